What follows belongs to an exercise in optimizing a design on an open flow for small area, a short achievable clock period and few clock cycles per item; a production flow would make more cautious choices. RTL that was checked went through simulation tests only; none was proved equivalent to the original. Order is by start time. A run may have started before the one above it ended, and the first run may already hold edits. The series may have gaps, and a smaller design here may also do less where the tests do not look. Function not checked in runs 2 to 6, 8, 9, 12, 13, 15 and 16: the RTL went through the layout flow alone.

<file path="flow/config.mk">
export PLATFORM = sky130hd
export DESIGN_NAME = sha_256
export DESIGN_NICKNAME = sha_256
export VERILOG_FILES = /design/flow/design.v
export SDC_FILE = /design/flow/constraint.sdc
export NUM_CORES = 4
export LEC_CHECK = 0
export CAP_MARGIN = 20
export CORE_MARGIN = 2
export CORE_UTILIZATION = 40
export SLEW_MARGIN = 20
</file>
<file path="flow/constraint.sdc">
create_clock -name core_clock -period 10.0 [get_ports {i_clk}]
set_input_delay 2.0000 -clock core_clock [delete_from_list [all_inputs] [get_ports {i_clk}]]
set_output_delay 2.0000 -clock core_clock [all_outputs]
set_load 0.01 [all_outputs]
</file>
<file path="flow/design.v">
module sha256_counter_i (
    input wire        i_clk,
    input wire        i_rst,
    input wire        clr_i,
    input wire        cnt_i_en,
    output reg [7:0]  i
);
    always @(posedge i_clk or negedge i_rst) begin
        if (!i_rst) begin
            i <= 0;
        end else begin
            if (clr_i) i <= 0;
            else if (cnt_i_en) i <= i + 8'd1;
            else i <= i;
        end
    end
endmodule
module sha256_counter_j (
    input wire        i_clk,
    input wire        i_rst,
    input wire        clr_j,
    input wire        cnt_j_en,
    output reg [6:0]  j
);
    always @(posedge i_clk or negedge i_rst) begin
        if (!i_rst) begin
            j <= 0;
        end else begin
            if (clr_j) j <= 0;
            else if (cnt_j_en) j <= j + 7'd1;
            else j <= j;
        end
    end
endmodule
module sha256_functions (
    input  wire [6:0]  j,
    output reg  [31:0] k_j
);
    always @(*) begin
        case (j)
            7'd0: k_j = 32'h428a2f98;
            7'd1: k_j = 32'h71374491;
            7'd2: k_j = 32'hb5c0fbcf;
            7'd3: k_j = 32'he9b5dba5;
            7'd4: k_j = 32'h3956c25b;
            7'd5: k_j = 32'h59f111f1;
            7'd6: k_j = 32'h923f82a4;
            7'd7: k_j = 32'hab1c5ed5;
            7'd8: k_j = 32'hd807aa98;
            7'd9: k_j = 32'h12835b01;
            7'd10: k_j = 32'h243185be;
            7'd11: k_j = 32'h550c7dc3;
            7'd12: k_j = 32'h72be5d74;
            7'd13: k_j = 32'h80deb1fe;
            7'd14: k_j = 32'h9bdc06a7;
            7'd15: k_j = 32'hc19bf174;
            7'd16: k_j = 32'he49b69c1;
            7'd17: k_j = 32'hefbe4786;
            7'd18: k_j = 32'h0fc19dc6;
            7'd19: k_j = 32'h240ca1cc;
            7'd20: k_j = 32'h2de92c6f;
            7'd21: k_j = 32'h4a7484aa;
            7'd22: k_j = 32'h5cb0a9dc;
            7'd23: k_j = 32'h76f988da;
            7'd24: k_j = 32'h983e5152;
            7'd25: k_j = 32'ha831c66d;
            7'd26: k_j = 32'hb00327c8;
            7'd27: k_j = 32'hbf597fc7;
            7'd28: k_j = 32'hc6e00bf3;
            7'd29: k_j = 32'hd5a79147;
            7'd30: k_j = 32'h06ca6351;
            7'd31: k_j = 32'h14292967;
            7'd32: k_j = 32'h27b70a85;
            7'd33: k_j = 32'h2e1b2138;
            7'd34: k_j = 32'h4d2c6dfc;
            7'd35: k_j = 32'h53380d13;
            7'd36: k_j = 32'h650a7354;
            7'd37: k_j = 32'h766a0abb;
            7'd38: k_j = 32'h81c2c92e;
            7'd39: k_j = 32'h92722c85;
            7'd40: k_j = 32'ha2bfe8a1;
            7'd41: k_j = 32'ha81a664b;
            7'd42: k_j = 32'hc24b8b70;
            7'd43: k_j = 32'hc76c51a3;
            7'd44: k_j = 32'hd192e819;
            7'd45: k_j = 32'hd6990624;
            7'd46: k_j = 32'hf40e3585;
            7'd47: k_j = 32'h106aa070;
            7'd48: k_j = 32'h19a4c116;
            7'd49: k_j = 32'h1e376c08;
            7'd50: k_j = 32'h2748774c;
            7'd51: k_j = 32'h34b0bcb5;
            7'd52: k_j = 32'h391c0cb3;
            7'd53: k_j = 32'h4ed8aa4a;
            7'd54: k_j = 32'h5b9cca4f;
            7'd55: k_j = 32'h682e6ff3;
            7'd56: k_j = 32'h748f82ee;
            7'd57: k_j = 32'h78a5636f;
            7'd58: k_j = 32'h84c87814;
            7'd59: k_j = 32'h8cc70208;
            7'd60: k_j = 32'h90befffa;
            7'd61: k_j = 32'ha4506ceb;
            7'd62: k_j = 32'hbef9a3f7;
            7'd63: k_j = 32'hc67178f2;
            default: k_j = 32'h00000000;
        endcase
    end
endmodule
module sha256_scheduler (
    input wire clk,
    input wire rst,
    input wire [511:0] i_block,
    input wire i_enable,
    output reg [31:0] W_out
);
    parameter  IDLE = 2'd0,
               LOAD = 2'd1,
               GEN  = 2'd2; 
    wire [31:0] w_new;
    reg [1:0] state, next_state;
    reg [511:0] i_block_reg;
    reg [31:0] w_mem [0:15];
    reg [5:0] j;
    assign w_new = sigma1(w_mem[14]) + w_mem[9] + sigma0(w_mem[1]) + w_mem[0];
    function [31:0] sigma0(input [31:0] x);
        sigma0 = {x[6:0], x[31:7]} ^ {x[17:0], x[31:18]} ^ (x >> 3);
    endfunction
    function [31:0] sigma1(input [31:0] x);
        sigma1 = {x[16:0], x[31:17]} ^ {x[18:0], x[31:19]} ^ (x >> 10);
    endfunction
    always @(*) begin
        next_state = state;
        case (state)
            IDLE: begin
                if (i_enable) next_state = LOAD;
            end
            LOAD: begin
                if (j == 6'd15) begin
                    next_state = GEN;
                end;
            end
            GEN: begin
                if (j == 6'd63) begin
                    next_state = IDLE;
                end
            end
            default: next_state = state;
        endcase
    end
    always @(posedge clk or negedge rst) begin
        if (!rst) begin
            state <= IDLE;
            j <= 0;
            W_out <= 0;
            i_block_reg <= 0;
            w_mem[0]  <= 0;
            w_mem[1]  <= 0;
            w_mem[2]  <= 0;
            w_mem[3]  <= 0;
            w_mem[4]  <= 0;
            w_mem[5]  <= 0;
            w_mem[6]  <= 0;
            w_mem[7]  <= 0;
            w_mem[8]  <= 0;
            w_mem[9]  <= 0;
            w_mem[10] <= 0;
            w_mem[11] <= 0;
            w_mem[12] <= 0;
            w_mem[13] <= 0;
            w_mem[14] <= 0;
            w_mem[15] <= 0;
        end else begin
            state <= next_state;
            i_block_reg <= i_block;
            case (state)
                IDLE: begin
                    j <= 0;
                    W_out <= 0;
                end
                LOAD: begin
                    w_mem[j] <= i_block_reg[511 - j*32 -: 32];
                    W_out <= i_block_reg[511 - j*32 -: 32];
                    j <= j + 1;
                end
                GEN: begin
                    W_out <= w_new;
                    w_mem[0] <= w_mem[1];
                    w_mem[1] <= w_mem[2];
                    w_mem[2] <= w_mem[3];
                    w_mem[3] <= w_mem[4];
                    w_mem[4] <= w_mem[5];
                    w_mem[5] <= w_mem[6];
                    w_mem[6] <= w_mem[7];
                    w_mem[7] <= w_mem[8];
                    w_mem[8] <= w_mem[9];
                    w_mem[9] <= w_mem[10];
                    w_mem[10] <= w_mem[11];
                    w_mem[11] <= w_mem[12];
                    w_mem[12] <= w_mem[13];
                    w_mem[13] <= w_mem[14];
                    w_mem[14] <= w_mem[15];
                    w_mem[15] <= w_new;
                    if (j < 63) begin
                        j <= j + 1;
                    end
                end
                default: state <= next_state;
            endcase
        end
    end
    reg [60:0] display;
    always @(*) begin
        case(state)
            IDLE: display = "IDLE";
            LOAD: display = "LOAD";
            GEN:  display = "GEN ";
            default: display = "UNKNOW";
        endcase
    end
endmodule
module sha_256(
    input wire i_clk,
    input wire i_rst,
    input wire i_enable,
    input [511:0] i_data,
    input [7:0] i_N,
    output reg [255:0] o_data,
    output reg o_done
);
    parameter IDLE = 2'd0,
              INITIAL = 2'd1,
              COMPRESS = 2'd2,
              FINISH = 2'd3;  
    reg [1:0] state, next_state;
    reg [31:0] a,b,c,d,e,f,g,h;
    reg [31:0] H [0:7];
    reg cnt_j_en, cnt_i_en;
    reg clr_j, clr_i;
    wire [31:0] w_out;
    wire [31:0] k_j;
    wire [6:0] counter_j;
    wire [7:0] counter_i;
    reg  [7:0] n_reg;
    wire [31:0] t1;
    wire [31:0] t2;
    wire last_blk = (counter_i == n_reg);
    sha256_counter_j u_counter_j(
        .i_clk(i_clk),
        .i_rst(i_rst),
        .clr_j(clr_j),
        .cnt_j_en(cnt_j_en),
        .j(counter_j)
    );
    sha256_counter_i u_counter_i(
        .i_clk(i_clk),
        .i_rst(i_rst),
        .clr_i(clr_i),
        .cnt_i_en(cnt_i_en),
        .i(counter_i)
    );
    sha256_scheduler u_scheduler(
        .clk(i_clk),
        .rst(i_rst),
        .i_block(i_data),
        .i_enable(i_enable),
        .W_out(w_out)
    );
    sha256_functions u_functions (
        .j(counter_j),
        .k_j(k_j)
    );
    always @(*) begin
        clr_j   = 0;
        clr_i   = 0;
        cnt_i_en = 0;
        cnt_j_en = 0;
        next_state = state;
        case(state)
            IDLE: begin
                clr_j = 1;
                clr_i = 1;
                if (i_enable) next_state = INITIAL;
            end
            INITIAL: begin
                next_state = COMPRESS;
                cnt_i_en = 1;
            end
            COMPRESS: begin
                cnt_j_en = 1;
                if (counter_j == 7'd64) begin
                    next_state = FINISH;
                    clr_j = 1;
                    cnt_j_en = 0;
                end
            end
            FINISH: begin
                if (last_blk) clr_i = 1;
                if (i_enable) next_state = INITIAL;
                else if(last_blk) next_state = IDLE;
            end
            default: next_state = state;
        endcase
    end
    always@(posedge i_clk or negedge i_rst) begin
        if(!i_rst) begin
            state <= IDLE;
            a <= 0; b <= 0; c <= 0; d <= 0; e <= 0; f <= 0; g <= 0; h <= 0;
            o_done <= 0;
            o_data <= 0;
            n_reg <= 0;
            H[0] <= 32'h6a09e667;
            H[1] <= 32'hbb67ae85;
            H[2] <= 32'h3c6ef372;
            H[3] <= 32'ha54ff53a;
            H[4] <= 32'h510e527f;
            H[5] <= 32'h9b05688c;
            H[6] <= 32'h1f83d9ab;
            H[7] <= 32'h5be0cd19;
        end else begin
            state <= next_state;
            case(state)
                IDLE: begin
                    o_done <= 1;
                    a <= H[0]; b <= H[1];
                    c <= H[2]; d <= H[3];
                    e <= H[4]; f <= H[5];
                    g <= H[6]; h <= H[7];
                    if (i_enable) begin
                        o_done <= 0;
                        n_reg <= i_N;
                    end
                    state <= next_state;
                end
                INITIAL: begin
                    o_done <= 0;
                    a <= H[0]; b <= H[1];
                    c <= H[2]; d <= H[3];
                    e <= H[4]; f <= H[5];
                    g <= H[6]; h <= H[7];
                    state <= next_state;
                end
                COMPRESS: begin
                    a <= t1 + t2;
                    b <= a;
                    c <= b;
                    d <= c;
                    e <= d + t1;
                    f <= e;
                    g <= f;
                    h <= g;
                    if (counter_j == 7'd64) begin
                        o_done <= 1;
                        H[0] <= a + H[0];
                        H[1] <= b + H[1];
                        H[2] <= c + H[2];
                        H[3] <= d + H[3];
                        H[4] <= e + H[4];
                        H[5] <= f + H[5];
                        H[6] <= g + H[6];
                        H[7] <= h + H[7];
                        if (last_blk) begin
                            o_data <= {
                                a + H[0],
                                b + H[1],
                                c + H[2],
                                d + H[3],
                                e + H[4],
                                f + H[5],
                                g + H[6],
                                h + H[7]
                            };
                        end
                    end 
                    state <= next_state;
                end
                FINISH: begin
                    if (i_enable) begin
                        o_done <= 0;
                        if (last_blk) n_reg <= i_N;
                    end
                    if (last_blk) begin
                        H[0] <= 32'h6a09e667;
                        H[1] <= 32'hbb67ae85;
                        H[2] <= 32'h3c6ef372;
                        H[3] <= 32'ha54ff53a;
                        H[4] <= 32'h510e527f;
                        H[5] <= 32'h9b05688c;
                        H[6] <= 32'h1f83d9ab;
                        H[7] <= 32'h5be0cd19;
                    end
                    state <= next_state;
                end
            endcase
        end
    end
    function [31:0] CH(input [31:0] e, f, g);
        CH = (e & f) ^ (~e & g);
    endfunction
    function [31:0] MAJ(input [31:0] a, b, c);
        MAJ = (a & b) ^ (a & c) ^ (b & c);
    endfunction
    function [31:0] SIG0(input [31:0] x);
        SIG0 = {x[1:0], x[31:2]} ^ {x[12:0], x[31:13]} ^ {x[21:0], x[31:22]};
    endfunction
    function [31:0] SIG1(input [31:0] x);
        SIG1 = {x[5:0], x[31:6]} ^ {x[10:0], x[31:11]} ^ {x[24:0], x[31:25]};
    endfunction
    assign t1 = h + SIG1(e) + CH(e, f, g) + k_j + w_out;
    assign t2 = SIG0(a) + MAJ(a, b, c);
    reg[8*8:0] DISPLAY;
    always@(*) begin
        case(state) 
            IDLE: DISPLAY = "IDLE";
            INITIAL: DISPLAY = "INITIAL";
            COMPRESS: DISPLAY = "COMPRESS";
            FINISH: DISPLAY = "FINISH";
            default: DISPLAY = "UNKNOW";
        endcase
    end
endmodule
</file>
<file path="flow/run.sh">
#!/bin/bash
# synth_recipe.tcl (not shown) runs the flow's synth.tcl, then flattens the netlist and writes it again
# the make line also repeats each setting of config.mk as NAME=value (left out here)
make -C /OpenROAD-flow-scripts/flow DESIGN_CONFIG=/design/flow/config.mk WORK_HOME=/design/flow/orfs CLKGATE_MAP_FILE= SYNTH_SCRIPT=/design/flow/synth_recipe.tcl finish
</file>
==> impl_metrics.tcl, run 1 <==
set metrics [dict create \
    initial_core_util_pct 40.33 \
    layout.nets 11390 \
    hold_class "reg -> reg" \
    grt_overflow 0 \
    synthCells 9593 \
    crit_fanout 11 \
    start_kind "flop" \
    clk_pin_slew_ns 0.07 \
    period_needed_ns 9.432 \
    synth_xor_area_share_pct 5.421 \
    worst_setup_path_end_kind "flop" \
    cts-htree-levels 4 \
    yosys_warnings 7 \
    synthDistinctLibCells 86 \
    synth_compound_area_share_pct 17.25 \
    final_common_cell "dfrtp_1" \
    grt_pass1_wl_um 544000 \
    track_usage_pct 29.32 \
    yosys.area_share.simple_pct 8.102 \
    cap_viol_max_count 0 \
    drt_pass1_iterations 7 \
    die_area_um2 252500 \
    drt_first_iter_violations 7069 \
    ys_seq_area_share_pct 46.96 \
    setup_viol 0 \
    timing.critical_path.max_delay_family "compound AO/OA/AOI/OAI gates" \
    tightest_slew_ns 1.166 \
    ys.flop_type "dfrtp_1" \
    avgViaCountPerCell 5.623 \
    synth.area.mux_share_pct 9.026 \
    place_congestion 0.9719 \
    ioPinCount 780 \
    port_buffers 779 \
    period_share_pct 94.32 \
    syn_nets 10720 \
    area_growth_pct 19.75 \
    syn_area_um2 99380 \
    crit_top_cell "inv_1" \
    tns_ns 0 \
    critPathRequiredTime_ns 10.69 \
    crit_arrival_ns 10.12 \
    ys_ff_latch 1858 \
    routedWlPerCell_um 27.11 \
    synth-edff-count 0 \
    wl_um 373700 \
    skew_ns 0.1298 \
    criticalPathCategory "reg -> reg" \
    synth_top_family_by_area "compound AO/OA/AOI/OAI gates" \
    rows 182 \
    path_buf_inv 9 \
    synthAdderAreaFrac_pct 9.060 \
    grt_start_max_net_pins 243 \
    final_hold_viol_count 0 \
    design.core.area_um2 246400 \
    numClockSinks 1858 \
    fmaxAchievable_ghz 0.1060 \
    cts_made_buffers 202 \
    rsz0062_at_grt "no" \
    antenna_found_initial 37 \
    clkLatencyLatePin_ns 0.94 \
    fillers 22780 \
    drive_above_1_share_pct 12.20 \
    die_y_um 502.5 \
    avgSynthCellArea_um2 10.36 \
    layout_common_cells "dfrtp_1, a21oi_1, nor2_1, clkdlybuf4s50_1, nand2_1" \
    vias 77510 \
    dp_hpwl_um 284000 \
    drc 0 \
    slew_viol_final 0 \
    grt_pass1_vias 77150 \
    cts_tree "yes" \
    async_flop_share_pct 100.0 \
    relSlewSlack_pct 21.48 \
    run_status "timing/DRC/antenna clean" \
    die_x_um 502.5 \
    cts_root_buffer "clkbuf_16" \
    cts.path.max_buffers 3 \
    worst_path_max_delay_cell "fa_1" \
    slowest_delay_ns 0.52 \
    drtAntennaViolNets 0 \
]
-- final timing paths --
kind	startpoint	endpoint	slack, ns	cells after the start
worst max-delay path	u_counter_j.j[1]$_DFFE_PN0P_	a[31]$_DFFE_PN0P_	0.57	41
worst min-delay path	u_scheduler.W_out[11]$_DFFE_PN0N_	u_scheduler.W_out[11]$_DFFE_PN0N_	0.48	1
worst max register to register	u_counter_j.j[1]$_DFFE_PN0P_	a[31]$_DFFE_PN0P_	0.57	41
worst min register to register	u_scheduler.W_out[11]$_DFFE_PN0N_	u_scheduler.W_out[11]$_DFFE_PN0N_	0.48	1
max in group asynchronous	i_rst	u_scheduler.i_block_reg[20]$_DFF_PN0_	6.78	3
min in group asynchronous	i_rst	u_scheduler.w_mem[4][17]$_DFFE_PN0P_	1.03	1
-- metrics by stage --
stage	util [%]	area (um2)	hold WS (ns)	cells	worst slack (ns)
6_report	48.30	119000	0.4763	13790	0.5679
5_1_grt	48.29	119000	0.4993	13780	0.04270
4_1_cts	48.24	118800	0.4792	13750	0.2750
3_5_place_dp	45.33	111700	0.4666	13370	0.3659
3_3_place_gp	45.32	111700	0.4541	13370	0.3533
2_1_floorplan	-	99380	0.4390	9593	1.831
-- metal layers --
layer,vias up,routed length (um),part of all wire (%),GRT usage (%)
li1,34990,-,-,-
met1,39320,157000,42,39.04
met2,2662,176900,47,47.90
met3,527,21800,5.8,4.161
met4,12,17850,4.8,12.39
met5,-,80,0.021,0
-- final cells by class --
cell class / count / area, um2 / share of cell area, %
sequential: 1858 / 46680 / 39.23
antenna: 36 / 90.09 / 0.07570
inverter: 481 / 1809 / 1.520
clock inverter: 94 / 1398 / 1.174
multi-input combinational: 6644 / 48860 / 41.06
clock buffer: 285 / 5767 / 4.846
tap: 3312 / 4144 / 3.482
timing repair buffer: 1076 / 10250 / 8.615
-- cells in the mapped netlist (159+ instances only) --
library cell,instances,area (um2)
a21o_1,178,1336
a21oi_1,1324,6626
clkbuf_1,509,1911
dfrtp_1,1722,43090
fa_1,195,3904
ha_1,406,5080
inv_1,478,1794
mux2_2,259,2917
mux2i_1,247,2472
mux4_2,159,3581
nand2_1,640,2402
nor2_1,809,3037
o21ai_0,617,3088
xnor2_1,402,3521
xor2_1,208,1822
-- what timing repair did --
| item | in CTS | in global routing |
|---|---|---|
| setup endpoints to repair | 0 | 6 |
| hold buffers | 0 | 0 |
| setup buffers | 0 | 2 |
| resized for setup | 0 | 8 |
-- cell families after synthesis --
| logic type | count (synthesis) |
|---|---|
| AOI/OAI and AO/OA | 2878 |
| and+or+nand+nor | 1886 |
| DFF | 1858 |
| buffers and inverters | 1091 |
| muxes | 665 |
| xor gates and xnor gates | 612 |
| adders and majority gates | 603 |
Testbench counts, summed over its fixed seeds: cycles 32,763, blocks 489.
Power of run 1 is not shown: default switching activity piles up to over one toggle a cycle in this logic, so the estimate is an artifact.
==> inputs of run 2 (changes only) <==
==> flow/design.v (replaced) <==
module sha256_counter_i (
    input wire        i_clk,
    input wire        i_rst,
    input wire        clr_i,
    input wire        cnt_i_en,
    output reg [7:0]  i
);
    always @(posedge i_clk or negedge i_rst) begin
        if (!i_rst) begin
            i <= 0;
        end else begin
            if (clr_i) i <= 0;
            else if (cnt_i_en) i <= i + 8'd1;
            else i <= i;
        end
    end
endmodule
module sha256_counter_j (
    input wire        i_clk,
    input wire        i_rst,
    input wire        clr_j,
    input wire        cnt_j_en,
    output reg [6:0]  j
);
    always @(posedge i_clk or negedge i_rst) begin
        if (!i_rst) begin
            j <= 0;
        end else begin
            if (clr_j) j <= 0;
            else if (cnt_j_en) j <= j + 7'd1;
            else j <= j;
        end
    end
endmodule
module sha256_functions (
    input  wire [5:0]  j,
    output reg  [31:0] k_j
);
    always @(*) begin
        case (j)
            6'd0: k_j = 32'h428a2f98;
            6'd1: k_j = 32'h71374491;
            6'd2: k_j = 32'hb5c0fbcf;
            6'd3: k_j = 32'he9b5dba5;
            6'd4: k_j = 32'h3956c25b;
            6'd5: k_j = 32'h59f111f1;
            6'd6: k_j = 32'h923f82a4;
            6'd7: k_j = 32'hab1c5ed5;
            6'd8: k_j = 32'hd807aa98;
            6'd9: k_j = 32'h12835b01;
            6'd10: k_j = 32'h243185be;
            6'd11: k_j = 32'h550c7dc3;
            6'd12: k_j = 32'h72be5d74;
            6'd13: k_j = 32'h80deb1fe;
            6'd14: k_j = 32'h9bdc06a7;
            6'd15: k_j = 32'hc19bf174;
            6'd16: k_j = 32'he49b69c1;
            6'd17: k_j = 32'hefbe4786;
            6'd18: k_j = 32'h0fc19dc6;
            6'd19: k_j = 32'h240ca1cc;
            6'd20: k_j = 32'h2de92c6f;
            6'd21: k_j = 32'h4a7484aa;
            6'd22: k_j = 32'h5cb0a9dc;
            6'd23: k_j = 32'h76f988da;
            6'd24: k_j = 32'h983e5152;
            6'd25: k_j = 32'ha831c66d;
            6'd26: k_j = 32'hb00327c8;
            6'd27: k_j = 32'hbf597fc7;
            6'd28: k_j = 32'hc6e00bf3;
            6'd29: k_j = 32'hd5a79147;
            6'd30: k_j = 32'h06ca6351;
            6'd31: k_j = 32'h14292967;
            6'd32: k_j = 32'h27b70a85;
            6'd33: k_j = 32'h2e1b2138;
            6'd34: k_j = 32'h4d2c6dfc;
            6'd35: k_j = 32'h53380d13;
            6'd36: k_j = 32'h650a7354;
            6'd37: k_j = 32'h766a0abb;
            6'd38: k_j = 32'h81c2c92e;
            6'd39: k_j = 32'h92722c85;
            6'd40: k_j = 32'ha2bfe8a1;
            6'd41: k_j = 32'ha81a664b;
            6'd42: k_j = 32'hc24b8b70;
            6'd43: k_j = 32'hc76c51a3;
            6'd44: k_j = 32'hd192e819;
            6'd45: k_j = 32'hd6990624;
            6'd46: k_j = 32'hf40e3585;
            6'd47: k_j = 32'h106aa070;
            6'd48: k_j = 32'h19a4c116;
            6'd49: k_j = 32'h1e376c08;
            6'd50: k_j = 32'h2748774c;
            6'd51: k_j = 32'h34b0bcb5;
            6'd52: k_j = 32'h391c0cb3;
            6'd53: k_j = 32'h4ed8aa4a;
            6'd54: k_j = 32'h5b9cca4f;
            6'd55: k_j = 32'h682e6ff3;
            6'd56: k_j = 32'h748f82ee;
            6'd57: k_j = 32'h78a5636f;
            6'd58: k_j = 32'h84c87814;
            6'd59: k_j = 32'h8cc70208;
            6'd60: k_j = 32'h90befffa;
            6'd61: k_j = 32'ha4506ceb;
            6'd62: k_j = 32'hbef9a3f7;
            default: k_j = 32'hc67178f2;
        endcase
    end
endmodule
module sha256_scheduler (
    input  wire         clk,
    input  wire [511:0] i_block,
    input  wire [5:0]   k,
    output wire [31:0]  W_out
);
    reg [511:0] win;    
    function [31:0] sigma0(input [31:0] x);
        sigma0 = {x[6:0], x[31:7]} ^ {x[17:0], x[31:18]} ^ (x >> 3);
    endfunction
    function [31:0] sigma1(input [31:0] x);
        sigma1 = {x[16:0], x[31:17]} ^ {x[18:0], x[31:19]} ^ (x >> 10);
    endfunction
    wire [31:0] w_new = sigma1(win[14*32 +: 32]) + win[9*32 +: 32] +
                        sigma0(win[1*32 +: 32]) + win[0 +: 32];
    wire [31:0] w_blk = i_block[511 - 32*k[3:0] -: 32];
    wire [31:0] w_in  = (k[5:4] != 2'd0) ? w_new : w_blk;
    always @(posedge clk) win <= {w_in, win[511:32]};
    assign W_out = win[511:480];
endmodule
module sha_256(
    input wire i_clk,
    input wire i_rst,
    input wire i_enable,
    input [511:0] i_data,
    input [7:0] i_N,
    output reg [255:0] o_data,
    output reg o_done
);
    localparam [255:0] IV = {32'h6a09e667, 32'hbb67ae85, 32'h3c6ef372, 32'ha54ff53a,
                             32'h510e527f, 32'h9b05688c, 32'h1f83d9ab, 32'h5be0cd19};
    reg  [5:0]  k;        
    reg         fin;      
    reg         first;    
    reg  [7:0]  nrem;     
    reg  [31:0] a, b, c, d, e, f, g, h;
    reg  [31:0] hk;       
    wire busy   = ~o_done;
    wire is_new = (nrem == 8'd1);
    wire hsh    = busy & ((k[5:1] == 5'b11111) | (k == 6'd0));
    wire [31:0] w;
    wire [31:0] k_j;
    sha256_scheduler u_scheduler (
        .clk(i_clk),
        .i_block(i_data),
        .k(k),
        .W_out(w)
    );
    sha256_functions u_functions (
        .j(k),
        .k_j(k_j)
    );
    function [31:0] CH(input [31:0] x, y, z);
        CH = (x & y) ^ (~x & z);
    endfunction
    function [31:0] MAJ(input [31:0] x, y, z);
        MAJ = (x & y) ^ (x & z) ^ (y & z);
    endfunction
    function [31:0] SIG0(input [31:0] x);
        SIG0 = {x[1:0], x[31:2]} ^ {x[12:0], x[31:13]} ^ {x[21:0], x[31:22]};
    endfunction
    function [31:0] SIG1(input [31:0] x);
        SIG1 = {x[5:0], x[31:6]} ^ {x[10:0], x[31:11]} ^ {x[24:0], x[31:25]};
    endfunction
    wire [31:0] s1 = SIG1(e);
    wire [31:0] ch = CH(e, f, g);
    wire [31:0] s0 = SIG0(a);
    wire [31:0] mj = MAJ(a, b, c);
    wire [31:0] a_n = hk + w + s1 + ch + s0 + mj;
    wire [31:0] e_n = d + hk + w + s1 + ch;
    wire [31:0] H0 = o_data[255:224], H1 = o_data[223:192], H2 = o_data[191:160], H3 = o_data[159:128];
    wire [31:0] H4 = o_data[127:96],  H5 = o_data[95:64],   H6 = o_data[63:32],   H7 = o_data[31:0];
    wire [255:0] start = is_new ? IV : o_data;
    always @(posedge i_clk or negedge i_rst) begin
        if (!i_rst) begin
            o_done <= 1'b0;
            k      <= 6'd0;
            fin    <= 1'b0;
            first  <= 1'b0;
            nrem   <= 8'd1;
        end else if (o_done) begin
            if (i_enable) begin
                o_done <= 1'b0;
                k      <= 6'd1;
                first  <= is_new;
                nrem   <= is_new ? i_N : nrem - 8'd1;
            end
        end else if (fin) begin
            fin    <= 1'b0;
            o_done <= 1'b1;
        end else if (k == 6'd0) begin
            fin <= 1'b1;
        end else begin
            k <= k + 6'd1;
        end
    end
    always @(posedge i_clk) begin
        if (o_done) begin
            {a, b, c, d, e, f, g, h} <= start;
            hk <= (is_new ? IV[31:0] : H7) + k_j;
        end else begin
            a <= a_n; b <= a; c <= b; d <= c;
            e <= e_n; f <= e; g <= f; h <= g;
            hk <= g + k_j;
        end
    end
    always @(posedge i_clk) begin
        if (busy & first & (k == 6'd1)) begin
            o_data <= IV;
        end else if (hsh) begin
            o_data <= {H3 + a, H0, H1, H2, H7 + e, H4, H5, H6};
        end
    end
endmodule
==> impl_metrics.tcl, run 2 <==
set metrics [dict create \
    syn_nets 6685 \
    yosysTopAreaCellShare_pct 37.89 \
    grt_start_max_net_pins 145 \
    die_y_um 371.8 \
    wl_um 236100 \
    slew_viol_final 0 \
    rows 134 \
    port_buffers 779 \
    grt_pass1_vias 42450 \
    die_area_um2 138200 \
    ioPinCount 780 \
    fillers 12320 \
    track_usage_pct 33.43 \
    final_hold_viol_count 0 \
    layout.nets 7270 \
    reg2regPathDepth 18 \
    skew_ns 0.04234 \
    avgSynthCellArea_um2 9.555 \
    cts_tree "yes" \
    period_needed_ns 6.208 \
    avgViaCountPerCell 5.531 \
    seq_area_um2 20950 \
    yosys.cell_count.top_type "dfxtp_1" \
    drc 0 \
    ys_ff_latch 1041 \
    start_kind "flop" \
    dp_hpwl_um 190500 \
    die_x_um 371.8 \
    drt_pass1_iterations 6 \
    rsz0062_at_grt "no" \
    vias 44870 \
    synth-edff-count 0 \
    cts.path.max_buffers 3 \
    drtAntennaViolNets 0 \
    crit_arrival_ns 6.83 \
    numClockSinks 1041 \
    synth_top_area_cell "dfxtp_1" \
    final_common_cell "dfxtp_1" \
    cap_viol_max_count 0 \
    largest_reg_flops 512 \
    synth_top_family_by_area "adder cells" \
    drive_above_1_share_pct 7.248 \
    initial_core_util_pct 40.44 \
    yosys.area_share.simple_pct 11.52 \
    relSlewSlack_pct 22.80 \
    tns_ns 0 \
    tightest_slew_ns 1.146 \
    synthAdderAreaFrac_pct 15.19 \
    setup_viol 0 \
    cts-resized-gates 0 \
    ys_seq_area_share_pct 38.67 \
    cts-htree-levels 3 \
    synth_compound_area_share_pct 14.08 \
    top_register "u_scheduler.win" \
    worst_setup_path_end_kind "flop" \
    grt_pass1_wl_um 327400 \
    cts_root_buffer "clkbuf_16" \
    crit_fanout 36 \
    routedWlPerCell_um 29.11 \
    synth_xor_area_share_pct 7.203 \
    run_status "timing/DRC/antenna clean" \
    criticalPathCategory "reg -> reg" \
    drt_first_iter_violations 4928 \
    ys.flop_type "dfxtp_1" \
    syn_area_um2 54110 \
    cts_hold_buf 0 \
    post_cts_buffers 0 \
    yosys_warnings 3 \
    layout_common_cells "dfxtp_1, clkdlybuf4s50_1, nand2_1, a21oi_1, inv_1" \
    antenna_found_initial 43 \
    synthCells 5663 \
    synthDistinctLibCells 91 \
    async_flop_share_pct 1.633 \
    clkLatencyLatePin_ns 0.73 \
    place_congestion 0.9911 \
    hp-start "u_scheduler.win[70]$_DFF_P_" \
    synth.area.mux_share_pct 7.982 \
    grt_overflow 0 \
    design.core.area_um2 133800 \
    hold-path-cell-count 0 \
    fmaxAchievable_ghz 0.1611 \
    area_growth_pct 23.80 \
    r2r_end "hk[30]$_DFF_P_" \
    r2r_start "k[0]$_DFFE_PN0P_" \
    holdPathEnd "u_scheduler.win[38]$_DFF_P_" \
    yosys-top-cells-area "dfxtp_1, fa_1, mux4_2, ha_1, xnor2_1" \
    period_share_pct 62.08 \
    clk_pin_slew_ns 0.07 \
    cts_made_buffers 101 \
    hold_class "reg -> reg" \
    reg2reg_setup_slack_ns 3.79 \
    synth_common_cells "dfxtp_1, nand2_1, a21oi_1" \
    critPathRequiredTime_ns 10.62 \
    multi_input_area_um2 30340 \
]
run 2: area by class of cell:
class	count	share of cell area [%]
inverter	432	2.424
timing repair buffer	819	12.14
tap	1768	3.302
clock inverter	53	1.182
clock buffer	135	4.343
multi-input combinational	3853	45.30
antenna	11	0.04109
sequential	1041	31.27
run 2: cell families (layout without fill, tap and decap cells):
logic type,count (synthesis),after routing
AND/OR/NAND/NOR,1474,1474
AO/OA/AOI/OAI,1213,1213
flip-flops,1041,1041
buffers and inverters,769,1439
adder cells (fa/ha/maj),506,506
XOR/XNOR,445,445
multiplexers,215,215
other,0,11
run 2: worst max-delay path by stage:
stage	start	endpoint	slack, ns
global placement	k[0]$_DFFE_PN0P_	hk[30]$_DFF_P_	3.85
detailed placement	k[0]$_DFFE_PN0P_	hk[30]$_DFF_P_	3.90
finish	k[0]$_DFFE_PN0P_	hk[30]$_DFF_P_	3.79
CTS	k[0]$_DFFE_PN0P_	hk[30]$_DFF_P_	3.88
floorplan	k[2]$_DFFE_PN0P_	hk[30]$_DFF_P_	4.79
global route	k[0]$_DFFE_PN0P_	hk[30]$_DFF_P_	3.46
run 2: metal layers:
layer | vias to the layer above | track usage, % | routed length (um) | share of wire [%]
li1 | 20400 | - | - | -
met3 | 236 | 5.668 | 17180 | 7.3
met4 | 0 | 6.126 | 4706 | 2.0
met1 | 22430 | 50.43 | 111600 | 47
met5 | - | 0 | 0 | 0
met2 | 1799 | 50.28 | 102600 | 43
run 2: critical path, cell delays in order (launching register included):
cell and delay (ns):
dfrtp_4 0.89, clkinv_1 0.55, ha_1 0.82, nand2_1 0.41, and3_1 0.32, o311ai_0 0.36
o21a_1 0.20, inv_1 0.05, fa_1 0.40, nor2b_1 0.17, o2111ai_1 0.17, a31oi_1 0.24
o221a_2 0.30, a221o_1 0.26, o211ai_2 0.13, a211oi_1 0.40, a311o_1 0.25, a21oi_2 0.07
xnor2_1 0.12
run 2: stage by stage:
stage	setup slack (ns)	hold slack, ns	utilization [%]	std cells	instance area, um2
2_1_floorplan	4.785	0.3096	-	5663	54110
3_3_place_gp	3.851	0.3096	47.28	7913	63260
3_5_place_dp	3.905	0.3121	47.28	7913	63260
4_1_cts	3.885	0.2992	50.05	8101	66960
5_1_grt	3.459	0.3065	50.05	8103	66970
6_report	3.792	0.3029	50.07	8112	66990
Power of run 2 is left out for the same reason.
==> inputs of run 3 (changes only) <==
--- a/flow/design.v
+++ b/flow/design.v
@@ -40,68 +40,91 @@
         case (j)
-            6'd0: k_j = 32'h428a2f98;
-            6'd1: k_j = 32'h71374491;
-            6'd2: k_j = 32'hb5c0fbcf;
-            6'd3: k_j = 32'he9b5dba5;
-            6'd4: k_j = 32'h3956c25b;
-            6'd5: k_j = 32'h59f111f1;
-            6'd6: k_j = 32'h923f82a4;
-            6'd7: k_j = 32'hab1c5ed5;
-            6'd8: k_j = 32'hd807aa98;
-            6'd9: k_j = 32'h12835b01;
-            6'd10: k_j = 32'h243185be;
-            6'd11: k_j = 32'h550c7dc3;
-            6'd12: k_j = 32'h72be5d74;
-            6'd13: k_j = 32'h80deb1fe;
-            6'd14: k_j = 32'h9bdc06a7;
-            6'd15: k_j = 32'hc19bf174;
-            6'd16: k_j = 32'he49b69c1;
-            6'd17: k_j = 32'hefbe4786;
-            6'd18: k_j = 32'h0fc19dc6;
-            6'd19: k_j = 32'h240ca1cc;
-            6'd20: k_j = 32'h2de92c6f;
-            6'd21: k_j = 32'h4a7484aa;
-            6'd22: k_j = 32'h5cb0a9dc;
-            6'd23: k_j = 32'h76f988da;
-            6'd24: k_j = 32'h983e5152;
-            6'd25: k_j = 32'ha831c66d;
-            6'd26: k_j = 32'hb00327c8;
-            6'd27: k_j = 32'hbf597fc7;
-            6'd28: k_j = 32'hc6e00bf3;
-            6'd29: k_j = 32'hd5a79147;
-            6'd30: k_j = 32'h06ca6351;
-            6'd31: k_j = 32'h14292967;
-            6'd32: k_j = 32'h27b70a85;
-            6'd33: k_j = 32'h2e1b2138;
-            6'd34: k_j = 32'h4d2c6dfc;
-            6'd35: k_j = 32'h53380d13;
-            6'd36: k_j = 32'h650a7354;
-            6'd37: k_j = 32'h766a0abb;
-            6'd38: k_j = 32'h81c2c92e;
-            6'd39: k_j = 32'h92722c85;
-            6'd40: k_j = 32'ha2bfe8a1;
-            6'd41: k_j = 32'ha81a664b;
-            6'd42: k_j = 32'hc24b8b70;
-            6'd43: k_j = 32'hc76c51a3;
-            6'd44: k_j = 32'hd192e819;
-            6'd45: k_j = 32'hd6990624;
-            6'd46: k_j = 32'hf40e3585;
-            6'd47: k_j = 32'h106aa070;
-            6'd48: k_j = 32'h19a4c116;
-            6'd49: k_j = 32'h1e376c08;
-            6'd50: k_j = 32'h2748774c;
-            6'd51: k_j = 32'h34b0bcb5;
-            6'd52: k_j = 32'h391c0cb3;
-            6'd53: k_j = 32'h4ed8aa4a;
-            6'd54: k_j = 32'h5b9cca4f;
-            6'd55: k_j = 32'h682e6ff3;
-            6'd56: k_j = 32'h748f82ee;
-            6'd57: k_j = 32'h78a5636f;
-            6'd58: k_j = 32'h84c87814;
-            6'd59: k_j = 32'h8cc70208;
-            6'd60: k_j = 32'h90befffa;
-            6'd61: k_j = 32'ha4506ceb;
-            6'd62: k_j = 32'hbef9a3f7;
-            default: k_j = 32'hc67178f2;
+            6'd0: k_j = 32'h71374491;
+            6'd1: k_j = 32'hb5c0fbcf;
+            6'd2: k_j = 32'he9b5dba5;
+            6'd3: k_j = 32'h3956c25b;
+            6'd4: k_j = 32'h59f111f1;
+            6'd5: k_j = 32'h923f82a4;
+            6'd6: k_j = 32'hab1c5ed5;
+            6'd7: k_j = 32'hd807aa98;
+            6'd8: k_j = 32'h12835b01;
+            6'd9: k_j = 32'h243185be;
+            6'd10: k_j = 32'h550c7dc3;
+            6'd11: k_j = 32'h72be5d74;
+            6'd12: k_j = 32'h80deb1fe;
+            6'd13: k_j = 32'h9bdc06a7;
+            6'd14: k_j = 32'hc19bf174;
+            6'd15: k_j = 32'he49b69c1;
+            6'd16: k_j = 32'hefbe4786;
+            6'd17: k_j = 32'h0fc19dc6;
+            6'd18: k_j = 32'h240ca1cc;
+            6'd19: k_j = 32'h2de92c6f;
+            6'd20: k_j = 32'h4a7484aa;
+            6'd21: k_j = 32'h5cb0a9dc;
+            6'd22: k_j = 32'h76f988da;
+            6'd23: k_j = 32'h983e5152;
+            6'd24: k_j = 32'ha831c66d;
+            6'd25: k_j = 32'hb00327c8;
+            6'd26: k_j = 32'hbf597fc7;
+            6'd27: k_j = 32'hc6e00bf3;
+            6'd28: k_j = 32'hd5a79147;
+            6'd29: k_j = 32'h06ca6351;
+            6'd30: k_j = 32'h14292967;
+            6'd31: k_j = 32'h27b70a85;
+            6'd32: k_j = 32'h2e1b2138;
+            6'd33: k_j = 32'h4d2c6dfc;
+            6'd34: k_j = 32'h53380d13;
+            6'd35: k_j = 32'h650a7354;
+            6'd36: k_j = 32'h766a0abb;
+            6'd37: k_j = 32'h81c2c92e;
+            6'd38: k_j = 32'h92722c85;
+            6'd39: k_j = 32'ha2bfe8a1;
+            6'd40: k_j = 32'ha81a664b;
+            6'd41: k_j = 32'hc24b8b70;
+            6'd42: k_j = 32'hc76c51a3;
+            6'd43: k_j = 32'hd192e819;
+            6'd44: k_j = 32'hd6990624;
+            6'd45: k_j = 32'hf40e3585;
+            6'd46: k_j = 32'h106aa070;
+            6'd47: k_j = 32'h19a4c116;
+            6'd48: k_j = 32'h1e376c08;
+            6'd49: k_j = 32'h2748774c;
+            6'd50: k_j = 32'h34b0bcb5;
+            6'd51: k_j = 32'h391c0cb3;
+            6'd52: k_j = 32'h4ed8aa4a;
+            6'd53: k_j = 32'h5b9cca4f;
+            6'd54: k_j = 32'h682e6ff3;
+            6'd55: k_j = 32'h748f82ee;
+            6'd56: k_j = 32'h78a5636f;
+            6'd57: k_j = 32'h84c87814;
+            6'd58: k_j = 32'h8cc70208;
+            6'd59: k_j = 32'h90befffa;
+            6'd60: k_j = 32'ha4506ceb;
+            6'd61: k_j = 32'hbef9a3f7;
+            6'd62: k_j = 32'hc67178f2;
+            default: k_j = 32'h428a2f98;
         endcase
     end
+endmodule
+module sha256_add (
+    input  wire [31:0] x,
+    input  wire [31:0] y,
+    output wire [31:0] s
+);
+    reg [31:0] g, p;
+    integer i, d;
+    always @(*) begin
+        g = x & y;
+        p = x ^ y;
+        for (d = 1; d < 32; d = d * 2)
+            for (i = 2 * d - 1; i < 32; i = i + 2 * d) begin
+                g[i] = g[i] | (p[i] & g[i - d]);
+                p[i] = p[i] & p[i - d];
+            end
+        for (d = 8; d >= 1; d = d / 2)
+            for (i = 3 * d - 1; i < 32; i = i + 2 * d) begin
+                g[i] = g[i] | (p[i] & g[i - d]);
+                p[i] = p[i] & p[i - d];
+            end
+    end
+    assign s = x ^ y ^ {g[30:0], 1'b0};
 endmodule
@@ -120,4 +143,10 @@
     endfunction
-    wire [31:0] w_new = sigma1(win[14*32 +: 32]) + win[9*32 +: 32] +
-                        sigma0(win[1*32 +: 32]) + win[0 +: 32];
+    wire [31:0] o1 = win[9*32 +: 32], o2 = win[0 +: 32];
+    wire [31:0] o3 = sigma0(win[1*32 +: 32]), o4 = sigma1(win[14*32 +: 32]);
+    wire [31:0] s1 = o1 ^ o2 ^ o3;
+    wire [31:0] c1 = {(o1[30:0] & o2[30:0]) | (o1[30:0] & o3[30:0]) | (o2[30:0] & o3[30:0]), 1'b0};
+    wire [31:0] s2 = s1 ^ c1 ^ o4;
+    wire [31:0] c2 = {(s1[30:0] & c1[30:0]) | (s1[30:0] & o4[30:0]) | (c1[30:0] & o4[30:0]), 1'b0};
+    wire [31:0] w_new;
+    sha256_add u_add (.x(s2), .y(c2), .s(w_new));
     wire [31:0] w_blk = i_block[511 - 32*k[3:0] -: 32];
@@ -142,6 +171,8 @@
     reg  [7:0]  nrem;     
+    reg         is_new;   
     reg  [31:0] a, b, c, d, e, f, g, h;
     reg  [31:0] hk;       
+    reg  [31:0] kq;       
     wire busy   = ~o_done;
-    wire is_new = (nrem == 8'd1);
+    wire [7:0] nrem_n = is_new ? i_N : nrem - 8'd1;
     wire hsh    = busy & ((k[5:1] == 5'b11111) | (k == 6'd0));
@@ -175,2 +206,8 @@
     wire [31:0] mj = MAJ(a, b, c);
+    function [31:0] FS(input [31:0] x, y, z);
+        FS = x ^ y ^ z;
+    endfunction
+    function [31:0] FC(input [31:0] x, y, z);
+        FC = {(x[30:0] & y[30:0]) | (x[30:0] & z[30:0]) | (y[30:0] & z[30:0]), 1'b0};
+    endfunction
     wire [31:0] a_n = hk + w + s1 + ch + s0 + mj;
@@ -180,2 +217,7 @@
     wire [255:0] start = is_new ? IV : o_data;
+    wire [31:0] hk_in = o_done ? (is_new ? IV[31:0] : H7) : g;
+    wire [31:0] hk_n, h3a, h7e;
+    sha256_add u_addk (.x(hk_in), .y(o_done ? 32'h428a2f98 : kq), .s(hk_n));
+    sha256_add u_addh (.x(H3), .y(a), .s(h3a));
+    sha256_add u_addl (.x(H7), .y(e), .s(h7e));
     always @(posedge i_clk or negedge i_rst) begin
@@ -187,2 +229,3 @@
             nrem   <= 8'd1;
+            is_new <= 1'b1;
         end else if (o_done) begin
@@ -192,3 +235,4 @@
                 first  <= is_new;
-                nrem   <= is_new ? i_N : nrem - 8'd1;
+                nrem   <= nrem_n;
+                is_new <= (nrem_n == 8'd1);
             end
@@ -206,3 +250,3 @@
             {a, b, c, d, e, f, g, h} <= start;
-            hk <= (is_new ? IV[31:0] : H7) + k_j;
+            kq <= 32'h71374491;
         end else begin
@@ -210,4 +254,5 @@
             e <= e_n; f <= e; g <= f; h <= g;
-            hk <= g + k_j;
-        end
+            kq <= k_j;
+        end
+        hk <= hk_n;
     end
@@ -217,5 +262,5 @@
         end else if (hsh) begin
-            o_data <= {H3 + a, H0, H1, H2, H7 + e, H4, H5, H6};
-        end
-    end
-endmodule
+            o_data <= {h3a, H0, H1, H2, h7e, H4, H5, H6};
+        end
+    end
+endmodule
--- a/flow/config.mk
+++ b/flow/config.mk
@@ -10,2 +10,3 @@
 export CORE_UTILIZATION = 40
+export SETUP_SLACK_MARGIN = 5
 export SLEW_MARGIN = 20
==> impl_metrics.tcl, run 3 <==
set metrics [dict create \
    avgViaCountPerCell 5.544 \
    drive_above_1_share_pct 9.595 \
    tightest_slew_ns 1.073 \
    avgSynthCellArea_um2 9.864 \
    cap_viol_max_count 0 \
    grt_pass1_vias 41810 \
    crit_arrival_ns 5.53 \
    yosysTopAreaCellShare_pct 39.17 \
    whs_ns 0.3110 \
    initial_core_util_pct 40.39 \
    layout_common_cells "dfxtp_1, clkdlybuf4s50_1, nand2_1, inv_1, a21oi_1" \
    cts_hold_buf 0 \
    clk_pin_slew_ns 0.06 \
    cts.path.max_buffers 3 \
    final_hold_viol_count 0 \
    setup_viol 0 \
    largest_reg_flops 512 \
    ys_seq_area_share_pct 40.01 \
    routedWlPerCell_um 29.42 \
    synthDistinctLibCells 72 \
    skew_ns 0.07590 \
    criticalPathCategory "reg -> reg" \
    drt_pass1_iterations 6 \
    crit_fanout 6 \
    period_share_pct 49.50 \
    async_flop_share_pct 1.676 \
    final_common_cell "dfxtp_1" \
    yosys_warnings 4 \
    dp_hpwl_um 187400 \
    antenna_found_initial 34 \
    grt_start_max_net_pins 161 \
    numClockSinks 1074 \
    relSlewSlack_pct 28.49 \
    hold_class "reg -> reg" \
    rows 134 \
    start_kind "flop" \
    drc 0 \
    cts_made_buffers 104 \
    cts-htree-levels 3 \
    drtAntennaViolNets 0 \
    cts_root_buffer "clkbuf_16" \
    yosys-top-cells-area "dfxtp_1, fa_1, mux4_2, nand2_1, ha_1" \
    period_needed_ns 4.950 \
    place_congestion 0.9854 \
    drt_first_iter_violations 5029 \
    run_status "timing/DRC/antenna clean" \
    die_area_um2 137900 \
    clkLatencyLatePin_ns 0.76 \
    design.core.area_um2 133600 \
    wl_um 233900 \
    fmaxAchievable_ghz 0.2020 \
    die_x_um 371.3 \
    syn_area_um2 53980 \
    grt_pass1_wl_um 325200 \
    rsz0062_at_grt "yes" \
    fillers 12200 \
    track_usage_pct 33.34 \
    port_buffers 779 \
    syn_nets 6535 \
    cts_tree "yes" \
    slew_viol_final 0 \
    grt_overflow 0 \
    worst_setup_path_end_kind "flop" \
    top_register "u_scheduler.win" \
    yosys.cell_count.top_type "dfxtp_1" \
    layout.nets 7147 \
    ioPinCount 780 \
    vias 44070 \
    ys_ff_latch 1074 \
    synthCells 5472 \
    synth_top_area_cell "dfxtp_1" \
    synth-edff-count 0 \
    area_growth_pct 25.10 \
    tns_ns 0 \
    synth_common_cells "dfxtp_1, nand2_1, inv_1" \
    critPathRequiredTime_ns 10.58 \
    ys.flop_type "dfxtp_1" \
    die_y_um 371.3 \
]
[run 3: changes by cell type in the layout (fill, tap and decap cells not counted), sizes merged, moves of 23 or more]
cell,before,now
o21ai,271,197
buf,40,70
ha,245,201
nor2,391,368
fa,254,339
xnor2,316,236
a21o,133,81
o22ai,11,34
a21oi,447,378
dfxtp,1024,1056
[run 3: worst paths after layout]
path / start / endpoint / slack (ns) / depth (start not counted)
setup / recovery: e[16]$_DFF_P_ / e[31]$_DFF_P_ / 5.05 / 17
hold / removal: u_scheduler.win[402]$_DFF_P_ / u_scheduler.win[370]$_DFF_P_ / 0.31 / 0
setup reg to reg: e[16]$_DFF_P_ / e[31]$_DFF_P_ / 5.05 / 17
hold reg to reg: u_scheduler.win[402]$_DFF_P_ / u_scheduler.win[370]$_DFF_P_ / 0.31 / 0
max in group asynchronous: i_rst / k[0]$_DFFE_PN0P_ / 8.23 / 1
min in group asynchronous: i_rst / nrem[7]$_DFFE_PN0P_ / 1.29 / 1
[run 3: logic make-up after synthesis]
| kind of cell | count (synthesis) | synth area share, % |
|---|---|---|
| XOR/XNOR | 370 | 6.004 |
| adder cells (fa/ha/maj) | 555 | 17.51 |
| AO/OA/AOI/OAI | 1002 | 11.55 |
| flip-flops | 1074 | 40.01 |
| buffers and inverters | 788 | 5.591 |
| multiplexers | 210 | 7.773 |
| AND/OR/NAND/NOR | 1473 | 11.57 |
[run 3: repair_timing]
action | 4_1_cts | 5_1_grt
endpoints found under the setup margin | 35 | 30
setup buffers | 5 | 23
pin swaps | 7 | 31
cloned | 1 | 0
resized for setup | 72 | 92
[run 3: worst max-delay path, stage by stage (launching register included)]
cell and delay (ns):
dfxtp_4 0.40, xnor2_2 0.28, xnor2_2 0.17, fa_1 0.47, fa_1 0.51, inv_1 0.05, fa_1 0.48, inv_1 0.04
ha_1 0.39, a21o_1 0.25, nand2_1 0.10, nand4b_1 0.16, a31oi_2 0.28, o211ai_1 0.20, o221ai_2 0.33, nor2b_1 0.11
or4_1 0.40, and4_1 0.16
[run 3: cell type report]
| type | instances | area (um2) | share of cell area, % |
|---|---|---|---|
| Tap cell | 1768 | 2212 | 3.276 |
| Timing Repair Buffer | 849 | 8443 | 12.50 |
| Clock inverter | 39 | 456.7 | 0.6763 |
| Sequential cell | 1074 | 21710 | 32.16 |
| Clock buffer | 153 | 3038 | 4.499 |
| Antenna cell | 10 | 25.02 | 0.03706 |
| Inverter | 445 | 1677 | 2.483 |
| Multi-Input combinational cell | 3610 | 29960 | 44.37 |
[run 3: metrics by stage]
step	std cells	setup slack (ns)	area [um2]	util [%]
floorplan	5472	5.261	53980	-
global placement	7717	4.582	63040	47.18
detailed placement	7717	4.546	63040	47.18
CTS	7915	5.002	66860	50.04
global route	7941	4.855	67510	50.52
finish	7948	5.050	67530	50.53
[run 3: per-layer routing]
metal | track usage (%) | vias to the layer above | part of all wire, % | wire length, um
met2 | 47.58 | 2001 | 42 | 97510
met5 | 0 | - | 0.012 | 27
li1 | - | 19590 | - | -
met4 | 6.423 | 4 | 2.0 | 4772
met1 | 51.93 | 22230 | 48 | 112200
met3 | 6.333 | 239 | 8.3 | 19340
Power of run 3 is left out for the same reason.
==> inputs of run 4 (changes only) <==
--- a/flow/config.mk
+++ b/flow/config.mk
@@ -10,3 +10,3 @@
 export CORE_UTILIZATION = 40
-export SETUP_SLACK_MARGIN = 5
+export SETUP_SLACK_MARGIN = 3
 export SLEW_MARGIN = 20
==> impl_metrics.tcl, run 4 <==
set metrics [dict create \
    run_status "timing/DRC/antenna clean" \
    avgViaCountPerCell 5.517 \
    cap_viol_max_count 0 \
    hold_class "reg -> reg" \
    track_usage_pct 33.20 \
    tns_ns 0 \
    rsz0062_at_grt "no" \
    cts.path.max_buffers 3 \
    r2r_end "e[31]$_DFF_P_" \
    cp-startpoint "e[14]$_DFF_P_" \
    cts-resized-gates 0 \
    syn_nets 6535 \
    die_y_um 371.3 \
    layout.nets 7118 \
    final_common_cell "dfxtp_1" \
    crit_fanout 7 \
    start_kind "flop" \
    relSlewSlack_pct 24.66 \
    cts-htree-levels 3 \
    dp_hpwl_um 187400 \
    fillers 12280 \
    skew_ns 0.07209 \
    layout_common_cells "dfxtp_1, clkdlybuf4s50_1, nand2_1, inv_1, a21oi_1" \
    initial_core_util_pct 40.39 \
    yosys.cell_count.top_type "dfxtp_1" \
    ioPinCount 780 \
    drt_pass1_iterations 8 \
    final_hold_viol_count 0 \
    syn_area_um2 53980 \
    slew_viol_final 0 \
    critPathCapture "e[31]$_DFF_P_" \
    vias 43690 \
    clkLatencyLatePin_ns 0.76 \
    drc 0 \
    period_needed_ns 5.647 \
    drtAntennaViolNets 0 \
    whs_ns 0.3111 \
    tightest_slew_ns 1.130 \
    cts_tree "yes" \
    stdcell_area_um2 66560 \
    top_register "u_scheduler.win" \
    die_x_um 371.3 \
    yosys-top-cells-area "dfxtp_1, fa_1, mux4_2, nand2_1, ha_1" \
    cts_root_buffer "clkbuf_16" \
    reg2reg_setup_slack_ns 4.35 \
    synth_common_cells "dfxtp_1, nand2_1, inv_1" \
    grt_pass1_wl_um 323700 \
    area_growth_pct 23.31 \
    grt_overflow 0 \
    numClockSinks 1074 \
    place_area_um2 63040 \
    clk_pin_slew_ns 0.07 \
    yosysTopAreaCellShare_pct 39.17 \
    cts_hold_buf 0 \
    antenna_found_initial 38 \
    ys.flop_type "dfxtp_1" \
    drt_first_iter_violations 5118 \
    synth-edff-count 0 \
    synthDistinctLibCells 72 \
    design.core.area_um2 133600 \
    criticalPathCategory "reg -> reg" \
    crit_arrival_ns 6.24 \
    worst_setup_path_end_kind "flop" \
    period_share_pct 56.47 \
    grt_start_max_net_pins 166 \
    wl_um 231900 \
    async_flop_share_pct 1.676 \
    place_congestion 0.9854 \
    yosys_warnings 4 \
    cts_made_buffers 104 \
    ys_seq_area_share_pct 40.01 \
    avgSynthCellArea_um2 9.864 \
    rows 134 \
    largest_reg_flops 512 \
    synth_top_area_cell "dfxtp_1" \
    routedWlPerCell_um 29.29 \
    fmaxAchievable_ghz 0.1771 \
    grt_pass1_vias 41680 \
    synthCells 5472 \
    port_buffers 779 \
    setup_viol 0 \
    drive_above_1_share_pct 7.246 \
    reg2regPathDepth 17 \
    critPathRequiredTime_ns 10.59 \
    die_area_um2 137900 \
    r2r_start "e[14]$_DFF_P_" \
    post_cts_buffers 0 \
    ys_ff_latch 1074 \
]
-- run 4: final cells by class --
class                      instances  area (um2)  share of cell area [%]
multi-input combinational       3610       29400                   44.17
inverter                         445        1674                   2.515
clock inverter                    39       456.7                  0.6862
timing repair buffer             820        8138                   12.23
sequential                      1074       21610                   32.48
clock buffer                     153        3038                   4.565
tap                             1768        2212                   3.324
antenna                            9       22.52                 0.03384
-- run 4: critical path, stage by stage (launching register included) --
cell and delay, ns:
dfxtp_1 0.61, xnor2_1 0.17, xnor2_1 0.48, fa_1 0.54, fa_1 0.51, inv_1 0.05, fa_1 0.47, inv_1 0.04
ha_1 0.32, nor2b_1 0.16, o2111ai_1 0.33, nand4b_1 0.20, a31oi_1 0.34, o211ai_1 0.19, o221ai_2 0.34, nor2b_1 0.11
or4_1 0.46, and4_1 0.16
-- run 4: worst min-delay path by stage --
stage,from,end,slack [ns],cells past startpoint
floorplan,u_scheduler.win[132]$_DFF_P_,u_scheduler.win[100]$_DFF_P_,0.31,0
global placement,u_scheduler.win[198]$_DFF_P_,u_scheduler.win[166]$_DFF_P_,0.31,0
detailed placement,u_scheduler.win[149]$_DFF_P_,u_scheduler.win[117]$_DFF_P_,0.31,0
CTS,u_scheduler.win[402]$_DFF_P_,u_scheduler.win[370]$_DFF_P_,0.31,0
global route,u_scheduler.win[262]$_DFF_P_,u_scheduler.win[230]$_DFF_P_,0.32,0
finish,u_scheduler.win[402]$_DFF_P_,u_scheduler.win[370]$_DFF_P_,0.31,0
-- run 4: logic make-up (layout without fill, tap and decap cells) --
family                   after synthesis  in the layout  synth area share (%)
AO/OA/AOI/OAI                       1002           1002                 11.55
buffers and inverters                788           1457                 5.591
flip-flops                          1074           1074                 40.01
multiplexers                         210            210                 7.773
adder cells (fa/ha/maj)              555            555                 17.51
AND/OR/NAND/NOR                     1473           1473                 11.57
XOR/XNOR                             370            370                 6.004
other                                  0              9                     0
-- run 4: metrics by stage --
step	util [%]	cells	worst slack [ns]
final	49.81	7918	4.353
after global routing	49.80	7913	4.085
after CTS	49.79	7909	4.372
after detailed placement	47.18	7717	4.546
after global placement	47.18	7717	4.582
after floorplan	-	5472	5.261
-- run 4: routing by layer --
metal	part of all wire [%]	global-route usage, %	wire length [um]	vias to the layer above
met3	8.3	6.220	19180	211
met5	0.012	0	27	-
met4	1.9	6.540	4421	4
li1	-	-	-	19520
met1	48	51.88	111500	21940
met2	42	47.18	96760	2007
Power of run 4 is left out for the same reason.
==> inputs of run 5 (changes only) <==
==> flow/flow/run.sh (new file) <==
#!/bin/bash
# Own layout flow: the standard ORFS flow with a few settings changed.
#  - ports are buffered with a plain buffer instead of the delay buffer the
#    resizer picks by default
set -euo pipefail
export BUFFER_PORTS_ARGS="-buffer_cell sky130_fd_sc_hd__buf_1"
export SETUP_SLACK_MARGIN=6

bash standard.sh > standard_flow.log 2>&1
==> flow/standard.sh (new file) <==
#!/bin/bash
# synth_recipe.tcl (not shown) runs the flow's synth.tcl, then flattens the netlist and writes it again
# the make line also repeats each setting of config.mk as NAME=value (left out here)
make -C /OpenROAD-flow-scripts/flow DESIGN_CONFIG=/design/flow/config.mk WORK_HOME=/design/flow/orfs CLKGATE_MAP_FILE= SYNTH_SCRIPT=/design/flow/synth_recipe.tcl "${@:-finish}"
--- a/flow/config.mk
+++ b/flow/config.mk
@@ -10,3 +10,2 @@
 export CORE_UTILIZATION = 40
-export SETUP_SLACK_MARGIN = 3
 export SLEW_MARGIN = 20
removed: flow/run.sh
==> impl_metrics.tcl, run 5 <==
set metrics [dict create \
    run_status "timing/DRC/antenna clean" \
    yosys_warnings 4 \
    layout_common_cells "dfxtp_1, buf_1, nand2_1, inv_1, nor2_1" \
    synth_top_area_cell "dfxtp_1" \
    track_usage_pct 32.95 \
    top_register "u_scheduler.win" \
    vias 45100 \
    fmaxAchievable_ghz 0.2020 \
    yosysTopAreaCellShare_pct 39.17 \
    slowest_delay_ns 0.55 \
    skew_ns 0.05857 \
    synth-edff-count 0 \
    clk_pin_slew_ns 0.06 \
    avgSynthCellArea_um2 9.864 \
    path_cells "xnor2_4, xnor2_4, fa_1, inv_2, fa_1, fa_1, inv_1, ha_2, inv_2, fa_2, nor2b_4, o2111ai_4, nand4b_1, a31oi_4, buf_6, buf_6, buf_6, buf_6, buf_6, o21ai_4, nand3_2, nand2_2, xnor2_2, o21ai_1" \
    period_share_pct 49.51 \
    yosys.cell_count.top_type "dfxtp_1" \
    cts_tree "yes" \
    dp_cells 7714 \
    cts_made_buffers 104 \
    hold_class "reg -> reg" \
    critPathRequiredTime_ns 10.62 \
    tightest_slew_ns 1.120 \
    routedWlPerCell_um 28.98 \
    drt_first_iter_violations 4719 \
    yosys.area_share.simple_pct 11.57 \
    drt_pass1_iterations 6 \
    design.core.area_um2 133600 \
    wl_um 234300 \
    final_hold_viol_count 0 \
    crit_arrival_ns 5.57 \
    cts_root_buffer "clkbuf_16" \
    cts-htree-levels 3 \
    synth_common_cells "dfxtp_1, nand2_1, inv_1" \
    dp_hpwl_um 182700 \
    die_area_um2 137900 \
    crit_fanout 4 \
    setup_viol 0 \
    antenna_found_initial 55 \
    async_flop_share_pct 1.676 \
    synth_compound_area_share_pct 11.55 \
    layout.nets 7272 \
    yosys-top-cells-area "dfxtp_1, fa_1, mux4_2, nand2_1, ha_1" \
    grt_pass1_vias 42630 \
    ys.flop_type "dfxtp_1" \
    synthCells 5472 \
    criticalPathCategory "reg -> reg" \
    synthDistinctLibCells 72 \
    worst_setup_path_end_kind "flop" \
    syn_nets 6535 \
    cts.path.max_buffers 3 \
    layout.cells.non_filler 8083 \
    ioPinCount 780 \
    drive_above_1_share_pct 16.00 \
    syn_area_um2 53980 \
    ys_ff_latch 1074 \
    drc 0 \
    grt_pass1_wl_um 321800 \
    synth.area.mux_share_pct 7.773 \
    tns_ns 0 \
    numClockSinks 1074 \
    die_x_um 371.3 \
    fillers 12240 \
    relSlewSlack_pct 25.35 \
    start_kind "flop" \
    rows 134 \
    area_growth_pct 22.82 \
    period_needed_ns 4.951 \
    slew_viol_final 0 \
    cap_viol_max_count 0 \
    grt_overflow 0 \
    rsz0062_at_grt "yes" \
    synthAdderAreaFrac_pct 17.51 \
    die_y_um 371.3 \
    grt_start_max_net_pins 184 \
    largest_reg_flops 512 \
    port_buffers 779 \
    final_common_cell "dfxtp_1" \
    ys_seq_area_share_pct 40.01 \
    crit_top_cell "buf_6" \
    clkLatencyLatePin_ns 0.75 \
    synth_top_family_by_area "adder cells" \
    synth_xor_area_share_pct 6.004 \
    place_congestion 1.054 \
    worst_path_max_delay_cell "fa_1" \
    initial_core_util_pct 40.39 \
    drtAntennaViolNets 0 \
    avgViaCountPerCell 5.580 \
]
==> run 5: cell counts after synthesis <==
No cell type changed its count.
==> run 5: final cells by class <==
cell class / instances / area [um2] / share of cell area (%)
Multi-Input combinational cell: 3611 / 31900 / 48.12
Clock inverter: 39 / 513.0 / 0.7738
Tap cell: 1768 / 2212 / 3.337
Clock buffer: 150 / 3005 / 4.533
Sequential cell: 1074 / 21860 / 32.98
Inverter: 445 / 1688 / 2.546
Timing Repair Buffer: 973 / 5057 / 7.629
Antenna cell: 23 / 57.56 / 0.08682
==> run 5: cell families after synthesis <==
family	count (synthesis)
and+or+nand+nor	1473
DFF	1074
AOI/OAI and AO/OA	1002
buffers and inverters	788
adders and majority gates	555
xor gates and xnor gates	370
muxes	210
==> run 5: path summary, 6_finish.rpt <==
check / startpoint / endpoint / slack (ns) / cells past startpoint
min: u_scheduler.win[348]$_DFF_P_ / u_scheduler.win[316]$_DFF_P_ / 0.31 / 0
min reg2reg: u_scheduler.win[348]$_DFF_P_ / u_scheduler.win[316]$_DFF_P_ / 0.31 / 0
max: e[12]$_DFF_P_ / e[19]$_DFF_P_ / 5.05 / 24
max reg2reg: e[12]$_DFF_P_ / e[19]$_DFF_P_ / 5.05 / 24
min in group asynchronous: i_rst / nrem[6]$_DFFE_PN0P_ / 1.24 / 1
max in group asynchronous: i_rst / o_done$_DFF_PN0_ / 8.32 / 1
==> run 5: worst max-delay path, delay by kind of cell, from the launching register on <==
kind,cells,cell delay [ns]
buffers and inverters,8,0.72
adder cells (fa/ha/maj),5,2.06
AND/OR/NAND/NOR,4,0.64
AO/OA/AOI/OAI,4,0.55
flip-flops,1,0.38
XOR/XNOR,3,0.45
==> run 5: repair_timing <==
item / in CTS / in global routing
buffers inserted: 78 / 67
pin swaps: 71 / 175
hold buffers: 0 / 0
endpoints found under the setup margin: 290 / 250
cloned: 6 / 6
gates resized for setup: 324 / 257
==> run 5: routing by layer <==
| layer | track usage (%) | wire length [um] |
|---|---|---|
| met1 | 48.56 | 105300 |
| met2 | 47.54 | 98530 |
| met3 | 8.561 | 23070 |
| met4 | 8.712 | 7221 |
| met5 | 0 | 155 |
==> run 5: through the flow <==
stage	setup WS (ns)	hold slack [ns]	util, %	area (um2)
after global placement	4.732	0.3096	43.92	58680
final	5.049	0.3106	49.61	66290
after floorplan	5.522	0.3095	-	54790
after detailed placement	4.642	0.3121	43.92	58680
after global routing	4.904	0.3142	49.58	66250
after CTS	5.174	0.3053	48.14	64320
Power of run 5 is left out for the same reason.
==> inputs of run 6 (changes only) <==
--- a/flow/flow/run.sh
+++ b/flow/flow/run.sh
@@ -7,3 +7,3 @@
 export SETUP_SLACK_MARGIN=6
-
+export ADDER_MAP_FILE=
 bash standard.sh > standard_flow.log 2>&1
==> impl_metrics.tcl, run 6 <==
set metrics [dict create \
    top_register "u_scheduler.win" \
    period_needed_ns 6.508 \
    initial_core_util_pct 40.21 \
    wl_um 248800 \
    setup_viol 0 \
    numClockSinks 1074 \
    reg2reg_setup_slack_ns 3.49 \
    syn_nets 7094 \
    final_hold_viol_count 0 \
    reg2regPathDepth 22 \
    track_usage_pct 32.34 \
    cap_viol_max_count 0 \
    die_area_um2 147100 \
    criticalPathCategory "reg -> reg" \
    ioPinCount 780 \
    start_kind "flop" \
    layout.cells.non_filler 9363 \
    clkLatencyLatePin_ns 0.76 \
    r2r_start "a[1]$_DFF_P_" \
    cts_tree "yes" \
    drive_above_1_share_pct 15.15 \
    routedWlPerCell_um 26.58 \
    critPathCapture "o_data[255]$_SDFFE_PP0P_" \
    drtAntennaViolNets 0 \
    tightest_slew_ns 1.175 \
    worst_setup_path_end_kind "flop" \
    async_flop_share_pct 1.676 \
    layout.nets 7870 \
    antenna_found_initial 59 \
    critPathRequiredTime_ns 10.65 \
    drt_pass1_iterations 6 \
    cp-startpoint "a[1]$_DFF_P_" \
    grt_start_max_net_pins 172 \
    rows 139 \
    design.core.area_um2 143300 \
    period_share_pct 65.08 \
    relSlewSlack_pct 21.69 \
    grt_pass1_vias 48370 \
    clk_pin_slew_ns 0.06 \
    vias 53150 \
    hold_class "reg -> reg" \
    slew_viol_final 0 \
    drc 0 \
    fillers 13610 \
    syn_area_um2 57620 \
    tns_ns 0 \
    synth-edff-count 0 \
    area_growth_pct 21.84 \
    place_ws_ns 3.148 \
    crit_fanout 4 \
    synthDistinctLibCells 84 \
    cts_root_buffer "clkbuf_16" \
    yosys.cell_count.top_type "dfxtp_1" \
    place_congestion 1.005 \
    synth_top_area_cell "dfxtp_1" \
    die_y_um 383.5 \
    fmaxAchievable_ghz 0.1537 \
    drt_first_iter_violations 5607 \
    grt_overflow 0 \
    rsz0062_at_grt "yes" \
    ys.flop_type "dfxtp_1" \
    multi_input_area_um2 36190 \
    port_buffers 779 \
    cts-htree-levels 3 \
    ys_ff_latch 1074 \
    cts.path.max_buffers 3 \
    avgViaCountPerCell 5.676 \
    yosys-top-cells-area "dfxtp_1, xnor2_1, nand2_1, mux4_2, a21oi_1" \
    layout_common_cells "dfxtp_1, nand2_1, buf_1, xnor2_1, nor2_1" \
    cts_hold_buf 0 \
    skew_ns 0.07358 \
    die_x_um 383.5 \
    synth_common_cells "dfxtp_1, nand2_1, xnor2_1" \
    yosys_warnings 4 \
    cts_made_buffers 108 \
    dp_hpwl_um 188300 \
    largest_reg_flops 512 \
    yosysTopAreaCellShare_pct 36.69 \
    dp_cells 8908 \
    ys_seq_area_share_pct 37.48 \
    r2r_end "o_data[255]$_SDFFE_PP0P_" \
    final_common_cell "dfxtp_1" \
    run_status "timing/DRC/antenna clean" \
    seq_area_um2 21760 \
    synthCells 6571 \
    fin_ws_ns 3.492 \
    avgSynthCellArea_um2 8.768 \
    grt_pass1_wl_um 347500 \
    crit_arrival_ns 7.16 \
]
-- run 6: cell types whose count changed after synthesis, moves of 220 or more --
| cell | before | now |
|---|---|---|
| nor2_1 | 368 | 614 |
| nand2_1 | 712 | 995 |
| inv_1 | 443 | 116 |
| xnor2_1 | 236 | 680 |
| fa_1 | 339 | 0 |
| maj3_1 | 15 | 235 |
-- run 6: how the worst min path moves through the flow --
stage                                  from                            to  slack [ns]  depth (start not counted)
3_3_place_gp   u_scheduler.win[342]$_DFF_P_  u_scheduler.win[310]$_DFF_P_        0.31                          0
3_5_place_dp    u_scheduler.win[87]$_DFF_P_   u_scheduler.win[55]$_DFF_P_        0.31                          0
5_1_grt        u_scheduler.win[145]$_DFF_P_  u_scheduler.win[113]$_DFF_P_        0.32                          0
6_report       u_scheduler.win[145]$_DFF_P_  u_scheduler.win[113]$_DFF_P_        0.31                          0
4_1_cts        u_scheduler.win[145]$_DFF_P_  u_scheduler.win[113]$_DFF_P_        0.32                          0
2_1_floorplan  u_scheduler.win[132]$_DFF_P_  u_scheduler.win[100]$_DFF_P_        0.31                          0
-- run 6: layout make-up --
cell class                      count  area share, %
Antenna cell                       22        0.07842
Sequential cell                  1074          31.00
Tap cell                         1903          3.392
Timing Repair Buffer             1060          7.969
Clock inverter                     53         0.9874
Multi-Input combinational cell   4984          51.56
Inverter                          119         0.6523
Clock buffer                      148          4.367
-- run 6: worst max-delay path: stages, from the launching register on --
cell      delay [ns]
dfxtp_4         0.36
o211ai_4        0.22
a31oi_4         0.12
maj3_2          0.34
maj3_2          0.33
maj3_2          0.37
a31oi_4         0.22
maj3_4          0.24
o211ai_4        0.08
maj3_2          0.32
a221o_1         0.32
maj3_2          0.36
a221oi_4        0.29
inv_2           0.05
maj3_2          0.33
maj3_2          0.34
maj3_2          0.36
maj3_2          0.34
maj3_2          0.36
maj3_2          0.34
maj3_2          0.35
a2111o_1        0.29
a31oi_1         0.12
-- run 6: what timing repair did --
action / in CTS / in global routing
setup endpoints to repair: 139 / 216
pin swaps: 184 / 151
endpoints found under the hold margin: 0 / 0
gates cloned: 4 / 2
buffers inserted: 161 / 65
gates resized for setup: 317 / 150
-- run 6: metrics by stage --
| step | util, % | hold slack (ns) | instance area [um2] |
|---|---|---|---|
| 6_report | 48.98 | 0.3108 | 70200 |
| 5_1_grt | 48.95 | 0.3210 | 70150 |
| 4_1_cts | 48.09 | 0.3153 | 68920 |
| 3_5_place_dp | 43.62 | 0.3121 | 62510 |
| 3_3_place_gp | 43.62 | 0.3096 | 62510 |
| 2_1_floorplan | - | 0.3096 | 58300 |
-- run 6: per-layer routing --
| layer | GRT usage, % | share of wire [%] |
|---|---|---|
| met1 | 48.23 | 46 |
| met3 | 6.488 | 9.4 |
| met4 | 8.402 | 2.9 |
| met2 | 47.14 | 42 |
| met5 | 0 | 0.069 |
-- run 6: cells by family (layout without fill, tap and decap cells) --
family / count (synthesis) / after routing / synth area share [%]
AOI/OAI and AO/OA: 1448 / 1448 / 15.41
xor gates and xnor gates: 1033 / 1033 / 17.29
adders and majority gates: 249 / 249 / 4.360
buffers and inverters: 514 / 1380 / 3.370
DFF: 1074 / 1074 / 37.48
muxes: 223 / 223 / 7.407
other: 0 / 22 / 0
and+or+nand+nor: 2030 / 2031 / 14.69
Power of run 6 is left out for the same reason.
==> inputs of run 7 (changes only) <==
--- a/flow/design.v
+++ b/flow/design.v
@@ -212,4 +212,11 @@
     endfunction
-    wire [31:0] a_n = hk + w + s1 + ch + s0 + mj;
-    wire [31:0] e_n = d + hk + w + s1 + ch;
+    wire [31:0] pa1 = FS(hk, w, ch),     qa1 = FC(hk, w, ch);
+    wire [31:0] pa2 = FS(s1, s0, mj),    qa2 = FC(s1, s0, mj);
+    wire [31:0] pa3 = FS(pa1, qa1, pa2), qa3 = FC(pa1, qa1, pa2);
+    wire [31:0] pa4 = FS(pa3, qa3, qa2), qa4 = FC(pa3, qa3, qa2);
+    wire [31:0] pe1 = FS(d, hk, w),      qe1 = FC(d, hk, w);
+    wire [31:0] pe2 = FS(pe1, qe1, ch),  qe2 = FC(pe1, qe1, ch);
+    wire [31:0] pe3 = FS(pe2, qe2, s1),  qe3 = FC(pe2, qe2, s1);
+    wire [31:0] a_n = pa4 + qa4;
+    wire [31:0] e_n = pe3 + qe3;
     wire [31:0] H0 = o_data[255:224], H1 = o_data[223:192], H2 = o_data[191:160], H3 = o_data[159:128];
--- a/flow/flow/run.sh
+++ b/flow/flow/run.sh
@@ -7,3 +7,3 @@
 export SETUP_SLACK_MARGIN=6
-export ADDER_MAP_FILE=
+
 bash standard.sh > standard_flow.log 2>&1
==> impl_metrics.tcl, run 7 <==
set metrics [dict create \
    run_status "timing/DRC/antenna clean" \
    start_kind "flop" \
    rows 135 \
    worst_setup_path_end_kind "flop" \
    rsz0062_at_grt "yes" \
    ys.flop_type "dfxtp_1" \
    cts-htree-levels 3 \
    multi_input_area_um2 32420 \
    cts_tree "yes" \
    avgViaCountPerCell 5.612 \
    relSlewSlack_pct 34.24 \
    wl_um 259100 \
    tns_ns 0 \
    drive_above_1_share_pct 17.43 \
    drt_pass1_iterations 6 \
    ys_seq_area_share_pct 39.67 \
    numClockSinks 1074 \
    cp-startpoint "e[20]$_DFF_P_" \
    crit_fanout 5 \
    syn_nets 6676 \
    seq_area_um2 21880 \
    cap_viol_max_count 0 \
    r2r_start "e[20]$_DFF_P_" \
    holdPathEnd "u_scheduler.win[322]$_DFF_P_" \
    largest_reg_flops 512 \
    fmaxAchievable_ghz 0.2047 \
    hold-path-cell-count 0 \
    yosysTopAreaCellShare_pct 38.84 \
    setup_viol 0 \
    synth-edff-count 0 \
    initial_core_util_pct 40.23 \
    place_congestion 1.019 \
    port_buffers 779 \
    grt_pass1_vias 44300 \
    clkLatencyLatePin_ns 0.74 \
    top_usage_layer "met2" \
    yosys.cell_count.top_type "dfxtp_1" \
    final_hold_viol_count 0 \
    vias 46450 \
    avgSynthCellArea_um2 9.697 \
    grt_use_met1_pct 53.61 \
    yosys_warnings 4 \
    routedWlPerCell_um 31.30 \
    crit_arrival_ns 5.55 \
    syn_area_um2 54430 \
    cts_made_buffers 102 \
    antenna_found_initial 59 \
    cts.path.max_buffers 3 \
    die_y_um 372.9 \
    hold_class "reg -> reg" \
    grt_util_met2_pct 53.73 \
    grt_overflow 0 \
    synthDistinctLibCells 85 \
    drt_first_iter_violations 5180 \
    critPathRequiredTime_ns 10.66 \
    die_x_um 372.9 \
    drtAntennaViolNets 0 \
    drc 0 \
    period_needed_ns 4.884 \
    final_common_cell "dfxtp_1" \
    ioPinCount 780 \
    clk_pin_slew_ns 0.07 \
    design.core.area_um2 135300 \
    tightest_slew_ns 0.9853 \
    synthCells 5613 \
    layout_common_cells "dfxtp_1, buf_1, nand2_1, inv_1, nor2_1" \
    dp_hpwl_um 200700 \
    top_register "u_scheduler.win" \
    layout.nets 7456 \
    grt_pass1_wl_um 354900 \
    synth_top_area_cell "dfxtp_1" \
    ys_ff_latch 1074 \
    slew_viol_final 0 \
    reg2regPathDepth 16 \
    area_growth_pct 24.02 \
    grt_start_max_net_pins 183 \
    hp-start "u_scheduler.win[354]$_DFF_P_" \
    cts_root_buffer "clkbuf_16" \
    gr-usage-met3_pct 7.290 \
    r2r_end "a[29]$_DFF_P_" \
    period_share_pct 48.84 \
    skew_ns 0.06902 \
    yosys-top-cells-area "dfxtp_1, fa_1, mux4_2, nand2_1, ha_1" \
    async_flop_share_pct 1.676 \
    synth_common_cells "dfxtp_1, nand2_1, inv_1" \
    track_usage_pct 36.33 \
    reg2reg_setup_slack_ns 5.12 \
    criticalPathCategory "reg -> reg" \
    die_area_um2 139000 \
    fillers 12570 \
]
-- run 7: worst max-delay path by stage --
stage	slack [ns]	end
detailed placement	4.65	a[27]$_DFF_P_
global route	5.05	a[27]$_DFF_P_
finish	5.12	a[29]$_DFF_P_
CTS	5.18	a[29]$_DFF_P_
floorplan	5.47	a[27]$_DFF_P_
global placement	4.69	a[27]$_DFF_P_
-- run 7: routing by layer --
| layer | share of wire (%) | vias to the layer above | wire [um] |
|---|---|---|---|
| met3 | 8.9 | 405 | 22970 |
| li1 | - | 20270 | - |
| met4 | 3.3 | 16 | 8469 |
| met2 | 43 | 2240 | 110600 |
| met1 | 45 | 23520 | 116900 |
| met5 | 0.034 | - | 88 |
-- run 7: layout make-up --
class / instances / area share (%)
repair inverters: 2 / 0.02595
inverters: 494 / 2.777
multi-input cells: 3697 / 48.02
clock inverters: 51 / 1.005
flip-flops and latches: 1074 / 32.42
repair buffers: 1022 / 8.111
clock buffers: 136 / 4.267
diodes: 20 / 0.07414
well taps: 1781 / 3.301
-- run 7: critical path, stage by stage (launching register included) --
cell       delay [ns]
dfxtp_4          0.39
xor2_2           0.20
xnor2_2          0.30
fa_1             0.51
fa_1             0.55
inv_2            0.05
fa_1             0.52
ha_4             0.23
inv_4            0.05
o21bai_1         0.06
a2111o_1         0.40
a211o_1          0.38
o211ai_4         0.26
a31oi_4          0.14
a2111oi_4        0.47
nor4_2           0.10
nor3_2           0.19
-- run 7: repair_timing --
item | CTS | global route
buffers inserted | 124 | 63
resized for setup | 459 | 225
endpoints found under the hold margin | 0 | 0
hold buffers | 0 | 0
gates cloned | 12 | 1
pin swaps | 173 | 167
endpoints found under the setup margin | 170 | 173
-- run 7: stage by stage --
step	setup slack, ns	instance area [um2]	hold slack, ns	instances	util, %
2_1_floorplan	5.470	54790	0.3095	5613	-
3_3_place_gp	4.691	58950	0.3096	7870	43.57
3_5_place_dp	4.646	58950	0.3120	7870	43.57
4_1_cts	5.177	65870	0.3138	8193	48.69
5_1_grt	5.049	67470	0.3244	8262	49.87
6_report	5.116	67500	0.3200	8277	49.89
-- run 7: logic make-up after synthesis --
kind of cell | synth area share, %
compound gates | 11.85
simple gates | 12.14
mux | 7.528
flops | 39.67
fa+ha+maj | 17.11
buf+inv | 5.823
xor+xnor | 5.889
Testbench counts for the RTL of run 7, summed over its fixed seeds: cycles 32,274, blocks 489.
Power of run 7 is left out for the same reason.
==> inputs of run 8 (changes only) <==
--- a/flow/design.v
+++ b/flow/design.v
@@ -143,13 +143,13 @@
     endfunction
-    wire [31:0] o1 = win[9*32 +: 32], o2 = win[0 +: 32];
-    wire [31:0] o3 = sigma0(win[1*32 +: 32]), o4 = sigma1(win[14*32 +: 32]);
-    wire [31:0] s1 = o1 ^ o2 ^ o3;
-    wire [31:0] c1 = {(o1[30:0] & o2[30:0]) | (o1[30:0] & o3[30:0]) | (o2[30:0] & o3[30:0]), 1'b0};
-    wire [31:0] s2 = s1 ^ c1 ^ o4;
-    wire [31:0] c2 = {(s1[30:0] & c1[30:0]) | (s1[30:0] & o4[30:0]) | (c1[30:0] & o4[30:0]), 1'b0};
-    wire [31:0] w_new;
-    sha256_add u_add (.x(s2), .y(c2), .s(w_new));
+    reg  [31:0] pre;
+    wire [31:0] o1 = win[10*32 +: 32], o2 = win[1*32 +: 32], o3 = sigma0(win[2*32 +: 32]);
+    wire [31:0] ps = o1 ^ o2 ^ o3;
+    wire [31:0] pc = {(o1[30:0] & o2[30:0]) | (o1[30:0] & o3[30:0]) | (o2[30:0] & o3[30:0]), 1'b0};
+    wire [31:0] w_new = sigma1(win[14*32 +: 32]) + pre;
     wire [31:0] w_blk = i_block[511 - 32*k[3:0] -: 32];
     wire [31:0] w_in  = (k[5:4] != 2'd0) ? w_new : w_blk;
-    always @(posedge clk) win <= {w_in, win[511:32]};
+    always @(posedge clk) begin
+        win <= {w_in, win[511:32]};
+        pre <= ps + pc;
+    end
     assign W_out = win[511:480];
@@ -227,4 +227,13 @@
     sha256_add u_addk (.x(hk_in), .y(o_done ? 32'h428a2f98 : kq), .s(hk_n));
-    sha256_add u_addh (.x(H3), .y(a), .s(h3a));
-    sha256_add u_addl (.x(H7), .y(e), .s(h7e));
+    reg [31:0] iva, ive;
+    always @(*) begin
+        case ({k[5], k[0], fin})
+            3'b100:  begin iva = IV[159:128]; ive = IV[31:0];  end
+            3'b110:  begin iva = IV[191:160]; ive = IV[63:32]; end
+            3'b000:  begin iva = IV[223:192]; ive = IV[95:64]; end
+            default: begin iva = IV[255:224]; ive = IV[127:96]; end
+        endcase
+    end
+    sha256_add u_addh (.x(first ? iva : H3), .y(a), .s(h3a));
+    sha256_add u_addl (.x(first ? ive : H7), .y(e), .s(h7e));
     always @(posedge i_clk or negedge i_rst) begin
@@ -266,5 +275,3 @@
     always @(posedge i_clk) begin
-        if (busy & first & (k == 6'd1)) begin
-            o_data <= IV;
-        end else if (hsh) begin
+        if (hsh) begin
             o_data <= {h3a, H0, H1, H2, h7e, H4, H5, H6};
--- a/flow/flow/run.sh
+++ b/flow/flow/run.sh
@@ -7,3 +7,3 @@
 export SETUP_SLACK_MARGIN=6
-
+export ADDER_MAP_FILE=
 bash standard.sh > standard_flow.log 2>&1
==> impl_metrics.tcl, run 8 <==
set metrics [dict create \
    vias 48850 \
    period_share_pct 48.52 \
    final_common_cell "buf_1" \
    grt_use_met1_pct 45.23 \
    criticalPathCategory "reg -> reg" \
    drive_above_1_share_pct 19.18 \
    grt_pass1_wl_um 338200 \
    initial_core_util_pct 40.30 \
    yosysTopAreaCellShare_pct 28.10 \
    worst_setup_path_end_kind "flop" \
    clk_pin_slew_ns 0.06 \
    worst_path_max_delay_cell "or4_4" \
    setup_viol 0 \
    cts_tree "yes" \
    syn_nets 6048 \
    start_kind "flop" \
    cap_viol_max_count 0 \
    relSlewSlack_pct 30.47 \
    gr-usage-met3_pct 7.071 \
    grt_util_met2_pct 49.95 \
    syn_area_um2 56990 \
    period_needed_ns 4.852 \
    synthDistinctLibCells 111 \
    place_congestion 0.9936 \
    ys_ff_latch 1074 \
    avgSynthCellArea_um2 10.32 \
    area_growth_pct 24.69 \
    reg2reg_setup_slack_ns 5.15 \
    ioPinCount 780 \
    rows 138 \
    design.core.area_um2 141400 \
    yosys-top-cells-area "dfxtp_1, edfxtp_1, xnor2_1, mux4_2, maj3_1" \
    die_y_um 381.5 \
    cts_made_buffers 108 \
    layout_common_cells "buf_1, dfxtp_1, xnor2_1, nor2_1, nand2_1" \
    die_x_um 381.5 \
    path_cells "mux2_4, maj3_2, xnor3_1, xnor2_2, or4_4, and3_4, maj3_2, buf_6, buf_6, buf_6, maj3_2, a21oi_4, o311ai_4, o311ai_4, nand2b_4, nand2_4, maj3_2, xor2_1, a21oi_1" \
    hold_class "reg -> reg" \
    numClockSinks 1074 \
    tns_ns 0 \
    yosys.cell_count.top_type "dfxtp_1" \
    top_register "u_scheduler.win" \
    cts_root_buffer "clkbuf_16" \
    run_status "timing/DRC/antenna clean" \
    antenna_found_initial 54 \
    stdcell_area_um2 71060 \
    largest_reg_flops 480 \
    grt_start_max_net_pins 123 \
    ys_seq_area_share_pct 42.39 \
    avgViaCountPerCell 5.761 \
    ys.flop_type "dfxtp_1" \
    rsz0062_at_grt "yes" \
    die_area_um2 145500 \
    cts-htree-levels 3 \
    slew_viol_final 0 \
    place_area_um2 62110 \
    grt_overflow 0 \
    tightest_slew_ns 1.036 \
    synth_common_cells "dfxtp_1, xnor2_1, nor2_1" \
    clkLatencyLatePin_ns 0.77 \
    top_usage_layer "met2" \
    skew_ns 0.07121 \
    final_hold_viol_count 0 \
    async_flop_share_pct 1.676 \
    critPathRequiredTime_ns 10.62 \
    synth-edff-count 256 \
    drt_pass1_iterations 6 \
    layout.nets 7005 \
    routedWlPerCell_um 28.98 \
    drtAntennaViolNets 0 \
    crit_top_cell "maj3_2" \
    synth_top_area_cell "dfxtp_1" \
    drc 0 \
    yosys_warnings 4 \
    fmaxAchievable_ghz 0.2061 \
    slowest_delay_ns 0.49 \
    wl_um 245800 \
    path_buf_inv 3 \
    track_usage_pct 32.51 \
    dp_hpwl_um 189500 \
    crit_arrival_ns 5.48 \
    drt_first_iter_violations 5014 \
    synthCells 5525 \
    cts.path.max_buffers 3 \
    timing.critical_path.max_delay_family "adder cells" \
    grt_pass1_vias 46030 \
    port_buffers 779 \
    crit_fanout 4 \
]
-- run 8: area by class of cell --
cell class                 count  area [um2]
sequential                  1074       24430
timing repair buffer        1110        5922
fill                       12900       70350
clock inverter                62       883.3
multi-input combinational   4064       33880
tap                         1890        2365
clock buffer                 142        3075
antenna                       14       35.03
inverter                     124       474.2
-- run 8: layer usage --
layer	up-vias	wire length, um
met3	401	23200
met2	2364	108100
met1	24350	105100
met5	-	103
li1	21720	-
met4	16	9342
-- run 8: timing repair --
action / CTS / global route
gates resized for setup: 442 / 234
hold buffers: 0 / 0
gates cloned: 5 / 0
endpoints found under the setup margin: 388 / 283
buffers inserted: 167 / 107
pin swaps: 161 / 143
-- run 8: cell families after synthesis --
group	Yosys count	synth area share (%)
muxes	210	7.245
adders and majority gates	264	4.643
AOI/OAI and AO/OA	1293	14.76
and+or+nand+nor	1260	9.787
buffers and inverters	389	2.639
xor gates and xnor gates	1035	18.54
DFF	1074	42.39
-- run 8: per-stage QoR --
step	worst slack [ns]	util [%]	instances	hold WS (ns)
floorplan	3.923	-	5525	0.3095
global placement	3.935	43.92	7982	0.3097
detailed placement	3.867	43.92	7983	0.3121
CTS	5.165	48.88	8359	0.3187
global route	5.052	50.23	8469	0.3259
finish	5.148	50.25	8480	0.3162
-- run 8: final timing paths --
kind	from	endpoint	depth (start not counted)
max	e[1]$_DFF_P_	a[25]$_DFF_P_	19
min	u_scheduler.win[413]$_DFF_P_	u_scheduler.win[381]$_DFF_P_	0
max reg2reg	e[1]$_DFF_P_	a[25]$_DFF_P_	19
min reg2reg	u_scheduler.win[413]$_DFF_P_	u_scheduler.win[381]$_DFF_P_	0
max in group asynchronous	i_rst	k[0]$_DFFE_PN0P_	1
min in group asynchronous	i_rst	nrem[7]$_DFFE_PN0P_	1
Power of run 8 is left out for the same reason.
==> inputs of run 9 (changes only) <==
--- a/flow/flow/run.sh
+++ b/flow/flow/run.sh
@@ -7,3 +7,3 @@
 export SETUP_SLACK_MARGIN=6
-export ADDER_MAP_FILE=
+
 bash standard.sh > standard_flow.log 2>&1
==> impl_metrics.tcl, run 9 <==
set metrics [dict create \
    grt_pass1_wl_um 321800 \
    yosys.cell_count.top_type "dfxtp_1" \
    run_status "timing/DRC/antenna clean" \
    yosysTopAreaCellShare_pct 29.38 \
    ys.flop_type "dfxtp_1" \
    grt_overflow 0 \
    design.core.area_um2 135300 \
    layout_common_cells "buf_1, dfxtp_1, inv_1, fa_1, edfxtp_1" \
    dp_hpwl_um 184600 \
    die_y_um 373.2 \
    async_flop_share_pct 1.676 \
    cts.path.max_buffers 3 \
    die_area_um2 139300 \
    grt_start_max_net_pins 98 \
    ys_ff_latch 1074 \
    synth_top_area_cell "dfxtp_1" \
    grt_pass1_vias 41330 \
    synth_common_cells "dfxtp_1, inv_1, fa_1" \
    clkLatencyLatePin_ns 0.74 \
    tns_ns 0 \
    reg2regPathDepth 16 \
    fmaxAchievable_ghz 0.1969 \
    cp-startpoint "e[18]$_DFF_P_" \
    final_hold_viol_count 0 \
    setup_viol 0 \
    syn_nets 5897 \
    criticalPathCategory "reg -> reg" \
    die_x_um 373.2 \
    r2r_end "a[31]$_DFF_P_" \
    skew_ns 0.04461 \
    cts_root_buffer "clkbuf_16" \
    period_share_pct 50.79 \
    port_buffers 779 \
    syn_area_um2 54520 \
    routedWlPerCell_um 30.78 \
    cts_tree "yes" \
    start_kind "flop" \
    largest_reg_flops 480 \
    synth-edff-count 256 \
    final_common_cell "buf_1" \
    place_congestion 1.018 \
    cts_made_buffers 107 \
    hold_class "reg -> reg" \
    synthDistinctLibCells 92 \
    period_needed_ns 5.079 \
    drive_above_1_share_pct 17.13 \
    drtAntennaViolNets 0 \
    wl_um 233700 \
    rsz0062_at_grt "yes" \
    cts-htree-levels 3 \
    critPathCapture "a[31]$_DFF_P_" \
    top_register "u_scheduler.win" \
    avgSynthCellArea_um2 11.25 \
    yosys-top-cells-area "dfxtp_1, edfxtp_1, fa_1, mux4_2, ha_1" \
    clk_pin_slew_ns 0.07 \
    area_growth_pct 22.31 \
    cap_viol_max_count 0 \
    yosys_warnings 4 \
    numClockSinks 1074 \
    avgViaCountPerCell 5.605 \
    grt_use_met1_pct 46.70 \
    critPathRequiredTime_ns 10.61 \
    synthCells 4847 \
    relSlewSlack_pct 31.80 \
    ys_seq_area_share_pct 44.31 \
    r2r_start "e[18]$_DFF_P_" \
    worst_setup_path_end_kind "flop" \
    crit_arrival_ns 5.69 \
    rows 135 \
    slew_viol_final 0 \
    cts_hold_buf 0 \
    layout.nets 6753 \
    ioPinCount 780 \
    vias 42540 \
    fillers 12350 \
    tightest_slew_ns 1.022 \
    antenna_found_initial 58 \
    reg2reg_setup_slack_ns 4.92 \
    gr-usage-met3_pct 6.020 \
    top_usage_layer "met2" \
    initial_core_util_pct 40.29 \
    crit_fanout 6 \
    drc 0 \
    drt_pass1_iterations 6 \
    grt_util_met2_pct 49.60 \
    track_usage_pct 32.80 \
    drt_first_iter_violations 4891 \
]
-- run 9: cell count changes in the layout (fill, tap and decap cells not counted), moves of 77 or more --
cell,previous run,this run
inv_1,119,545
xnor2_1,591,213
nor2_1,475,182
fa_1,0,276
maj3_1,213,1
nand2_1,416,211
ha_1,0,200
xor2_1,239,123
buf_4,253,150
o21ai_0,290,191
a21oi_1,285,206
a21o_1,46,123
-- run 9: timing repair --
action / CTS / global route
buffers inserted: 110 / 55
endpoints found under the setup margin: 361 / 155
resized for setup: 396 / 147
cloned: 6 / 3
pin swaps: 113 / 110
-- run 9: area by class of cell --
| class | count | area [um2] | area share (%) |
|---|---|---|---|
| multi-input cells | 2963 | 29330 | 43.99 |
| flip-flops and latches | 1074 | 24410 | 36.61 |
| repair buffers | 986 | 4980 | 7.468 |
| clock buffers | 137 | 2944 | 4.415 |
| well taps | 1781 | 2228 | 3.342 |
| inverters | 570 | 2201 | 3.301 |
| clock inverters | 59 | 528.0 | 0.7919 |
| diodes | 19 | 47.55 | 0.07131 |
| repair inverters | 1 | 8.758 | 0.01314 |
-- run 9: per-layer routing --
layer | vias up | part of all wire [%]
met2 | 2161 | 43
met5 | - | 0.065
met4 | 22 | 4.5
met1 | 21380 | 44
met3 | 444 | 8.5
li1 | 18530 | -
-- run 9: how the worst min path moves through the flow --
| stage | to | cells after the start | slack (ns) | start |
|---|---|---|---|---|
| 2_1_floorplan | u_scheduler.win[100]$_DFF_P_ | 0 | 0.31 | u_scheduler.win[132]$_DFF_P_ |
| 3_3_place_gp | u_scheduler.win[198]$_DFF_P_ | 0 | 0.31 | u_scheduler.win[230]$_DFF_P_ |
| 3_5_place_dp | u_scheduler.win[143]$_DFF_P_ | 0 | 0.31 | u_scheduler.win[175]$_DFF_P_ |
| 4_1_cts | u_scheduler.win[388]$_DFF_P_ | 0 | 0.31 | u_scheduler.win[420]$_DFF_P_ |
| 5_1_grt | u_scheduler.win[93]$_DFF_P_ | 0 | 0.33 | u_scheduler.win[125]$_DFF_P_ |
| 6_report | u_scheduler.win[388]$_DFF_P_ | 0 | 0.31 | u_scheduler.win[420]$_DFF_P_ |
-- run 9: kinds of logic after synthesis --
family                     share of synthesized area [%]
adders and majority gates                          16.19
xor gates and xnor gates                           6.426
and+or+nand+nor                                    6.442
buffers and inverters                              5.644
DFF                                                44.31
AOI/OAI and AO/OA                                  13.46
muxes                                              7.530
-- run 9: critical path, cell delays in order, from the launching register on --
cell and delay, ns:
dfxtp_4 0.41, xor2_2 0.21, xnor2_1 0.42, fa_1 0.54, fa_1 0.56, inv_1 0.05, fa_1 0.45, ha_1 0.38
o21a_2 0.15, o21ai_1 0.33, nor3_4 0.11, o2111ai_4 0.28, a211oi_2 0.13, or4_1 0.52, a31oi_1 0.18, xnor2_1 0.14
o21ai_1 0.08
-- run 9: stage by stage --
step	hold slack (ns)	instances	area (um2)	setup slack (ns)	utilization (%)
floorplan	0.3096	4847	54910	3.695	-
global placement	0.3096	7201	59310	4.106	43.84
detailed placement	0.3121	7201	59310	4.095	43.84
CTS	0.3053	7513	65470	4.935	48.39
global route	0.3254	7585	66670	4.780	49.27
finish	0.3145	7590	66680	4.921	49.28
Power of run 9 is left out for the same reason.
==> inputs of run 10 (changes only) <==
--- a/flow/design.v
+++ b/flow/design.v
@@ -143,13 +143,13 @@
     endfunction
-    reg  [31:0] pre;
-    wire [31:0] o1 = win[10*32 +: 32], o2 = win[1*32 +: 32], o3 = sigma0(win[2*32 +: 32]);
-    wire [31:0] ps = o1 ^ o2 ^ o3;
-    wire [31:0] pc = {(o1[30:0] & o2[30:0]) | (o1[30:0] & o3[30:0]) | (o2[30:0] & o3[30:0]), 1'b0};
-    wire [31:0] w_new = sigma1(win[14*32 +: 32]) + pre;
+    wire [31:0] o1 = win[9*32 +: 32], o2 = win[0 +: 32];
+    wire [31:0] o3 = sigma0(win[1*32 +: 32]), o4 = sigma1(win[14*32 +: 32]);
+    wire [31:0] s1 = o1 ^ o2 ^ o3;
+    wire [31:0] c1 = {(o1[30:0] & o2[30:0]) | (o1[30:0] & o3[30:0]) | (o2[30:0] & o3[30:0]), 1'b0};
+    wire [31:0] s2 = s1 ^ c1 ^ o4;
+    wire [31:0] c2 = {(s1[30:0] & c1[30:0]) | (s1[30:0] & o4[30:0]) | (c1[30:0] & o4[30:0]), 1'b0};
+    wire [31:0] w_new;
+    sha256_add u_add (.x(s2), .y(c2), .s(w_new));
     wire [31:0] w_blk = i_block[511 - 32*k[3:0] -: 32];
     wire [31:0] w_in  = (k[5:4] != 2'd0) ? w_new : w_blk;
-    always @(posedge clk) begin
-        win <= {w_in, win[511:32]};
-        pre <= ps + pc;
-    end
+    always @(posedge clk) win <= {w_in, win[511:32]};
     assign W_out = win[511:480];
@@ -227,13 +227,4 @@
     sha256_add u_addk (.x(hk_in), .y(o_done ? 32'h428a2f98 : kq), .s(hk_n));
-    reg [31:0] iva, ive;
-    always @(*) begin
-        case ({k[5], k[0], fin})
-            3'b100:  begin iva = IV[159:128]; ive = IV[31:0];  end
-            3'b110:  begin iva = IV[191:160]; ive = IV[63:32]; end
-            3'b000:  begin iva = IV[223:192]; ive = IV[95:64]; end
-            default: begin iva = IV[255:224]; ive = IV[127:96]; end
-        endcase
-    end
-    sha256_add u_addh (.x(first ? iva : H3), .y(a), .s(h3a));
-    sha256_add u_addl (.x(first ? ive : H7), .y(e), .s(h7e));
+    sha256_add u_addh (.x(H3), .y(a), .s(h3a));
+    sha256_add u_addl (.x(H7), .y(e), .s(h7e));
     always @(posedge i_clk or negedge i_rst) begin
@@ -275,3 +266,5 @@
     always @(posedge i_clk) begin
-        if (hsh) begin
+        if (busy & first & (k == 6'd1)) begin
+            o_data <= IV;
+        end else if (hsh) begin
             o_data <= {h3a, H0, H1, H2, h7e, H4, H5, H6};
--- a/flow/flow/run.sh
+++ b/flow/flow/run.sh
@@ -7,3 +7,3 @@
 export SETUP_SLACK_MARGIN=6
-
+export ADDER_MAP_FILE=
 bash standard.sh > standard_flow.log 2>&1
==> impl_metrics.tcl, run 10 <==
set metrics [dict create \
    run_status "timing/DRC/antenna clean" \
    top_usage_layer "met2" \
    grt_pass1_wl_um 374100 \
    slew_viol_final 0 \
    antenna_found_initial 48 \
    slowest_delay_ns 0.52 \
    rows 141 \
    routedWlPerCell_um 28.42 \
    fmaxAchievable_ghz 0.2286 \
    grt_util_met2_pct 51.31 \
    avgSynthCellArea_um2 9.090 \
    stdcell_area_um2 73050 \
    cts_hold_buf 0 \
    wl_um 268000 \
    port_buffers 779 \
    die_area_um2 150900 \
    largest_reg_flops 512 \
    track_usage_pct 34.11 \
    setup_viol 0 \
    layout.nets 7917 \
    skew_ns 0.05296 \
    ys.flop_type "dfxtp_1" \
    cts.path.max_buffers 3 \
    final_hold_viol_count 0 \
    top_register "u_scheduler.win" \
    period_needed_ns 4.374 \
    yosysTopAreaCellShare_pct 35.76 \
    cts_root_buffer "clkbuf_16" \
    period_share_pct 43.74 \
    yosys-top-cells-area "dfxtp_1, xnor2_1, mux4_2, nand2_1, maj3_1" \
    numClockSinks 1074 \
    synth_common_cells "dfxtp_1, nand2_1, xnor2_1" \
    worst_path_max_delay_cell "xnor3_2" \
    path_cells "xnor3_2, xnor2_2, xor3_2, xnor2_2, a211oi_2, o221a_2, o31ai_4, buf_4, buf_6, buf_6, o31a_1, or2_4, a21o_1, o221a_2, o21ai_2, xor2_2, o21ai_2" \
    dp_hpwl_um 204000 \
    synthCells 6504 \
    drtAntennaViolNets 0 \
    yosys.cell_count.top_type "dfxtp_1" \
    tightest_slew_ns 1.083 \
    cts-htree-levels 3 \
    grt_pass1_vias 50780 \
    layout_common_cells "dfxtp_1, nand2_1, buf_1, nor2_1, xnor2_1" \
    drive_above_1_share_pct 18.53 \
    grt_use_met1_pct 49.01 \
    die_x_um 388.5 \
    async_flop_share_pct 1.676 \
    tns_ns 0 \
    drc 0 \
    syn_area_um2 59120 \
    design.core.area_um2 147300 \
    gr-usage-met3_pct 5.973 \
    ioPinCount 780 \
    drt_pass1_iterations 8 \
    relSlewSlack_pct 27.56 \
    avgViaCountPerCell 5.842 \
    initial_core_util_pct 40.14 \
    worst_setup_path_end_kind "flop" \
    cts_tree "yes" \
    hold_class "reg -> reg" \
    place_area_um2 63620 \
    cap_viol_max_count 0 \
    yosys_warnings 4 \
    rsz0062_at_grt "yes" \
    syn_nets 7027 \
    synth-edff-count 0 \
    grt_overflow 0 \
    place_congestion 1.026 \
    crit_arrival_ns 4.97 \
    die_y_um 388.5 \
    criticalPathCategory "reg -> reg" \
    ys_ff_latch 1074 \
    final_common_cell "dfxtp_1" \
    synth_top_area_cell "dfxtp_1" \
    ys_seq_area_share_pct 36.52 \
    critPathRequiredTime_ns 10.60 \
    vias 55090 \
    crit_fanout 4 \
    drt_first_iter_violations 6140 \
    grt_start_max_net_pins 169 \
    clk_pin_slew_ns 0.06 \
    cts_made_buffers 107 \
    clkLatencyLatePin_ns 0.76 \
    synthDistinctLibCells 110 \
    start_kind "flop" \
    area_growth_pct 23.56 \
]
-- run 10: cell types whose count changed after synthesis, moves of 231 or more --
| cell | delta |
|---|---|
| dfxtp_1 | +256 |
| nand2_1 | +693 |
| edfxtp_1 | -256 |
| ha_1 | -231 |
| inv_1 | -474 |
| xnor2_1 | +372 |
| nor2_1 | +424 |
| fa_1 | -296 |
| maj3_1 | +270 |
| a21oi_1 | +237 |
-- run 10: critical path: cells and delay by family, from the launching register on --
kind / cells / cell delay, ns
AND/OR/NAND/NOR: 1 / 0.25
XOR/XNOR: 5 / 1.51
flip-flops: 1 / 0.39
AO/OA/AOI/OAI: 8 / 1.68
buffers and inverters: 3 / 0.37
-- run 10: area by class of cell --
cell class                      count  area (um2)
Antenna cell                       15       37.54
Clock buffer                      147        3088
Clock inverter                     52       721.9
Fill cell                       13740       74260
Inverter                           96       379.1
Multi-Input combinational cell   4973       38300
Sequential cell                  1074       21980
Tap cell                         1930        2415
Timing Repair Buffer             1140        6116
Timing Repair inverter              2       17.52
-- run 10: routing by layer --
metal	share of wire, %	wire length (um)
met1	44	117600
met2	43	116100
met3	8.8	23660
met4	3.9	10570
met5	0.013	34
-- run 10: logic make-up (layout without fill, tap and decap cells) --
logic type	count (synthesis)	count (layout)	share of synthesized area, %
xor+xnor	1016	1016	18.29
flops	1074	1074	36.52
other cells	0	15	0
mux	227	227	7.316
simple gates	1988	1989	14.20
fa+ha+maj	280	280	4.759
buf+inv	458	1437	3.096
compound gates	1461	1461	15.81
-- run 10: final timing paths --
kind,startpoint,to,slack (ns),cells past startpoint
worst max-delay path,u_scheduler.win[43]$_DFF_P_,u_scheduler.win[495]$_DFF_P_,5.63,17
worst min-delay path,u_scheduler.win[421]$_DFF_P_,u_scheduler.win[389]$_DFF_P_,0.30,0
worst max register to register,u_scheduler.win[43]$_DFF_P_,u_scheduler.win[495]$_DFF_P_,5.63,17
worst min register to register,u_scheduler.win[421]$_DFF_P_,u_scheduler.win[389]$_DFF_P_,0.30,0
max in group asynchronous,i_rst,nrem[0]$_DFFE_PN1P_,8.52,2
min in group asynchronous,i_rst,nrem[4]$_DFFE_PN0P_,1.20,2
-- run 10: metrics by stage --
step	setup slack (ns)	hold WS, ns	instances	utilization (%)
2_1_floorplan	6.006	0.3096	6504	-
3_3_place_gp	4.823	0.3098	8911	43.17
3_5_place_dp	4.827	0.3121	8911	43.19
4_1_cts	5.655	0.2945	9309	48.29
5_1_grt	5.552	0.3036	9417	49.57
6_report	5.626	0.2982	9429	49.59
-- run 10: timing repair --
| item | CTS | global route |
|---|---|---|
| setup buffers | 194 | 105 |
| pin swaps | 181 | 203 |
| endpoints found under the setup margin | 276 | 177 |
| gates cloned | 5 | 0 |
| gates resized for setup | 549 | 244 |
Testbench counts for the RTL of run 10, summed over its fixed seeds: cycles 32,274, blocks 489.
Power of run 10 is left out for the same reason.
==> inputs of run 11 (changes only) <==
--- a/flow/flow/run.sh
+++ b/flow/flow/run.sh
@@ -7,3 +7,3 @@
 export SETUP_SLACK_MARGIN=6
-export ADDER_MAP_FILE=
+
 bash standard.sh > standard_flow.log 2>&1
--- a/flow/config.mk
+++ b/flow/config.mk
@@ -7,2 +7,3 @@
 export LEC_CHECK = 0
+export ABC_AREA = 1
 export CAP_MARGIN = 20
==> impl_metrics.tcl, run 11 <==
set metrics [dict create \
    drtAntennaViolNets 0 \
    synth_common_cells "nand2_1, dfxtp_1, inv_1" \
    worst_setup_path_end_kind "flop" \
    synth-edff-count 0 \
    initial_core_util_pct 40.24 \
    syn_nets 7693 \
    period_share_pct 42.69 \
    yosys.cell_count.top_type "nand2_1" \
    clkLatencyLatePin_ns 0.75 \
    ys_seq_area_share_pct 39.13 \
    synthCells 6630 \
    drc 0 \
    yosys-top-cells-area "dfxtp_1, fa_1, nand2_1, inv_1, o21ai_0" \
    top_register "u_scheduler.win" \
    hold_class "reg -> reg" \
    fillers 13110 \
    ys_ff_latch 1074 \
    reg2regPathDepth 22 \
    ioPinCount 780 \
    rsz0062_at_grt "yes" \
    fmaxAchievable_ghz 0.2342 \
    drt_first_iter_violations 5021 \
    tightest_slew_ns 1.145 \
    cts_tree "yes" \
    slew_viol_final 0 \
    start_kind "flop" \
    antenna_found_initial 32 \
    die_y_um 375.4 \
    place_congestion 1.013 \
    design.core.area_um2 137200 \
    yosys_warnings 4 \
    tns_ns 0 \
    synthDistinctLibCells 55 \
    layout.nets 8541 \
    async_flop_share_pct 1.676 \
    grt_overflow 0 \
    drive_above_1_share_pct 15.08 \
    dp_hpwl_um 205900 \
    vias 51080 \
    numClockSinks 1074 \
    grt_pass1_wl_um 364800 \
    critPathRequiredTime_ns 10.60 \
    setup_viol 0 \
    cts_root_buffer "clkbuf_16" \
    period_needed_ns 4.269 \
    syn_area_um2 55180 \
    critPathCapture "u_scheduler.win[511]$_DFF_P_" \
    largest_reg_flops 512 \
    r2r_start "u_scheduler.win[56]$_DFF_P_" \
    synth_top_area_cell "dfxtp_1" \
    crit_fanout 3 \
    crit_arrival_ns 4.87 \
    avgViaCountPerCell 5.448 \
    clk_pin_slew_ns 0.06 \
    seq_area_um2 21980 \
    die_area_um2 140900 \
    reg2reg_setup_slack_ns 5.73 \
    layout_common_cells "nand2_1, dfxtp_1, inv_1, buf_1, nor2_1" \
    routedWlPerCell_um 28.32 \
    cts.path.max_buffers 3 \
    multi_input_area_um2 32470 \
    criticalPathCategory "reg -> reg" \
    cp-startpoint "u_scheduler.win[56]$_DFF_P_" \
    yosysTopAreaCellShare_pct 38.31 \
    grt_pass1_vias 49260 \
    wl_um 265500 \
    track_usage_pct 36.04 \
    skew_ns 0.02690 \
    run_status "timing/DRC/antenna clean" \
    area_growth_pct 25.46 \
    cap_viol_max_count 0 \
    final_hold_viol_count 0 \
    drt_pass1_iterations 6 \
    grt_start_max_net_pins 161 \
    cts_made_buffers 110 \
    die_x_um 375.4 \
    final_common_cell "nand2_1" \
    ys.flop_type "dfxtp_1" \
    r2r_end "u_scheduler.win[511]$_DFF_P_" \
    avgSynthCellArea_um2 8.323 \
    relSlewSlack_pct 22.86 \
    port_buffers 779 \
    cts-htree-levels 3 \
    rows 136 \
]
==> run 11: worst max-delay path: stages (launching register included) <==
cell	delay [ns]
dfxtp_4	0.38
buf_12	0.14
xnor2_4	0.15
xor2_2	0.21
fa_1	0.46
fa_1	0.51
inv_2	0.04
ha_4	0.20
a21o_1	0.19
a21oi_2	0.11
nor2_1	0.05
nor3_2	0.26
nand2_4	0.13
nand2_4	0.09
nand2_4	0.06
nand2_2	0.07
nand2_2	0.05
fa_2	0.37
xnor2_2	0.16
xnor2_2	0.15
xor2_1	0.18
nand2_1	0.08
o21ai_2	0.06
==> run 11: layout make-up <==
type / count / area share [%]
multi-input cells: 4416 / 46.91
flip-flops and latches: 1074 / 31.75
repair buffers: 1053 / 8.026
inverters: 821 / 4.561
clock buffers: 142 / 4.310
well taps: 1794 / 3.242
clock inverters: 64 / 1.137
diodes: 10 / 0.03614
repair inverters: 2 / 0.02530
==> run 11: cell families (layout without fill, tap and decap cells) <==
group / after synthesis / in the layout / share of synthesized area [%]
xor gates and xnor gates: 330 / 330 / 5.238
adders and majority gates: 540 / 540 / 16.86
DFF: 1074 / 1074 / 39.13
other: 0 / 10 / 0
AOI/OAI and AO/OA: 1244 / 1244 / 13.36
buffers and inverters: 1140 / 2082 / 8.296
and+or+nand+nor: 2302 / 2302 / 17.12
==> run 11: worst min-delay path by stage <==
stage	start	endpoint	slack, ns	cells past startpoint
3_5_place_dp	u_scheduler.win[447]$_DFF_P_	u_scheduler.win[415]$_DFF_P_	0.31	0
4_1_cts	u_scheduler.win[267]$_DFF_P_	u_scheduler.win[235]$_DFF_P_	0.32	0
5_1_grt	u_scheduler.win[267]$_DFF_P_	u_scheduler.win[235]$_DFF_P_	0.32	0
3_3_place_gp	u_scheduler.win[360]$_DFF_P_	u_scheduler.win[328]$_DFF_P_	0.31	0
6_report	u_scheduler.win[146]$_DFF_P_	u_scheduler.win[114]$_DFF_P_	0.32	0
2_1_floorplan	u_scheduler.win[76]$_DFF_P_	u_scheduler.win[44]$_DFF_P_	0.31	0
==> run 11: repair_timing <==
item                       CTS  global route
setup endpoints to repair  259           233
cloned                       3             9
hold buffers                 0             0
pin swaps                  108           210
resized for setup          586           372
buffers inserted            90           119
==> run 11: per-layer routing <==
layer / global-route usage (%) / wire [um] / part of all wire, %
met4: 17.63 / 16290 / 6.1
met3: 5.288 / 18340 / 6.9
met2: 57.82 / 120500 / 45
met1: 47.59 / 110300 / 42
met5: 0 / 123 / 0.046
==> run 11: stage by stage <==
stage               setup WS, ns  std cells  cell area [um2]  hold slack (ns)  util, %
finish                     5.731       9376            69230           0.3166    50.48
global route               5.576       9370            69220           0.3229    50.47
floorplan                  6.001       6630            55260           0.3095        -
global placement           4.917       8939            59430           0.3097    43.33
CTS                        5.726       9238            66350           0.3180    48.38
detailed placement         4.905       8939            59430           0.3121    43.33
Power of run 11 is left out for the same reason.
==> inputs of run 12 (changes only) <==
--- a/flow/design.v
+++ b/flow/design.v
@@ -143,13 +143,13 @@
     endfunction
-    wire [31:0] o1 = win[9*32 +: 32], o2 = win[0 +: 32];
-    wire [31:0] o3 = sigma0(win[1*32 +: 32]), o4 = sigma1(win[14*32 +: 32]);
-    wire [31:0] s1 = o1 ^ o2 ^ o3;
-    wire [31:0] c1 = {(o1[30:0] & o2[30:0]) | (o1[30:0] & o3[30:0]) | (o2[30:0] & o3[30:0]), 1'b0};
-    wire [31:0] s2 = s1 ^ c1 ^ o4;
-    wire [31:0] c2 = {(s1[30:0] & c1[30:0]) | (s1[30:0] & o4[30:0]) | (c1[30:0] & o4[30:0]), 1'b0};
-    wire [31:0] w_new;
-    sha256_add u_add (.x(s2), .y(c2), .s(w_new));
+    reg  [31:0] pre;
+    wire [31:0] o1 = win[10*32 +: 32], o2 = win[1*32 +: 32], o3 = sigma0(win[2*32 +: 32]);
+    wire [31:0] ps = o1 ^ o2 ^ o3;
+    wire [31:0] pc = {(o1[30:0] & o2[30:0]) | (o1[30:0] & o3[30:0]) | (o2[30:0] & o3[30:0]), 1'b0};
+    wire [31:0] w_new = sigma1(win[14*32 +: 32]) + pre;
     wire [31:0] w_blk = i_block[511 - 32*k[3:0] -: 32];
     wire [31:0] w_in  = (k[5:4] != 2'd0) ? w_new : w_blk;
-    always @(posedge clk) win <= {w_in, win[511:32]};
+    always @(posedge clk) begin
+        win <= {w_in, win[511:32]};
+        pre <= ps + pc;
+    end
     assign W_out = win[511:480];
@@ -227,4 +227,13 @@
     sha256_add u_addk (.x(hk_in), .y(o_done ? 32'h428a2f98 : kq), .s(hk_n));
-    sha256_add u_addh (.x(H3), .y(a), .s(h3a));
-    sha256_add u_addl (.x(H7), .y(e), .s(h7e));
+    reg [31:0] iva, ive;
+    always @(*) begin
+        case ({k[5], k[0], fin})
+            3'b100:  begin iva = IV[159:128]; ive = IV[31:0];  end
+            3'b110:  begin iva = IV[191:160]; ive = IV[63:32]; end
+            3'b000:  begin iva = IV[223:192]; ive = IV[95:64]; end
+            default: begin iva = IV[255:224]; ive = IV[127:96]; end
+        endcase
+    end
+    sha256_add u_addh (.x(first ? iva : H3), .y(a), .s(h3a));
+    sha256_add u_addl (.x(first ? ive : H7), .y(e), .s(h7e));
     always @(posedge i_clk or negedge i_rst) begin
@@ -266,5 +275,3 @@
     always @(posedge i_clk) begin
-        if (busy & first & (k == 6'd1)) begin
-            o_data <= IV;
-        end else if (hsh) begin
+        if (hsh) begin
             o_data <= {h3a, H0, H1, H2, h7e, H4, H5, H6};
--- a/flow/flow/run.sh
+++ b/flow/flow/run.sh
@@ -6,4 +6,4 @@
 export BUFFER_PORTS_ARGS="-buffer_cell sky130_fd_sc_hd__buf_1"
-export SETUP_SLACK_MARGIN=6
-
+export SETUP_SLACK_MARGIN=7
+export ADDER_MAP_FILE=
 bash standard.sh > standard_flow.log 2>&1
==> impl_metrics.tcl, run 12 <==
set metrics [dict create \
    multi_input_area_um2 38110 \
    avgSynthCellArea_um2 6.975 \
    fillers 13050 \
    rsz0062_at_grt "yes" \
    grt_start_max_net_pins 82 \
    slowest_delay_ns 0.55 \
    cts_tree "yes" \
    clk_pin_slew_ns 0.07 \
    cts.path.max_buffers 3 \
    grt_util_met2_pct 62.29 \
    reg2regPathDepth 24 \
    cts_made_buffers 111 \
    largest_reg_flops 480 \
    drive_above_1_share_pct 33.20 \
    final_hold_viol_count 0 \
    period_share_pct 35.18 \
    hold_class "reg -> reg" \
    drt_first_iter_violations 7778 \
    drt_pass1_iterations 8 \
    ys_ff_latch 1074 \
    rows 140 \
    port_buffers 779 \
    die_area_um2 149500 \
    cts_hold_buf 0 \
    worst_setup_path_end_kind "output port" \
    clkLatencyLatePin_ns 0.77 \
    hp-start "u_scheduler.win[213]$_DFF_P_" \
    place_congestion 1.055 \
    grt_pass1_wl_um 437400 \
    ys.flop_type "dfxtp_1" \
    r2r_end "o_data[127]$_DFFE_PP_" \
    synth-edff-count 256 \
    area_growth_pct 44.86 \
    timing.critical_path.max_delay_family "flip-flops" \
    grt_overflow 0 \
    worst_path_max_delay_cell "edfxtp_1" \
    crit_fanout 3 \
    fmaxAchievable_ghz 0.2843 \
    critPathRequiredTime_ns 8.00 \
    die_y_um 386.7 \
    hold-path-cell-count 0 \
    layout.nets 10480 \
    initial_core_util_pct 40.24 \
    period_needed_ns 3.518 \
    wl_um 329100 \
    path_buf_inv 1 \
    syn_nets 8920 \
    ys_seq_area_share_pct 41.24 \
    die_x_um 386.7 \
    fin_util_pct 58.29 \
    drc 0 \
    crit_arrival_ns 1.52 \
    drtAntennaViolNets 0 \
    path_cells "buf_6" \
    design.core.area_um2 145600 \
    cts-htree-levels 3 \
    synthCells 8397 \
    track_usage_pct 40.63 \
    setup_viol 0 \
    final_common_cell "nand2_1" \
    reg2reg_setup_slack_ns 6.73 \
    start_kind "flop" \
    r2r_start "k[0]$_DFFE_PN0P_" \
    tightest_slew_ns 1.021 \
    cts_root_buffer "clkbuf_16" \
    grt_pass1_vias 60620 \
    synth_common_cells "nand2_1, inv_1, dfxtp_1" \
    cap_viol_max_count 0 \
    synth_top_area_cell "dfxtp_1" \
    syn_area_um2 58570 \
    dp_hpwl_um 241900 \
    grt_use_met1_pct 52.38 \
    relSlewSlack_pct 31.94 \
    layout_common_cells "nand2_1, inv_1, buf_4, dfxtp_1, buf_1" \
    top_register "u_scheduler.win" \
    yosysTopAreaCellShare_pct 27.34 \
    skew_ns 0.05110 \
    holdPathEnd "u_scheduler.win[181]$_DFF_P_" \
    vias 67900 \
    run_status "timing/DRC/antenna clean" \
    place_ws_ns 5.703 \
    routedWlPerCell_um 27.43 \
    seq_area_um2 24670 \
    synthDistinctLibCells 76 \
    criticalPathCategory "reg -> out" \
    slew_viol_final 0 \
    numClockSinks 1074 \
    tns_ns 0 \
    gr-usage-met3_pct 9.446 \
    yosys_warnings 4 \
    fin_ws_ns 6.482 \
    ioPinCount 780 \
    yosys-top-cells-area "dfxtp_1, nand2_1, edfxtp_1, inv_1, nand3_1" \
    async_flop_share_pct 1.676 \
    top_usage_layer "met2" \
    yosys.cell_count.top_type "nand2_1" \
    avgViaCountPerCell 5.660 \
    antenna_found_initial 51 \
    whs_ns 0.2954 \
]
run 12: cell families after synthesis:
kind of cell | share of synthesized area, %
adders and majority gates | 0.01709
DFF | 41.24
AOI/OAI and AO/OA | 14.91
xor gates and xnor gates | 5.541
buffers and inverters | 8.049
and+or+nand+nor | 30.24
run 12: worst max path at each step:
stage	cells past startpoint	end	startpoint
after floorplan	7	o_data[0]$_DFFE_PP_	o_done$_DFF_PN0_
after CTS	1	o_data[126]	o_data[126]$_DFFE_PP_
after detailed placement	21	o_data[251]$_DFFE_PP_	first$_DFFE_PN0P_
final	1	o_data[126]	o_data[126]$_DFFE_PP_
after global routing	1	o_data[126]	o_data[126]$_DFFE_PP_
after global placement	26	hk[31]$_DFF_P_	is_new$_DFFE_PN1P_
run 12: routing by layer:
| layer | vias to the layer above | wire (um) |
|---|---|---|
| met5 | - | 241 |
| met4 | 23 | 25460 |
| met3 | 1093 | 35860 |
| met2 | 4000 | 140300 |
| met1 | 32330 | 127200 |
| li1 | 30460 | - |
run 12: layout make-up:
| cell class | instances | area share (%) |
|---|---|---|
| antenna | 25 | 0.07373 |
| tap | 1917 | 2.827 |
| sequential | 1074 | 29.07 |
| inverter | 1044 | 5.003 |
| clock inverter | 70 | 1.090 |
| timing repair buffer | 1630 | 13.32 |
| clock buffer | 140 | 3.669 |
| timing repair inverter | 3 | 0.03392 |
| multi-input combinational | 6093 | 44.91 |
run 12: worst reg2reg max path, cell delays in order (launching register included):
cell      delay [ns]
dfrtp_1         0.41
buf_12          0.14
buf_12          0.13
buf_6           0.13
nand4_4         0.10
inv_4           0.07
nor2_8          0.23
buf_12          0.15
nand2_2         0.06
nand2_2         0.07
inv_1           0.04
nor2_2          0.16
nand2_2         0.11
nor4_4          0.37
nand2_4         0.11
nand2_8         0.12
nand2_4         0.06
nand2_4         0.10
nand2_4         0.06
nand2_4         0.08
nand2_2         0.05
nand2_2         0.08
nand2_2         0.07
nand3b_1        0.09
nand2_1         0.05
run 12: what timing repair did:
action	CTS	global route
pin swaps	159	640
endpoints found under the setup margin	800	576
gates resized for setup	1165	1854
setup buffers	443	347
cloned	17	8
run 12: per-stage QoR:
| stage | instances | area, um2 |
|---|---|---|
| floorplan | 8397 | 58630 |
| global placement | 10950 | 63520 |
| detailed placement | 10950 | 63520 |
| CTS | 11620 | 75520 |
| global route | 11980 | 84820 |
| finish | 12000 | 84850 |
Power of run 12 is left out for the same reason.
==> inputs of run 13 (changes only) <==
--- a/flow/flow/run.sh
+++ b/flow/flow/run.sh
@@ -6,3 +6,3 @@
 export BUFFER_PORTS_ARGS="-buffer_cell sky130_fd_sc_hd__buf_1"
-export SETUP_SLACK_MARGIN=7
+export SETUP_SLACK_MARGIN=6
 export ADDER_MAP_FILE=
==> impl_metrics.tcl, run 13 <==
set metrics [dict create \
    hp-start "u_scheduler.win[213]$_DFF_P_" \
    critPathRequiredTime_ns 10.52 \
    numClockSinks 1074 \
    grt_pass1_wl_um 412000 \
    ys_seq_area_share_pct 41.24 \
    setup_viol 0 \
    drt_first_iter_violations 6904 \
    layout.nets 9676 \
    yosysTopAreaCellShare_pct 27.34 \
    period_share_pct 40.00 \
    clk_pin_slew_ns 0.07 \
    avgSynthCellArea_um2 6.975 \
    cap_viol_max_count 0 \
    synth_top_area_cell "dfxtp_1" \
    hold_class "reg -> reg" \
    cts.path.max_buffers 3 \
    yosys.cell_count.top_type "nand2_1" \
    tightest_slew_ns 1.210 \
    area_growth_pct 15.97 \
    period_needed_ns 4.000 \
    place_congestion 1.055 \
    die_area_um2 149500 \
    drive_above_1_share_pct 6.368 \
    synthCells 8397 \
    initial_core_util_pct 40.24 \
    vias 61360 \
    yosys-top-cells-area "dfxtp_1, nand2_1, edfxtp_1, inv_1, nand3_1" \
    ioPinCount 780 \
    synth.area.mux_share_pct 0 \
    design.core.area_um2 145600 \
    worst_setup_path_end_kind "flop" \
    rows 140 \
    antenna_found_initial 46 \
    cts_tree "yes" \
    yosys.area_share.simple_pct 30.24 \
    synth_top_family_by_area "simple AND/OR/NAND/NOR gates" \
    place_ws_ns 5.703 \
    track_usage_pct 38.25 \
    cts-htree-levels 3 \
    tns_ns 0 \
    r2r_end "u_scheduler.win[485]$_DFF_P_" \
    ys.flop_type "dfxtp_1" \
    drc 0 \
    relSlewSlack_pct 18.60 \
    skew_ns 0.04244 \
    start_kind "flop" \
    dp_hpwl_um 241900 \
    yosys_warnings 4 \
    avgViaCountPerCell 5.482 \
    reg2reg_setup_slack_ns 6.00 \
    syn_nets 8920 \
    criticalPathCategory "reg -> reg" \
    clkLatencyLatePin_ns 0.76 \
    layout_common_cells "nand2_1, inv_1, dfxtp_1, buf_1, nor2_1" \
    r2r_start "k[0]$_DFFE_PN0P_" \
    cts_root_buffer "clkbuf_16" \
    synthAdderAreaFrac_pct 0.01709 \
    grt_overflow 0 \
    hold-path-cell-count 0 \
    die_x_um 386.7 \
    fmaxAchievable_ghz 0.2500 \
    reg2regPathDepth 8 \
    cts_made_buffers 111 \
    fin_ws_ns 6.000 \
    routedWlPerCell_um 26.56 \
    synth-edff-count 256 \
    wl_um 297400 \
    grt_start_max_net_pins 144 \
    cts_hold_buf 0 \
    syn_area_um2 58570 \
    synth_xor_area_share_pct 5.541 \
    slew_viol_final 0 \
    ys_ff_latch 1074 \
    port_buffers 779 \
    final_hold_viol_count 0 \
    die_y_um 386.7 \
    grt_pass1_vias 56620 \
    crit_fanout 81 \
    synth_compound_area_share_pct 14.91 \
    drtAntennaViolNets 0 \
    largest_reg_flops 480 \
    async_flop_share_pct 1.676 \
    holdPathEnd "u_scheduler.win[181]$_DFF_P_" \
    synth_common_cells "nand2_1, inv_1, dfxtp_1" \
    rsz0062_at_grt "yes" \
    run_status "timing/DRC/antenna clean" \
    final_common_cell "nand2_1" \
    top_register "u_scheduler.win" \
    crit_arrival_ns 4.52 \
    synthDistinctLibCells 76 \
    drt_pass1_iterations 8 \
]
[run 13: cell type report]
type / instances / area [um2]
Timing Repair Buffer: 829 / 3408
Multi-Input combinational cell: 6093 / 29890
Tap cell: 1917 / 2399
Fill cell: 14760 / 77640
Clock inverter: 70 / 924.6
Antenna cell: 27 / 67.56
Sequential cell: 1074 / 24190
Inverter: 1044 / 3935
Clock buffer: 140 / 3113
[run 13: timing repair]
| action | CTS | global route |
|---|---|---|
| gates cloned | 0 | 2 |
| setup endpoints to repair | 179 | 198 |
| setup buffers | 1 | 8 |
| pin swaps | 0 | 3 |
| gates resized for setup | 8 | 50 |
[run 13: worst max path at each step]
stage	start	to	depth (start not counted)
global route	e[19]$_DFF_P_	a[30]$_DFF_P_	25
floorplan	o_done$_DFF_PN0_	o_data[0]$_DFFE_PP_	7
global placement	is_new$_DFFE_PN1P_	hk[31]$_DFF_P_	26
CTS	o_done$_DFF_PN0_	o_data[178]$_DFFE_PP_	6
finish	k[0]$_DFFE_PN0P_	u_scheduler.win[485]$_DFF_P_	8
detailed placement	first$_DFFE_PN0P_	o_data[251]$_DFFE_PP_	21
[run 13: layer usage]
metal / share of wire [%] / global-route usage [%]
met1: 42 / 50.48
met2: 43 / 59.30
met3: 9.2 / 7.886
met4: 5.6 / 19.07
met5: 0.039 / 0
[run 13: critical path: stages, from the launching register on]
cell     delay, ns
dfrtp_1       0.40
buf_4         0.25
nand2_1       0.37
inv_4         0.34
buf_6         0.38
a22oi_1       0.52
a21oi_1       0.15
o41ai_1       0.93
o21ai_0       0.30
[run 13: metrics by stage]
stage,hold WS [ns],cells,area [um2],utilization [%]
after global routing,0.3054,11180,67900,46.64
after CTS,0.2934,11160,67610,46.45
final,0.2926,11190,67930,46.66
after floorplan,0.3096,8397,58630,-
after detailed placement,0.3121,10950,63520,43.64
after global placement,0.3095,10950,63520,43.64
[run 13: logic make-up after synthesis]
family | after synthesis
AO/OA/AOI/OAI | 1432
buffers and inverters | 1231
adder cells (fa/ha/maj) | 1
flip-flops | 1074
XOR/XNOR | 368
AND/OR/NAND/NOR | 4291
Power of run 13 is left out for the same reason.
==> inputs of run 14 (changes only) <==
--- a/flow/design.v
+++ b/flow/design.v
@@ -143,13 +143,13 @@
     endfunction
-    reg  [31:0] pre;
-    wire [31:0] o1 = win[10*32 +: 32], o2 = win[1*32 +: 32], o3 = sigma0(win[2*32 +: 32]);
-    wire [31:0] ps = o1 ^ o2 ^ o3;
-    wire [31:0] pc = {(o1[30:0] & o2[30:0]) | (o1[30:0] & o3[30:0]) | (o2[30:0] & o3[30:0]), 1'b0};
-    wire [31:0] w_new = sigma1(win[14*32 +: 32]) + pre;
+    wire [31:0] o1 = win[9*32 +: 32], o2 = win[0 +: 32];
+    wire [31:0] o3 = sigma0(win[1*32 +: 32]), o4 = sigma1(win[14*32 +: 32]);
+    wire [31:0] s1 = o1 ^ o2 ^ o3;
+    wire [31:0] c1 = {(o1[30:0] & o2[30:0]) | (o1[30:0] & o3[30:0]) | (o2[30:0] & o3[30:0]), 1'b0};
+    wire [31:0] s2 = s1 ^ c1 ^ o4;
+    wire [31:0] c2 = {(s1[30:0] & c1[30:0]) | (s1[30:0] & o4[30:0]) | (c1[30:0] & o4[30:0]), 1'b0};
+    wire [31:0] w_new;
+    sha256_add u_add (.x(s2), .y(c2), .s(w_new));
     wire [31:0] w_blk = i_block[511 - 32*k[3:0] -: 32];
     wire [31:0] w_in  = (k[5:4] != 2'd0) ? w_new : w_blk;
-    always @(posedge clk) begin
-        win <= {w_in, win[511:32]};
-        pre <= ps + pc;
-    end
+    always @(posedge clk) win <= {w_in, win[511:32]};
     assign W_out = win[511:480];
@@ -227,13 +227,4 @@
     sha256_add u_addk (.x(hk_in), .y(o_done ? 32'h428a2f98 : kq), .s(hk_n));
-    reg [31:0] iva, ive;
-    always @(*) begin
-        case ({k[5], k[0], fin})
-            3'b100:  begin iva = IV[159:128]; ive = IV[31:0];  end
-            3'b110:  begin iva = IV[191:160]; ive = IV[63:32]; end
-            3'b000:  begin iva = IV[223:192]; ive = IV[95:64]; end
-            default: begin iva = IV[255:224]; ive = IV[127:96]; end
-        endcase
-    end
-    sha256_add u_addh (.x(first ? iva : H3), .y(a), .s(h3a));
-    sha256_add u_addl (.x(first ? ive : H7), .y(e), .s(h7e));
+    sha256_add u_addh (.x(H3), .y(a), .s(h3a));
+    sha256_add u_addl (.x(H7), .y(e), .s(h7e));
     always @(posedge i_clk or negedge i_rst) begin
@@ -275,3 +266,5 @@
     always @(posedge i_clk) begin
-        if (hsh) begin
+        if (busy & first & (k == 6'd1)) begin
+            o_data <= IV;
+        end else if (hsh) begin
             o_data <= {h3a, H0, H1, H2, h7e, H4, H5, H6};
==> impl_metrics.tcl, run 14 <==
set metrics [dict create \
    die_y_um 387.6 \
    avgSynthCellArea_um2 6.747 \
    die_area_um2 150200 \
    drt_first_iter_violations 5999 \
    track_usage_pct 36.27 \
    synth-edff-count 0 \
    tns_ns 0 \
    antenna_found_initial 40 \
    cts_tree "yes" \
    top_register "u_scheduler.win" \
    clk_pin_slew_ns 0.06 \
    seq_area_um2 21640 \
    slew_viol_final 0 \
    final_hold_viol_count 0 \
    fin_ws_ns 6.069 \
    place_ws_ns 5.599 \
    period_needed_ns 3.931 \
    drive_above_1_share_pct 7.453 \
    place_congestion 1.061 \
    grt_overflow 0 \
    reg2regPathDepth 22 \
    area_growth_pct 14.67 \
    design.core.area_um2 145900 \
    ys_seq_area_share_pct 36.69 \
    layout_common_cells "nand2_1, dfxtp_1, inv_1, buf_1, nand3_1" \
    criticalPathCategory "reg -> out" \
    synth_common_cells "nand2_1, dfxtp_1, inv_1" \
    syn_area_um2 58850 \
    dp_hpwl_um 229600 \
    r2r_start "e[10]$_DFF_P_" \
    grt_pass1_wl_um 396100 \
    drtAntennaViolNets 0 \
    largest_reg_flops 512 \
    cap_viol_max_count 0 \
    hold-path-cell-count 0 \
    cts.path.max_buffers 3 \
    final_common_cell "nand2_1" \
    synthCells 8722 \
    worst_setup_path_end_kind "output port" \
    hold_class "reg -> reg" \
    gr-usage-met3_pct 7.047 \
    top_usage_layer "met2" \
    run_status "timing/DRC/antenna clean" \
    cts_root_buffer "clkbuf_16" \
    synth_top_area_cell "dfxtp_1" \
    synthDistinctLibCells 77 \
    ys.flop_type "dfxtp_1" \
    rows 140 \
    syn_nets 9245 \
    relSlewSlack_pct 20.45 \
    ioPinCount 780 \
    start_kind "flop" \
    grt_util_met2_pct 56.89 \
    avgViaCountPerCell 5.381 \
    yosys.cell_count.top_type "nand2_1" \
    routedWlPerCell_um 24.89 \
    holdPathEnd "u_scheduler.win[134]$_DFF_P_" \
    wl_um 283600 \
    grt_pass1_vias 55860 \
    rsz0062_at_grt "yes" \
    skew_ns 0.04837 \
    crit_fanout 71 \
    setup_viol 0 \
    cts_made_buffers 110 \
    reg2reg_setup_slack_ns 6.10 \
    fmaxAchievable_ghz 0.2544 \
    drt_pass1_iterations 7 \
    multi_input_area_um2 31980 \
    cts-htree-levels 3 \
    fillers 15230 \
    cp-startpoint "o_done$_DFF_PN0_" \
    ys_ff_latch 1074 \
    grt_use_met1_pct 48.95 \
    drc 0 \
    crit_arrival_ns 1.93 \
    async_flop_share_pct 1.676 \
    cts_hold_buf 0 \
    layout.nets 9890 \
    die_x_um 387.6 \
    numClockSinks 1074 \
    tightest_slew_ns 1.181 \
    vias 61300 \
    yosys_warnings 4 \
    clkLatencyLatePin_ns 0.78 \
    period_share_pct 39.31 \
    critPathRequiredTime_ns 8.00 \
    yosys-top-cells-area "dfxtp_1, nand2_1, inv_1, nand3_1, xor2_1" \
    hp-start "u_scheduler.win[166]$_DFF_P_" \
    grt_start_max_net_pins 183 \
    yosysTopAreaCellShare_pct 35.92 \
    r2r_end "a[23]$_DFF_P_" \
    port_buffers 779 \
    initial_core_util_pct 40.33 \
]
[run 14: cell types whose count changed after synthesis, moves of 51 or more]
| cell | change |
|---|---|
| clkbuf_1 | +72 |
| dfxtp_1 | +256 |
| edfxtp_1 | -256 |
| nand2_1 | -87 |
| nand2_2 | +51 |
| nand3_1 | +76 |
| o21ai_0 | +65 |
| xor2_1 | +53 |
[run 14: cells by family after synthesis]
family                 synth area share [%]
buffers and inverters                 9.368
AND/OR/NAND/NOR                       31.18
flip-flops                            36.69
AO/OA/AOI/OAI                         15.27
XOR/XNOR                              7.492
[run 14: worst max-delay path, stage by stage (launching register included)]
cell     delay (ns)
dfrtp_4        0.61
buf_16         0.31
buf_1          0.19
[run 14: timing repair]
item,4_1_cts,5_1_grt
pin swaps,1,0
buffers inserted,2,9
hold endpoints to repair,0,0
resized for setup,15,62
endpoints found under the setup margin,115,210
cloned,0,1
[run 14: area by class of cell]
class	count	share of cell area (%)
well taps	1917	3.554
clock inverters	47	0.9993
multi-input cells	6274	47.38
flip-flops and latches	1074	32.07
repair buffers	846	5.273
clock buffers	157	4.696
diodes	17	0.06304
inverters	1061	5.964
[run 14: per-stage QoR]
step	hold slack (ns)	cell area [um2]	util, %	instances
2_1_floorplan	0.3096	58850	-	8722
3_3_place_gp	0.3096	63190	43.30	11160
3_5_place_dp	0.3121	63210	43.32	11160
4_1_cts	0.2910	67130	46.01	11370
5_1_grt	0.3054	67450	46.23	11380
6_report	0.3088	67480	46.25	11390
[run 14: worst max-delay path by stage]
stage	endpoint	depth (start not counted)
6_report	o_done	2
5_1_grt	hk[31]$_DFF_P_	26
3_3_place_gp	u_scheduler.win[498]$_DFF_P_	5
3_5_place_dp	hk[31]$_DFF_P_	25
4_1_cts	o_done	2
2_1_floorplan	u_scheduler.win[495]$_DFF_P_	4
[run 14: routing by layer]
metal  up-vias  share of wire [%]  wire length [um]
met1     28820                 44            123400
met4        12                4.5             12650
met5         -              0.028                80
met3       467                8.4             23690
li1      29260                  -                 -
met2      2736                 44            123800
Testbench counts for the RTL of run 14, summed over its fixed seeds: cycles 32,274, blocks 489.
Power of run 14 is left out for the same reason.
==> inputs of run 15 (changes only) <==
--- a/flow/design.v
+++ b/flow/design.v
@@ -143,13 +143,13 @@
     endfunction
-    wire [31:0] o1 = win[9*32 +: 32], o2 = win[0 +: 32];
-    wire [31:0] o3 = sigma0(win[1*32 +: 32]), o4 = sigma1(win[14*32 +: 32]);
-    wire [31:0] s1 = o1 ^ o2 ^ o3;
-    wire [31:0] c1 = {(o1[30:0] & o2[30:0]) | (o1[30:0] & o3[30:0]) | (o2[30:0] & o3[30:0]), 1'b0};
-    wire [31:0] s2 = s1 ^ c1 ^ o4;
-    wire [31:0] c2 = {(s1[30:0] & c1[30:0]) | (s1[30:0] & o4[30:0]) | (c1[30:0] & o4[30:0]), 1'b0};
-    wire [31:0] w_new;
-    sha256_add u_add (.x(s2), .y(c2), .s(w_new));
+    reg  [31:0] pre;
+    wire [31:0] o1 = win[10*32 +: 32], o2 = win[1*32 +: 32], o3 = sigma0(win[2*32 +: 32]);
+    wire [31:0] ps = o1 ^ o2 ^ o3;
+    wire [31:0] pc = {(o1[30:0] & o2[30:0]) | (o1[30:0] & o3[30:0]) | (o2[30:0] & o3[30:0]), 1'b0};
+    wire [31:0] w_new = sigma1(win[14*32 +: 32]) + pre;
     wire [31:0] w_blk = i_block[511 - 32*k[3:0] -: 32];
     wire [31:0] w_in  = (k[5:4] != 2'd0) ? w_new : w_blk;
-    always @(posedge clk) win <= {w_in, win[511:32]};
+    always @(posedge clk) begin
+        win <= {w_in, win[511:32]};
+        pre <= ps + pc;
+    end
     assign W_out = win[511:480];
@@ -227,4 +227,13 @@
     sha256_add u_addk (.x(hk_in), .y(o_done ? 32'h428a2f98 : kq), .s(hk_n));
-    sha256_add u_addh (.x(H3), .y(a), .s(h3a));
-    sha256_add u_addl (.x(H7), .y(e), .s(h7e));
+    reg [31:0] iva, ive;
+    always @(*) begin
+        case ({k[5], k[0], fin})
+            3'b100:  begin iva = IV[159:128]; ive = IV[31:0];  end
+            3'b110:  begin iva = IV[191:160]; ive = IV[63:32]; end
+            3'b000:  begin iva = IV[223:192]; ive = IV[95:64]; end
+            default: begin iva = IV[255:224]; ive = IV[127:96]; end
+        endcase
+    end
+    sha256_add u_addh (.x(first ? iva : H3), .y(a), .s(h3a));
+    sha256_add u_addl (.x(first ? ive : H7), .y(e), .s(h7e));
     always @(posedge i_clk or negedge i_rst) begin
@@ -266,5 +275,3 @@
     always @(posedge i_clk) begin
-        if (busy & first & (k == 6'd1)) begin
-            o_data <= IV;
-        end else if (hsh) begin
+        if (hsh) begin
             o_data <= {h3a, H0, H1, H2, h7e, H4, H5, H6};
--- a/flow/flow/run.sh
+++ b/flow/flow/run.sh
@@ -6,3 +6,3 @@
 export BUFFER_PORTS_ARGS="-buffer_cell sky130_fd_sc_hd__buf_1"
-export SETUP_SLACK_MARGIN=6
+export SETUP_SLACK_MARGIN=6.5
 export ADDER_MAP_FILE=
==> impl_metrics.tcl, run 15 <==
set metrics [dict create \
    tightest_slew_ns 1.178 \
    cts_root_buffer "clkbuf_16" \
    die_y_um 386.7 \
    criticalPathCategory "reg -> reg" \
    slew_viol_final 0 \
    drc 0 \
    period_share_pct 36.95 \
    crit_top_cell "a21oi_1" \
    wl_um 302700 \
    ioPinCount 780 \
    cap_viol_max_count 0 \
    r2r_start "k[0]$_DFFE_PN0P_" \
    cts-htree-levels 3 \
    routedWlPerCell_um 26.79 \
    syn_area_um2 58570 \
    drt_pass1_iterations 8 \
    top_register "u_scheduler.win" \
    worst_path_max_delay_cell "a21oi_1" \
    period_needed_ns 3.695 \
    drtAntennaViolNets 0 \
    path_cells "buf_12, inv_1, nor2_4, buf_6, a22oi_1, a21oi_1, nor3_1, a21oi_1, o21bai_1" \
    hold_class "reg -> reg" \
    reg2reg_setup_slack_ns 6.31 \
    yosys.cell_count.top_type "nand2_1" \
    grt_pass1_wl_um 415400 \
    critPathRequiredTime_ns 10.65 \
    avgSynthCellArea_um2 6.975 \
    start_kind "flop" \
    yosysTopAreaCellShare_pct 27.34 \
    grt_overflow 0 \
    holdPathEnd "u_scheduler.win[181]$_DFF_P_" \
    syn_nets 8920 \
    run_status "timing/DRC/antenna clean" \
    path_buf_inv 3 \
    design.core.area_um2 145600 \
    cts_tree "yes" \
    ys_ff_latch 1074 \
    numClockSinks 1074 \
    dp_hpwl_um 241900 \
    synthDistinctLibCells 76 \
    hp-start "u_scheduler.win[213]$_DFF_P_" \
    rsz0062_at_grt "yes" \
    cts_hold_buf 0 \
    die_area_um2 149500 \
    grt_start_max_net_pins 129 \
    reg2regPathDepth 9 \
    ys.flop_type "dfxtp_1" \
    synth_top_area_cell "dfxtp_1" \
    yosys-top-cells-area "dfxtp_1, nand2_1, edfxtp_1, inv_1, nand3_1" \
    crit_fanout 66 \
    relSlewSlack_pct 21.48 \
    fmaxAchievable_ghz 0.2707 \
    synth_common_cells "nand2_1, inv_1, dfxtp_1" \
    track_usage_pct 38.60 \
    largest_reg_flops 480 \
    tns_ns 0 \
    slowest_delay_ns 0.65 \
    place_congestion 1.055 \
    setup_viol 0 \
    drive_above_1_share_pct 10.71 \
    antenna_found_initial 44 \
    initial_core_util_pct 40.24 \
    synth-edff-count 256 \
    ys_seq_area_share_pct 41.24 \
    clkLatencyLatePin_ns 0.77 \
    layout.nets 9780 \
    clk_pin_slew_ns 0.07 \
    rows 140 \
    avgViaCountPerCell 5.540 \
    final_hold_viol_count 0 \
    cts_made_buffers 111 \
    worst_setup_path_end_kind "flop" \
    r2r_end "u_scheduler.win[489]$_DFF_P_" \
    hold-path-cell-count 0 \
    final_common_cell "nand2_1" \
    yosys_warnings 4 \
    timing.critical_path.max_delay_family "compound AO/OA/AOI/OAI gates" \
    crit_arrival_ns 4.35 \
    cp.depth 9 \
    drt_first_iter_violations 7040 \
    grt_pass1_vias 57130 \
    async_flop_share_pct 1.676 \
    synthCells 8397 \
    vias 62600 \
    cts.path.max_buffers 3 \
    skew_ns 0.04606 \
    area_growth_pct 20.05 \
    layout_common_cells "nand2_1, inv_1, buf_1, dfxtp_1, nor2_1" \
    port_buffers 779 \
    die_x_um 386.7 \
]
==> run 15: changes by cell type in the layout (fill, tap and decap cells not counted), moves of 28 or more <==
| cell | change |
|---|---|
| dfxtp_4 | +31 |
| nand3_1 | -99 |
| nor3_1 | +28 |
| dfxtp_1 | -323 |
| edfxtp_1 | +256 |
| dfxtp_2 | +36 |
| buf_4 | +72 |
| inv_1 | -53 |
| xor2_1 | -50 |
| o21ai_0 | -80 |
==> run 15: layout make-up <==
class                   instances  area (um2)
fillers                     14580       75250
multi-input cells            6093       30920
flip-flops and latches       1074       24370
clock buffers                 140        3113
well taps                    1917        2399
inverters                    1044        4021
diodes                         28       70.07
clock inverters                70       924.6
repair buffers                933        4494
==> run 15: metrics by stage <==
step	instances	instance area (um2)	worst slack (ns)	utilization [%]	hold WS (ns)
finish	11300	70320	6.305	48.31	0.2911
global placement	10950	63520	5.794	43.64	0.3095
floorplan	8397	58630	0.1266	-	0.3096
global route	11290	70290	6.384	48.29	0.3055
detailed placement	10950	63520	5.703	43.64	0.3121
CTS	11210	68460	6.472	47.03	0.2934
==> run 15: worst register-to-register path: stages (launching register included) <==
cell and delay, ns:
dfrtp_1 0.44, buf_12 0.21, inv_1 0.29, nor2_4 0.21, buf_6 0.48, a22oi_1 0.35, a21oi_1 0.65, nor3_1 0.12
a21oi_1 0.65, o21bai_1 0.21
==> run 15: worst max-delay path by stage <==
stage                                from                      endpoint  slack (ns)
floorplan                o_done$_DFF_PN0_           o_data[0]$_DFFE_PP_        0.13
global placement       is_new$_DFFE_PN1P_                hk[31]$_DFF_P_        5.79
detailed placement      first$_DFFE_PN0P_         o_data[251]$_DFFE_PP_        5.70
CTS                 o_data[126]$_DFFE_PP_                   o_data[126]        6.47
global route                e[28]$_DFF_P_                 a[30]$_DFF_P_        6.38
finish                   k[0]$_DFFE_PN0P_  u_scheduler.win[489]$_DFF_P_        6.31
==> run 15: logic make-up (layout without fill, tap and decap cells) <==
family / Yosys count / count (layout) / synth area share (%)
and+or+nand+nor: 4291 / 4292 / 30.24
DFF: 1074 / 1074 / 41.24
buffers and inverters: 1231 / 2187 / 8.049
xor gates and xnor gates: 368 / 368 / 5.541
adders and majority gates: 1 / 1 / 0.01709
other: 0 / 28 / 0
AOI/OAI and AO/OA: 1432 / 1432 / 14.91
==> run 15: routing by layer <==
layer / wire length [um] / part of all wire, % / GRT usage (%)
met1: 125200 / 41 / 51.02
met5: 106 / 0.035 / 0
met2: 130300 / 43 / 59.65
met3: 28690 / 9.5 / 7.788
met4: 18510 / 6.1 / 19.72
==> run 15: repair_timing <==
item / in CTS / in global routing
endpoints found under the setup margin: 351 / 239
buffers inserted: 48 / 60
gates resized for setup: 142 / 377
pin swaps: 4 / 27
cloned: 3 / 4
Power of run 15 is left out for the same reason.
==> inputs of run 16 (changes only) <==
--- a/flow/config.mk
+++ b/flow/config.mk
@@ -10,3 +10,4 @@
 export CORE_MARGIN = 2
-export CORE_UTILIZATION = 40
+export CORE_UTILIZATION = 50
+export PLACE_DENSITY = 0.65
 export SLEW_MARGIN = 20
==> impl_metrics.tcl, run 16 <==
set metrics [dict create \
    final_hold_viol_count 0 \
    path_buf_inv 3 \
    antenna_found_initial 85 \
    syn_area_um2 58570 \
    clkLatencyLatePin_ns 0.75 \
    crit_top_cell "nand2_1" \
    yosys.area_share.simple_pct 30.24 \
    drt_first_iter_violations 9470 \
    fmaxAchievable_ghz 0.2716 \
    path_cells "buf_4, nor2_1, inv_1, nand2_1, inv_1, nand2_1, nand2_1, a31oi_1, o21ai_0, nand2_1, nand3_1" \
    final_common_cell "nand2_1" \
    routedWlPerCell_um 28.20 \
    design.core.area_um2 116200 \
    wl_um 307200 \
    fin_util_pct 59.49 \
    synthCells 8397 \
    drive_above_1_share_pct 9.970 \
    track_usage_pct 48.74 \
    die_area_um2 119900 \
    avgSynthCellArea_um2 6.975 \
    synth.area.mux_share_pct 0 \
    drt_pass1_iterations 10 \
    synth_compound_area_share_pct 14.91 \
    slew_viol_final 0 \
    drtAntennaViolNets 0 \
    skew_ns 0.04950 \
    whs_ns 0.3231 \
    slowest_delay_ns 0.51 \
    numClockSinks 1074 \
    rows 125 \
    reg2reg_setup_slack_ns 6.32 \
    place_congestion 1.108 \
    initial_core_util_pct 50.40 \
    avgViaCountPerCell 6.006 \
    ioPinCount 780 \
    die_y_um 346.3 \
    yosys_warnings 4 \
    seq_area_um2 24330 \
    period_share_pct 36.82 \
    hold_class "reg -> reg" \
    worst_setup_path_end_kind "flop" \
    dp_hpwl_um 240600 \
    setup_viol 0 \
    grt_overflow 0 \
    worst_path_max_delay_cell "nand3_1" \
    criticalPathCategory "reg -> reg" \
    synth_common_cells "nand2_1, inv_1, dfxtp_1" \
    largest_reg_flops 480 \
    fillers 10500 \
    syn_nets 8920 \
    start_kind "flop" \
    crit_fanout 21 \
    tns_ns 0 \
    drc 0 \
    rsz0062_at_grt "yes" \
    synthDistinctLibCells 76 \
    grt_start_max_net_pins 153 \
    run_status "timing/DRC/antenna clean" \
    crit_arrival_ns 4.08 \
    cts-htree-levels 3 \
    ys_ff_latch 1074 \
    area_growth_pct 18.02 \
    tightest_slew_ns 1.260 \
    critPathRequiredTime_ns 10.40 \
    yosys.cell_count.top_type "nand2_1" \
    synth-edff-count 256 \
    layout_common_cells "nand2_1, inv_1, buf_1, dfxtp_1, nor2_1" \
    async_flop_share_pct 1.676 \
    cap_viol_max_count 0 \
    cts_tree "yes" \
    synth_xor_area_share_pct 5.541 \
    yosys-top-cells-area "dfxtp_1, nand2_1, edfxtp_1, inv_1, nand3_1" \
    synth_top_family_by_area "simple AND/OR/NAND/NOR gates" \
    ys_seq_area_share_pct 41.24 \
    cts_root_buffer "clkbuf_16" \
    period_needed_ns 3.682 \
    cts.path.max_buffers 3 \
    layout.nets 9759 \
    grt_pass1_wl_um 417700 \
    ys.flop_type "dfxtp_1" \
    top_register "u_scheduler.win" \
    synthAdderAreaFrac_pct 0.01709 \
    grt_pass1_vias 58940 \
    relSlewSlack_pct 15.13 \
    port_buffers 779 \
    vias 65420 \
    synth_top_area_cell "dfxtp_1" \
    timing.critical_path.max_delay_family "simple AND/OR/NAND/NOR gates" \
    yosysTopAreaCellShare_pct 27.34 \
    clk_pin_slew_ns 0.07 \
    multi_input_area_um2 30710 \
    cts_made_buffers 107 \
    die_x_um 346.3 \
    cts_hold_buf 0 \
]
==> run 16: final timing paths <==
| kind | depth (start not counted) | to | from |
|---|---|---|---|
| max | 11 | kq[0]$_SDFF_PP1_ | k[2]$_DFFE_PN0P_ |
| min | 0 | u_scheduler.win[349]$_DFF_P_ | u_scheduler.win[381]$_DFF_P_ |
| max reg2reg | 11 | kq[0]$_SDFF_PP1_ | k[2]$_DFFE_PN0P_ |
| min reg2reg | 0 | u_scheduler.win[349]$_DFF_P_ | u_scheduler.win[381]$_DFF_P_ |
| max in group asynchronous | 2 | nrem[0]$_DFFE_PN1P_ | i_rst |
| min in group asynchronous | 2 | nrem[6]$_DFFE_PN0P_ | i_rst |
==> run 16: logic make-up (layout without fill, tap and decap cells) <==
logic type	count (synthesis)	count (layout)
compound gates	1432	1432
simple gates	4291	4292
other cells	0	41
xor+xnor	368	368
buf+inv	1231	2161
flops	1074	1074
fa+ha+maj	1	1
==> run 16: what timing repair did <==
| action | CTS | global route |
|---|---|---|
| setup endpoints to repair | 348 | 270 |
| pin swaps | 5 | 27 |
| buffers inserted | 30 | 54 |
| gates cloned | 1 | 5 |
| gates resized for setup | 100 | 335 |
| hold endpoints to repair | 0 | 0 |
==> run 16: metal layers <==
| metal | vias up | wire (um) | part of all wire [%] | track usage [%] |
|---|---|---|---|---|
| met4 | 44 | 27010 | 8.8 | 35.10 |
| met2 | 4843 | 124400 | 41 | 69.88 |
| met1 | 30370 | 111000 | 36 | 59.16 |
| li1 | 28970 | - | - | - |
| met5 | - | 711 | 0.23 | 0 |
| met3 | 1191 | 44010 | 14 | 19.42 |
==> run 16: layout make-up <==
cell class	instances	share of cell area, %
antenna	41	0.1484
clock buffer	138	4.351
clock inverter	63	1.046
inverter	1044	5.806
multi-input combinational	6093	44.42
sequential	1074	35.19
tap	1524	2.758
timing repair buffer	916	6.284
==> run 16: through the flow <==
stage	area, um2	cells	worst slack, ns
2_1_floorplan	58630	8397	0.1266
3_3_place_gp	63040	10560	5.757
3_5_place_dp	63060	10560	5.723
4_1_cts	67360	10790	6.454
5_1_grt	69040	10860	6.297
6_report	69130	10890	6.318
Power of run 16 is left out for the same reason.
==> inputs of run 17 (changes only) <==
--- a/flow/design.v
+++ b/flow/design.v
@@ -143,13 +143,13 @@
     endfunction
-    reg  [31:0] pre;
-    wire [31:0] o1 = win[10*32 +: 32], o2 = win[1*32 +: 32], o3 = sigma0(win[2*32 +: 32]);
-    wire [31:0] ps = o1 ^ o2 ^ o3;
-    wire [31:0] pc = {(o1[30:0] & o2[30:0]) | (o1[30:0] & o3[30:0]) | (o2[30:0] & o3[30:0]), 1'b0};
-    wire [31:0] w_new = sigma1(win[14*32 +: 32]) + pre;
+    wire [31:0] o1 = win[9*32 +: 32], o2 = win[0 +: 32];
+    wire [31:0] o3 = sigma0(win[1*32 +: 32]), o4 = sigma1(win[14*32 +: 32]);
+    wire [31:0] s1 = o1 ^ o2 ^ o3;
+    wire [31:0] c1 = {(o1[30:0] & o2[30:0]) | (o1[30:0] & o3[30:0]) | (o2[30:0] & o3[30:0]), 1'b0};
+    wire [31:0] s2 = s1 ^ c1 ^ o4;
+    wire [31:0] c2 = {(s1[30:0] & c1[30:0]) | (s1[30:0] & o4[30:0]) | (c1[30:0] & o4[30:0]), 1'b0};
+    wire [31:0] w_new;
+    sha256_add u_add (.x(s2), .y(c2), .s(w_new));
     wire [31:0] w_blk = i_block[511 - 32*k[3:0] -: 32];
     wire [31:0] w_in  = (k[5:4] != 2'd0) ? w_new : w_blk;
-    always @(posedge clk) begin
-        win <= {w_in, win[511:32]};
-        pre <= ps + pc;
-    end
+    always @(posedge clk) win <= {w_in, win[511:32]};
     assign W_out = win[511:480];
@@ -227,13 +227,4 @@
     sha256_add u_addk (.x(hk_in), .y(o_done ? 32'h428a2f98 : kq), .s(hk_n));
-    reg [31:0] iva, ive;
-    always @(*) begin
-        case ({k[5], k[0], fin})
-            3'b100:  begin iva = IV[159:128]; ive = IV[31:0];  end
-            3'b110:  begin iva = IV[191:160]; ive = IV[63:32]; end
-            3'b000:  begin iva = IV[223:192]; ive = IV[95:64]; end
-            default: begin iva = IV[255:224]; ive = IV[127:96]; end
-        endcase
-    end
-    sha256_add u_addh (.x(first ? iva : H3), .y(a), .s(h3a));
-    sha256_add u_addl (.x(first ? ive : H7), .y(e), .s(h7e));
+    sha256_add u_addh (.x(H3), .y(a), .s(h3a));
+    sha256_add u_addl (.x(H7), .y(e), .s(h7e));
     always @(posedge i_clk or negedge i_rst) begin
@@ -275,3 +266,5 @@
     always @(posedge i_clk) begin
-        if (hsh) begin
+        if (busy & first & (k == 6'd1)) begin
+            o_data <= IV;
+        end else if (hsh) begin
             o_data <= {h3a, H0, H1, H2, h7e, H4, H5, H6};
--- a/flow/flow/run.sh
+++ b/flow/flow/run.sh
@@ -6,3 +6,3 @@
 export BUFFER_PORTS_ARGS="-buffer_cell sky130_fd_sc_hd__buf_1"
-export SETUP_SLACK_MARGIN=6.5
+export SETUP_SLACK_MARGIN=6
 export ADDER_MAP_FILE=
--- a/flow/config.mk
+++ b/flow/config.mk
@@ -10,4 +10,5 @@
 export CORE_MARGIN = 2
-export CORE_UTILIZATION = 50
-export PLACE_DENSITY = 0.65
+export CORE_UTILIZATION = 40
+export CTS_CLUSTER_DIAMETER = 100
+export CTS_CLUSTER_SIZE = 30
 export SLEW_MARGIN = 20
==> impl_metrics.tcl, run 17 <==
set metrics [dict create \
    hold-path-cell-count 0 \
    criticalPathCategory "reg -> out" \
    setup_viol 0 \
    fmaxAchievable_ghz 0.2520 \
    die_y_um 387.6 \
    wl_um 280400 \
    routedWlPerCell_um 24.92 \
    grt_pass1_vias 55010 \
    yosys.cell_count.top_type "nand2_1" \
    synth.area.mux_share_pct 0 \
    hold_class "reg -> reg" \
    period_needed_ns 3.969 \
    cts_hold_buf 0 \
    reg2regPathDepth 21 \
    yosysTopAreaCellShare_pct 35.92 \
    syn_area_um2 58850 \
    grt_start_max_net_pins 183 \
    final_common_cell "nand2_1" \
    numClockSinks 1074 \
    critPathRequiredTime_ns 8.00 \
    cts.path.max_buffers 3 \
    tns_ns 0 \
    synthCells 8722 \
    dp_hpwl_um 229600 \
    yosys-top-cells-area "dfxtp_1, nand2_1, inv_1, nand3_1, xor2_1" \
    skew_ns 0.05582 \
    cts-htree-levels 2 \
    holdPathEnd "u_scheduler.win[147]$_DFF_P_" \
    grt_use_met1_pct 48.90 \
    synth_compound_area_share_pct 15.27 \
    synth_xor_area_share_pct 7.492 \
    yosys.area_share.simple_pct 31.18 \
    ys_seq_area_share_pct 36.69 \
    top_register "u_scheduler.win" \
    reg2reg_setup_slack_ns 6.15 \
    rows 140 \
    avgViaCountPerCell 5.389 \
    r2r_start "e[8]$_DFF_P_" \
    cts_root_buffer "clkbuf_16" \
    grt_pass1_wl_um 392000 \
    place_congestion 1.061 \
    cts_tree "yes" \
    track_usage_pct 35.85 \
    synth-edff-count 0 \
    grt_overflow 0 \
    r2r_end "a[23]$_DFF_P_" \
    crit_arrival_ns 1.97 \
    cts_made_buffers 49 \
    fin_util_pct 44.68 \
    rsz0062_at_grt "yes" \
    die_area_um2 150200 \
    layout.cells.non_filler 11250 \
    run_status "timing/DRC/antenna clean" \
    grt_util_met2_pct 56.65 \
    ys_ff_latch 1074 \
    final_hold_viol_count 0 \
    fillers 15410 \
    syn_nets 9245 \
    dp_cells 11160 \
    antenna_found_initial 39 \
    clkLatencyLatePin_ns 0.73 \
    fin_ws_ns 6.031 \
    synth_top_family_by_area "simple AND/OR/NAND/NOR gates" \
    port_buffers 779 \
    ys.flop_type "dfxtp_1" \
    gr-usage-met3_pct 5.898 \
    yosys_warnings 4 \
    async_flop_share_pct 1.676 \
    area_growth_pct 10.78 \
    vias 60640 \
    top_usage_layer "met2" \
    layout.nets 9821 \
    start_kind "flop" \
    crit_fanout 71 \
    synthDistinctLibCells 77 \
    period_share_pct 39.69 \
    drtAntennaViolNets 0 \
    drc 0 \
    design.core.area_um2 145900 \
    synth_top_area_cell "dfxtp_1" \
    tightest_slew_ns 1.150 \
    cap_viol_max_count 0 \
    die_x_um 387.6 \
    ioPinCount 780 \
    avgSynthCellArea_um2 6.747 \
    drt_first_iter_violations 6032 \
    layout_common_cells "nand2_1, dfxtp_1, inv_1, buf_1, nand3_1" \
    worst_setup_path_end_kind "output port" \
    initial_core_util_pct 40.33 \
    synth_common_cells "nand2_1, dfxtp_1, inv_1" \
    synthAdderAreaFrac_pct 0 \
    hp-start "u_scheduler.win[179]$_DFF_P_" \
    drive_above_1_share_pct 6.321 \
    drt_pass1_iterations 6 \
    place_ws_ns 5.599 \
    slew_viol_final 0 \
    relSlewSlack_pct 22.56 \
    multi_input_area_um2 31980 \
    seq_area_um2 21650 \
    clk_pin_slew_ns 0.11 \
    largest_reg_flops 512 \
]
## run 17: cell count changes after synthesis, sizes merged, moves of 17 or more
cell | previous run | this run
xnor2 | 142 | 164
clkbuf | 138 | 209
nand3 | 549 | 633
o22a | 31 | 13
buf | 48 | 103
edfxtp | 256 | 0
xor2 | 226 | 303
a21oi | 445 | 411
dfxtp | 800 | 1056
nand2 | 2828 | 2800
o21ai | 446 | 502
inv | 1035 | 1052
nor3 | 53 | 26
## run 17: worst max path at each step
stage,startpoint,endpoint,cells past startpoint
5_1_grt,o_done$_DFF_PN0_,hk[31]$_DFF_P_,26
6_report,o_done$_DFF_PN0_,o_done,3
3_5_place_dp,o_done$_DFF_PN0_,hk[31]$_DFF_P_,25
4_1_cts,o_done$_DFF_PN0_,o_done,2
3_3_place_gp,i_data[242],u_scheduler.win[498]$_DFF_P_,5
2_1_floorplan,i_data[239],u_scheduler.win[495]$_DFF_P_,4
## run 17: layout make-up
| class | instances | share of cell area [%] |
|---|---|---|
| antenna | 16 | 0.06142 |
| sequential | 1074 | 33.21 |
| clock inverter | 18 | 0.5758 |
| timing repair buffer | 838 | 5.336 |
| inverter | 1061 | 6.174 |
| multi-input combinational | 6274 | 49.05 |
| tap | 1917 | 3.679 |
| clock buffer | 53 | 1.919 |
## run 17: cell families (layout without fill, tap and decap cells)
| family | count (synthesis) | in the layout |
|---|---|---|
| AO/OA/AOI/OAI | 1469 | 1469 |
| XOR/XNOR | 467 | 467 |
| buffers and inverters | 1374 | 1970 |
| flip-flops | 1074 | 1074 |
| other | 0 | 16 |
| AND/OR/NAND/NOR | 4338 | 4338 |
## run 17: repair_timing
item | in CTS | in global routing
resized for setup | 14 | 65
pin swaps | 1 | 0
setup buffers | 2 | 2
setup endpoints to repair | 63 | 187
gates cloned | 0 | 0
## run 17: critical path: stages (launching register included)
cell	delay, ns
dfrtp_4	0.58
buf_12	0.17
buf_16	0.27
buf_1	0.19
## run 17: through the flow
stage	instance area [um2]	hold WS, ns
CTS	64910	0.3326
global route	65170	0.3389
global placement	63190	0.3096
detailed placement	63210	0.3121
floorplan	58850	0.3096
finish	65190	0.3310
## run 17: per-layer routing
metal  vias up  routed length (um)  part of all wire, %
met1     28540              123200                   44
met3       422               21990                  7.8
li1      29050                   -                    -
met2      2613              122900                   44
met5         -                 217                0.077
met4        18               12140                  4.3
Testbench counts for the RTL of run 17, summed over its fixed seeds: cycles 32,274, blocks 489.
Power of run 17 is left out for the same reason.
==> inputs of run 18 (changes only) <==
--- a/flow/design.v
+++ b/flow/design.v
@@ -40,66 +40,66 @@
         case (j)
-            6'd0: k_j = 32'h71374491;
-            6'd1: k_j = 32'hb5c0fbcf;
-            6'd2: k_j = 32'he9b5dba5;
-            6'd3: k_j = 32'h3956c25b;
-            6'd4: k_j = 32'h59f111f1;
-            6'd5: k_j = 32'h923f82a4;
-            6'd6: k_j = 32'hab1c5ed5;
-            6'd7: k_j = 32'hd807aa98;
-            6'd8: k_j = 32'h12835b01;
-            6'd9: k_j = 32'h243185be;
-            6'd10: k_j = 32'h550c7dc3;
-            6'd11: k_j = 32'h72be5d74;
-            6'd12: k_j = 32'h80deb1fe;
-            6'd13: k_j = 32'h9bdc06a7;
-            6'd14: k_j = 32'hc19bf174;
-            6'd15: k_j = 32'he49b69c1;
-            6'd16: k_j = 32'hefbe4786;
-            6'd17: k_j = 32'h0fc19dc6;
-            6'd18: k_j = 32'h240ca1cc;
-            6'd19: k_j = 32'h2de92c6f;
-            6'd20: k_j = 32'h4a7484aa;
-            6'd21: k_j = 32'h5cb0a9dc;
-            6'd22: k_j = 32'h76f988da;
-            6'd23: k_j = 32'h983e5152;
-            6'd24: k_j = 32'ha831c66d;
-            6'd25: k_j = 32'hb00327c8;
-            6'd26: k_j = 32'hbf597fc7;
-            6'd27: k_j = 32'hc6e00bf3;
-            6'd28: k_j = 32'hd5a79147;
-            6'd29: k_j = 32'h06ca6351;
-            6'd30: k_j = 32'h14292967;
-            6'd31: k_j = 32'h27b70a85;
-            6'd32: k_j = 32'h2e1b2138;
-            6'd33: k_j = 32'h4d2c6dfc;
-            6'd34: k_j = 32'h53380d13;
-            6'd35: k_j = 32'h650a7354;
-            6'd36: k_j = 32'h766a0abb;
-            6'd37: k_j = 32'h81c2c92e;
-            6'd38: k_j = 32'h92722c85;
-            6'd39: k_j = 32'ha2bfe8a1;
-            6'd40: k_j = 32'ha81a664b;
-            6'd41: k_j = 32'hc24b8b70;
-            6'd42: k_j = 32'hc76c51a3;
-            6'd43: k_j = 32'hd192e819;
-            6'd44: k_j = 32'hd6990624;
-            6'd45: k_j = 32'hf40e3585;
-            6'd46: k_j = 32'h106aa070;
-            6'd47: k_j = 32'h19a4c116;
-            6'd48: k_j = 32'h1e376c08;
-            6'd49: k_j = 32'h2748774c;
-            6'd50: k_j = 32'h34b0bcb5;
-            6'd51: k_j = 32'h391c0cb3;
-            6'd52: k_j = 32'h4ed8aa4a;
-            6'd53: k_j = 32'h5b9cca4f;
-            6'd54: k_j = 32'h682e6ff3;
-            6'd55: k_j = 32'h748f82ee;
-            6'd56: k_j = 32'h78a5636f;
-            6'd57: k_j = 32'h84c87814;
-            6'd58: k_j = 32'h8cc70208;
-            6'd59: k_j = 32'h90befffa;
-            6'd60: k_j = 32'ha4506ceb;
-            6'd61: k_j = 32'hbef9a3f7;
-            6'd62: k_j = 32'hc67178f2;
-            default: k_j = 32'h428a2f98;
+            6'd0: k_j = 32'h428a2f98;
+            6'd1: k_j = 32'h71374491;
+            6'd2: k_j = 32'hb5c0fbcf;
+            6'd3: k_j = 32'he9b5dba5;
+            6'd4: k_j = 32'h3956c25b;
+            6'd5: k_j = 32'h59f111f1;
+            6'd6: k_j = 32'h923f82a4;
+            6'd7: k_j = 32'hab1c5ed5;
+            6'd8: k_j = 32'hd807aa98;
+            6'd9: k_j = 32'h12835b01;
+            6'd10: k_j = 32'h243185be;
+            6'd11: k_j = 32'h550c7dc3;
+            6'd12: k_j = 32'h72be5d74;
+            6'd13: k_j = 32'h80deb1fe;
+            6'd14: k_j = 32'h9bdc06a7;
+            6'd15: k_j = 32'hc19bf174;
+            6'd16: k_j = 32'he49b69c1;
+            6'd17: k_j = 32'hefbe4786;
+            6'd18: k_j = 32'h0fc19dc6;
+            6'd19: k_j = 32'h240ca1cc;
+            6'd20: k_j = 32'h2de92c6f;
+            6'd21: k_j = 32'h4a7484aa;
+            6'd22: k_j = 32'h5cb0a9dc;
+            6'd23: k_j = 32'h76f988da;
+            6'd24: k_j = 32'h983e5152;
+            6'd25: k_j = 32'ha831c66d;
+            6'd26: k_j = 32'hb00327c8;
+            6'd27: k_j = 32'hbf597fc7;
+            6'd28: k_j = 32'hc6e00bf3;
+            6'd29: k_j = 32'hd5a79147;
+            6'd30: k_j = 32'h06ca6351;
+            6'd31: k_j = 32'h14292967;
+            6'd32: k_j = 32'h27b70a85;
+            6'd33: k_j = 32'h2e1b2138;
+            6'd34: k_j = 32'h4d2c6dfc;
+            6'd35: k_j = 32'h53380d13;
+            6'd36: k_j = 32'h650a7354;
+            6'd37: k_j = 32'h766a0abb;
+            6'd38: k_j = 32'h81c2c92e;
+            6'd39: k_j = 32'h92722c85;
+            6'd40: k_j = 32'ha2bfe8a1;
+            6'd41: k_j = 32'ha81a664b;
+            6'd42: k_j = 32'hc24b8b70;
+            6'd43: k_j = 32'hc76c51a3;
+            6'd44: k_j = 32'hd192e819;
+            6'd45: k_j = 32'hd6990624;
+            6'd46: k_j = 32'hf40e3585;
+            6'd47: k_j = 32'h106aa070;
+            6'd48: k_j = 32'h19a4c116;
+            6'd49: k_j = 32'h1e376c08;
+            6'd50: k_j = 32'h2748774c;
+            6'd51: k_j = 32'h34b0bcb5;
+            6'd52: k_j = 32'h391c0cb3;
+            6'd53: k_j = 32'h4ed8aa4a;
+            6'd54: k_j = 32'h5b9cca4f;
+            6'd55: k_j = 32'h682e6ff3;
+            6'd56: k_j = 32'h748f82ee;
+            6'd57: k_j = 32'h78a5636f;
+            6'd58: k_j = 32'h84c87814;
+            6'd59: k_j = 32'h8cc70208;
+            6'd60: k_j = 32'h90befffa;
+            6'd61: k_j = 32'ha4506ceb;
+            6'd62: k_j = 32'hbef9a3f7;
+            default: k_j = 32'hc67178f2;
         endcase
@@ -174,3 +174,2 @@
     reg  [31:0] hk;       
-    reg  [31:0] kq;       
     wire busy   = ~o_done;
@@ -226,5 +225,14 @@
     wire [31:0] hk_n, h3a, h7e;
-    sha256_add u_addk (.x(hk_in), .y(o_done ? 32'h428a2f98 : kq), .s(hk_n));
-    sha256_add u_addh (.x(H3), .y(a), .s(h3a));
-    sha256_add u_addl (.x(H7), .y(e), .s(h7e));
+    sha256_add u_addk (.x(hk_in), .y(k_j), .s(hk_n));
+    reg [31:0] iva, ive;
+    always @(*) begin
+        case ({k[5], k[0], fin})
+            3'b100:  begin iva = IV[159:128]; ive = IV[31:0];  end
+            3'b110:  begin iva = IV[191:160]; ive = IV[63:32]; end
+            3'b000:  begin iva = IV[223:192]; ive = IV[95:64]; end
+            default: begin iva = IV[255:224]; ive = IV[127:96]; end
+        endcase
+    end
+    sha256_add u_addh (.x(first ? iva : H3), .y(a), .s(h3a));
+    sha256_add u_addl (.x(first ? ive : H7), .y(e), .s(h7e));
     always @(posedge i_clk or negedge i_rst) begin
@@ -257,3 +265,2 @@
             {a, b, c, d, e, f, g, h} <= start;
-            kq <= 32'h71374491;
         end else begin
@@ -261,3 +268,2 @@
             e <= e_n; f <= e; g <= f; h <= g;
-            kq <= k_j;
         end
@@ -266,5 +272,3 @@
     always @(posedge i_clk) begin
-        if (busy & first & (k == 6'd1)) begin
-            o_data <= IV;
-        end else if (hsh) begin
+        if (hsh) begin
             o_data <= {h3a, H0, H1, H2, h7e, H4, H5, H6};
--- a/flow/flow/run.sh
+++ b/flow/flow/run.sh
@@ -6,3 +6,3 @@
 export BUFFER_PORTS_ARGS="-buffer_cell sky130_fd_sc_hd__buf_1"
-export SETUP_SLACK_MARGIN=6
+export SETUP_SLACK_MARGIN=6.2
 export ADDER_MAP_FILE=
--- a/flow/config.mk
+++ b/flow/config.mk
@@ -11,4 +11,4 @@
 export CORE_UTILIZATION = 40
-export CTS_CLUSTER_DIAMETER = 100
-export CTS_CLUSTER_SIZE = 30
+export CTS_CLUSTER_DIAMETER = 90
+export CTS_CLUSTER_SIZE = 24
 export SLEW_MARGIN = 20
==> impl_metrics.tcl, run 18 <==
set metrics [dict create \
    run_status "timing/DRC/antenna clean" \
    path_buf_inv 5 \
    cap_viol_max_count 0 \
    yosys.cell_count.top_type "nand2_1" \
    rsz0062_at_grt "yes" \
    async_flop_share_pct 1.727 \
    grt_overflow 0 \
    grt_pass1_vias 52540 \
    grt_pass1_wl_um 369500 \
    grt_start_max_net_pins 107 \
    final_common_cell "nand2_1" \
    synth_top_area_cell "dfxtp_1" \
    holdPathEnd "u_scheduler.win[357]$_DFF_P_" \
    period_share_pct 36.82 \
    drive_above_1_share_pct 6.942 \
    syn_nets 8472 \
    largest_reg_flops 512 \
    layout.nets 9189 \
    place_area_um2 61380 \
    yosys_warnings 4 \
    layout_common_cells "nand2_1, inv_1, buf_1, dfxtp_1, nor2_1" \
    synthDistinctLibCells 78 \
    design.core.area_um2 141100 \
    initial_core_util_pct 40.17 \
    stdcell_area_um2 65110 \
    cts.path.max_buffers 3 \
    hold_class "reg -> reg" \
    routedWlPerCell_um 24.93 \
    crit_fanout 72 \
    slew_viol_final 0 \
    yosys-top-cells-area "dfxtp_1, nand2_1, edfxtp_1, inv_1, xor2_1" \
    critPathRequiredTime_ns 10.60 \
    setup_viol 0 \
    slowest_delay_ns 0.90 \
    avgSynthCellArea_um2 7.128 \
    dp_cells 10450 \
    place_congestion 1.036 \
    tightest_slew_ns 1.235 \
    cts_hold_buf 0 \
    wl_um 264400 \
    top_register "u_scheduler.win" \
    tns_ns 0 \
    path_cells "buf_12, buf_8, nand2_4, clkinv_8, buf_12, buf_6, a22oi_1, a21oi_1, nor3_1, a21oi_1, o21bai_1" \
    drtAntennaViolNets 0 \
    yosysTopAreaCellShare_pct 27.13 \
    final_hold_viol_count 0 \
    numClockSinks 1042 \
    cts-htree-levels 2 \
    relSlewSlack_pct 16.91 \
    ys_seq_area_share_pct 41.50 \
    hold-path-cell-count 0 \
    die_area_um2 144700 \
    vias 56820 \
    synth_common_cells "nand2_1, inv_1, dfxtp_1" \
    cts_made_buffers 59 \
    clk_pin_slew_ns 0.10 \
    drc 0 \
    drt_pass1_iterations 7 \
    die_x_um 380.4 \
    cts_root_buffer "clkbuf_16" \
    cts_tree "yes" \
    criticalPathCategory "reg -> reg" \
    track_usage_pct 35.17 \
    period_needed_ns 3.682 \
    start_kind "flop" \
    die_y_um 380.4 \
    ioPinCount 780 \
    cp-startpoint "k[0]$_DFFE_PN0P_" \
    ys_ff_latch 1042 \
    syn_area_um2 56660 \
    crit_arrival_ns 4.28 \
    port_buffers 779 \
    area_growth_pct 14.90 \
    worst_path_max_delay_cell "nor3_1" \
    clkLatencyLatePin_ns 0.75 \
    reg2reg_setup_slack_ns 6.32 \
    drt_first_iter_violations 5766 \
    layout.cells.non_filler 10610 \
    timing.critical_path.max_delay_family "simple AND/OR/NAND/NOR gates" \
    dp_hpwl_um 217100 \
    synthCells 7949 \
    hp-start "u_scheduler.win[389]$_DFF_P_" \
    r2r_start "k[0]$_DFFE_PN0P_" \
    worst_setup_path_end_kind "flop" \
    synth-edff-count 256 \
    ys.flop_type "dfxtp_1" \
    fin_ws_ns 6.318 \
    rows 138 \
    place_ws_ns 5.492 \
    fillers 14560 \
    fmaxAchievable_ghz 0.2716 \
    avgViaCountPerCell 5.358 \
    skew_ns 0.05190 \
    antenna_found_initial 32 \
    reg2regPathDepth 11 \
    r2r_end "u_scheduler.win[491]$_DFF_P_" \
]
## run 18: layout make-up
type	count	area [um2]	share of cell area, %
repair buffers	868	3891	5.977
flip-flops and latches	1042	23670	36.35
clock buffers	75	1558	2.393
multi-input cells	5692	29230	44.90
clock inverters	21	430.4	0.6611
well taps	1890	2365	3.632
inverters	1003	3924	6.027
diodes	15	37.54	0.05765
## run 18: per-stage QoR
step                hold slack, ns  utilization (%)
detailed placement          0.3121            43.51
global route                0.2927            46.14
CTS                         0.2920            45.27
finish                      0.3105            46.15
floorplan                   0.3096                -
global placement            0.3095            43.51
## run 18: cell families after synthesis
| kind of cell | after synthesis | share of synthesized area (%) |
|---|---|---|
| fa+ha+maj | 1 | 0.01987 |
| simple gates | 3931 | 28.85 |
| buf+inv | 1217 | 8.486 |
| compound gates | 1282 | 13.78 |
| flops | 1042 | 41.50 |
| xor+xnor | 476 | 7.371 |
## run 18: how the worst max path moves through the flow
| stage | to | slack (ns) | cells past startpoint |
|---|---|---|---|
| 6_report | u_scheduler.win[491]$_DFF_P_ | 6.32 | 11 |
| 5_1_grt | a[26]$_DFF_P_ | 6.15 | 19 |
| 4_1_cts | hk[31]$_DFF_P_ | 6.09 | 21 |
| 3_5_place_dp | o_data[127]$_DFFE_PP_ | 5.49 | 22 |
| 3_3_place_gp | o_data[127]$_DFFE_PP_ | 5.51 | 22 |
| 2_1_floorplan | o_data[0]$_DFFE_PP_ | 0.25 | 8 |
## run 18: layer usage
metal | track usage [%] | wire (um)
met2 | 55.93 | 117000
met3 | 5.458 | 20430
met1 | 46.86 | 112300
met5 | 0 | 57
met4 | 16.28 | 14620
## run 18: what timing repair did
action | 4_1_cts | 5_1_grt
setup buffers | 10 | 30
gates resized for setup | 82 | 260
gates cloned | 2 | 2
pin swaps | 5 | 12
endpoints found under the setup margin | 251 | 235
Testbench counts for the RTL of run 18, summed over its fixed seeds: cycles 32,274, blocks 489.
Power of run 18 is left out for the same reason.
==> inputs of run 19 (changes only) <==
--- a/flow/flow/run.sh
+++ b/flow/flow/run.sh
@@ -6,3 +6,3 @@
 export BUFFER_PORTS_ARGS="-buffer_cell sky130_fd_sc_hd__buf_1"
-export SETUP_SLACK_MARGIN=6.2
+export SETUP_SLACK_MARGIN=6.5
 export ADDER_MAP_FILE=
==> impl_metrics.tcl, run 19 <==
set metrics [dict create \
    wl_um 270100 \
    async_flop_share_pct 1.727 \
    cts_made_buffers 59 \
    port_buffers 779 \
    r2r_end "u_scheduler.win[491]$_DFF_P_" \
    die_y_um 380.4 \
    critPathRequiredTime_ns 8.00 \
    design.core.area_um2 141100 \
    drt_first_iter_violations 5848 \
    dp_hpwl_um 217100 \
    fillers 14310 \
    die_x_um 380.4 \
    final_hold_viol_count 0 \
    final_common_cell "nand2_1" \
    cts-htree-levels 2 \
    layout_common_cells "nand2_1, inv_1, buf_1, dfxtp_1, nand3_1" \
    reg2regPathDepth 9 \
    track_usage_pct 35.45 \
    tightest_slew_ns 1.100 \
    rows 138 \
    synth-edff-count 256 \
    holdPathEnd "u_scheduler.win[357]$_DFF_P_" \
    grt_pass1_wl_um 372400 \
    worst_setup_path_end_kind "output port" \
    ys_ff_latch 1042 \
    crit_arrival_ns 1.50 \
    place_area_um2 61380 \
    yosys-top-cells-area "dfxtp_1, nand2_1, edfxtp_1, inv_1, xor2_1" \
    worst_path_max_delay_cell "edfxtp_1" \
    start_kind "flop" \
    period_share_pct 34.99 \
    top_register "u_scheduler.win" \
    largest_reg_flops 512 \
    vias 58030 \
    antenna_found_initial 40 \
    drt_pass1_iterations 8 \
    syn_area_um2 56660 \
    slew_viol_final 0 \
    cts.path.max_buffers 3 \
    crit_fanout 3 \
    ys.flop_type "dfxtp_1" \
    slowest_delay_ns 0.53 \
    r2r_start "k[0]$_DFFE_PN0P_" \
    avgSynthCellArea_um2 7.128 \
    drive_above_1_share_pct 12.22 \
    yosysTopAreaCellShare_pct 27.13 \
    drc 0 \
    grt_pass1_vias 52980 \
    avgViaCountPerCell 5.400 \
    seq_area_um2 23890 \
    synth_common_cells "nand2_1, inv_1, dfxtp_1" \
    grt_start_max_net_pins 107 \
    hold-path-cell-count 0 \
    syn_nets 8472 \
    clkLatencyLatePin_ns 0.76 \
    die_area_um2 144700 \
    multi_input_area_um2 30880 \
    path_buf_inv 1 \
    cts_root_buffer "clkbuf_16" \
    yosys_warnings 4 \
    cp.depth 1 \
    place_congestion 1.036 \
    reg2reg_setup_slack_ns 6.51 \
    cts_hold_buf 0 \
    rsz0062_at_grt "yes" \
    cap_viol_max_count 0 \
    period_needed_ns 3.499 \
    ys_seq_area_share_pct 41.50 \
    skew_ns 0.05811 \
    path_cells "buf_1" \
    ioPinCount 780 \
    tns_ns 0 \
    hold_class "reg -> reg" \
    timing.critical_path.max_delay_family "flip-flops" \
    initial_core_util_pct 40.17 \
    criticalPathCategory "reg -> out" \
    hp-start "u_scheduler.win[389]$_DFF_P_" \
    fmaxAchievable_ghz 0.2858 \
    synth_top_area_cell "dfxtp_1" \
    area_growth_pct 20.64 \
    setup_viol 0 \
    synthCells 7949 \
    synthDistinctLibCells 78 \
    run_status "timing/DRC/antenna clean" \
    relSlewSlack_pct 25.99 \
    stdcell_area_um2 68360 \
    layout.nets 9326 \
    drtAntennaViolNets 0 \
    numClockSinks 1042 \
    yosys.cell_count.top_type "nand2_1" \
    clk_pin_slew_ns 0.10 \
    grt_overflow 0 \
    routedWlPerCell_um 25.14 \
    cts_tree "yes" \
]
run 19: cell counts after synthesis:
No cell type changed its count.
run 19: area by class of cell:
class                           count  share of cell area [%]
Timing Repair Buffer             1000                   7.592
Antenna cell                       19                 0.06955
Clock buffer                       75                   2.279
Tap cell                         1890                   3.459
Inverter                         1003                   5.798
Timing Repair inverter              5                 0.06223
Multi-Input combinational cell   5692                   45.17
Sequential cell                  1042                   34.94
Clock inverter                     21                  0.6296
run 19: how the worst max path moves through the flow:
| stage | start | endpoint | slack, ns |
|---|---|---|---|
| final | o_data[7]$_DFFE_PP_ | o_data[7] | 6.50 |
| after global placement | first$_DFFE_PN0P_ | o_data[127]$_DFFE_PP_ | 5.51 |
| after global routing | e[17]$_DFF_P_ | a[27]$_DFF_P_ | 6.43 |
| after detailed placement | first$_DFFE_PN0P_ | o_data[127]$_DFFE_PP_ | 5.49 |
| after CTS | first$_DFFE_PN0P_ | o_data[127]$_DFFE_PP_ | 6.47 |
| after floorplan | k[3]$_DFFE_PN0P_ | o_data[0]$_DFFE_PP_ | 0.25 |
run 19: metrics by stage:
| step | setup WS (ns) | instances | utilization [%] | hold WS [ns] |
|---|---|---|---|---|
| after floorplan | 0.2514 | 7949 | - | 0.3096 |
| after global placement | 5.509 | 10450 | 43.51 | 0.3095 |
| after detailed placement | 5.492 | 10450 | 43.51 | 0.3121 |
| after CTS | 6.471 | 10600 | 46.11 | 0.2920 |
| after global routing | 6.425 | 10740 | 48.44 | 0.2927 |
| final | 6.501 | 10750 | 48.46 | 0.3109 |
run 19: cell families (layout without fill, tap and decap cells):
logic type / Yosys count / in the layout / synth area share (%)
compound gates: 1282 / 1282 / 13.78
xor+xnor: 476 / 476 / 7.371
fa+ha+maj: 1 / 1 / 0.01987
buf+inv: 1217 / 2104 / 8.486
flops: 1042 / 1042 / 41.50
other cells: 0 / 19 / 0
simple gates: 3931 / 3933 / 28.85
run 19: what timing repair did:
item	4_1_cts	5_1_grt
resized for setup	293	599
pin swaps	12	88
setup buffers	50	115
gates cloned	7	9
endpoints found under the hold margin	0	0
endpoints found under the setup margin	321	246
run 19: routing by layer:
metal / GRT usage (%) / wire [um]
met5: 0 / 80
met2: 56.37 / 118600
met1: 47.05 / 113000
met3: 5.724 / 21710
met4: 16.58 / 16750
Power of run 19 is left out for the same reason.
==> inputs of run 20 (changes only) <==
--- a/flow/flow/run.sh
+++ b/flow/flow/run.sh
@@ -6,3 +6,3 @@
 export BUFFER_PORTS_ARGS="-buffer_cell sky130_fd_sc_hd__buf_1"
-export SETUP_SLACK_MARGIN=6.5
+export SETUP_SLACK_MARGIN=6.35
 export ADDER_MAP_FILE=
==> impl_metrics.tcl, run 20 <==
set metrics [dict create \
    numClockSinks 1042 \
    area_growth_pct 16.90 \
    period_share_pct 36.43 \
    wl_um 266800 \
    drt_pass1_iterations 6 \
    r2r_end "hk[31]$_DFF_P_" \
    slew_viol_final 0 \
    reg2reg_setup_slack_ns 6.36 \
    cts_tree "yes" \
    yosys-top-cells-area "dfxtp_1, nand2_1, edfxtp_1, inv_1, xor2_1" \
    antenna_found_initial 33 \
    avgSynthCellArea_um2 7.128 \
    port_buffers 779 \
    tightest_slew_ns 1.131 \
    r2r_start "k[0]$_DFFE_PN0P_" \
    hold-path-cell-count 0 \
    die_y_um 380.4 \
    initial_core_util_pct 40.17 \
    worst_setup_path_end_kind "flop" \
    die_area_um2 144700 \
    period_needed_ns 3.643 \
    cts.path.max_buffers 3 \
    clkLatencyLatePin_ns 0.75 \
    cts_root_buffer "clkbuf_16" \
    cts_hold_buf 0 \
    yosysTopAreaCellShare_pct 27.13 \
    rsz0062_at_grt "yes" \
    ys_ff_latch 1042 \
    dp_cells 10450 \
    cap_viol_max_count 0 \
    fin_util_pct 46.96 \
    largest_reg_flops 512 \
    grt_overflow 0 \
    setup_viol 0 \
    grt_start_max_net_pins 107 \
    tns_ns 0 \
    syn_area_um2 56660 \
    top_register "u_scheduler.win" \
    design.core.area_um2 141100 \
    drive_above_1_share_pct 8.823 \
    final_common_cell "nand2_1" \
    crit_fanout 11 \
    dp_hpwl_um 217100 \
    yosys_warnings 4 \
    run_status "timing/DRC/antenna clean" \
    track_usage_pct 35.31 \
    ys_seq_area_share_pct 41.50 \
    ys.flop_type "dfxtp_1" \
    drt_first_iter_violations 5734 \
    rows 138 \
    layout.cells.non_filler 10650 \
    clk_pin_slew_ns 0.10 \
    cts_made_buffers 59 \
    vias 57340 \
    avgViaCountPerCell 5.382 \
    hp-start "u_scheduler.win[389]$_DFF_P_" \
    synth_top_area_cell "dfxtp_1" \
    layout.nets 9238 \
    async_flop_share_pct 1.727 \
    routedWlPerCell_um 25.04 \
    whs_ns 0.3093 \
    syn_nets 8472 \
    grt_pass1_wl_um 370600 \
    grt_pass1_vias 52700 \
    fillers 14490 \
    final_hold_viol_count 0 \
    hold_class "reg -> reg" \
    crit_arrival_ns 4.27 \
    synth_common_cells "nand2_1, inv_1, dfxtp_1" \
    place_congestion 1.036 \
    cts-htree-levels 2 \
    layout_common_cells "nand2_1, inv_1, buf_1, dfxtp_1, nand3_1" \
    start_kind "flop" \
    yosys.cell_count.top_type "nand2_1" \
    critPathRequiredTime_ns 10.62 \
    die_x_um 380.4 \
    synth-edff-count 256 \
    synthDistinctLibCells 78 \
    criticalPathCategory "reg -> reg" \
    relSlewSlack_pct 23.92 \
    ioPinCount 780 \
    holdPathEnd "u_scheduler.win[357]$_DFF_P_" \
    synthCells 7949 \
    drc 0 \
    fmaxAchievable_ghz 0.2745 \
    drtAntennaViolNets 0 \
    skew_ns 0.04991 \
    reg2regPathDepth 22 \
]
-- run 20: cell counts after synthesis --
No cell type changed its count.
-- run 20: cells by family after synthesis --
logic type,count (synthesis),share of synthesized area (%)
xor+xnor,476,7.371
compound gates,1282,13.78
fa+ha+maj,1,0.01987
buf+inv,1217,8.486
flops,1042,41.50
simple gates,3931,28.85
-- run 20: critical path: stages, from the launching register on --
cell	delay, ns
dfrtp_2	0.53
buf_12	0.22
nor2_4	0.25
inv_2	0.08
nand2_1	0.18
nand2_1	0.16
o21ai_0	0.48
a31oi_1	0.19
or2_1	0.25
nand2_1	0.06
inv_1	0.07
nand2_1	0.06
o21ai_0	0.10
a21oi_1	0.25
nand2_4	0.11
nand2_1	0.09
nand2_2	0.07
nand2_1	0.07
nand2_2	0.06
nand2_1	0.09
nand2_1	0.05
nand2_1	0.05
nand2_1	0.05
-- run 20: per-layer routing --
| metal | wire length [um] | vias up | global-route usage (%) |
|---|---|---|---|
| met5 | 82 | - | 0 |
| met3 | 20910 | 483 | 5.533 |
| met4 | 15450 | 12 | 16.53 |
| li1 | - | 27140 | - |
| met2 | 117800 | 2528 | 56.22 |
| met1 | 112600 | 27180 | 46.87 |
-- run 20: worst max path at each step --
| stage | start | end | slack (ns) | depth (start not counted) |
|---|---|---|---|---|
| 2_1_floorplan | k[3]$_DFFE_PN0P_ | o_data[0]$_DFFE_PP_ | 0.25 | 8 |
| 3_3_place_gp | first$_DFFE_PN0P_ | o_data[127]$_DFFE_PP_ | 5.51 | 22 |
| 3_5_place_dp | first$_DFFE_PN0P_ | o_data[127]$_DFFE_PP_ | 5.49 | 22 |
| 4_1_cts | k[5]$_DFFE_PN0P_ | o_data[127]$_DFFE_PP_ | 6.32 | 23 |
| 5_1_grt | e[31]$_DFF_P_ | a[29]$_DFF_P_ | 6.32 | 24 |
| 6_report | k[0]$_DFFE_PN0P_ | hk[31]$_DFF_P_ | 6.36 | 22 |
-- run 20: metrics by stage --
step	area [um2]	setup WS (ns)
2_1_floorplan	56730	0.2514
3_3_place_gp	61380	5.509
3_5_place_dp	61380	5.492
4_1_cts	64300	6.322
5_1_grt	66220	6.323
6_report	66240	6.357
-- run 20: cell type report --
cell class / instances / area [um2] / share of cell area (%)
antenna: 14 / 35.03 / 0.05289
clock buffer: 75 / 1558 / 2.352
clock inverter: 21 / 430.4 / 0.6498
inverter: 1003 / 3918 / 5.914
multi-input combinational: 5692 / 29760 / 44.93
sequential: 1042 / 23780 / 35.91
tap: 1890 / 2365 / 3.570
timing repair buffer: 914 / 4365 / 6.590
timing repair inverter: 3 / 23.77 / 0.03589
-- run 20: what timing repair did --
item,in CTS,in global routing
pin swaps,8,30
gates cloned,5,4
buffers inserted,20,64
setup endpoints to repair,289,237
gates resized for setup,177,358
Power of run 20 is left out for the same reason.
==> inputs of run 21 (changes only) <==
==> flow/run.sh (new file) <==
#!/bin/bash
# synth_recipe.tcl (not shown) runs the flow's synth.tcl, then flattens the netlist and writes it again
# the make line also repeats each setting of config.mk as NAME=value (left out here)
make -C /OpenROAD-flow-scripts/flow DESIGN_CONFIG=/design/flow/config.mk WORK_HOME=/design/flow/orfs CLKGATE_MAP_FILE= SYNTH_SCRIPT=/design/flow/synth_recipe.tcl finish
--- a/flow/config.mk
+++ b/flow/config.mk
@@ -13,2 +13,3 @@
 export CTS_CLUSTER_SIZE = 24
+export SETUP_SLACK_MARGIN = 5
 export SLEW_MARGIN = 20
removed: flow/flow/run.sh
removed: flow/standard.sh
==> impl_metrics.tcl, run 21 <==
set metrics [dict create \
    run_status "timing/DRC/antenna clean" \
    grt_overflow 0 \
    numClockSinks 1042 \
    grt_pass1_wl_um 340100 \
    clkLatencyLatePin_ns 0.72 \
    relSlewSlack_pct 13.47 \
    vias 44010 \
    worst_path_max_delay_cell "nor3_1" \
    top_register "u_scheduler.win" \
    critPathRequiredTime_ns 10.60 \
    cts_hold_buf 0 \
    dp_hpwl_um 202300 \
    setup_viol 0 \
    path_cells "buf_6, inv_4, o21ai_0, o22ai_1, a31oi_1, a21oi_1, nor3_1, ha_1, nand4_1, a21oi_1, nor2_1, nand2_1, nand2_1, nand2_1, nand2_1, nand2_1, fa_1, xnor2_1, xnor2_1, inv_1" \
    ys.flop_type "dfxtp_1" \
    seq_area_um2 23560 \
    routedWlPerCell_um 30.12 \
    cts.path.max_buffers 3 \
    place_ws_ns 4.116 \
    synth_top_area_cell "dfxtp_1" \
    track_usage_pct 35.97 \
    drtAntennaViolNets 0 \
    criticalPathCategory "reg -> reg" \
    drive_above_1_share_pct 4.171 \
    hold_class "reg -> reg" \
    path_buf_inv 3 \
    cts_made_buffers 55 \
    fin_ws_ns 5.025 \
    gr-usage-met3_pct 6.691 \
    design.core.area_um2 131500 \
    yosys-top-cells-area "dfxtp_1, edfxtp_1, fa_1, inv_1, nand2_1" \
    tns_ns 0 \
    crit_arrival_ns 5.58 \
    start_kind "flop" \
    final_hold_viol_count 0 \
    rows 133 \
    cts_root_buffer "clkbuf_16" \
    largest_reg_flops 512 \
    yosysTopAreaCellShare_pct 29.05 \
    wl_um 247000 \
    yosys.cell_count.top_type "inv_1" \
    slew_viol_final 0 \
    async_flop_share_pct 1.727 \
    antenna_found_initial 25 \
    die_y_um 367.8 \
    final_common_cell "inv_1" \
    avgSynthCellArea_um2 9.317 \
    ys_ff_latch 1042 \
    drt_pass1_iterations 6 \
    avgViaCountPerCell 5.367 \
    skew_ns 0.03897 \
    grt_use_met1_pct 39.68 \
    cap_viol_max_count 0 \
    tightest_slew_ns 1.284 \
    initial_core_util_pct 40.26 \
    crit_fanout 36 \
    slowest_delay_ns 0.62 \
    yosys_warnings 4 \
    cts_tree "yes" \
    fillers 12450 \
    synth_common_cells "inv_1, nand2_1, dfxtp_1" \
    drc 0 \
    ys_seq_area_share_pct 44.43 \
    syn_nets 6741 \
    layout.nets 7450 \
    timing.critical_path.max_delay_family "compound AO/OA/AOI/OAI gates" \
    rsz0062_at_grt "yes" \
    die_area_um2 135300 \
    synthCells 5681 \
    top_usage_layer "met2" \
    crit_top_cell "nand2_1" \
    period_share_pct 49.75 \
    fmaxAchievable_ghz 0.2010 \
    layout_common_cells "inv_1, nand2_1, clkdlybuf4s50_1, dfxtp_1, a21oi_1" \
    cts-htree-levels 2 \
    worst_setup_path_end_kind "flop" \
    clk_pin_slew_ns 0.10 \
    port_buffers 779 \
    drt_first_iter_violations 4085 \
    grt_start_max_net_pins 105 \
    syn_area_um2 52930 \
    place_congestion 1.001 \
    multi_input_area_um2 25390 \
    grt_util_met2_pct 61.42 \
    area_growth_pct 22.82 \
    synthDistinctLibCells 55 \
    grt_pass1_vias 44460 \
    period_needed_ns 4.975 \
    synth-edff-count 256 \
    ioPinCount 780 \
    die_x_um 367.8 \
]
run 21: worst paths after layout:
kind / endpoint / slack (ns) / startpoint / depth (start not counted)
worst max-delay path: hk[31]$_DFF_P_ / 5.03 / k[2]$_DFFE_PN0P_ / 20
worst min-delay path: u_scheduler.win[395]$_DFF_P_ / 0.33 / u_scheduler.win[427]$_DFF_P_ / 0
worst max register to register: hk[31]$_DFF_P_ / 5.03 / k[2]$_DFFE_PN0P_ / 20
worst min register to register: u_scheduler.win[395]$_DFF_P_ / 0.33 / u_scheduler.win[427]$_DFF_P_ / 0
max in group asynchronous: is_new$_DFFE_PN1P_ / 8.07 / i_rst / 2
min in group asynchronous: first$_DFFE_PN0P_ / 1.64 / i_rst / 2
run 21: worst register-to-register path, delay by kind of cell (launching register included):
kind,cells,cell delay [ns]
compound gates,5,1.43
fa+ha+maj,2,0.81
flops,1,0.35
simple gates,8,1.34
xor+xnor,2,0.34
buf+inv,3,0.62
run 21: per-layer routing:
layer	up-vias	part of all wire [%]
li1	19820	-
met1	21790	36
met2	1810	48
met3	584	6.3
met4	12	9.2
met5	-	0.030
run 21: cell type report:
class                           instances  share of cell area [%]
Timing Repair Buffer                  855                   12.99
Clock buffer                           74                   2.258
Tap cell                             1755                   3.378
Clock inverter                         18                  0.4484
Antenna cell                           20                 0.07699
Multi-Input combinational cell       3484                   39.06
Inverter                              952                   5.553
Sequential cell                      1042                   36.24
run 21: cell families (layout without fill, tap and decap cells):
group,Yosys count,in the layout,synth area share [%]
buffers and inverters,1156,1899,8.380
adder cells (fa/ha/maj),537,537,17.50
other,0,20,0
AO/OA/AOI/OAI,1198,1198,13.46
flip-flops,1042,1042,44.43
AND/OR/NAND/NOR,1430,1431,10.96
XOR/XNOR,318,318,5.262
run 21: metrics by stage:
step | instances | area (um2) | hold slack [ns] | utilization [%]
5_1_grt | 8184 | 64970 | 0.3320 | 49.42
3_5_place_dp | 8070 | 62590 | 0.3121 | 47.61
3_3_place_gp | 8068 | 62570 | 0.3096 | 47.59
4_1_cts | 8173 | 64580 | 0.3269 | 49.12
6_report | 8200 | 65010 | 0.3262 | 49.45
2_1_floorplan | 5681 | 52940 | 0.3096 | -
run 21: timing repair:
item                                   CTS  global route
gates cloned                             1             0
resized for setup                       45            86
pin swaps                                2             9
endpoints found under the hold margin    0             0
setup buffers                           10             4
setup endpoints to repair               65            38
Power of run 21 is left out for the same reason.
==> inputs of run 22 (changes only) <==
==> flow/flow/run.sh (new file) <==
#!/bin/bash
# Own layout flow: the standard ORFS flow with a few settings changed.
#  - ports are buffered with a plain buffer instead of the delay buffer the
#    resizer picks by default
set -euo pipefail
export BUFFER_PORTS_ARGS="-buffer_cell sky130_fd_sc_hd__buf_1"
export SETUP_SLACK_MARGIN=6.5
export ADDER_MAP_FILE=
bash standard.sh > standard_flow.log 2>&1
==> flow/standard.sh (new file) <==
#!/bin/bash
# synth_recipe.tcl (not shown) runs the flow's synth.tcl, then flattens the netlist and writes it again
# the make line also repeats each setting of config.mk as NAME=value (left out here)
make -C /OpenROAD-flow-scripts/flow DESIGN_CONFIG=/design/flow/config.mk WORK_HOME=/design/flow/orfs CLKGATE_MAP_FILE= SYNTH_SCRIPT=/design/flow/synth_recipe.tcl "${@:-finish}"
--- a/flow/config.mk
+++ b/flow/config.mk
@@ -10,6 +10,5 @@
 export CORE_MARGIN = 2
-export CORE_UTILIZATION = 40
+export CORE_UTILIZATION = 46
 export CTS_CLUSTER_DIAMETER = 90
 export CTS_CLUSTER_SIZE = 24
-export SETUP_SLACK_MARGIN = 5
 export SLEW_MARGIN = 20
removed: flow/run.sh
==> impl_metrics.tcl, run 22 <==
set metrics [dict create \
    run_status "timing/DRC/antenna clean" \
    numClockSinks 1042 \
    drive_above_1_share_pct 12.01 \
    hp-start "u_scheduler.win[322]$_DFF_P_" \
    layout.nets 9313 \
    async_flop_share_pct 1.727 \
    tns_ns 0 \
    top_register "u_scheduler.win" \
    crit_arrival_ns 3.93 \
    area_growth_pct 19.78 \
    final_common_cell "nand2_1" \
    drt_first_iter_violations 7311 \
    criticalPathCategory "reg -> reg" \
    die_y_um 355.0 \
    synth_common_cells "nand2_1, inv_1, dfxtp_1" \
    cp-startpoint "k[3]$_DFFE_PN0P_" \
    synthDistinctLibCells 78 \
    drt_pass1_iterations 7 \
    grt_pass1_wl_um 374900 \
    fillers 11800 \
    clk_pin_slew_ns 0.10 \
    crit_fanout 108 \
    dp_cells 10180 \
    synth_top_area_cell "dfxtp_1" \
    slew_viol_final 0 \
    cap_viol_max_count 0 \
    die_area_um2 126000 \
    final_hold_viol_count 0 \
    wl_um 278800 \
    yosys_warnings 4 \
    synth-edff-count 256 \
    grt_use_met1_pct 52.76 \
    worst_setup_path_end_kind "flop" \
    antenna_found_initial 69 \
    ys.flop_type "dfxtp_1" \
    period_share_pct 36.01 \
    grt_pass1_vias 52980 \
    relSlewSlack_pct 27.50 \
    largest_reg_flops 512 \
    cts_root_buffer "clkbuf_16" \
    cts.path.max_buffers 3 \
    clkLatencyLatePin_ns 0.73 \
    cts-htree-levels 2 \
    avgViaCountPerCell 5.667 \
    ioPinCount 780 \
    initial_core_util_pct 46.43 \
    period_needed_ns 3.601 \
    dp_hpwl_um 221700 \
    vias 59430 \
    rsz0062_at_grt "yes" \
    fmaxAchievable_ghz 0.2777 \
    place_congestion 1.088 \
    tightest_slew_ns 1.088 \
    yosysTopAreaCellShare_pct 27.13 \
    rows 128 \
    design.core.area_um2 122000 \
    grt_start_max_net_pins 109 \
    yosys.cell_count.top_type "nand2_1" \
    layout_common_cells "nand2_1, inv_1, buf_1, dfxtp_1, nand3_1" \
    gr-usage-met3_pct 12.37 \
    layout.cells.non_filler 10490 \
    ys_ff_latch 1042 \
    drc 0 \
    cts_tree "yes" \
    syn_area_um2 56660 \
    synthCells 7949 \
    yosys-top-cells-area "dfxtp_1, nand2_1, edfxtp_1, inv_1, xor2_1" \
    top_usage_layer "met2" \
    cts_made_buffers 55 \
    routedWlPerCell_um 26.58 \
    drtAntennaViolNets 0 \
    grt_overflow 0 \
    hold_class "reg -> reg" \
    start_kind "flop" \
    grt_util_met2_pct 63.09 \
    r2r_start "k[3]$_DFFE_PN0P_" \
    track_usage_pct 41.74 \
    avgSynthCellArea_um2 7.128 \
    syn_nets 8472 \
    die_x_um 355.0 \
    setup_viol 0 \
    ys_seq_area_share_pct 41.50 \
    port_buffers 779 \
    critPathRequiredTime_ns 10.33 \
    skew_ns 0.04946 \
]
## run 22: logic make-up (layout without fill, tap and decap cells)
family	after synthesis	after routing	synth area share, %
other	0	44	0
AND/OR/NAND/NOR	3931	3931	28.85
buffers and inverters	1217	2087	8.486
XOR/XNOR	476	476	7.371
adder cells (fa/ha/maj)	1	1	0.01987
flip-flops	1042	1042	41.50
AO/OA/AOI/OAI	1282	1282	13.78
## run 22: layer usage
| metal | part of all wire, % | wire [um] |
|---|---|---|
| met1 | 38 | 106800 |
| met2 | 42 | 117900 |
| met3 | 12 | 33270 |
| met4 | 7.4 | 20680 |
| met5 | 0.068 | 190 |
## run 22: critical path: stages (launching register included)
cell and delay (ns):
dfrtp_2 0.44, buf_12 0.16, clkinv_16 0.12, nand2_8 0.07, buf_4 0.20, nor3_1 0.53, nand2_1 0.25, o41ai_4 0.12
buf_12 0.43, buf_8 0.54
## run 22: cell type report
cell class / instances / area (um2) / area share, %
inverter: 1003 / 3951 / 5.822
clock inverter: 18 / 277.8 / 0.4093
multi-input combinational: 5690 / 30890 / 45.51
tap: 1625 / 2033 / 2.996
timing repair buffer: 996 / 5301 / 7.811
sequential: 1042 / 23860 / 35.16
clock buffer: 68 / 1425 / 2.100
antenna: 44 / 110.1 / 0.1622
timing repair inverter: 2 / 17.52 / 0.02581
## run 22: stage by stage
step	hold slack [ns]	worst slack [ns]	area, um2	util (%)
after floorplan	0.3096	0.2514	56730	-
after global placement	0.3097	5.628	61000	49.98
after detailed placement	0.3121	5.568	61000	49.98
after CTS	0.3284	6.410	64370	52.75
after global routing	0.3290	6.349	67780	55.54
final	0.3259	6.399	67870	55.62
## run 22: final timing paths
check | endpoint | slack, ns | depth (start not counted)
setup / recovery | o_data[149]$_DFFE_PP_ | 6.40 | 9
hold / removal | u_scheduler.win[290]$_DFF_P_ | 0.33 | 0
setup reg to reg | o_data[149]$_DFFE_PP_ | 6.40 | 9
hold reg to reg | u_scheduler.win[290]$_DFF_P_ | 0.33 | 0
max in group asynchronous | k[2]$_DFFE_PN0P_ | 8.41 | 2
min in group asynchronous | nrem[5]$_DFFE_PN0P_ | 1.25 | 2
## run 22: repair_timing
item / CTS / global route
setup buffers: 46 / 114
gates resized for setup: 272 / 614
pin swaps: 14 / 64
hold buffers: 0 / 0
gates cloned: 6 / 11
endpoints found under the setup margin: 310 / 254
Power of run 22 is left out for the same reason.
==> inputs of run 23 (changes only) <==
--- a/flow/config.mk
+++ b/flow/config.mk
@@ -10,5 +10,6 @@
 export CORE_MARGIN = 2
-export CORE_UTILIZATION = 46
+export CORE_UTILIZATION = 40
 export CTS_CLUSTER_DIAMETER = 90
 export CTS_CLUSTER_SIZE = 24
+export PLACE_DENSITY = 0.72
 export SLEW_MARGIN = 20
==> impl_metrics.tcl, run 23 <==
set metrics [dict create \
    run_status "timing/DRC/antenna clean" \
    ys.flop_type "dfxtp_1" \
    criticalPathCategory "reg -> out" \
    drt_first_iter_violations 6365 \
    tightest_slew_ns 1.101 \
    period_needed_ns 3.528 \
    wl_met3_um 24610 \
    syn_nets 8472 \
    async_flop_share_pct 1.727 \
    critPathRequiredTime_ns 8.00 \
    start_kind "flop" \
    slew_viol_final 0 \
    clk_pin_slew_ns 0.09 \
    yosysTopAreaCellShare_pct 27.13 \
    die_y_um 380.4 \
    numClockSinks 1042 \
    cts_root_buffer "clkbuf_16" \
    port_buffers 779 \
    vias 58600 \
    wl_um 265300 \
    cts_tree "yes" \
    ys_seq_area_share_pct 41.50 \
    dp_cells 10450 \
    ioPinCount 780 \
    synthDistinctLibCells 78 \
    tns_ns 0 \
    highest_layer "met5" \
    crit_arrival_ns 1.53 \
    crit_fanout 4 \
    drive_above_1_share_pct 11.94 \
    hold_class "reg -> reg" \
    cts_made_buffers 56 \
    place_area_um2 61380 \
    grt_pass1_vias 53030 \
    clkLatencyLatePin_ns 0.73 \
    die_x_um 380.4 \
    stdcell_area_um2 67890 \
    rsz0062_at_grt "yes" \
    grt_start_max_net_pins 83 \
    drc 0 \
    synthCells 7949 \
    track_usage_pct 34.56 \
    final_common_cell "nand2_1" \
    drt_pass1_iterations 7 \
    final_hold_viol_count 0 \
    reg2regPathDepth 21 \
    hold-path-cell-count 0 \
    fillers 14030 \
    layout_common_cells "nand2_1, inv_1, buf_1, dfxtp_1, nand3_1" \
    synth_common_cells "nand2_1, inv_1, dfxtp_1" \
    cap_viol_max_count 0 \
    dp_hpwl_um 211400 \
    ys_ff_latch 1042 \
    yosys-top-cells-area "dfxtp_1, nand2_1, edfxtp_1, inv_1, xor2_1" \
    syn_area_um2 56660 \
    routedWlPerCell_um 24.78 \
    synth-edff-count 256 \
    rows 138 \
    skew_ns 0.04480 \
    met1Wirelength_um 106300 \
    fmaxAchievable_ghz 0.2835 \
    whs_ns 0.3208 \
    synth_top_area_cell "dfxtp_1" \
    grt_pass1_wl_um 364800 \
    avgViaCountPerCell 5.473 \
    layout.cells.non_filler 10710 \
    cts.path.max_buffers 3 \
    worst_setup_path_end_kind "output port" \
    yosys_warnings 4 \
    yosys.cell_count.top_type "nand2_1" \
    cts-htree-levels 2 \
    largest_reg_flops 512 \
    design.core.area_um2 141100 \
    layout.nets 9288 \
    grt_overflow 0 \
    period_share_pct 35.28 \
    relSlewSlack_pct 26.63 \
    wl_met2_um 115800 \
    antenna_found_initial 34 \
    place_congestion 1.059 \
    top_register "u_scheduler.win" \
    die_area_um2 144700 \
    drtAntennaViolNets 0 \
    setup_viol 0 \
    initial_core_util_pct 40.17 \
    avgSynthCellArea_um2 7.128 \
    area_growth_pct 19.81 \
]
run 23: cell counts after synthesis:
No cell type changed its count.
run 23: final cells by class:
cell class                 count  area, um2  share of cell area [%]
multi-input combinational   5691      30810                   45.38
tap                         1890       2365                   3.483
timing repair inverter         3      22.52                 0.03317
antenna                       20      50.05                 0.07372
inverter                    1003       3971                   5.850
clock buffer                  72       1483                   2.184
sequential                  1042      23860                   35.15
clock inverter                18      347.8                  0.5124
timing repair buffer         968       4976                   7.330
run 23: critical path: stages (launching register included):
cell     delay [ns]
dfrtp_4        0.54
buf_16         0.15
buf_6          0.11
run 23: cells by family (layout without fill, tap and decap cells):
kind of cell | Yosys count | count (layout) | synth area share [%]
other | 0 | 20 | 0
buffers and inverters | 1217 | 2064 | 8.486
XOR/XNOR | 476 | 476 | 7.371
adder cells (fa/ha/maj) | 1 | 1 | 0.01987
flip-flops | 1042 | 1042 | 41.50
AND/OR/NAND/NOR | 3931 | 3932 | 28.85
AO/OA/AOI/OAI | 1282 | 1282 | 13.78
run 23: final timing paths:
check,start,endpoint,slack (ns)
setup / recovery,o_done$_DFF_PN0_,o_done,6.47
hold / removal,u_scheduler.win[194]$_DFF_P_,u_scheduler.win[162]$_DFF_P_,0.32
setup reg to reg,a[7]$_DFF_P_,a[26]$_DFF_P_,6.52
min in group asynchronous,i_rst,first$_DFFE_PN0P_,1.24
hold reg to reg,u_scheduler.win[194]$_DFF_P_,u_scheduler.win[162]$_DFF_P_,0.32
max in group asynchronous,i_rst,k[2]$_DFFE_PN0P_,8.42
run 23: through the flow:
| stage | setup slack, ns | util [%] |
|---|---|---|
| CTS | 6.418 | 45.86 |
| global route | 6.405 | 48.11 |
| detailed placement | 5.577 | 43.51 |
| finish | 6.472 | 48.12 |
| floorplan | 0.2514 | - |
| global placement | 5.224 | 43.46 |
run 23: routing by layer:
| layer | track usage [%] | up-vias |
|---|---|---|
| li1 | - | 27230 |
| met1 | 44.69 | 27560 |
| met2 | 54.53 | 3177 |
| met3 | 5.858 | 622 |
| met4 | 19.62 | 8 |
| met5 | 0 | - |
run 23: timing repair:
item                                    CTS  global route
endpoints found under the setup margin  401           171
pin swaps                                17            65
gates cloned                              8            10
hold buffers                              0             0
resized for setup                       247           618
buffers inserted                         48            84
Power of run 23 is left out for the same reason.

## afterwards: timing with drivers on the ports
The results above use ideal ports. As a check the final layouts listed here were re-extracted and re-timed, cells and wires unchanged.
Step 1 assumes that a clkbuf_16 drives the clock port and a buf_2 every other input.
Step 2 moves the port delays by t, midway between the first and last clock arrival at a register: inputs arrive t later, outputs are due t later. That takes back most of the time a late clock gives input paths.
Slacks: no drivers / after step 1 / after step 2; pairs: no drivers / after step 1.
run | t (ns) | setup slack, ns | clock arrival spread, ns | worst register clock-pin slew, ns | pins driven straight from the clock port
run 1 | 0.968 | 0.568 / 0.568 / 0.568 | 0.132 / 0.132 | 0.07 / 0.07 | 1
run 2 | 0.796 | 3.792 / 3.792 / 3.792 | 0.043 / 0.043 | 0.08 / 0.08 | 1
run 3 | 0.812 | 5.050 / 5.050 / 5.050 | 0.076 / 0.076 | 0.07 / 0.07 | 1
run 4 | 0.811 | 4.353 / 4.310 / 4.353 | 0.073 / 0.072 | 0.07 / 0.07 | 1
run 5 | 0.805 | 5.049 / 5.049 / 5.049 | 0.059 / 0.059 | 0.07 / 0.07 | 1
run 6 | 0.801 | 3.492 / 3.492 / 3.492 | 0.075 / 0.074 | 0.07 / 0.07 | 1
run 7 | 0.788 | 5.116 / 5.116 / 5.116 | 0.069 / 0.069 | 0.07 / 0.07 | 1
run 8 | 0.818 | 5.148 / 5.148 / 5.148 | 0.073 / 0.073 | 0.08 / 0.08 | 1
run 9 | 0.795 | 4.921 / 4.921 / 4.921 | 0.044 / 0.045 | 0.07 / 0.07 | 1
run 10 | 0.813 | 5.626 / 5.626 / 5.626 | 0.055 / 0.054 | 0.08 / 0.08 | 1
run 11 | 0.820 | 5.731 / 5.731 / 5.731 | 0.034 / 0.034 | 0.07 / 0.07 | 1
run 12 | 0.838 | 6.482 / 6.390 / 6.143 | 0.059 / 0.059 | 0.07 / 0.07 | 1
run 13 | 0.823 | 6.000 / 6.000 / 5.891 | 0.047 / 0.046 | 0.07 / 0.07 | 1
run 14 | 0.847 | 6.069 / 5.981 / 5.588 | 0.051 / 0.051 | 0.07 / 0.07 | 1
run 15 | 0.826 | 6.305 / 6.305 / 5.930 | 0.053 / 0.053 | 0.07 / 0.07 | 1
run 16 | 0.814 | 6.318 / 6.318 / 5.992 | 0.050 / 0.050 | 0.08 / 0.08 | 1
run 17 | 0.794 | 6.031 / 5.941 / 5.655 | 0.060 / 0.060 | 0.12 / 0.12 | 1
run 18 | 0.809 | 6.318 / 6.298 / 5.700 | 0.060 / 0.059 | 0.11 / 0.11 | 1
run 19 | 0.815 | 6.501 / 6.413 / 5.998 | 0.065 / 0.065 | 0.11 / 0.11 | 1
run 20 | 0.810 | 6.357 / 6.357 / 5.722 | 0.057 / 0.057 | 0.11 / 0.11 | 1
run 21 | 0.780 | 5.025 / 5.025 / 5.025 | 0.040 / 0.039 | 0.10 / 0.10 | 1
run 22 | 0.788 | 6.399 / 6.345 / 5.832 | 0.054 / 0.054 | 0.11 / 0.11 | 1
run 23 | 0.796 | 6.472 / 6.386 / 6.004 | 0.045 / 0.045 | 0.10 / 0.10 | 1
After both steps every run listed still meets setup and hold. The setup slack of run 20, which loses most, moves by 0.000 ns with the drivers and by -0.635 ns with both steps.
